Source: an optimization exercise on an open RTL-to-GDS flow (aim: small area, a short achievable clock period and few clock cycles per item). Production flows keep margins and buffers that such runs may drop. RTL that was checked went through simulation tests only; none was proved equivalent to the original. Order is by start time. A run may have started before the one above it ended, and the first run may already hold edits. The series may have gaps, and a smaller design here may also do less where the tests do not look. Only the layout flow was run in runs 10 and 22; the RTL was not checked for function there.

<file path="flow/run.sh">
#!/bin/bash
# synth_recipe.tcl (not shown) runs the flow's synth.tcl, then flattens the netlist and writes it again
# the make line also repeats each setting of config.mk as NAME=value (left out here)
make -C /OpenROAD-flow-scripts/flow DESIGN_CONFIG=/design/flow/config.mk WORK_HOME=/design/flow/orfs CLKGATE_MAP_FILE= SYNTH_SCRIPT=/design/flow/synth_recipe.tcl finish
</file>
<file path="flow/config.mk">
export PLATFORM = sky130hd
export DESIGN_NAME = bcd_calc
export DESIGN_NICKNAME = bcd_calc
export VERILOG_FILES = /design/flow/design.v
export SDC_FILE = /design/flow/constraint.sdc
export NUM_CORES = 4
export LEC_CHECK = 0
export CAP_MARGIN = 20
export CORE_MARGIN = 2
export CORE_UTILIZATION = 40
export PLACE_DENSITY = 0.6
export SLEW_MARGIN = 20
</file>
<file path="flow/constraint.sdc">
create_clock -name core_clock -period 42.0 [get_ports {clk}]
set_input_delay 8.4000 -clock core_clock [delete_from_list [all_inputs] [get_ports {clk}]]
set_output_delay 8.4000 -clock core_clock [all_outputs]
set_load 0.01 [all_outputs]
</file>
<file path="flow/design.v">
`timescale 1ns / 1ps
module n2bcd(
input signed [15:0] n,
input clk,
output reg [19:0] bcd
);
reg signed [15:0] abs_n;     
wire [15:0] d1,d2,d3;        
wire [15:0] q1,q2,q3;        
wire [15:0] f1,f2,f3;        
	assign d1=16'd1000;
	assign d2=16'd100;
	assign d3=16'd10;
always@(posedge clk)
begin
	bcd[19:16]<=n>=0?4'd0:4'd5;
	bcd[15:12]<=q1[3:0];
	bcd[11:8]<=q2[3:0];
	bcd[7:4] <=q3[3:0];
	bcd[3:0] <=f3[3:0];
end
always@(*)
	abs_n=n>0?n:-n;
assign q1=abs_n/d1;
assign f1=abs_n%d1;
assign q2=f1/d2;
assign f2=f1%d2;
assign q3=f2/d3;
assign f3=f2%d3;
endmodule
module bcd2n(
input signed [19:0] bcd,
input en,
input clk,
output reg signed [15:0] n
);
always@(posedge clk)
if(en)
	n<=(bcd[19:16]==4'd5)?(-bcd[15:12]*1000-bcd[11:8]*100-bcd[7:4]*10-bcd[3:0]):(bcd[15:12]*1000+bcd[11:8]*100+bcd[7:4]*10+bcd[3:0]);
else
	n<=0;
endmodule
`timescale 1ns / 1ps
module bcd_calc(
	input clk,
	input rst,
	input in_valid,
	input [19:0] in_a,
	input [19:0] in_b,
	input [1:0] in_op,        
	output in_ready,
	output out_valid,
	output [19:0] out_result,
	output out_error
);
wire signed [15:0] lo,ro;
wire signed [31:0] mult_re;
wire signed [15:0] div_re;
reg signed [31:0] result;
wire [19:0] re_bcd;
reg [1:0] op1;
reg v1,v2,v3;
reg dz2;
reg error;
assign in_ready = 1'b1;
bcd2n lb(in_a,1'b1,clk,lo);				 
bcd2n rb(in_b,1'b1,clk,ro);
n2bcd reb(result[15:0],clk,re_bcd);		 
assign mult_re = lo*ro;					 
assign div_re = lo/ro;					 
always@(posedge clk)
begin
	op1<=in_op;
	if(op1==2'd0)
		result<=lo+ro;
	else if(op1==2'd1)
		result<=lo-ro;
	else if(op1==2'd2)
		result<=mult_re;
	else
		result<=div_re;
	dz2<=(op1==2'd3)&&(ro==0);
	error<=dz2||(result>9999)||(result<-9999);
end
always@(posedge clk)
if(rst)
begin
	v1<=0;
	v2<=0;
	v3<=0;
end
else
begin
	v1<=in_valid;
	v2<=v1;
	v3<=v2;
end
assign out_valid = v3;
assign out_error = error;
assign out_result = error ? 20'd0 : re_bcd;
endmodule
</file>
==> flow_metrics.tcl, run 1 <==
set metrics [dict create \
    outcome "complete, no violations" \
    cts_root_buffer "clkbuf_16" \
    cp_common_cell "o21a_1" \
    synthAdderAreaFrac_pct 41.71 \
    grt_max_degree 52 \
    synthFlopType "dfxtp_1" \
    syn_to_final_growth_pct 7.705 \
    synthXorXnorAreaFrac_pct 6.489 \
    dpl.cell_count 4784 \
    die_h_um 281.4 \
    drv_cap 0 \
    antenna_found_initial 1 \
    register_area_um2 1765 \
    nets 4622 \
    wl_per_cell_um 16.78 \
    ant_nets 0 \
    yosysTopAreaCellShare_pct 23.55 \
    final-hold-violation-count 0 \
    layout_common_cells "inv_1, ha_1, fa_1" \
    numClockSinks 88 \
    max_freq_mhz 25.55 \
    initial_core_util_pct 40.45 \
    synth.distinct_cells 107 \
    worstHoldPathType "register to register" \
    hpwl_um 66650 \
    timing.final.ws_setup_ns 2.867 \
    yosys.area.top_type "fa_1" \
    startpoint_type "register" \
    multiInputGateArea_um2 26430 \
    synth-simple-area-share_pct 15.90 \
    cp_max_fo 20 \
    grt_pass1_vias 25630 \
    synth-async-reset-ratio_pct 0 \
    cts.clk_slew.worst_paths_ns 0.07 \
    synth_cells 3757 \
    ys_warn_count 3 \
    coreArea_um2 76080 \
    track_usage_pct 21.01 \
    tightest_slew_ns 1.009 \
    cts_hold_buf 0 \
    grt_pass1_wl_um 133800 \
    crit_path_end_kind "register" \
    final_max_slew_viol_count 0 \
    port_buffers 64 \
    final_area_um2 33140 \
    worst-path-buf-inv 8 \
    cts_buffers 9 \
    worstSetupPathType "register to register" \
    required_ns 42.25 \
    final_common_cell "inv_1" \
    avgViaCountPerCell 5.326 \
    drt_pass1_iterations 6 \
    synth_compound_area_share_pct 17.37 \
    htreeDepth 3 \
    instances_no_fill 4805 \
    drtIter0Drc 1787 \
    synthMuxAreaShare_pct 3.810 \
    die_w_um 281.4 \
    io_pins 68 \
    synth.area.top_cells "fa_1, ha_1, inv_1" \
    fin_crit_sh_pct 93.17 \
    clock_path_buffers 2 \
    maxSlewHeadroom_pct 32.63 \
    insertion_delay_ns 0.41 \
    drc_errors 0 \
    grt_overflow 0 \
    fin_skew_ns 0.03666 \
    drive_above_1_share_pct 6.437 \
    min_period_ns 39.13 \
    synth_top_family_by_area "adder cells" \
    finalSetupViolCount 0 \
    synth_area_um2 30770 \
    synth_seq_cells 88 \
    wirelength_um 80640 \
    slowest_stage "or3_1" \
    synth_area_per_cell_um2 8.191 \
    arrival_ns 39.39 \
    cp_top_family "compound AO/OA/AOI/OAI gates" \
    vias 25590 \
    fillCellCount 7725 \
    cpPeakStageDelay_ns 0.46 \
    die_area_um2 79170 \
    dp_slack_ns 0.1927 \
    tritoncts "yes" \
    dpl-instance-area_um2 32690 \
    antenna_cells 0 \
    place.gp.congestion 0.9277 \
    synth_edf_count 0 \
    rows 101 \
    yosysSeqAreaShare_pct 5.725 \
]
-- worst paths after layout --
check | slack [ns] | end | start | depth (start not counted)
hold / removal | 0.44 | v3 | v2 | 1
setup / recovery | 2.87 | result[10] | rb.n[2] | 197
setup reg to reg | 2.87 | result[10] | rb.n[2] | 197
hold reg to reg | 0.44 | v3 | v2 | 1
-- synth_stat cells, types with 45 or more instances --
library cell / instances
dfxtp_1: 88
mux2_2: 72
nand2_1: 297
ha_1: 445
a21o_1: 45
o21ai_0: 149
and2_1: 82
nor3_1: 137
o21a_1: 100
inv_1: 588
xnor2_1: 180
xor2_1: 48
o21bai_1: 56
fa_1: 362
a21oi_1: 206
clkbuf_1: 102
nor2_1: 242
-- timing repair --
item / 4_1_cts / 5_1_grt
buffers inserted: 0 / 5
resized for setup: 0 / 28
setup endpoints to repair: 0 / 32
-- through the flow --
step	hold WS [ns]	utilization, %	setup TNS (ns)
2_1_floorplan	0.3795	-	0
3_3_place_gp	0.4180	42.97	0
3_5_place_dp	0.4303	42.97	0
4_1_cts	0.4478	43.35	0
5_1_grt	0.4612	43.57	-0.07021
6_report	0.4401	43.57	0
-- registers in the layout (all words and copies together), names as in the netlist --
name and count:
dz2 1, error 1, lb.n 16, op1 2, rb.n 16, reb.bcd 17, result 32, v1 1
v2 1, v3 1
-- cell type report --
cell class	count	share of cell area [%]
tap	1030	3.888
clock buffer	10	0.7210
sequential	88	5.327
inverter	595	6.738
timing repair buffer	129	3.416
clock inverter	6	0.1586
multi-input combinational	2947	79.75
-- cell families (layout without fill, tap and decap cells) --
logic type,after synthesis,after routing
xor+xnor,228,228
mux,107,107
fa+ha+maj,809,809
buf+inv,723,740
simple gates,1014,1014
other cells,2,3
compound gates,786,786
flops,88,88
-- layer usage --
layer  vias to the layer above  part of all wire (%)  global-route usage [%]
met2                       603                    47                   35.85
met3                        91                   4.8                   2.428
met1                     12220                    46                   28.59
li1                      12670                     -                       -
met5                         -                 0.012                       0
met4                         2                   1.8                   4.405
Testbench counts, summed over its fixed seeds: cycles 8,024, items 8,000.
Power of run 1 is left out: the tool's default activity adds up to more than one toggle a clock period on the data nets, which glitch-free logic cannot reach.
==> run 2, diff against run 1 <==
==> flow/design.v (replaced) <==
`timescale 1ns / 1ps
module radd #(parameter W = 8, parameter FAST = 0) (
	input  [W-1:0] a,
	input  [W-1:0] b,
	input          ci,
	output [W-1:0] s,
	output         co
);
wire [W:0] c;
assign c[0] = ci;
genvar i;
generate for (i = 0; i < W; i = i + 1) begin : g
	wire p = a[i] ^ b[i];
	assign s[i] = p ^ c[i];
	if (FAST) begin : f
		assign c[i+1] = p ? c[i] : a[i];
	end else begin : r
		assign c[i+1] = (a[i] & b[i]) | (c[i] & p);
	end
end endgenerate
assign co = c[W];
endmodule
module dig10(
	input  [3:0] d,
	input  [3:0] e,
	output [6:0] y
);
wire [5:0] d5;		 
assign d5[1:0] = d[1:0];
radd #(4) a0(.a({2'b00, d[3:2]}), .b(d), .ci(1'b0), .s(d5[5:2]), .co());
assign y[0] = e[0];
radd #(6) a1(.a(d5), .b({3'b000, e[3:1]}), .ci(1'b0), .s(y[6:1]), .co());
endmodule
module bcd2n(
	input  [15:0] bcd,
	output [13:0] n
);
wire [6:0] t, u;
dig10 h(bcd[15:12], bcd[11:8], t);
dig10 l(bcd[7:4], bcd[3:0], u);
wire [8:0] v;		 
assign v[1:0] = u[1:0];
radd #(7) a1(.a(t), .b({2'b00, u[6:2]}), .ci(1'b0), .s(v[8:2]), .co());
wire [8:0] w;		 
assign w[0] = t[0];
radd #(7) a2(.a(t), .b({1'b0, t[6:1]}), .ci(1'b0), .s(w[7:1]), .co(w[8]));
assign n[4:0] = v[4:0];
radd #(9) a3(.a(w), .b({5'd0, v[8:5]}), .ci(1'b0), .s(n[13:5]), .co());
endmodule
module n2bcd(
	input  [13:0] n,
	output [15:0] bcd
);
function [4:0] dbl;	 
	input [3:0] d;
	input b;
	reg c;
	begin
		c = d[3] | (d[2] & (d[1] | d[0]));
		dbl = {c, (d[2] & ~d[1] & ~d[0]) | (d[3] & d[0]),
		          (d[1] & ~d[2]) | (d[1] & d[0]) | (d[3] & ~d[0]),
		          d[0] ^ c, b};
	end
endfunction
reg [3:0] d0, d1, d2, d3;
reg c0, c1, c2;
integer k;
always @(*) begin
	d0 = {1'b0, n[13:11]}; d1 = 4'd0; d2 = 4'd0; d3 = 4'd0;
	for (k = 10; k >= 0; k = k - 1) begin
		{c0, d0} = dbl(d0, n[k]);
		{c1, d1} = dbl(d1, c0);
		{c2, d2} = dbl(d2, c1);
		d3 = {d3[2:0], c2};
	end
end
assign bcd = {d3, d2, d1, d0};
endmodule
`timescale 1ns / 1ps
module bcd_calc(
	input clk,
	input rst,
	input in_valid,
	input [19:0] in_a,
	input [19:0] in_b,
	input [1:0] in_op,        
	output in_ready,
	output out_valid,
	output [19:0] out_result,
	output out_error
);
localparam K1 = 3;
localparam K2 = 8;
localparam K3 = 13;
assign in_ready = 1'b1;
reg [4:0] vp;
always @(posedge clk)
	if (rst) vp <= 5'd0;
	else vp <= {vp[3:0], in_valid};
assign out_valid = vp[4];
reg [15:0] a0, b0;
reg sa0, sb0;
reg [1:0] op0;
always @(posedge clk) begin
	a0 <= in_a[15:0];
	b0 <= in_b[15:0];
	sa0 <= in_a[16];	 
	sb0 <= in_b[16];
	op0 <= in_op;
end
wire [13:0] ma, mb;
bcd2n ca(a0, ma);
bcd2n cb(b0, mb);
wire gt = a0 > b0;
wire is_div0 = op0 == 2'd3;
wire is_mul0 = op0 == 2'd2;
wire is_add0 = ~op0[1];
wire esb = sb0 ^ op0[0];
wire diff = sa0 ^ esb;		 
wire sub_b = is_div0 | (is_add0 & diff & gt);
wire inv_a = is_add0 & diff & ~gt;
wire cin0 = is_div0 | (is_add0 & diff);
wire sign0 = is_add0 ? ((~diff | gt) ? sa0 : esb) : (sa0 ^ sb0);
wire [14:0] bor;	 
assign bor[14] = 1'b0;
genvar i;
generate for (i = 13; i >= 0; i = i - 1) begin : borg
	assign bor[i] = bor[i+1] | mb[i];
end endgenerate
wire m_hi = |(ma[13:1] & {bor[1], bor[2], bor[3], bor[4], bor[5], bor[6], bor[7],
	bor[8], bor[9], bor[10], bor[11], bor[12], bor[13]});
wire err0 = (is_div0 & (b0 == 16'd0)) | (is_mul0 & m_hi);
wire [13:0] xs [0:14];
wire [13:0] zs [0:14];
wire [13:0] ys [0:14];
wire [5:0]  fs [0:14];	 
assign xs[0] = 14'd0;
assign zs[0] = ma;
assign ys[0] = mb ^ {14{sub_b}};
assign fs[0] = {is_div0, is_mul0, inv_a, cin0, err0, sign0};
genvar k;
generate for (k = 1; k <= 14; k = k + 1) begin : row
	wire [13:0] xi, zi, yi;
	wire [5:0] fi;
	if (k - 1 == K1 || k - 1 == K2 || k - 1 == K3) begin : cut
		reg [13:0] xr, zr, yr;
		reg [5:0] fr;
		always @(posedge clk) begin
			xr <= xs[k-1];
			zr <= zs[k-1];
			yr <= ys[k-1];
			fr <= fs[k-1];
		end
		assign xi = xr; assign zi = zr; assign yi = yr; assign fi = fr;
	end else begin : nocut
		assign xi = xs[k-1]; assign zi = zs[k-1]; assign yi = ys[k-1]; assign fi = fs[k-1];
	end
	wire f_div = fi[5], f_mul = fi[4], f_inva = fi[3], f_cin = fi[2];
	wire zb = zi[13];
	wire inj = ~f_mul & (zb ^ f_inva);
	wire [k-1:0] p;
	if (k == 1) begin : p1
		assign p = inj;
	end else begin : pk
		assign p = {xi[k-2:0], inj};
	end
	wire [k-1:0] s;
	wire co;
	radd #(.W(k), .FAST(1)) ad(.a(p), .b(yi[k-1:0]), .ci(f_cin), .s(s), .co(co));
	wire yok;	 
	if (k == 14) begin : yk14
		assign yok = 1'b1;
	end else begin : ykn
		assign yok = &yi[13:k];
	end
	wire q = co & yok;
	wire sel = f_div ? q : f_mul ? zb : ((k == 14) & ~f_div & ~f_mul);
	wire [k-1:0] xo = sel ? s : p;
	if (k == 14) begin : x14
		assign xs[k] = xo;
	end else begin : xk
		assign xs[k] = {{(14-k){1'b0}}, xo};
	end
	assign zs[k] = {zi[12:0], q};
	assign ys[k] = yi;
	wire ovf = (f_mul & zb & co) | ((k == 14) & ~f_div & ~f_mul & ~f_cin & co);
	assign fs[k] = {fi[5:2], fi[1] | ovf, fi[0]};
end endgenerate
wire [5:0] ff = fs[14];
wire [13:0] mag = ff[5] ? zs[14] : xs[14];
wire err3 = ff[1] | (mag > 14'd9999);
wire neg3 = ff[0] & (mag != 14'd0) & ~err3;
wire [15:0] dig;
n2bcd cv(mag, dig);
reg [15:0] res5;
reg neg5, err5;
always @(posedge clk) begin
	res5 <= err3 ? 16'd0 : dig;
	neg5 <= neg3;
	err5 <= err3;
end
assign out_result = {1'b0, neg5, 1'b0, neg5, res5};
assign out_error = err5;
endmodule
--- a/flow/config.mk
+++ b/flow/config.mk
@@ -7,2 +7,3 @@
 export LEC_CHECK = 0
+export ABC_AREA = 1
 export CAP_MARGIN = 20
==> run 2 against run 1 <==
  * Critical path type unchanged
  * Highest routed layer is now met4
  * Hold slack worse by 0.11 ns
  * Setup slack better by 28 ns
  * Via count is 54% lower
  * Register-to-register slack better by 28 ns
==> flow_metrics.tcl, run 2 <==
set metrics [dict create \
    grt_pass1_vias 11050 \
    rrSetupSlack_ns 31.21 \
    cts.clk_slew.worst_paths_ns 0.08 \
    cts_resized 0 \
    grt_pass1_wl_um 52590 \
    synthFlopType "dfxtp_1" \
    cts_root_buffer "clkbuf_16" \
    fin_crit_sh_pct 25.68 \
    maxSlewHeadroom_pct 45.06 \
    grt_overflow 0 \
    cpPeakStageDelay_ns 0.71 \
    cts_buffers 17 \
    clock_path_buffers 2 \
    tightest_slew_ns 0.8230 \
    synth_area_um2 13470 \
    htreeDepth 4 \
    wl_per_cell_um 12.73 \
    synth_edf_count 0 \
    track_usage_pct 18.18 \
    vias 11720 \
    synth_cells 1941 \
    cts_hold_buf 0 \
    antenna_found_initial 0 \
    insertion_delay_ns 0.44 \
    yosysTopAreaCellShare_pct 27.49 \
    max_freq_mhz 92.71 \
    ys_warn_count 2 \
    fin_setup_tns_ns 0 \
    slowest_stage "dfxtp_1" \
    cp_common_cell "nand2_2" \
    final_max_slew_viol_count 0 \
    crit_path_end_kind "register" \
    yosysMostFrequentCell "nand2_1" \
    antenna_cells 0 \
    rows 67 \
    grt_setup_unrepaired "no" \
    final_common_cell "nand2_1" \
    outcome "complete, no violations" \
    drtIter0Drc 563 \
    grt_max_degree 28 \
    synthTopCellsByCount "nand2_1, inv_1, dfxtp_1" \
    reg_top3 "row.cut.yr: 42 flops, row.cut.zr: 42 flops, row.cut.xr: 24 flops" \
    coreArea_um2 33360 \
    avgViaCountPerCell 4.796 \
    synth-async-reset-ratio_pct 0 \
    drc_errors 0 \
    ant_nets 0 \
    nets 2116 \
    fin_skew_ns 0.01388 \
    hpwl_um 25510 \
    numClockSinks 185 \
    syn_to_final_growth_pct 11.35 \
    min_period_ns 10.79 \
    initial_core_util_pct 40.38 \
    drive_above_1_share_pct 11.17 \
    place.gp.congestion 0.8471 \
    layout_common_cells "nand2_1, inv_1, dfxtp_1" \
    synth.distinct_cells 59 \
    startpoint_type "register" \
    die_area_um2 35170 \
    drt_pass1_iterations 5 \
    yosys.area.top_type "dfxtp_1" \
    wirelength_um 31120 \
    worst-path-buf-inv 5 \
    instances_no_fill 2444 \
    die_h_um 187.5 \
    dpl.cell_count 2412 \
    finalSetupViolCount 0 \
    yosysSeqAreaShare_pct 27.49 \
    cp_top_family "simple AND/OR/NAND/NOR gates" \
    postCtsSetupBuffers 0 \
    cp_max_fo 21 \
    die_w_um 187.5 \
    worstHoldPathType "register to register" \
    drv_cap 0 \
    io_pins 68 \
    synth_area_per_cell_um2 6.942 \
    port_buffers 58 \
    worstSetupPathType "register to register" \
    final-hold-violation-count 0 \
    synth_seq_cells 185 \
    arrival_ns 11.10 \
    tritoncts "yes" \
    synth.area.top_cells "dfxtp_1, nand2_1, inv_1" \
    required_ns 42.31 \
]
run 2: path summary, 6_finish.rpt:
check | start | end | cells after the start
worst min register to register | row[4].cut.zr[7] | row[9].cut.zr[12] | 0
worst max register to register | row[9].cut.fr[4] | row[14].cut.xr[8] | 114
worst min-delay path | row[4].cut.zr[7] | row[9].cut.zr[12] | 0
worst max-delay path | row[9].cut.fr[4] | row[14].cut.xr[8] | 114
run 2: routing by layer:
layer	global-route usage [%]	share of wire, %	wire [µm]	vias up
li1	-	-	-	6219
met1	23.57	48	14920	5290
met2	31.21	47	14590	171
met3	2.583	3.0	941	42
met4	5.694	2.2	669	0
met5	0	0	0	-
run 2: kinds of logic after synthesis:
logic type	Yosys count	share of synthesized area (%)
AO/OA/AOI/OAI	240	10.34
XOR/XNOR	105	6.825
AND/OR/NAND/NOR	944	33.40
flip-flops	185	27.49
adder cells (fa/ha/maj)	93	10.71
other	2	0.05574
buffers and inverters	372	11.18
run 2: cell type report:
type,count,area [µm²]
Multi-Input combinational cell,1385,8268
Fill cell,3433,18360
Inverter,335,1257
Sequential cell,185,3704
Clock inverter,15,200.2
Clock buffer,17,425.4
Tap cell,448,560.5
Timing Repair Buffer,59,588.1
run 2: stage by stage:
step / util, % / instance area (µm²) / hold slack (ns) / setup WS (ns)
2_1_floorplan: - / 13480 / 0.3096 / 33.18
3_3_place_gp: 43.09 / 14380 / 0.3115 / 31.53
3_5_place_dp: 43.09 / 14380 / 0.3121 / 31.27
4_1_cts: 44.97 / 15000 / 0.3306 / 31.22
5_1_grt: 44.97 / 15000 / 0.3356 / 29.71
6_report: 44.97 / 15000 / 0.3307 / 31.21
Testbench counts for the RTL of run 2, summed over its fixed seeds: cycles 8,040, items 8,000.
Power of run 2 is left out for the same reason.
==> run 3, diff against run 2 <==
--- a/flow/config.mk
+++ b/flow/config.mk
@@ -10,4 +10,4 @@
 export CORE_MARGIN = 2
-export CORE_UTILIZATION = 40
-export PLACE_DENSITY = 0.6
+export CORE_UTILIZATION = 65
+export PLACE_DENSITY = 0.8
 export SLEW_MARGIN = 20
==> run 3 against run 2 <==
  * Final area down 1.6%
  * Flip-flop and latch count stayed put
  * Hold slack worse by 0.0035 ns
  * Synthesized area stayed put
  * Fmax is 0.27% lower
  * Sequential share of layout area rose by 0.41 points
  * Via count up 2.1%
  * Die area shrank 38%
  * Utilization increased by 28 points
  * Final cell count decreased by 7.2%
  * Largest cell class unchanged
==> flow_metrics.tcl, run 3 <==
set metrics [dict create \
    outcome "complete, no violations" \
    synth_top_family_by_area "simple AND/OR/NAND/NOR gates" \
    final-hold-violation-count 0 \
    hold_ws_ns 0.3272 \
    fillCellCount 1683 \
    synth_area_per_cell_um2 6.942 \
    register_area_um2 3704 \
    vias 11970 \
    drv_cap 0 \
    htreeDepth 4 \
    die_area_um2 21900 \
    grt_pass1_wl_um 51250 \
    track_usage_pct 28.73 \
    crit_path_end_kind "register" \
    cts_hold_buf 0 \
    synthMuxAreaShare_pct 0 \
    critPathCapture "row[14].cut.xr[8]" \
    synth-async-reset-ratio_pct 0 \
    wl_per_cell_um 13.44 \
    wl_met3_um 1419 \
    drtIter0Drc 706 \
    synthAdderAreaFrac_pct 10.71 \
    maxSlewHeadroom_pct 45.41 \
    synth_compound_area_share_pct 10.34 \
    top_layer "met4" \
    final_area_um2 14760 \
    startpoint_type "register" \
    layout_common_cells "nand2_1, inv_1, dfxtp_1" \
    drt_pass1_iterations 6 \
    yosysSeqAreaShare_pct 27.49 \
    ant_nets 0 \
    tightest_slew_ns 0.8178 \
    grt_setup_unrepaired "no" \
    rows 52 \
    final_common_cell "nand2_1" \
    slowest_stage "dfxtp_1" \
    arrival_ns 11.13 \
    synth.area.top_cells "dfxtp_1, nand2_1, inv_1" \
    dpl-instance-area_um2 14160 \
    synth.distinct_cells 59 \
    dp_slack_ns 31.27 \
    synth_edf_count 0 \
    grt_pass1_vias 11330 \
    grt_overflow 0 \
    max_freq_mhz 92.46 \
    rr_worst_depth 115 \
    synth-simple-area-share_pct 33.40 \
    crit-reg2reg-launch "row[9].cut.fr[4]" \
    wirelength_um 30470 \
    cpPeakStageDelay_ns 0.73 \
    hpwl_um 24300 \
    synth_seq_cells 185 \
    cts_root_buffer "clkbuf_16" \
    port_buffers 58 \
    place.gp.congestion 0.8971 \
    die_h_um 148.0 \
    nets 2117 \
    tritoncts "yes" \
    antenna_found_initial 0 \
    cts.clk_slew.worst_paths_ns 0.07 \
    postCtsSetupBuffers 0 \
    timing.final.ws_setup_ns 31.18 \
    io_pins 68 \
    synthFlopType "dfxtp_1" \
    worstHoldPathType "register to register" \
    numClockSinks 185 \
    wl_met2_um 15270 \
    fin_crit_sh_pct 25.75 \
    clock_path_buffers 2 \
    final_max_slew_viol_count 0 \
    yosysTopAreaCellShare_pct 27.49 \
    insertion_delay_ns 0.44 \
    worstSetupPathType "register to register" \
    drc_errors 0 \
    yosys.area.top_type "dfxtp_1" \
    cp_max_fo 21 \
    die_w_um 148.0 \
    synth_cells 1941 \
    coreArea_um2 20300 \
    reg_top3 "row.cut.yr: 42 flops, row.cut.zr: 42 flops, row.cut.xr: 24 flops" \
    cts_buffers 17 \
    min_from "row[9].cut.zr[1]" \
    multiInputGateArea_um2 8268 \
    syn_to_final_growth_pct 9.518 \
    cp_common_cell "nand2_2" \
    rrSetupSlack_ns 31.18 \
    min_period_ns 10.82 \
    synthTopCellsByCount "nand2_1, inv_1, dfxtp_1" \
    yosysMostFrequentCell "nand2_1" \
    avgViaCountPerCell 5.281 \
    grt_max_degree 28 \
    synth_area_um2 13470 \
    startpoint "row[9].cut.fr[4]" \
    initial_core_util_pct 66.38 \
    ys_warn_count 2 \
    fin_skew_ns 0.01294 \
    antenna_cells 0 \
    cts_resized 0 \
    required_ns 42.32 \
    drive_above_1_share_pct 11.17 \
    finalSetupViolCount 0 \
    synthXorXnorAreaFrac_pct 6.825 \
    fin_setup_tns_ns 0 \
    met1_length_um 13230 \
    r2r-end "row[14].cut.xr[8]" \
]
run 3: cell types whose count changed in the layout (fill, tap and decap cells not counted), sizes merged:
cell and change:
clkinv -2, inv +2, buf +1, bufinv -1, clkbuf +1
run 3: how the worst min path moves through the flow:
stage	end	slack [ns]	depth (start not counted)
after CTS	row[14].cut.zr[6]	0.33	0
final	row[14].cut.zr[6]	0.33	0
after global routing	row[9].cut.zr[12]	0.33	0
after floorplan	row[14].cut.fr[0]	0.31	0
after global placement	row[9].cut.fr[0]	0.31	0
after detailed placement	row[14].cut.zr[6]	0.31	0
run 3: stage by stage:
step / util (%) / cells
2_1_floorplan: - / 1942
3_3_place_gp: 69.77 / 2235
3_5_place_dp: 69.77 / 2235
4_1_cts: 72.69 / 2267
5_1_grt: 72.69 / 2267
6_report: 72.69 / 2267
run 3: cell families after synthesis:
group	Yosys count
buffers and inverters	372
DFF	185
adders and majority gates	93
other	2
xor gates and xnor gates	105
AOI/OAI and AO/OA	240
and+or+nand+nor	944
run 3: worst max-delay path, delay by kind of cell, from the launching register on:
kind	cells	cell delay [ns]
buf+inv	4	0.27
simple gates	109	9.53
flops	1	0.73
compound gates	2	0.16
run 3: cell type report:
type | instances | area share (%)
clock buffer | 18 | 2.908
clock inverter | 14 | 1.119
inverter | 335 | 8.521
multi-input combinational | 1385 | 56.03
sequential | 185 | 25.10
tap | 270 | 2.289
timing repair buffer | 60 | 4.036
run 3: per-layer routing:
| metal | vias to the layer above | track usage, % |
|---|---|---|
| li1 | 6215 | - |
| met2 | 265 | 52.71 |
| met5 | - | 0 |
| met4 | 0 | 8.000 |
| met3 | 45 | 4.444 |
| met1 | 5448 | 34.87 |
Power of run 3 is left out for the same reason.
==> run 4, diff against run 3 <==
--- a/flow/config.mk
+++ b/flow/config.mk
@@ -10,4 +10,4 @@
 export CORE_MARGIN = 2
-export CORE_UTILIZATION = 65
-export PLACE_DENSITY = 0.8
+export CORE_UTILIZATION = 80
+export PLACE_DENSITY = 0.92
 export SLEW_MARGIN = 20
==> run 4 against run 3 <==
  * Critical path depth increased by 1
  * Largest cell class unchanged
  * Synthesized cell count unchanged
  * Hold slack gained 0.0011 ns
  * Global-route usage grew 13 points
  * Via count is 12% higher
  * Die area down 18%
  * Non-clock buffer count is the same
  * Register-to-register slack got worse by 0.37 ns
  * Final area is 0.39% lower
  * Final cell count shrank 2.2%
  * First-iteration DRC count up 120%
  * Critical path type unchanged
  * Clock skew shrank 0.0033 ns
==> flow_metrics.tcl, run 4 <==
set metrics [dict create \
    layout_common_cells "nand2_1, inv_1, dfxtp_1" \
    drt_pass1_iterations 9 \
    fin_setup_tns_ns 0 \
    cts.clk_slew.worst_paths_ns 0.07 \
    grt_pass1_wl_um 60680 \
    wl_per_cell_um 16.66 \
    fin_skew_ns 0.009665 \
    fillCellCount 832 \
    antenna_found_initial 0 \
    synth_cells 1941 \
    outcome "complete, no violations" \
    rr_worst_depth 116 \
    hpwl_um 26060 \
    numClockSinks 185 \
    initial_core_util_pct 81.54 \
    final_max_slew_viol_count 0 \
    track_usage_pct 42.02 \
    r2r-end "row[14].cut.xr[2]" \
    worstSetupPathType "register to register" \
    syn_to_final_growth_pct 9.091 \
    maxSlewHeadroom_pct 34.43 \
    finalSetupViolCount 0 \
    crit-reg2reg-launch "row[9].cut.fr[4]" \
    io_pins 68 \
    worstHoldPathCells 0 \
    final_common_cell "nand2_1" \
    ys_warn_count 2 \
    grt_overflow 0 \
    die_area_um2 17900 \
    drive_above_1_share_pct 11.22 \
    synthTopCellsByCount "nand2_1, inv_1, dfxtp_1" \
    coreArea_um2 16520 \
    die_w_um 133.8 \
    port_buffers 58 \
    clock_path_buffers 2 \
    die_h_um 133.8 \
    rows 47 \
    tightest_slew_ns 0.9733 \
    cp_max_fo 21 \
    synth_edf_count 0 \
    worstHoldPathType "register to register" \
    required_ns 42.33 \
    grt_pass1_vias 13230 \
    cp_common_cell "nand2_2" \
    fin_crit_sh_pct 26.63 \
    place.gp.congestion 0.9480 \
    insertion_delay_ns 0.45 \
    drc_errors 0 \
    htreeDepth 4 \
    drv_cap 0 \
    synth.distinct_cells 59 \
    final-hold-violation-count 0 \
    synth_area_um2 13470 \
    synthFlopType "dfxtp_1" \
    synth-async-reset-ratio_pct 0 \
    yosysMostFrequentCell "nand2_1" \
    drtIter0Drc 1519 \
    arrival_ns 11.52 \
    nets 2117 \
    synth.area.top_cells "dfxtp_1, nand2_1, inv_1" \
    synth_seq_cells 185 \
    cpPeakStageDelay_ns 0.51 \
    ant_nets 0 \
    startpoint_type "register" \
    avgViaCountPerCell 6.074 \
    tritoncts "yes" \
    vias 13470 \
    startpoint "row[9].cut.fr[4]" \
    wirelength_um 36930 \
    cts_buffers 17 \
    cts_hold_buf 0 \
    grt_setup_unrepaired "no" \
    reg_top3 "row.cut.yr: 42 flops, row.cut.zr: 42 flops, row.cut.xr: 24 flops" \
    yosys.area.top_type "dfxtp_1" \
    yosysTopAreaCellShare_pct 27.49 \
    slowest_stage "dfxtp_1" \
    rrSetupSlack_ns 30.82 \
    cts_resized 0 \
    cts_root_buffer "clkbuf_16" \
    antenna_cells 0 \
    synth_area_per_cell_um2 6.942 \
    max_freq_mhz 89.42 \
    postCtsSetupBuffers 0 \
    crit_path_end_kind "register" \
    grt_max_degree 27 \
    critPathCapture "row[14].cut.xr[2]" \
    min_period_ns 11.18 \
    yosysSeqAreaShare_pct 27.49 \
]
-- run 4: cell counts after synthesis --
No cell type changed its count.
-- run 4: area by class of cell --
type / instances / area, µm² / share of cell area, %
repair buffers: 60 / 595.6 / 4.052
inverters: 335 / 1257 / 8.555
clock inverters: 14 / 160.2 / 1.090
flip-flops and latches: 185 / 3704 / 25.20
well taps: 220 / 275.3 / 1.873
clock buffers: 18 / 439.2 / 2.988
multi-input cells: 1385 / 8268 / 56.25
-- run 4: worst min path at each step --
stage / start / end / slack (ns)
after floorplan: row[9].cut.fr[0] / row[14].cut.fr[0] / 0.31
after global placement: row[9].cut.zr[8] / row[14].cut.zr[13] / 0.31
after detailed placement: row[9].cut.zr[5] / row[14].cut.zr[10] / 0.31
after CTS: row[9].cut.zr[6] / row[14].cut.zr[11] / 0.33
after global routing: row[9].cut.zr[6] / row[14].cut.zr[11] / 0.33
final: row[9].cut.zr[6] / row[14].cut.zr[11] / 0.33
-- run 4: logic make-up after synthesis --
family / after synthesis / synth area share [%]
buffers and inverters: 372 / 11.18
adder cells (fa/ha/maj): 93 / 10.71
XOR/XNOR: 105 / 6.825
flip-flops: 185 / 27.49
AND/OR/NAND/NOR: 944 / 33.40
other: 2 / 0.05574
AO/OA/AOI/OAI: 240 / 10.34
-- run 4: critical path: cells and delay by family, from the launching register on --
family          cells  cell delay, ns
buf+inv             5            0.39
flops               1            0.51
compound gates      2            0.30
simple gates      109            9.84
-- run 4: stage by stage --
step / area, µm² / utilization [%] / setup slack (ns) / hold slack [ns] / instances
2_1_floorplan: 13480 / - / 33.18 / 0.3096 / 1942
3_3_place_gp: 14100 / 85.33 / 31.69 / 0.3111 / 2185
3_5_place_dp: 14100 / 85.33 / 31.27 / 0.3121 / 2185
4_1_cts: 14700 / 88.95 / 31.09 / 0.3268 / 2217
5_1_grt: 14700 / 88.95 / 29.72 / 0.3347 / 2217
6_report: 14700 / 88.95 / 30.82 / 0.3282 / 2217
-- run 4: metal layers --
layer	global-route usage [%]	share of wire, %	routed length [µm]	vias to the layer above
met3	7.937	9.5	3513	278
met2	74.16	49	17920	914
li1	-	-	-	6221
met4	27.60	6.8	2522	0
met1	46.13	35	12980	6054
met5	0	0	0	-
Power of run 4 is left out for the same reason.
==> run 5, diff against run 4 <==
--- a/flow/design.v
+++ b/flow/design.v
@@ -91,11 +91,11 @@
 );
-localparam K1 = 3;
-localparam K2 = 8;
-localparam K3 = 13;
+localparam K1 = 2;
+localparam K2 = 6;
+localparam K3 = 10;
 assign in_ready = 1'b1;
-reg [4:0] vp;
+reg [5:0] vp;
 always @(posedge clk)
-	if (rst) vp <= 5'd0;
-	else vp <= {vp[3:0], in_valid};
-assign out_valid = vp[4];
+	if (rst) vp <= 6'd0;
+	else vp <= {vp[4:0], in_valid};
+assign out_valid = vp[5];
 reg [15:0] a0, b0;
@@ -190,6 +190,12 @@
 wire [13:0] mag = ff[5] ? zs[14] : xs[14];
-wire err3 = ff[1] | (mag > 14'd9999);
-wire neg3 = ff[0] & (mag != 14'd0) & ~err3;
+reg [13:0] mag4;
+reg err4, sg4;
+always @(posedge clk) begin
+	mag4 <= mag;
+	err4 <= ff[1];
+	sg4 <= ff[0];
+end
+wire err = err4 | (mag4 > 14'd9999);
 wire [15:0] dig;
-n2bcd cv(mag, dig);
+n2bcd cv(mag4, dig);
 reg [15:0] res5;
@@ -197,5 +203,5 @@
 always @(posedge clk) begin
-	res5 <= err3 ? 16'd0 : dig;
-	neg5 <= neg3;
-	err5 <= err3;
+	res5 <= err ? 16'd0 : dig;
+	neg5 <= sg4 & (mag4 != 14'd0) & ~err;
+	err5 <= err;
 end
--- a/flow/config.mk
+++ b/flow/config.mk
@@ -10,4 +10,4 @@
 export CORE_MARGIN = 2
-export CORE_UTILIZATION = 80
-export PLACE_DENSITY = 0.92
+export CORE_UTILIZATION = 40
+export PLACE_DENSITY = 0.6
 export SLEW_MARGIN = 20
==> run 5 against run 4 <==
  * Still clean
  * Sequential share of layout area rose by 0.15 points
  * Via count fell by 14%
  * Utilization fell by 44 points
  * Clock-buffer cell count fell by 1
  * Critical path depth fell by 115
  * Wire length fell by 18%
  * Hold slack improved by 0.00068 ns
  * First-iteration DRC count fell by 70%
  * Die area rose by 100%
  * Critical path type is now register to output pin
==> flow_metrics.tcl, run 5 <==
set metrics [dict create \
    cp_cell_sequence "clkdlybuf4s50_1" \
    layout_common_cells "nand2_1, inv_1, dfxtp_1" \
    wirelength_um 30300 \
    syn_to_final_growth_pct 10.82 \
    worstHoldEndpoint "row[7].cut.zr[13]" \
    worstHoldPathCells 0 \
    final_common_cell "nand2_1" \
    ys_warn_count 2 \
    finalSetupViolCount 0 \
    synth_seq_cells 196 \
    drt_pass1_iterations 5 \
    cp_top_family "buffers and inverters" \
    die_w_um 190.9 \
    max_freq_mhz 103.0 \
    nets 2155 \
    drv_cap 0 \
    cts_root_buffer "clkbuf_16" \
    yosysMostFrequentCell "nand2_1" \
    synthTopCellsByCount "nand2_1, inv_1, dfxtp_1" \
    grtUsageMet1_pct 21.04 \
    synth_edf_count 0 \
    dp_slack_ns 32.76 \
    worst-path-buf-inv 1 \
    numClockSinks 196 \
    grt_setup_unrepaired "no" \
    crit-reg2reg-launch "row[7].cut.fr[3]" \
    reg_top3 "row.cut.yr: 42 flops, row.cut.zr: 42 flops" \
    postCtsSetupBuffers 0 \
    outcome "complete, no violations" \
    required_ns 33.60 \
    min_from "row[3].cut.zr[9]" \
    crit_cells 1 \
    worstHoldPathType "register to register" \
    avgViaCountPerCell 4.673 \
    antenna_cells 0 \
    fin_crit_sh_pct 23.13 \
    maxSlewHeadroom_pct 52.99 \
    wl_per_cell_um 12.17 \
    gr-max-usage-layer "met2" \
    synthFlopType "dfxtp_1" \
    grt_max_degree 25 \
    port_buffers 58 \
    drtIter0Drc 462 \
    synth_area_per_cell_um2 7.068 \
    synth.distinct_cells 63 \
    die_h_um 190.9 \
    r2r-end "row[11].cut.xr[5]" \
    place.gp.congestion 0.8197 \
    use_met3_pct 2.466 \
    cts.clk_slew.worst_paths_ns 0.08 \
    fin_skew_ns 0.01349 \
    synth-async-reset-ratio_pct 0 \
    fillCellCount 3538 \
    slowest_stage "clkdlybuf4s50_1" \
    post-route-util_pct 44.92 \
    arrival_ns 1.31 \
    final_max_slew_viol_count 0 \
    dpl.cell_count 2458 \
    hpwl_um 25050 \
    grt_pass1_vias 10910 \
    worstSetupPathType "register to output pin" \
    drive_above_1_share_pct 13.17 \
    grt_pass1_wl_um 51290 \
    synth_area_um2 13970 \
    clock_path_buffers 2 \
    final-hold-violation-count 0 \
    initial_core_util_pct 40.53 \
    tritoncts "yes" \
    cts_resized 0 \
    startpoint_type "register" \
    io_pins 68 \
    rr_worst_depth 86 \
    min_period_ns 9.713 \
    tightest_slew_ns 0.7051 \
    insertion_delay_ns 0.45 \
    yosysTopAreaCellShare_pct 28.09 \
    track_usage_pct 17.45 \
    htreeDepth 4 \
    rows 68 \
    synth_cells 1976 \
    timing.final.ws_setup_ns 32.29 \
    yosys.area.top_type "dfxtp_1" \
    cp_max_fo 2 \
    cpPeakStageDelay_ns 0.53 \
    die_area_um2 36430 \
    yosysSeqAreaShare_pct 28.09 \
    cts_buffers 17 \
    cts_hold_buf 0 \
    crit_path_end_kind "output pin" \
    antenna_found_initial 0 \
    fin_setup_tns_ns 0 \
    rrSetupSlack_ns 33.42 \
    coreArea_um2 34460 \
    ant_nets 0 \
    instances_no_fill 2490 \
    use_met2_pct 31.95 \
    grt_overflow 0 \
    vias 11640 \
    synth.area.top_cells "dfxtp_1, nand2_1, inv_1" \
    drc_errors 0 \
]
## run 5: cell count changes in the layout (fill, tap and decap cells not counted), moves of 6 or more
cell | previous run | this run
o21ai_2 | 11 | 26
or2_2 | 27 | 21
a21oi_1 | 48 | 54
dfxtp_1 | 185 | 196
inv_1 | 318 | 331
o21ai_0 | 93 | 78
nand2_1 | 463 | 470
nand3_2 | 32 | 23
o21ai_1 | 27 | 12
nand2_2 | 72 | 99
nand2_4 | 9 | 27
## run 5: worst max-delay path by stage
stage                     end  start  slack [ns]
2_1_floorplan  out_result[16]   neg5       33.18
3_3_place_gp   out_result[16]   neg5       32.77
3_5_place_dp   out_result[18]   neg5       32.76
4_1_cts        out_result[18]   neg5       32.26
5_1_grt        out_result[16]   neg5       32.22
6_report       out_result[18]   neg5       32.29
## run 5: metal layers
| layer | part of all wire, % | wire length, µm |
|---|---|---|
| met5 | 0 | 0 |
| met1 | 46 | 13980 |
| met3 | 2.5 | 754 |
| met4 | 2.1 | 634 |
| met2 | 49 | 14930 |
## run 5: kinds of logic (layout without fill, tap and decap cells)
family,count (synthesis),after routing,share of synthesized area (%)
other,2,3,0.05377
buffers and inverters,386,444,11.76
adder cells (fa/ha/maj),89,89,9.997
multiplexers,1,1,0.08062
AND/OR/NAND/NOR,971,971,33.69
flip-flops,196,196,28.09
AO/OA/AOI/OAI,227,227,9.747
XOR/XNOR,104,104,6.575
## run 5: cell type report
| cell class | instances | area [µm²] | share of cell area [%] |
|---|---|---|---|
| Inverter | 352 | 1331 | 8.601 |
| Timing Repair Buffer | 60 | 595.6 | 3.848 |
| Clock buffer | 17 | 425.4 | 2.748 |
| Multi-Input combinational cell | 1395 | 8404 | 54.30 |
| Sequential cell | 196 | 3924 | 25.35 |
| Tap cell | 455 | 569.3 | 3.678 |
| Clock inverter | 15 | 229.0 | 1.479 |
## run 5: metrics by stage
step / area (µm²) / hold slack [ns]
floorplan: 13970 / 0.3096
global placement: 14820 / 0.3097
detailed placement: 14820 / 0.3121
CTS: 15480 / 0.3326
global route: 15480 / 0.3350
finish: 15480 / 0.3289
Testbench counts for the RTL of run 5, summed over its fixed seeds: cycles 8,048, items 8,000.
Power of run 5 is left out for the same reason.
==> run 6, diff against run 5 <==
--- a/flow/design.v
+++ b/flow/design.v
@@ -91,11 +91,11 @@
 );
-localparam K1 = 2;
-localparam K2 = 6;
-localparam K3 = 10;
+localparam K1 = 3;
+localparam K2 = 8;
+localparam K3 = 13;
 assign in_ready = 1'b1;
-reg [5:0] vp;
+reg [4:0] vp;
 always @(posedge clk)
-	if (rst) vp <= 6'd0;
-	else vp <= {vp[4:0], in_valid};
-assign out_valid = vp[5];
+	if (rst) vp <= 5'd0;
+	else vp <= {vp[3:0], in_valid};
+assign out_valid = vp[4];
 reg [15:0] a0, b0;
@@ -190,12 +190,6 @@
 wire [13:0] mag = ff[5] ? zs[14] : xs[14];
-reg [13:0] mag4;
-reg err4, sg4;
-always @(posedge clk) begin
-	mag4 <= mag;
-	err4 <= ff[1];
-	sg4 <= ff[0];
-end
-wire err = err4 | (mag4 > 14'd9999);
+wire err3 = ff[1] | (mag > 14'd9999);
+wire neg3 = ff[0] & (mag != 14'd0) & ~err3;
 wire [15:0] dig;
-n2bcd cv(mag4, dig);
+n2bcd cv(mag, dig);
 reg [15:0] res5;
@@ -203,5 +197,5 @@
 always @(posedge clk) begin
-	res5 <= err ? 16'd0 : dig;
-	neg5 <= sg4 & (mag4 != 14'd0) & ~err;
-	err5 <= err;
+	res5 <= err3 ? 16'd0 : dig;
+	neg5 <= neg3;
+	err5 <= err3;
 end
==> flow/flow/run.sh (new file) <==
#!/bin/bash
# Own layout flow: the standard ORFS flow (standard.sh), with the port
# buffers made from sky130_fd_sc_hd__buf_2 cells, and timing repair asked to
# leave a setup margin. Each ORFS step logs to orfs/logs/; the make output
# goes to flow.log in this folder.
set -euo pipefail
bash standard.sh "BUFFER_PORTS_ARGS=-buffer_cell sky130_fd_sc_hd__buf_2" "SETUP_SLACK_MARGIN=32.6" finish > flow.log 2>&1
==> flow/standard.sh (new file) <==
#!/bin/bash
# synth_recipe.tcl (not shown) runs the flow's synth.tcl, then flattens the netlist and writes it again
# the make line also repeats each setting of config.mk as NAME=value (left out here)
make -C /OpenROAD-flow-scripts/flow DESIGN_CONFIG=/design/flow/config.mk WORK_HOME=/design/flow/orfs CLKGATE_MAP_FILE= SYNTH_SCRIPT=/design/flow/synth_recipe.tcl "${@:-finish}"
removed: flow/run.sh
==> run 6 against run 5 <==
  * Die area decreased by 3.5%
  * Non-clock buffer count up 276
  * Wire length grew 27%
  * Clock-buffer cell count rose by 2
  * Synthesized area decreased by 3.5%
  * Global-route usage increased by 3.2 points
  * Fmax is 0.76% higher
  * Flip-flop and latch count down 11
  * Critical path type is now register to register
  * Highest routed layer unchanged
==> flow_metrics.tcl, run 6 <==
set metrics [dict create \
    yosysSeqAreaShare_pct 27.49 \
    wl_met3_um 1839 \
    synthTopCellsByCount "nand2_1, inv_1, dfxtp_1" \
    cts_root_buffer "clkbuf_16" \
    synth_edf_count 0 \
    cts_buffers 17 \
    synth_seq_cells 185 \
    fin_skew_ns 0.01228 \
    drt_pass1_iterations 6 \
    drc_errors 0 \
    vias 13580 \
    fin_crit_sh_pct 22.95 \
    finalSetupViolCount 0 \
    worstHoldEndpoint "row[14].cut.zr[13]" \
    insertion_delay_ns 0.45 \
    worst-path-buf-inv 5 \
    wirelength_um 38460 \
    avgViaCountPerCell 4.978 \
    reg_top3 "row.cut.yr: 42 flops, row.cut.zr: 42 flops, row.cut.xr: 24 flops" \
    io_pins 68 \
    grt_max_degree 28 \
    maxSlewHeadroom_pct 36.85 \
    min_from "row[9].cut.zr[8]" \
    yosysTopAreaCellShare_pct 27.49 \
    cp_common_cell "nand2_2" \
    die_w_um 187.5 \
    required_ns 42.39 \
    timing.final.ws_setup_ns 32.36 \
    rrSetupSlack_ns 32.36 \
    tightest_slew_ns 0.9460 \
    grt_pass1_vias 12740 \
    clock_path_buffers 2 \
    cts.clk_slew.worst_paths_ns 0.08 \
    dp_slack_ns 31.21 \
    coreArea_um2 33360 \
    rr_worst_depth 110 \
    instances_no_fill 2728 \
    synthFlopType "dfxtp_1" \
    fin_setup_tns_ns 0 \
    htreeDepth 4 \
    grt_pass1_wl_um 59460 \
    nets 2400 \
    cts_hold_buf 0 \
    die_area_um2 35170 \
    arrival_ns 10.03 \
    cp_max_fo 7 \
    drtIter0Drc 833 \
    antenna_found_initial 0 \
    top_layer "met4" \
    worstSetupPathType "register to register" \
    yosysMostFrequentCell "nand2_1" \
    max_freq_mhz 103.7 \
    outcome "complete, no violations" \
    met1_length_um 16020 \
    initial_core_util_pct 40.38 \
    place.gp.congestion 0.8580 \
    r2r-end "row[14].cut.xr[4]" \
    yosys.area.top_type "dfxtp_1" \
    min_period_ns 9.640 \
    synth_area_um2 13470 \
    ys_warn_count 2 \
    cpPeakStageDelay_ns 0.37 \
    antenna_cells 0 \
    startpoint_type "register" \
    hpwl_um 25470 \
    crit_path_end_kind "register" \
    wl_met2_um 19110 \
    worstHoldPathType "register to register" \
    drv_cap 0 \
    synth.area.top_cells "dfxtp_1, nand2_1, inv_1" \
    layout_common_cells "nand2_1, inv_1, buf_4" \
    port_buffers 58 \
    synth_area_per_cell_um2 6.942 \
    worstHoldPathCells 0 \
    syn_to_final_growth_pct 34.09 \
    wl_per_cell_um 14.10 \
    grt_overflow 0 \
    ant_nets 0 \
    drive_above_1_share_pct 34.12 \
    numClockSinks 185 \
    die_h_um 187.5 \
    rows 67 \
    final_common_cell "nand2_1" \
    final-hold-violation-count 0 \
    crit-reg2reg-launch "row[9].cut.zr[13]" \
    slowest_stage "dfxtp_4" \
    dpl.cell_count 2412 \
    synth_cells 1941 \
    final_max_slew_viol_count 0 \
    synth-async-reset-ratio_pct 0 \
    cp_top_family "simple AND/OR/NAND/NOR gates" \
    grt_setup_unrepaired "yes" \
    tritoncts "yes" \
    track_usage_pct 20.69 \
    synth.distinct_cells 59 \
]
run 6: changes by cell type after synthesis, moves of 11 or more:
cell	before	now
o21ai_1	12	27
dfxtp_1	196	185
o21ai_2	26	11
nand2_4	27	9
nand2_2	99	72
inv_1	331	318
o21ai_0	78	93
run 6: metal layers:
metal | track usage (%) | vias up
met5 | 0 | -
met4 | 8.480 | 0
met3 | 3.275 | 108
met2 | 36.32 | 387
met1 | 25.21 | 6282
li1 | - | 6804
run 6: per-stage QoR:
step	hold slack [ns]	util (%)	area, µm²
final	0.3144	54.15	18070
after global routing	0.3245	54.15	18070
after CTS	0.3167	49.86	16640
after detailed placement	0.3121	42.22	14090
after global placement	0.3118	42.22	14090
after floorplan	0.3096	-	13480
run 6: worst max path at each step:
stage / startpoint / cells after the start / endpoint / slack, ns
5_1_grt: row[9].cut.fr[3] / 111 / row[14].cut.xr[10] / 31.61
3_3_place_gp: row[9].cut.fr[4] / 114 / row[14].cut.xr[7] / 31.52
4_1_cts: row[9].cut.zr[13] / 117 / row[14].cut.xr[8] / 32.58
6_report: row[9].cut.zr[13] / 110 / row[14].cut.xr[4] / 32.36
2_1_floorplan: neg5 / 1 / out_result[16] / 33.18
3_5_place_dp: row[9].cut.fr[4] / 114 / row[14].cut.xr[7] / 31.21
run 6: kinds of logic (layout without fill, tap and decap cells):
family,Yosys count,in the layout,share of synthesized area (%)
adders and majority gates,93,93,10.71
other,2,3,0.05574
xor gates and xnor gates,105,105,6.825
and+or+nand+nor,944,948,33.40
DFF,185,185,27.49
AOI/OAI and AO/OA,240,240,10.34
buffers and inverters,372,706,11.18
run 6: repair_timing:
item,4_1_cts,5_1_grt
endpoints found under the setup margin,40,43
buffers inserted,186,91
resized for setup,136,209
gates cloned,5,2
pin swaps,91,189
run 6: area by class of cell:
cell class / count / area [µm²]
Sequential cell: 185 / 3735
Timing Repair Buffer: 336 / 2436
Clock inverter: 13 / 131.4
Tap cell: 448 / 560.5
Timing Repair inverter: 3 / 25.02
Multi-Input combinational cell: 1389 / 9442
Inverter: 335 / 1285
Clock buffer: 19 / 452.9
Fill cell: 3090 / 15300
Testbench counts for the RTL of run 6, summed over its fixed seeds: cycles 8,040, items 8,000.
Power of run 6 is left out for the same reason.
==> run 7, diff against run 6 <==
--- a/flow/design.v
+++ b/flow/design.v
@@ -91,11 +91,11 @@
 );
-localparam K1 = 3;
-localparam K2 = 8;
-localparam K3 = 13;
+localparam K1 = 2;
+localparam K2 = 6;
+localparam K3 = 10;
 assign in_ready = 1'b1;
-reg [4:0] vp;
+reg [5:0] vp;
 always @(posedge clk)
-	if (rst) vp <= 5'd0;
-	else vp <= {vp[3:0], in_valid};
-assign out_valid = vp[4];
+	if (rst) vp <= 6'd0;
+	else vp <= {vp[4:0], in_valid};
+assign out_valid = vp[5];
 reg [15:0] a0, b0;
@@ -190,6 +190,12 @@
 wire [13:0] mag = ff[5] ? zs[14] : xs[14];
-wire err3 = ff[1] | (mag > 14'd9999);
-wire neg3 = ff[0] & (mag != 14'd0) & ~err3;
+reg [13:0] mag4;
+reg err4, sg4;
+always @(posedge clk) begin
+	mag4 <= mag;
+	err4 <= ff[1];
+	sg4 <= ff[0];
+end
+wire err = err4 | (mag4 > 14'd9999);
 wire [15:0] dig;
-n2bcd cv(mag, dig);
+n2bcd cv(mag4, dig);
 reg [15:0] res5;
@@ -197,5 +203,5 @@
 always @(posedge clk) begin
-	res5 <= err3 ? 16'd0 : dig;
-	neg5 <= neg3;
-	err5 <= err3;
+	res5 <= err ? 16'd0 : dig;
+	neg5 <= sg4 & (mag4 != 14'd0) & ~err;
+	err5 <= err;
 end
==> flow/flow/run.sh (replaced) <==
#!/bin/bash
# Own layout flow: the standard ORFS flow (standard.sh), with the port
# buffers made from sky130_fd_sc_hd__buf_2 cells instead of the cell
# buffer_ports picks by default. Each ORFS step logs to orfs/logs/; the make
# output goes to flow.log in this folder.
set -euo pipefail
bash standard.sh "BUFFER_PORTS_ARGS=-buffer_cell sky130_fd_sc_hd__buf_2" finish > flow.log 2>&1
==> run 7 against run 6 <==
  * Wire length is 21% lower
  * Via count is 14% lower
  * Non-clock buffer count is 276 lower
  * Critical path depth is 109 lower
  * Register-to-register slack better by 1.0 ns
  * Die area is 3.6% higher
  * Critical path type is now register to output pin
  * Highest routed layer unchanged
==> flow_metrics.tcl, run 7 <==
set metrics [dict create \
    outcome "complete, no violations" \
    final_max_slew_viol_count 0 \
    yosysSeqAreaShare_pct 28.09 \
    maxSlewHeadroom_pct 52.84 \
    ys_warn_count 2 \
    fin_crit_sh_pct 22.13 \
    port_buffers 58 \
    vias 11650 \
    track_usage_pct 17.71 \
    required_ns 33.60 \
    worstSetupPathType "register to output pin" \
    grt_overflow 0 \
    clock_path_buffers 2 \
    nets 2155 \
    rr_worst_depth 85 \
    drtIter0Drc 519 \
    worst-path-buf-inv 1 \
    place.gp.congestion 0.8361 \
    syn_to_final_growth_pct 8.376 \
    grt_pass1_wl_um 52110 \
    finalSetupViolCount 0 \
    cpPeakStageDelay_ns 0.32 \
    grt_pass1_vias 11270 \
    crit-reg2reg-launch "row[7].cut.fr[3]" \
    yosysTopAreaCellShare_pct 28.09 \
    insertion_delay_ns 0.45 \
    wl_per_cell_um 12.18 \
    wirelength_um 30320 \
    min_period_ns 9.295 \
    rows 68 \
    cp_max_fo 2 \
    yosys.area.top_type "dfxtp_1" \
    synthFlopType "dfxtp_1" \
    final_area_um2 15140 \
    max_freq_mhz 107.6 \
    die_h_um 190.9 \
    dpl-instance-area_um2 14530 \
    final-hold-violation-count 0 \
    fin_skew_ns 0.01416 \
    cp_cell_sequence "buf_2" \
    post-route-util_pct 43.93 \
    die_area_um2 36430 \
    tightest_slew_ns 0.7073 \
    rrSetupSlack_ns 33.37 \
    worstHoldPathType "register to register" \
    antenna_cells 0 \
    synth_area_um2 13970 \
    final_common_cell "nand2_1" \
    min_from "row[7].cut.zr[0]" \
    drt_pass1_iterations 5 \
    cts.clk_slew.worst_paths_ns 0.08 \
    arrival_ns 0.90 \
    numClockSinks 196 \
    synth-async-reset-ratio_pct 0 \
    reg_top3 "row.cut.yr: 42 flops, row.cut.zr: 42 flops" \
    coreArea_um2 34460 \
    die_w_um 190.9 \
    avgViaCountPerCell 4.680 \
    ant_nets 0 \
    synth_cells 1976 \
    layout_common_cells "nand2_1, inv_1, dfxtp_1" \
    synth_edf_count 0 \
    synth.area.top_cells "dfxtp_1, nand2_1, inv_1" \
    cts_root_buffer "clkbuf_16" \
    drive_above_1_share_pct 15.97 \
    grt_setup_unrepaired "no" \
    htreeDepth 4 \
    synth.distinct_cells 63 \
    io_pins 68 \
    worstHoldPathCells 0 \
    synth_area_per_cell_um2 7.068 \
    drv_cap 0 \
    drc_errors 0 \
    cts_resized 0 \
    crit_path_end_kind "output pin" \
    slowest_stage "dfxtp_1" \
    worstHoldEndpoint "row[11].cut.zr[4]" \
    cts_buffers 17 \
    hold_ws_ns 0.3289 \
    antenna_found_initial 0 \
    initial_core_util_pct 40.53 \
    postCtsSetupBuffers 0 \
    grt_max_degree 24 \
    startpoint_type "register" \
    synthTopCellsByCount "nand2_1, inv_1, dfxtp_1" \
    yosysMostFrequentCell "nand2_1" \
    hpwl_um 25220 \
    synth_seq_cells 196 \
    r2r-end "row[11].cut.xr[0]" \
    fin_setup_tns_ns 0 \
    cp_top_family "flip-flops" \
    tritoncts "yes" \
    cts_hold_buf 0 \
]
==> run 7: cell types whose count changed after synthesis, sizes merged, moves of 4 or more <==
cell    previous run  this run
a21oi             50        55
dfxtp            185       196
inv              334       349
maj3               5         1
nand2            544       597
nand3            174       164
nand3b            11         6
nand4             23        16
nor2             131       127
nor3              13        18
o21ai            131       116
o22ai             16        20
or2               40        32
==> run 7: worst max-delay path by stage <==
stage	slack, ns	end	cells past startpoint	startpoint
floorplan	33.18	out_result[16]	1	neg5
global placement	33.18	out_result[16]	1	neg5
detailed placement	33.18	out_result[16]	1	neg5
CTS	32.68	out_result[16]	1	neg5
global route	32.26	row[11].cut.xr[1]	86	row[7].cut.fr[3]
finish	32.70	out_result[16]	1	neg5
==> run 7: cells by family (layout without fill, tap and decap cells) <==
logic type                 count (synthesis)  after routing  share of synthesized area (%)
buffers and inverters                    386            444                          11.76
adders and majority gates                 89             89                          9.997
DFF                                      196            196                          28.09
other                                      2              3                        0.05377
AOI/OAI and AO/OA                        227            227                          9.747
muxes                                      1              1                        0.08062
xor gates and xnor gates                 104            104                          6.575
and+or+nand+nor                          971            971                          33.69
==> run 7: routing by layer <==
| layer | wire length, µm | GRT usage (%) | vias to the layer above |
|---|---|---|---|
| li1 | - | - | 6273 |
| met1 | 14150 | 21.30 | 5209 |
| met2 | 14880 | 32.29 | 128 |
| met3 | 618 | 2.503 | 44 |
| met4 | 671 | 5.635 | 0 |
| met5 | 0 | 0 | - |
==> run 7: area by class of cell <==
cell class,count,area (µm²)
fillers,3532,19320
multi-input cells,1395,8404
flip-flops and latches,196,3924
inverters,352,1331
well taps,455,569.3
clock buffers,18,429.2
repair buffers,60,305.3
clock inverters,14,173.9
==> run 7: metrics by stage <==
stage	std cells	setup WS [ns]
3_5_place_dp	2458	33.18
5_1_grt	2490	32.26
3_3_place_gp	2458	33.18
2_1_floorplan	1977	33.18
4_1_cts	2490	32.68
6_report	2490	32.70
Testbench counts for the RTL of run 7, summed over its fixed seeds: cycles 8,048, items 8,000.
Power of run 7 is left out for the same reason.
==> run 8, diff against run 7 <==
--- a/flow/flow/run.sh
+++ b/flow/flow/run.sh
@@ -6,2 +6,2 @@
 set -euo pipefail
-bash standard.sh "BUFFER_PORTS_ARGS=-buffer_cell sky130_fd_sc_hd__buf_2" finish > flow.log 2>&1
+bash standard.sh "BUFFER_PORTS_ARGS=-buffer_cell sky130_fd_sc_hd__buf_1" finish > flow.log 2>&1
==> run 8 against run 7 <==
  * Still clean on timing, DRC and antenna
  * Wire length increased by 0.42%
  * Setup slack got worse by 0.029 ns
  * Synthesized cell count unchanged
  * Clock-buffer cell count decreased by 1
  * First-iteration DRC count decreased by 4.0%
  * Clock skew decreased by 0.0028 ns
==> flow_metrics.tcl, run 8 <==
set metrics [dict create \
    final_area_um2 15060 \
    antenna_found_initial 0 \
    slowest_stage "dfxtp_1" \
    required_ns 33.60 \
    yosysMostFrequentCell "nand2_1" \
    fin_crit_sh_pct 22.20 \
    die_w_um 190.9 \
    postCtsSetupBuffers 0 \
    startpoint_type "register" \
    coreArea_um2 34460 \
    io_pins 68 \
    finalSetupViolCount 0 \
    post-route-util_pct 43.70 \
    numClockSinks 196 \
    tightest_slew_ns 0.6964 \
    synth_area_per_cell_um2 7.068 \
    synth_seq_cells 196 \
    hpwl_um 25080 \
    cts_hold_buf 0 \
    htreeDepth 4 \
    synth.distinct_cells 63 \
    grt_max_degree 24 \
    crit-reg2reg-launch "row[7].cut.fr[3]" \
    ys_warn_count 2 \
    clock_path_buffers 2 \
    avgViaCountPerCell 4.704 \
    syn_to_final_growth_pct 7.820 \
    grt_pass1_wl_um 51660 \
    synth_area_um2 13970 \
    maxSlewHeadroom_pct 53.57 \
    synth_cells 1976 \
    die_h_um 190.9 \
    cts.clk_slew.worst_paths_ns 0.08 \
    drive_above_1_share_pct 13.17 \
    worstHoldPathCells 0 \
    grt_pass1_vias 11130 \
    wl_per_cell_um 12.23 \
    cp_top_family "flip-flops" \
    antenna_cells 0 \
    cts_resized 0 \
    min_from "row[7].cut.zr[2]" \
    drv_cap 0 \
    max_freq_mhz 107.2 \
    track_usage_pct 17.58 \
    fillCellCount 3517 \
    rrSetupSlack_ns 33.35 \
    arrival_ns 0.92 \
    min_period_ns 9.324 \
    yosysSeqAreaShare_pct 28.09 \
    yosys.area.top_type "dfxtp_1" \
    synth_edf_count 0 \
    rows 68 \
    synth-async-reset-ratio_pct 0 \
    hold_ws_ns 0.3286 \
    drc_errors 0 \
    tritoncts "yes" \
    cts_root_buffer "clkbuf_16" \
    die_area_um2 36430 \
    grt_overflow 0 \
    synthTopCellsByCount "nand2_1, inv_1, dfxtp_1" \
    nets 2155 \
    worstSetupPathType "register to output pin" \
    layout_common_cells "nand2_1, inv_1, dfxtp_1" \
    place.gp.congestion 0.8341 \
    worstHoldPathType "register to register" \
    crit_path_end_kind "output pin" \
    grt_setup_unrepaired "no" \
    cp_max_fo 2 \
    r2r-end "row[11].cut.xr[4]" \
    worstHoldEndpoint "row[11].cut.zr[6]" \
    drtIter0Drc 498 \
    final-hold-violation-count 0 \
    cts_buffers 17 \
    initial_core_util_pct 40.53 \
    cp_cell_sequence "buf_1" \
    fin_skew_ns 0.01131 \
    synthFlopType "dfxtp_1" \
    port_buffers 58 \
    reg_top3 "row.cut.yr: 42 flops, row.cut.zr: 42 flops" \
    ant_nets 0 \
    wirelength_um 30450 \
    fin_setup_tns_ns 0 \
    yosysTopAreaCellShare_pct 28.09 \
    dpl-instance-area_um2 14460 \
    insertion_delay_ns 0.45 \
    outcome "complete, no violations" \
    vias 11710 \
    cpPeakStageDelay_ns 0.33 \
    synth.area.top_cells "dfxtp_1, nand2_1, inv_1" \
    final_max_slew_viol_count 0 \
    drt_pass1_iterations 6 \
    worst-path-buf-inv 1 \
    rr_worst_depth 86 \
    final_common_cell "nand2_1" \
]
[run 8: cell types whose count changed in the layout (fill, tap and decap cells not counted), sizes merged]
cell / before / now
inv: 355 / 358
clkbuf: 18 / 17
clkinvlp: 1 / 0
clkinv: 10 / 9
[run 8: area by class of cell]
cell class              count  area (µm²)  share of cell area (%)
multi-input cells        1395        8404                   55.81
flip-flops and latches    196        3924                   26.06
inverters                 352        1331                   8.840
well taps                 455       569.3                   3.780
clock buffers              17       425.4                   2.825
repair buffers             60       232.7                   1.545
clock inverters            15       172.7                   1.147
[run 8: cell families after synthesis]
group / after synthesis / synth area share (%)
AOI/OAI and AO/OA: 227 / 9.747
xor gates and xnor gates: 104 / 6.575
adders and majority gates: 89 / 9.997
buffers and inverters: 386 / 11.76
DFF: 196 / 28.09
muxes: 1 / 0.08062
other: 2 / 0.05377
and+or+nand+nor: 971 / 33.69
[run 8: through the flow]
stage / setup WS (ns) / cells
2_1_floorplan: 33.18 / 1977
3_3_place_gp: 33.15 / 2458
3_5_place_dp: 33.15 / 2458
4_1_cts: 32.65 / 2490
5_1_grt: 32.31 / 2490
6_report: 32.68 / 2490
[run 8: worst max-delay path by stage]
stage / from / end / slack (ns) / cells past startpoint
after floorplan: neg5 / out_result[16] / 33.18 / 1
after global placement: neg5 / out_result[16] / 33.15 / 1
final: neg5 / out_result[16] / 32.68 / 1
after detailed placement: neg5 / out_result[16] / 33.15 / 1
after CTS: neg5 / out_result[16] / 32.65 / 1
after global routing: row[7].cut.fr[3] / row[11].cut.xr[2] / 32.31 / 86
[run 8: per-layer routing]
layer	share of wire [%]	track usage, %	vias up
met5	0	0	-
met4	2.4	6.023	0
met3	2.5	2.282	44
met2	49	31.87	169
met1	46	21.25	5223
li1	-	-	6278
Power of run 8 is left out for the same reason.
==> run 9, diff against run 8 <==
--- a/flow/flow/run.sh
+++ b/flow/flow/run.sh
@@ -6,2 +6,2 @@
 set -euo pipefail
-bash standard.sh "BUFFER_PORTS_ARGS=-buffer_cell sky130_fd_sc_hd__buf_1" finish > flow.log 2>&1
+bash standard.sh "BUFFER_PORTS_ARGS=-buffer_cell sky130_fd_sc_hd__buf_2" finish > flow.log 2>&1
--- a/flow/config.mk
+++ b/flow/config.mk
@@ -11,2 +11,4 @@
 export CORE_UTILIZATION = 40
+export CTS_BUF_LIST = sky130_fd_sc_hd__clkbuf_8
+export CTS_CLUSTER_SIZE = 10
 export PLACE_DENSITY = 0.6
==> run 9 against run 8 <==
  * Fmax decreased by 0.20%
  * Final area down 0.76%
  * Critical path depth is the same
  * Still clean
  * Die area is the same
  * Via count is 0.51% lower
  * Critical endpoint unchanged
  * Wire length decreased by 0.92%
  * Setup slack worse by 0.018 ns
  * Flip-flop and latch count is the same
  * Largest cell class unchanged
  * Hold slack gained 0.0078 ns
  * Clock skew up 0.0064 ns
  * Sequential share of layout area increased by 0.20 points
  * Synthesized area unchanged
==> flow_metrics.tcl, run 9 <==
set metrics [dict create \
    reg_top3 "row.cut.yr: 42 flops, row.cut.zr: 42 flops" \
    htreeDepth 4 \
    tritoncts "yes" \
    worstHoldEndpoint "row[7].cut.zr[10]" \
    worst-path-buf-inv 1 \
    insertion_delay_ns 0.49 \
    tightest_slew_ns 0.7037 \
    grt_setup_unrepaired "no" \
    worstSetupPathType "register to output pin" \
    synth_seq_cells 196 \
    synth-async-reset-ratio_pct 0 \
    final_common_cell "nand2_1" \
    startpoint_type "register" \
    cp_max_fo 2 \
    hpwl_um 25220 \
    cp_cell_sequence "buf_2" \
    avgViaCountPerCell 4.680 \
    worstHoldPathCells 0 \
    rrSetupSlack_ns 33.34 \
    register_area_um2 3924 \
    initial_core_util_pct 40.53 \
    yosysSeqAreaShare_pct 28.09 \
    grtUsageMet1_pct 21.27 \
    min_period_ns 9.343 \
    synth.distinct_cells 63 \
    synth_cells 1976 \
    drive_above_1_share_pct 15.97 \
    worstHoldPathType "register to register" \
    cpPeakStageDelay_ns 0.34 \
    multiInputGateArea_um2 8404 \
    coreArea_um2 34460 \
    yosysTopAreaCellShare_pct 28.09 \
    drv_cap 0 \
    nets 2155 \
    cts_resized 0 \
    synthFlopType "dfxtp_1" \
    fin_skew_ns 0.01773 \
    cts_root_buffer "clkbuf_8" \
    required_ns 33.60 \
    grt_overflow 0 \
    synth.area.top_cells "dfxtp_1, nand2_1, inv_1" \
    fillCellCount 3565 \
    wirelength_um 30170 \
    layout_common_cells "nand2_1, inv_1, dfxtp_1" \
    cp_top_family "flip-flops" \
    ant_nets 0 \
    gr-max-usage-layer "met2" \
    synth_edf_count 0 \
    io_pins 68 \
    die_w_um 190.9 \
    rr_worst_depth 85 \
    grt_pass1_vias 11200 \
    drc_errors 0 \
    yosys.area.top_type "dfxtp_1" \
    crit-reg2reg-launch "row[7].cut.fr[3]" \
    synth_area_per_cell_um2 7.068 \
    use_met2_pct 32.30 \
    track_usage_pct 17.55 \
    final_max_slew_viol_count 0 \
    clock_path_buffers 2 \
    arrival_ns 0.94 \
    yosysMostFrequentCell "nand2_1" \
    cts_buffers 17 \
    grt_pass1_wl_um 51840 \
    numClockSinks 196 \
    drt_pass1_iterations 8 \
    final-hold-violation-count 0 \
    fin_setup_tns_ns 0 \
    cts.clk_slew.worst_paths_ns 0.11 \
    grt_max_degree 24 \
    syn_to_final_growth_pct 7.005 \
    postCtsSetupBuffers 0 \
    port_buffers 58 \
    min_from "row[3].cut.zr[6]" \
    fin_crit_sh_pct 22.24 \
    ys_warn_count 2 \
    finalSetupViolCount 0 \
    r2r-end "row[11].cut.xr[0]" \
    slowest_stage "dfxtp_1" \
    rows 68 \
    cts_hold_buf 0 \
    crit_cells 1 \
    drtIter0Drc 435 \
    max_freq_mhz 107.0 \
    die_area_um2 36430 \
    wl_per_cell_um 12.12 \
    synth_area_um2 13970 \
    antenna_cells 0 \
    maxSlewHeadroom_pct 53.08 \
    use_met3_pct 2.411 \
    place.gp.congestion 0.8361 \
    vias 11650 \
    antenna_found_initial 0 \
    outcome "complete, no violations" \
    die_h_um 190.9 \
    synthTopCellsByCount "nand2_1, inv_1, dfxtp_1" \
    crit_path_end_kind "output pin" \
]
-- run 9: cell types whose count changed in the layout (fill, tap and decap cells not counted), moves of 2 or more --
cell,change
buf_2,+58
clkinv_8,+2
buf_1,-58
clkbuf_8,+17
clkbuf_16,-17
inv_6,-2
-- run 9: cell families after synthesis --
| logic type | Yosys count | synth area share (%) |
|---|---|---|
| multiplexers | 1 | 0.08062 |
| buffers and inverters | 386 | 11.76 |
| AND/OR/NAND/NOR | 971 | 33.69 |
| other | 2 | 0.05377 |
| flip-flops | 196 | 28.09 |
| XOR/XNOR | 104 | 6.575 |
| adder cells (fa/ha/maj) | 89 | 9.997 |
| AO/OA/AOI/OAI | 227 | 9.747 |
-- run 9: metal layers --
metal	share of wire [%]	up-vias
met5	0	-
met4	1.9	0
met3	2.4	32
met2	49	149
met1	46	5202
li1	-	6271
-- run 9: stage by stage --
| step | hold WS, ns | setup WS [ns] | utilization (%) | instances | cell area (µm²) |
|---|---|---|---|---|---|
| 2_1_floorplan | 0.3096 | 33.18 | - | 1977 | 13970 |
| 3_3_place_gp | 0.3103 | 33.18 | 42.18 | 2458 | 14530 |
| 3_5_place_dp | 0.3121 | 33.18 | 42.18 | 2458 | 14530 |
| 4_1_cts | 0.3379 | 32.62 | 43.37 | 2490 | 14950 |
| 5_1_grt | 0.3329 | 32.26 | 43.37 | 2490 | 14950 |
| 6_report | 0.3364 | 32.66 | 43.37 | 2490 | 14950 |
-- run 9: final cells by class --
class | instances | share of cell area (%)
Multi-Input combinational cell | 1395 | 56.23
Clock buffer | 17 | 1.566
Clock inverter | 15 | 1.189
Tap cell | 455 | 3.809
Sequential cell | 196 | 26.25
Timing Repair Buffer | 60 | 2.043
Inverter | 352 | 8.908
-- run 9: worst max-delay path by stage --
stage | from | end | slack (ns)
finish | neg5 | out_result[16] | 32.66
global route | row[7].cut.fr[3] | row[11].cut.xr[1] | 32.26
CTS | neg5 | out_result[16] | 32.62
detailed placement | neg5 | out_result[16] | 33.18
global placement | neg5 | out_result[16] | 33.18
floorplan | neg5 | out_result[16] | 33.18
Power of run 9 is left out for the same reason.
==> run 10, diff against run 9 <==
--- a/flow/design.v
+++ b/flow/design.v
@@ -113,3 +113,4 @@
 bcd2n cb(b0, mb);
-wire gt = a0 > b0;
+wire gt;	 
+radd #(14) cmp(.a(ma), .b(~mb), .ci(1'b0), .s(), .co(gt));
 wire is_div0 = op0 == 2'd3;
@@ -119,5 +120,5 @@
 wire diff = sa0 ^ esb;		 
-wire sub_b = is_div0 | (is_add0 & diff & gt);
-wire inv_a = is_add0 & diff & ~gt;
-wire cin0 = is_div0 | (is_add0 & diff);
+wire sub_b = is_div0 | (is_add0 & diff);
+wire inv_r = is_add0 & diff & ~gt;	 
+wire cin0 = is_div0 | (is_add0 & diff & gt);
 wire sign0 = is_add0 ? ((~diff | gt) ? sa0 : esb) : (sa0 ^ sb0);
@@ -139,3 +140,3 @@
 assign ys[0] = mb ^ {14{sub_b}};
-assign fs[0] = {is_div0, is_mul0, inv_a, cin0, err0, sign0};
+assign fs[0] = {is_div0, is_mul0, inv_r, cin0, err0, sign0};
 genvar k;
@@ -157,5 +158,5 @@
 	end
-	wire f_div = fi[5], f_mul = fi[4], f_inva = fi[3], f_cin = fi[2];
+	wire f_div = fi[5], f_mul = fi[4], f_cin = fi[2];
 	wire zb = zi[13];
-	wire inj = ~f_mul & (zb ^ f_inva);
+	wire inj = ~f_mul & zb;
 	wire [k-1:0] p;
@@ -168,3 +169,4 @@
 	wire co;
-	radd #(.W(k), .FAST(1)) ad(.a(p), .b(yi[k-1:0]), .ci(f_cin), .s(s), .co(co));
+	wire ci = (k == 14) ? f_cin : f_div;
+	radd #(.W(k), .FAST(1)) ad(.a(p), .b(yi[k-1:0]), .ci(ci), .s(s), .co(co));
 	wire yok;	 
@@ -189,3 +191,3 @@
 wire [5:0] ff = fs[14];
-wire [13:0] mag = ff[5] ? zs[14] : xs[14];
+wire [13:0] mag = ff[5] ? zs[14] : xs[14] ^ {14{ff[3]}};
 reg [13:0] mag4;
==> run 10 against run 9 <==
  * Setup slack got worse by 0.43 ns
  * Final area decreased by 2.0%
  * Sequential share of layout area increased by 0.53 points
  * Die area is 2.1% lower
  * Register-to-register slack got worse by 1.1 ns
  * Non-clock buffer count unchanged
  * Critical path depth up 101
  * Clock skew rose by 0.0056 ns
  * Utilization is 0.21 points higher
  * Clock-buffer cell count did not move
  * Flip-flop and latch count unchanged
  * Critical endpoint is now mag4[8]
==> flow_metrics.tcl, run 10 <==
set metrics [dict create \
    nets 2114 \
    wl_met3_um 826 \
    htreeDepth 4 \
    place.gp.congestion 0.8485 \
    port_buffers 58 \
    hpwl_um 23870 \
    wirelength_um 29300 \
    numClockSinks 196 \
    final_max_slew_viol_count 0 \
    finalSetupViolCount 0 \
    wl_per_cell_um 11.98 \
    die_area_um2 35660 \
    yosysTopAreaCellShare_pct 28.71 \
    synth_compound_area_share_pct 8.845 \
    required_ns 42.36 \
    synth_top_family_by_area "simple AND/OR/NAND/NOR gates" \
    postCtsSetupBuffers 0 \
    synthXorXnorAreaFrac_pct 7.178 \
    layout_common_cells "nand2_1, inv_1, dfxtp_1" \
    synth-simple-area-share_pct 33.38 \
    drv_cap 0 \
    arrival_ns 10.13 \
    grt_max_degree 26 \
    startpoint_type "register" \
    grt_pass1_vias 11070 \
    cts_resized 0 \
    slowest_stage "dfxtp_1" \
    drt_pass1_iterations 5 \
    met1_length_um 13950 \
    synth.area.top_cells "dfxtp_1, nand2_1, inv_1" \
    synth_seq_cells 196 \
    worst-path-buf-inv 3 \
    max_freq_mhz 102.4 \
    syn_to_final_growth_pct 7.215 \
    outcome "complete, no violations" \
    grt_setup_unrepaired "no" \
    drive_above_1_share_pct 14.82 \
    tritoncts "yes" \
    yosys.area.top_type "dfxtp_1" \
    synth_edf_count 0 \
    worstSetupPathType "register to register" \
    initial_core_util_pct 40.65 \
    die_h_um 188.8 \
    die_w_um 188.8 \
    insertion_delay_ns 0.48 \
    ys_warn_count 2 \
    fin_setup_tns_ns 0 \
    dp_slack_ns 32.26 \
    drc_errors 0 \
    cts.clk_slew.worst_paths_ns 0.12 \
    coreArea_um2 33620 \
    worstHoldPathType "register to register" \
    post-route-util_pct 43.59 \
    cts_buffers 17 \
    synth_cells 1935 \
    synth.distinct_cells 57 \
    top_layer "met4" \
    synth_area_per_cell_um2 7.062 \
    rows 67 \
    grt_pass1_wl_um 49820 \
    yosysSeqAreaShare_pct 28.71 \
    cts_hold_buf 0 \
    grt_overflow 0 \
    synth-async-reset-ratio_pct 0 \
    track_usage_pct 16.94 \
    io_pins 68 \
    fin_crit_sh_pct 23.26 \
    timing.final.ws_setup_ns 32.23 \
    wl_met2_um 14060 \
    crit_path_end_kind "register" \
    antenna_cells 0 \
    synthTopCellsByCount "nand2_1, inv_1, dfxtp_1" \
    synthAdderAreaFrac_pct 10.36 \
    antenna_found_initial 0 \
    synth_area_um2 13670 \
    synthMuxAreaShare_pct 0 \
    cts_root_buffer "clkbuf_8" \
    synthFlopType "dfxtp_1" \
    tightest_slew_ns 1.045 \
    vias 11620 \
    cp_max_fo 25 \
    maxSlewHeadroom_pct 29.88 \
    reg_top3 "row.cut.yr: 42 flops, row.cut.zr: 42 flops" \
    yosysMostFrequentCell "nand2_1" \
    drtIter0Drc 544 \
    cp_common_cell "nand2_2" \
    avgViaCountPerCell 4.754 \
    cp_top_family "simple AND/OR/NAND/NOR gates" \
    clock_path_buffers 2 \
    ant_nets 0 \
    min_period_ns 9.769 \
    final_common_cell "nand2_1" \
    fin_skew_ns 0.02334 \
    final-hold-violation-count 0 \
    cpPeakStageDelay_ns 0.33 \
]
==> run 10: cell count changes in the layout (fill, tap and decap cells not counted), moves of 9 or more <==
cell	before	now
nand3_1	137	168
nor2_1	122	94
nand2_4	27	12
nand2_1	470	484
inv_1	332	319
nand2_2	99	112
a21oi_1	54	43
o21ai_2	26	15
xor2_1	78	89
inv_2	16	6
o21ai_0	78	87
==> run 10: path summary, 6_finish.rpt <==
check | endpoint | slack (ns) | startpoint | cells past startpoint
min | row[7].cut.zr[10] | 0.32 | row[3].cut.zr[6] | 0
max reg2reg | mag4[8] | 32.23 | row[11].cut.fr[5] | 102
min reg2reg | row[7].cut.zr[10] | 0.32 | row[3].cut.zr[6] | 0
max | mag4[8] | 32.23 | row[11].cut.fr[5] | 102
==> run 10: final cells by class <==
class | instances | area, µm²
fillers | 3416 | 18960
multi-input cells | 1379 | 8178
flip-flops and latches | 196 | 3924
inverters | 330 | 1257
well taps | 448 | 560.5
repair buffers | 60 | 305.3
clock buffers | 17 | 234.0
clock inverters | 15 | 192.7
==> run 10: layer usage <==
layer / up-vias / global-route usage (%)
li1: 6172 / -
met1: 5267 / 20.80
met2: 159 / 30.80
met3: 25 / 2.347
met4: 0 / 4.748
met5: - / 0
==> run 10: kinds of logic after synthesis <==
| kind of cell | count (synthesis) |
|---|---|
| XOR/XNOR | 112 |
| flip-flops | 196 |
| buffers and inverters | 361 |
| adder cells (fa/ha/maj) | 91 |
| AND/OR/NAND/NOR | 964 |
| other | 2 |
| AO/OA/AOI/OAI | 209 |
==> run 10: through the flow <==
stage                     hold WS, ns  instances  area (µm²)
after global placement         0.3101       2413       14220
after CTS                      0.3313       2445       14650
after floorplan                0.3096       1936       13670
after global routing           0.3401       2445       14650
final                          0.3237       2445       14650
after detailed placement       0.3121       2413       14220
Power of run 10 is left out for the same reason.
==> run 11, diff against run 10 <==
--- a/flow/design.v
+++ b/flow/design.v
@@ -27,7 +27,7 @@
 );
-wire [5:0] d5;		 
-assign d5[1:0] = d[1:0];
-radd #(4) a0(.a({2'b00, d[3:2]}), .b(d), .ci(1'b0), .s(d5[5:2]), .co());
+wire c4 = d[2] & d[0];
+wire c5 = d[1] & c4;
+wire [6:0] d10 = {d[3] | (d[2] & c5), d[2] ^ c5, d[3] | (d[1] ^ c4), d[2] ^ d[0], d[1], d[0], 1'b0};
 assign y[0] = e[0];
-radd #(6) a1(.a(d5), .b({3'b000, e[3:1]}), .ci(1'b0), .s(y[6:1]), .co());
+radd #(6) a1(.a(d10[6:1]), .b({3'b000, e[3:1]}), .ci(1'b0), .s(y[6:1]), .co());
 endmodule
@@ -191,7 +191,8 @@
 wire [5:0] ff = fs[14];
-wire [13:0] mag = ff[5] ? zs[14] : xs[14] ^ {14{ff[3]}};
+wire [13:0] mag = ff[5] ? zs[14] : xs[14];
 reg [13:0] mag4;
-reg err4, sg4;
+reg err4, sg4, inv4;
 always @(posedge clk) begin
 	mag4 <= mag;
+	inv4 <= ff[3];
 	err4 <= ff[1];
@@ -199,5 +200,6 @@
 end
-wire err = err4 | (mag4 > 14'd9999);
+wire [13:0] m = mag4 ^ {14{inv4}};
+wire err = err4 | (m > 14'd9999);
 wire [15:0] dig;
-n2bcd cv(mag4, dig);
+n2bcd cv(m, dig);
 reg [15:0] res5;
@@ -206,3 +208,3 @@
 	res5 <= err ? 16'd0 : dig;
-	neg5 <= sg4 & (mag4 != 14'd0) & ~err;
+	neg5 <= sg4 & (m != 14'd0) & ~err;
 	err5 <= err;
--- a/flow/config.mk
+++ b/flow/config.mk
@@ -11,4 +11,2 @@
 export CORE_UTILIZATION = 40
-export CTS_BUF_LIST = sky130_fd_sc_hd__clkbuf_8
-export CTS_CLUSTER_SIZE = 10
 export PLACE_DENSITY = 0.6
==> run 11 against run 10 <==
  * Utilization up 0.36 points
  * Flip-flop and latch count grew 1
  * Final area is 0.19% lower
  * Critical path depth shrank 101
  * Synthesized cell count down 2.3%
  * First-iteration DRC count rose by 17%
  * Clock skew fell by 0.012 ns
  * Setup slack improved by 0.46 ns
  * Die area is 1.9% lower
  * Synthesized area decreased by 1.9%
  * Highest routed layer unchanged
==> flow_metrics.tcl, run 11 <==
set metrics [dict create \
    wirelength_um 29060 \
    synth_compound_area_share_pct 10.19 \
    synthXorXnorAreaFrac_pct 7.188 \
    grt_overflow 0 \
    place.gp.congestion 0.8369 \
    vias 11470 \
    synth.distinct_cells 62 \
    tightest_slew_ns 0.7775 \
    yosysMostFrequentCell "nand2_1" \
    drive_above_1_share_pct 14.24 \
    maxSlewHeadroom_pct 48.10 \
    numClockSinks 197 \
    port_buffers 58 \
    die_area_um2 34990 \
    cpPeakStageDelay_ns 0.34 \
    drv_cap 0 \
    tritoncts "yes" \
    timing.final.ws_setup_ns 32.70 \
    required_ns 33.60 \
    synth_edf_count 0 \
    postCtsSetupBuffers 0 \
    synth_seq_cells 197 \
    cts.clk_slew.worst_paths_ns 0.08 \
    crit_path_end_kind "output pin" \
    drc_errors 0 \
    worst-path-buf-inv 1 \
    coreArea_um2 33280 \
    cts_resized 0 \
    worstHoldPathType "register to register" \
    synthTopCellsByCount "nand2_1, inv_1, dfxtp_1" \
    io_pins 68 \
    synth_area_um2 13400 \
    syn_to_final_growth_pct 9.111 \
    synthAdderAreaFrac_pct 9.998 \
    max_freq_mhz 107.5 \
    hpwl_um 23300 \
    yosysTopAreaCellShare_pct 29.42 \
    synth_top_family_by_area "simple AND/OR/NAND/NOR gates" \
    grt_setup_unrepaired "no" \
    die_h_um 187.1 \
    final_common_cell "nand2_1" \
    synthFlopType "dfxtp_1" \
    synth.area.top_cells "dfxtp_1, nand2_1, inv_1" \
    clock_path_buffers 2 \
    cts_hold_buf 0 \
    rrSetupSlack_ns 32.99 \
    fin_setup_tns_ns 0 \
    yosysSeqAreaShare_pct 29.42 \
    final-hold-violation-count 0 \
    grt_pass1_vias 10960 \
    yosys.area.top_type "dfxtp_1" \
    htreeDepth 4 \
    grt_max_degree 29 \
    reg_top3 "row.cut.yr: 42 flops, row.cut.zr: 42 flops" \
    synth-async-reset-ratio_pct 0 \
    antenna_cells 0 \
    finalSetupViolCount 0 \
    insertion_delay_ns 0.44 \
    cp_cell_sequence "buf_2" \
    avgViaCountPerCell 4.778 \
    synth_cells 1890 \
    die_w_um 187.1 \
    ant_nets 0 \
    outcome "complete, no violations" \
    fin_crit_sh_pct 22.15 \
    slowest_stage "dfxtp_1" \
    cts_buffers 17 \
    drt_pass1_iterations 5 \
    worstSetupPathType "register to output pin" \
    ys_warn_count 2 \
    arrival_ns 0.90 \
    layout_common_cells "nand2_1, inv_1, dfxtp_1" \
    startpoint_type "register" \
    final_max_slew_viol_count 0 \
    synth-simple-area-share_pct 32.22 \
    rows 67 \
    min_period_ns 9.304 \
    grt_pass1_wl_um 50060 \
    drtIter0Drc 638 \
    cp_top_family "flip-flops" \
    cts_root_buffer "clkbuf_16" \
    initial_core_util_pct 40.27 \
    dp_slack_ns 33.07 \
    antenna_found_initial 0 \
    track_usage_pct 17.12 \
    fillCellCount 3390 \
    fin_skew_ns 0.01152 \
    synthMuxAreaShare_pct 0.1680 \
    cp_max_fo 2 \
    wl_per_cell_um 12.11 \
    nets 2069 \
    synth_area_per_cell_um2 7.091 \
]
-- run 11: cells by family after synthesis --
kind of cell / Yosys count
AND/OR/NAND/NOR: 922
flip-flops: 197
XOR/XNOR: 110
adder cells (fa/ha/maj): 87
buffers and inverters: 336
other: 2
AO/OA/AOI/OAI: 234
multiplexers: 2
-- run 11: path summary, 6_finish.rpt --
path	start	end	cells after the start
hold reg to reg	row[7].cut.zr[6]	row[11].cut.zr[10]	0
setup / recovery	neg5	out_result[18]	1
hold / removal	row[7].cut.zr[6]	row[11].cut.zr[10]	0
setup reg to reg	row[11].cut.fr[5]	mag4[1]	89
-- run 11: cell type report --
type	instances	area, µm²	share of cell area, %
clock inverter	15	217.7	1.489
clock buffer	17	425.4	2.909
inverter	306	1157	7.914
tap	448	560.5	3.833
multi-input combinational	1358	8021	54.85
sequential	197	3944	26.97
timing repair buffer	59	297.8	2.036
-- run 11: per-layer routing --
metal  share of wire [%]  global-route usage [%]  up-vias
li1                    -                       -     6065
met1                  46                   21.18     5190
met2                  49                   31.04      172
met3                 3.0                   2.064       41
met4                 2.1                   5.098        0
met5                   0                       0        -
-- run 11: per-stage QoR --
step / cell area, µm² / hold slack, ns / std cells / util, %
floorplan: 13410 / 0.3096 / 1891 / -
global placement: 13980 / 0.3113 / 2368 / 42.01
detailed placement: 13980 / 0.3121 / 2368 / 42.01
CTS: 14620 / 0.3310 / 2400 / 43.94
global route: 14620 / 0.3338 / 2400 / 43.94
finish: 14620 / 0.3301 / 2400 / 43.94
Testbench counts for the RTL of run 11, summed over its fixed seeds: cycles 8,048, items 8,000.
Power of run 11 is left out for the same reason.
==> run 12, diff against run 11 <==
--- a/flow/config.mk
+++ b/flow/config.mk
@@ -11,2 +11,3 @@
 export CORE_UTILIZATION = 40
+export CTS_BUF_LIST = sky130_fd_sc_hd__clkbuf_8 sky130_fd_sc_hd__clkbuf_16
 export PLACE_DENSITY = 0.6
==> run 12 against run 11 <==
  * Still clean on timing, DRC and antenna
  * Flip-flop and latch count unchanged
  * Utilization unchanged
  * Setup slack unchanged
  * Hold slack unchanged
  * Die area unchanged
==> flow_metrics.tcl, run 12 <==
set metrics [dict create \
    outcome "complete, no violations" \
    cpPeakStageDelay_ns 0.34 \
    avgViaCountPerCell 4.778 \
    yosysMostFrequentCell "nand2_1" \
    synth_area_per_cell_um2 7.091 \
    worstSetupPathType "register to output pin" \
    cts_root_buffer "clkbuf_16" \
    final-hold-violation-count 0 \
    numClockSinks 197 \
    wirelength_um 29060 \
    cts_resized 0 \
    coreArea_um2 33280 \
    tritoncts "yes" \
    cts_hold_buf 0 \
    synth_seq_cells 197 \
    final_max_slew_viol_count 0 \
    cp_top_family "flip-flops" \
    startpoint_type "register" \
    drc_errors 0 \
    worstHoldEndpoint "row[11].cut.zr[10]" \
    grt_pass1_vias 10960 \
    cp_cell_sequence "buf_2" \
    io_pins 68 \
    antenna_found_initial 0 \
    synth-async-reset-ratio_pct 0 \
    top_layer "met4" \
    drt_pass1_iterations 5 \
    met1_length_um 13400 \
    synthFlopType "dfxtp_1" \
    cts_buffers 17 \
    synth_edf_count 0 \
    yosys.area.top_type "dfxtp_1" \
    synth_cells 1890 \
    required_ns 33.60 \
    syn_to_final_growth_pct 9.111 \
    antenna_cells 0 \
    nets 2069 \
    worst-path-buf-inv 1 \
    maxSlewHeadroom_pct 48.10 \
    grt_pass1_wl_um 50060 \
    hpwl_um 23300 \
    rr_worst_depth 89 \
    htreeDepth 4 \
    drv_cap 0 \
    die_w_um 187.1 \
    fin_setup_tns_ns 0 \
    r2r-end "mag4[1]" \
    slowest_stage "dfxtp_1" \
    drive_above_1_share_pct 14.24 \
    grt_max_degree 29 \
    tightest_slew_ns 0.7775 \
    max_freq_mhz 107.5 \
    fin_skew_ns 0.01152 \
    synthTopCellsByCount "nand2_1, inv_1, dfxtp_1" \
    worstHoldPathType "register to register" \
    min_from "row[7].cut.zr[6]" \
    crit-reg2reg-launch "row[11].cut.fr[5]" \
    wl_met3_um 872 \
    die_h_um 187.1 \
    worstHoldPathCells 0 \
    grt_overflow 0 \
    reg_top3 "row.cut.yr: 42 flops, row.cut.zr: 42 flops" \
    cp_max_fo 2 \
    fillCellCount 3390 \
    grt_setup_unrepaired "no" \
    synth.distinct_cells 62 \
    track_usage_pct 17.12 \
    yosysTopAreaCellShare_pct 29.42 \
    crit_path_end_kind "output pin" \
    final_common_cell "nand2_1" \
    wl_met2_um 14180 \
    finalSetupViolCount 0 \
    die_area_um2 34990 \
    cts.clk_slew.worst_paths_ns 0.08 \
    insertion_delay_ns 0.44 \
    rrSetupSlack_ns 32.99 \
    min_period_ns 9.304 \
    synth_area_um2 13400 \
    initial_core_util_pct 40.27 \
    place.gp.congestion 0.8369 \
    synth.area.top_cells "dfxtp_1, nand2_1, inv_1" \
    ant_nets 0 \
    layout_common_cells "nand2_1, inv_1, dfxtp_1" \
    ys_warn_count 2 \
    clock_path_buffers 2 \
    rows 67 \
    drtIter0Drc 638 \
    wl_per_cell_um 12.11 \
    yosysSeqAreaShare_pct 29.42 \
    fin_crit_sh_pct 22.15 \
    postCtsSetupBuffers 0 \
    arrival_ns 0.90 \
    port_buffers 58 \
    vias 11470 \
    hold_ws_ns 0.3301 \
]
[run 12: kinds of logic after synthesis]
kind of cell	after synthesis	share of synthesized area, %
compound gates	234	10.19
xor+xnor	110	7.188
fa+ha+maj	87	9.998
buf+inv	336	10.75
flops	197	29.42
mux	2	0.1680
other cells	2	0.05603
simple gates	922	32.22
[run 12: stage by stage]
step	utilization, %	instance area, µm²	instances	worst slack (ns)
final	43.94	14620	2400	32.70
after global routing	43.94	14620	2400	31.87
after CTS	43.94	14620	2400	32.67
after detailed placement	42.01	13980	2368	33.07
after global placement	42.01	13980	2368	33.16
after floorplan	-	13410	1891	33.18
[run 12: how the worst max path moves through the flow]
stage | depth (start not counted) | from | end
global route | 89 | row[11].cut.fr[5] | mag4[1]
floorplan | 1 | neg5 | out_result[16]
CTS | 1 | neg5 | out_result[18]
global placement | 1 | neg5 | out_result[16]
detailed placement | 89 | row[11].cut.fr[5] | mag4[1]
finish | 1 | neg5 | out_result[18]
[run 12: cell type report]
| class | instances | area, µm² | area share (%) |
|---|---|---|---|
| repair buffers | 59 | 297.8 | 2.036 |
| flip-flops and latches | 197 | 3944 | 26.97 |
| clock buffers | 17 | 425.4 | 2.909 |
| inverters | 306 | 1157 | 7.914 |
| clock inverters | 15 | 217.7 | 1.489 |
| well taps | 448 | 560.5 | 3.833 |
| multi-input cells | 1358 | 8021 | 54.85 |
[run 12: metal layers]
layer  global-route usage, %  up-vias
met5                       0        -
met4                   5.098        0
met3                   2.064       41
met2                   31.04      172
met1                   21.18     5190
li1                        -     6065
Power of run 12 is left out for the same reason.
==> run 13, diff against run 12 <==
--- a/flow/config.mk
+++ b/flow/config.mk
@@ -11,3 +11,3 @@
 export CORE_UTILIZATION = 40
-export CTS_BUF_LIST = sky130_fd_sc_hd__clkbuf_8 sky130_fd_sc_hd__clkbuf_16
+export CTS_CLUSTER_SIZE = 24
 export PLACE_DENSITY = 0.6
==> run 13 against run 12 <==
  * Flip-flop and latch count stayed put
  * Clock skew is the same
  * Wire length is the same
  * Hold slack is the same
  * Synthesized area unchanged
  * Final area unchanged
  * Synthesized cell count is the same
  * Critical endpoint unchanged
  * Largest cell class unchanged
==> flow_metrics.tcl, run 13 <==
set metrics [dict create \
    outcome "complete, no violations" \
    initial_core_util_pct 40.27 \
    required_ns 33.60 \
    synthFlopType "dfxtp_1" \
    max_freq_mhz 107.5 \
    use_met2_pct 31.04 \
    synth-async-reset-ratio_pct 0 \
    fin_setup_tns_ns 0 \
    drive_above_1_share_pct 14.24 \
    grtUsageMet1_pct 21.18 \
    yosysMostFrequentCell "nand2_1" \
    drc_errors 0 \
    cpPeakStageDelay_ns 0.34 \
    cts_buffers 17 \
    cts_root_buffer "clkbuf_16" \
    cts_hold_buf 0 \
    grt_max_degree 29 \
    syn_to_final_growth_pct 9.111 \
    avgViaCountPerCell 4.778 \
    insertion_delay_ns 0.44 \
    synth.distinct_cells 62 \
    worstHoldPathType "register to register" \
    wirelength_um 29060 \
    die_area_um2 34990 \
    synth_edf_count 0 \
    vias 11470 \
    layout_common_cells "nand2_1, inv_1, dfxtp_1" \
    post-route-util_pct 43.94 \
    clock_path_buffers 2 \
    io_pins 68 \
    synth_seq_cells 197 \
    fillCellCount 3390 \
    rows 67 \
    numClockSinks 197 \
    cts.clk_slew.worst_paths_ns 0.08 \
    min_period_ns 9.304 \
    crit_path_end_kind "output pin" \
    startpoint_type "register" \
    reg_top3 "row.cut.yr: 42 flops, row.cut.zr: 42 flops" \
    worstSetupPathType "register to output pin" \
    synth.area.top_cells "dfxtp_1, nand2_1, inv_1" \
    dpl.cell_count 2368 \
    worst-path-buf-inv 1 \
    yosysSeqAreaShare_pct 29.42 \
    die_w_um 187.1 \
    grt_overflow 0 \
    htreeDepth 4 \
    finalSetupViolCount 0 \
    drtIter0Drc 638 \
    final_common_cell "nand2_1" \
    postCtsSetupBuffers 0 \
    drt_pass1_iterations 5 \
    track_usage_pct 17.12 \
    yosys.area.top_type "dfxtp_1" \
    final_max_slew_viol_count 0 \
    ant_nets 0 \
    yosysTopAreaCellShare_pct 29.42 \
    cp_max_fo 2 \
    antenna_found_initial 0 \
    cp_cell_sequence "buf_2" \
    port_buffers 58 \
    antenna_cells 0 \
    cts_resized 0 \
    grt_pass1_vias 10960 \
    ys_warn_count 2 \
    grt_setup_unrepaired "no" \
    grt_pass1_wl_um 50060 \
    synthTopCellsByCount "nand2_1, inv_1, dfxtp_1" \
    coreArea_um2 33280 \
    synth_cells 1890 \
    wl_per_cell_um 12.11 \
    tightest_slew_ns 0.7775 \
    fin_skew_ns 0.01152 \
    tritoncts "yes" \
    instances_no_fill 2400 \
    nets 2069 \
    slowest_stage "dfxtp_1" \
    fin_crit_sh_pct 22.15 \
    die_h_um 187.1 \
    synth_area_per_cell_um2 7.091 \
    use_met3_pct 2.064 \
    place.gp.congestion 0.8369 \
    arrival_ns 0.90 \
    gr-max-usage-layer "met2" \
    drv_cap 0 \
    synth_area_um2 13400 \
    cp_top_family "flip-flops" \
    maxSlewHeadroom_pct 48.10 \
    final-hold-violation-count 0 \
    hpwl_um 23300 \
]
## run 13: cell counts after synthesis
Identical to the previous run, type by type.
## run 13: cells by family after synthesis
| family | after synthesis | share of synthesized area [%] |
|---|---|---|
| and+or+nand+nor | 922 | 32.22 |
| buffers and inverters | 336 | 10.75 |
| AOI/OAI and AO/OA | 234 | 10.19 |
| DFF | 197 | 29.42 |
| xor gates and xnor gates | 110 | 7.188 |
| adders and majority gates | 87 | 9.998 |
| other | 2 | 0.05603 |
| muxes | 2 | 0.1680 |
## run 13: final timing paths
kind | to | from | slack, ns | depth (start not counted)
setup / recovery | out_result[18] | neg5 | 32.70 | 1
hold / removal | row[11].cut.zr[10] | row[7].cut.zr[6] | 0.33 | 0
setup reg to reg | mag4[1] | row[11].cut.fr[5] | 32.99 | 89
hold reg to reg | row[11].cut.zr[10] | row[7].cut.zr[6] | 0.33 | 0
## run 13: metrics by stage
stage / setup slack (ns) / instance area [µm²] / hold slack (ns)
final: 32.70 / 14620 / 0.3301
after global routing: 31.87 / 14620 / 0.3338
after CTS: 32.67 / 14620 / 0.3310
after detailed placement: 33.07 / 13980 / 0.3121
after global placement: 33.16 / 13980 / 0.3113
after floorplan: 33.18 / 13410 / 0.3096
## run 13: routing by layer
layer	vias up	wire [µm]
met1	5190	13400
met5	-	0
met2	172	14180
met3	41	872
li1	6065	-
met4	0	609
## run 13: area by class of cell
| class | instances | area, µm² | share of cell area, % |
|---|---|---|---|
| Timing Repair Buffer | 59 | 297.8 | 2.036 |
| Inverter | 306 | 1157 | 7.914 |
| Multi-Input combinational cell | 1358 | 8021 | 54.85 |
| Clock inverter | 15 | 217.7 | 1.489 |
| Sequential cell | 197 | 3944 | 26.97 |
| Tap cell | 448 | 560.5 | 3.833 |
| Clock buffer | 17 | 425.4 | 2.909 |
Power of run 13 is left out for the same reason.
==> run 14, diff against run 13 <==
--- a/flow/config.mk
+++ b/flow/config.mk
@@ -11,3 +11,3 @@
 export CORE_UTILIZATION = 40
-export CTS_CLUSTER_SIZE = 24
+export CTS_CLUSTER_SIZE = 32
 export PLACE_DENSITY = 0.6
==> run 14 against run 13 <==
  * Still clean on timing, DRC and antenna
  * Clock-buffer cell count unchanged
  * Synthesized area unchanged
  * Wire length unchanged
  * Via count unchanged
  * Flip-flop and latch count unchanged
  * Critical endpoint unchanged
  * Largest cell class unchanged
  * Highest routed layer unchanged
==> flow_metrics.tcl, run 14 <==
set metrics [dict create \
    outcome "complete, no violations" \
    cp_top_family "flip-flops" \
    synth_compound_area_share_pct 10.19 \
    synthTopCellsByCount "nand2_1, inv_1, dfxtp_1" \
    synth_area_per_cell_um2 7.091 \
    postCtsSetupBuffers 0 \
    synth-async-reset-ratio_pct 0 \
    initial_core_util_pct 40.27 \
    die_area_um2 34990 \
    final-hold-violation-count 0 \
    worst-path-buf-inv 1 \
    grt_overflow 0 \
    synth_seq_cells 197 \
    wl_per_cell_um 12.11 \
    clock_path_buffers 2 \
    rr_worst_depth 89 \
    vias 11470 \
    crit_cells 1 \
    place.gp.congestion 0.8369 \
    nets 2069 \
    synth.area.top_cells "dfxtp_1, nand2_1, inv_1" \
    ant_nets 0 \
    htreeDepth 4 \
    antenna_found_initial 0 \
    hpwl_um 23300 \
    port_buffers 58 \
    maxSlewHeadroom_pct 48.10 \
    fin_crit_sh_pct 22.15 \
    syn_to_final_growth_pct 9.111 \
    cp_max_fo 2 \
    drtIter0Drc 638 \
    synthXorXnorAreaFrac_pct 7.188 \
    cts_buffers 17 \
    die_h_um 187.1 \
    fin_setup_tns_ns 0 \
    cts_hold_buf 0 \
    required_ns 33.60 \
    grt_setup_unrepaired "no" \
    rrSetupSlack_ns 32.99 \
    fillCellCount 3390 \
    r2r-end "mag4[1]" \
    cts_root_buffer "clkbuf_16" \
    final_common_cell "nand2_1" \
    min_from "row[7].cut.zr[6]" \
    rows 67 \
    drv_cap 0 \
    fin_skew_ns 0.01152 \
    synth_edf_count 0 \
    io_pins 68 \
    tritoncts "yes" \
    min_period_ns 9.304 \
    layout_common_cells "nand2_1, inv_1, dfxtp_1" \
    insertion_delay_ns 0.44 \
    drt_pass1_iterations 5 \
    yosysSeqAreaShare_pct 29.42 \
    arrival_ns 0.90 \
    finalSetupViolCount 0 \
    yosysTopAreaCellShare_pct 29.42 \
    cpPeakStageDelay_ns 0.34 \
    worstHoldPathType "register to register" \
    synth.distinct_cells 62 \
    yosys.area.top_type "dfxtp_1" \
    synth_cells 1890 \
    grt_pass1_wl_um 50060 \
    worstHoldPathCells 0 \
    antenna_cells 0 \
    synth_area_um2 13400 \
    grt_max_degree 29 \
    worstSetupPathType "register to output pin" \
    hold_ws_ns 0.3301 \
    startpoint_type "register" \
    grt_pass1_vias 10960 \
    wirelength_um 29060 \
    crit_path_end_kind "output pin" \
    drc_errors 0 \
    synthFlopType "dfxtp_1" \
    synthAdderAreaFrac_pct 9.998 \
    cp_cell_sequence "buf_2" \
    synthMuxAreaShare_pct 0.1680 \
    worstHoldEndpoint "row[11].cut.zr[10]" \
    cts.clk_slew.worst_paths_ns 0.08 \
    reg_top3 "row.cut.yr: 42 flops, row.cut.zr: 42 flops" \
    post-route-util_pct 43.94 \
    slowest_stage "dfxtp_1" \
    yosysMostFrequentCell "nand2_1" \
    max_freq_mhz 107.5 \
    track_usage_pct 17.12 \
    coreArea_um2 33280 \
    die_w_um 187.1 \
    final_max_slew_viol_count 0 \
    numClockSinks 197 \
    tightest_slew_ns 0.7775 \
    avgViaCountPerCell 4.778 \
    drive_above_1_share_pct 14.24 \
    synth_top_family_by_area "simple AND/OR/NAND/NOR gates" \
    ys_warn_count 2 \
    cts_resized 0 \
    crit-reg2reg-launch "row[11].cut.fr[5]" \
    synth-simple-area-share_pct 32.22 \
]
## run 14: cell counts after synthesis
Identical to the previous run, type by type.
## run 14: worst max path at each step
stage	start	end	slack, ns
after floorplan	neg5	out_result[16]	33.18
after global placement	neg5	out_result[16]	33.16
after detailed placement	row[11].cut.fr[5]	mag4[1]	33.07
after CTS	neg5	out_result[18]	32.67
after global routing	row[11].cut.fr[5]	mag4[1]	31.87
final	neg5	out_result[18]	32.70
## run 14: routing by layer
layer	share of wire, %	global-route usage, %	vias to the layer above
li1	-	-	6065
met1	46	21.18	5190
met2	49	31.04	172
met3	3.0	2.064	41
met4	2.1	5.098	0
met5	0	0	-
## run 14: kinds of logic after synthesis
kind of cell,Yosys count
AOI/OAI and AO/OA,234
other,2
DFF,197
xor gates and xnor gates,110
and+or+nand+nor,922
muxes,2
adders and majority gates,87
buffers and inverters,336
## run 14: layout make-up
type	instances	area [µm²]	share of cell area, %
well taps	448	560.5	3.833
clock buffers	17	425.4	2.909
clock inverters	15	217.7	1.489
repair buffers	59	297.8	2.036
multi-input cells	1358	8021	54.85
inverters	306	1157	7.914
flip-flops and latches	197	3944	26.97
## run 14: through the flow
stage / instance area [µm²] / setup WS [ns] / std cells
2_1_floorplan: 13410 / 33.18 / 1891
3_3_place_gp: 13980 / 33.16 / 2368
3_5_place_dp: 13980 / 33.07 / 2368
4_1_cts: 14620 / 32.67 / 2400
5_1_grt: 14620 / 31.87 / 2400
6_report: 14620 / 32.70 / 2400
Power of run 14 is left out for the same reason.
==> run 15, diff against run 14 <==
--- a/flow/config.mk
+++ b/flow/config.mk
@@ -8,7 +8,6 @@
 export ABC_AREA = 1
-export CAP_MARGIN = 20
+export CAP_MARGIN = 0
 export CORE_MARGIN = 2
 export CORE_UTILIZATION = 40
-export CTS_CLUSTER_SIZE = 32
 export PLACE_DENSITY = 0.6
-export SLEW_MARGIN = 20
+export SLEW_MARGIN = 0
==> run 15 against run 14 <==
  * Still clean on timing, DRC and antenna
  * Global-route usage unchanged
  * Synthesized area unchanged
  * Final cell count unchanged
  * Critical endpoint unchanged
  * Largest cell class unchanged
==> flow_metrics.tcl, run 15 <==
set metrics [dict create \
    worstHoldPathType "register to register" \
    layout_common_cells "nand2_1, inv_1, dfxtp_1" \
    multiInputGateArea_um2 8021 \
    wirelength_um 29060 \
    synth.distinct_cells 62 \
    cp_top_family "flip-flops" \
    synth_area_um2 13400 \
    grt_setup_unrepaired "no" \
    reg_top3 "row.cut.yr: 42 flops, row.cut.zr: 42 flops" \
    outcome "complete, no violations" \
    min_period_ns 9.304 \
    final_max_slew_viol_count 0 \
    die_w_um 187.1 \
    worstSetupPathType "register to output pin" \
    synthFlopType "dfxtp_1" \
    grt_pass1_vias 10960 \
    synth_edf_count 0 \
    fin_skew_ns 0.01152 \
    syn_to_final_growth_pct 9.111 \
    register_area_um2 3944 \
    drive_above_1_share_pct 14.24 \
    finalSetupViolCount 0 \
    postCtsSetupBuffers 0 \
    antenna_cells 0 \
    cpPeakStageDelay_ns 0.34 \
    htreeDepth 4 \
    die_h_um 187.1 \
    tightest_slew_ns 0.7775 \
    io_pins 68 \
    grt_pass1_wl_um 50060 \
    max_freq_mhz 107.5 \
    instances_no_fill 2400 \
    cts_root_buffer "clkbuf_16" \
    track_usage_pct 17.12 \
    cp_max_fo 2 \
    arrival_ns 0.90 \
    fin_setup_tns_ns 0 \
    initial_core_util_pct 40.27 \
    clock_path_buffers 2 \
    synth-async-reset-ratio_pct 0 \
    cts.clk_slew.worst_paths_ns 0.08 \
    fin_crit_sh_pct 22.15 \
    fillCellCount 3390 \
    drt_pass1_iterations 5 \
    cts_buffers 17 \
    synth_cells 1890 \
    insertion_delay_ns 0.44 \
    slowest_stage "dfxtp_1" \
    startpoint_type "register" \
    synth.area.top_cells "dfxtp_1, nand2_1, inv_1" \
    yosysTopAreaCellShare_pct 29.42 \
    synth_area_per_cell_um2 7.091 \
    ant_nets 0 \
    wl_per_cell_um 12.11 \
    drc_errors 0 \
    synth_seq_cells 197 \
    cp_cell_sequence "buf_2" \
    yosysSeqAreaShare_pct 29.42 \
    drtIter0Drc 638 \
    yosys.area.top_type "dfxtp_1" \
    final-hold-violation-count 0 \
    grt_max_degree 29 \
    vias 11470 \
    cts_resized 0 \
    worst-path-buf-inv 1 \
    post-route-util_pct 43.94 \
    rows 67 \
    avgViaCountPerCell 4.778 \
    place.gp.congestion 0.8369 \
    port_buffers 58 \
    drv_cap 0 \
    dpl.cell_count 2368 \
    final_common_cell "nand2_1" \
    coreArea_um2 33280 \
    ys_warn_count 2 \
    cts_hold_buf 0 \
    grt_overflow 0 \
    maxSlewHeadroom_pct 48.10 \
    yosysMostFrequentCell "nand2_1" \
    tritoncts "yes" \
    synthTopCellsByCount "nand2_1, inv_1, dfxtp_1" \
    required_ns 33.60 \
    crit_path_end_kind "output pin" \
    nets 2069 \
    hpwl_um 23300 \
    die_area_um2 34990 \
    antenna_found_initial 0 \
    numClockSinks 197 \
]
## run 15: final timing paths
path                     startpoint            endpoint  cells after the start  slack [ns]
setup / recovery               neg5      out_result[18]                      1       32.70
hold / removal     row[7].cut.zr[6]  row[11].cut.zr[10]                      0        0.33
setup reg to reg  row[11].cut.fr[5]             mag4[1]                     89       32.99
hold reg to reg    row[7].cut.zr[6]  row[11].cut.zr[10]                      0        0.33
## run 15: cells by family (layout without fill, tap and decap cells)
family	count (synthesis)	in the layout	share of synthesized area, %
flops	197	197	29.42
xor+xnor	110	110	7.188
compound gates	234	234	10.19
mux	2	2	0.1680
other cells	2	3	0.05603
buf+inv	336	397	10.75
fa+ha+maj	87	87	9.998
simple gates	922	922	32.22
## run 15: per-stage QoR
step | area (µm²) | hold WS (ns) | setup slack, ns
2_1_floorplan | 13410 | 0.3096 | 33.18
3_3_place_gp | 13980 | 0.3113 | 33.16
3_5_place_dp | 13980 | 0.3121 | 33.07
4_1_cts | 14620 | 0.3310 | 32.67
5_1_grt | 14620 | 0.3338 | 31.87
6_report | 14620 | 0.3301 | 32.70
## run 15: per-layer routing
| metal | global-route usage (%) | vias up | part of all wire (%) | wire, µm |
|---|---|---|---|---|
| met2 | 31.04 | 172 | 49 | 14180 |
| met5 | 0 | - | 0 | 0 |
| met1 | 21.18 | 5190 | 46 | 13400 |
| li1 | - | 6065 | - | - |
| met3 | 2.064 | 41 | 3.0 | 872 |
| met4 | 5.098 | 0 | 2.1 | 609 |
## run 15: final cells by class
| class | count | share of cell area, % |
|---|---|---|
| Tap cell | 448 | 3.833 |
| Timing Repair Buffer | 59 | 2.036 |
| Clock buffer | 17 | 2.909 |
| Inverter | 306 | 7.914 |
| Clock inverter | 15 | 1.489 |
| Sequential cell | 197 | 26.97 |
| Multi-Input combinational cell | 1358 | 54.85 |
Power of run 15 is left out for the same reason.
==> run 16, diff against run 15 <==
--- a/flow/config.mk
+++ b/flow/config.mk
@@ -8,3 +8,3 @@
 export ABC_AREA = 1
-export CAP_MARGIN = 0
+export CAP_MARGIN = 10
 export CORE_MARGIN = 2
@@ -12,2 +12,2 @@
 export PLACE_DENSITY = 0.6
-export SLEW_MARGIN = 0
+export SLEW_MARGIN = 10
==> run 16 against run 15 <==
  * Final area unchanged
  * Die area did not move
  * Sequential share of layout area is the same
  * Synthesized cell count unchanged
  * Clock skew stayed put
  * Non-clock buffer count unchanged
  * Clock-buffer cell count is the same
  * First-iteration DRC count unchanged
  * Final cell count unchanged
  * Still clean
==> flow_metrics.tcl, run 16 <==
set metrics [dict create \
    worstHoldPathType "register to register" \
    drtIter0Drc 638 \
    grt_pass1_vias 10960 \
    final_common_cell "nand2_1" \
    rr_worst_depth 89 \
    yosysSeqAreaShare_pct 29.42 \
    fin_crit_sh_pct 22.15 \
    finalSetupViolCount 0 \
    grt_setup_unrepaired "no" \
    cts_root_buffer "clkbuf_16" \
    arrival_ns 0.90 \
    port_buffers 58 \
    tightest_slew_ns 0.7775 \
    rrSetupSlack_ns 32.99 \
    yosys.area.top_type "dfxtp_1" \
    r2r-end "mag4[1]" \
    fin_skew_ns 0.01152 \
    layout_common_cells "nand2_1, inv_1, dfxtp_1" \
    drc_errors 0 \
    postCtsSetupBuffers 0 \
    startpoint_type "register" \
    crit_path_end_kind "output pin" \
    cts_resized 0 \
    antenna_found_initial 0 \
    slowest_stage "dfxtp_1" \
    initial_core_util_pct 40.27 \
    synth.distinct_cells 62 \
    max_freq_mhz 107.5 \
    synth-async-reset-ratio_pct 0 \
    io_pins 68 \
    final-hold-violation-count 0 \
    worstSetupPathType "register to output pin" \
    worstHoldPathCells 0 \
    grt_overflow 0 \
    ant_nets 0 \
    synth_area_per_cell_um2 7.091 \
    avgViaCountPerCell 4.778 \
    yosysMostFrequentCell "nand2_1" \
    hold_ws_ns 0.3301 \
    die_w_um 187.1 \
    dp_slack_ns 33.07 \
    synthFlopType "dfxtp_1" \
    dpl.cell_count 2368 \
    cp_max_fo 2 \
    drt_pass1_iterations 5 \
    synth.area.top_cells "dfxtp_1, nand2_1, inv_1" \
    coreArea_um2 33280 \
    cp_top_family "flip-flops" \
    synth_seq_cells 197 \
    synth_edf_count 0 \
    worst-path-buf-inv 1 \
    cts_buffers 17 \
    htreeDepth 4 \
    tritoncts "yes" \
    timing.final.ws_setup_ns 32.70 \
    crit-reg2reg-launch "row[11].cut.fr[5]" \
    cts_hold_buf 0 \
    insertion_delay_ns 0.44 \
    top_layer "met4" \
    clock_path_buffers 2 \
    numClockSinks 197 \
    die_h_um 187.1 \
    die_area_um2 34990 \
    wirelength_um 29060 \
    ys_warn_count 2 \
    drive_above_1_share_pct 14.24 \
    cts.clk_slew.worst_paths_ns 0.08 \
    wl_met3_um 872 \
    cpPeakStageDelay_ns 0.34 \
    synthTopCellsByCount "nand2_1, inv_1, dfxtp_1" \
    drv_cap 0 \
    hpwl_um 23300 \
    synth_area_um2 13400 \
    grt_max_degree 29 \
    required_ns 33.60 \
    worstHoldEndpoint "row[11].cut.zr[10]" \
    maxSlewHeadroom_pct 48.10 \
    instances_no_fill 2400 \
    grt_pass1_wl_um 50060 \
    antenna_cells 0 \
    rows 67 \
    yosysTopAreaCellShare_pct 29.42 \
    cp_cell_sequence "buf_2" \
    place.gp.congestion 0.8369 \
    vias 11470 \
    reg_top3 "row.cut.yr: 42 flops, row.cut.zr: 42 flops" \
    wl_per_cell_um 12.11 \
    syn_to_final_growth_pct 9.111 \
    wl_met2_um 14180 \
    min_from "row[7].cut.zr[6]" \
    met1_length_um 13400 \
    final_max_slew_viol_count 0 \
    synth_cells 1890 \
    nets 2069 \
    min_period_ns 9.304 \
    outcome "complete, no violations" \
    track_usage_pct 17.12 \
    fin_setup_tns_ns 0 \
]
-- run 16: logic make-up (layout without fill, tap and decap cells) --
kind of cell,after synthesis,after routing,synth area share [%]
AND/OR/NAND/NOR,922,922,32.22
other,2,3,0.05603
AO/OA/AOI/OAI,234,234,10.19
buffers and inverters,336,397,10.75
flip-flops,197,197,29.42
XOR/XNOR,110,110,7.188
adder cells (fa/ha/maj),87,87,9.998
multiplexers,2,2,0.1680
-- run 16: how the worst max path moves through the flow --
stage,from,depth (start not counted),to
finish,neg5,1,out_result[18]
global route,row[11].cut.fr[5],89,mag4[1]
CTS,neg5,1,out_result[18]
detailed placement,row[11].cut.fr[5],89,mag4[1]
global placement,neg5,1,out_result[16]
floorplan,neg5,1,out_result[16]
-- run 16: metal layers --
| layer | up-vias | track usage, % |
|---|---|---|
| met1 | 5190 | 21.18 |
| met4 | 0 | 5.098 |
| li1 | 6065 | - |
| met5 | - | 0 |
| met3 | 41 | 2.064 |
| met2 | 172 | 31.04 |
-- run 16: final cells by class --
| cell class | count | area (µm²) |
|---|---|---|
| sequential | 197 | 3944 |
| inverter | 306 | 1157 |
| multi-input combinational | 1358 | 8021 |
| tap | 448 | 560.5 |
| clock buffer | 17 | 425.4 |
| timing repair buffer | 59 | 297.8 |
| clock inverter | 15 | 217.7 |
| fill | 3390 | 18660 |
-- run 16: metrics by stage --
stage                     util [%]  instance area [µm²]
after CTS                    43.94                14620
after detailed placement     42.01                13980
after global routing         43.94                14620
after global placement       42.01                13980
final                        43.94                14620
after floorplan                  -                13410
Power of run 16 is left out for the same reason.
==> run 17, diff against run 16 <==
==> flow/flow/run.sh (replaced) <==
#!/bin/bash
# Own layout flow: the standard ORFS flow (standard.sh), with the port
# buffers made from sky130_fd_sc_hd__buf_2 cells and the clock tree built
# with its own options. Each ORFS step logs to orfs/logs/; the make output
# goes to flow.log in this folder.
set -euo pipefail
bash standard.sh "BUFFER_PORTS_ARGS=-buffer_cell sky130_fd_sc_hd__buf_2" "CTS_ARGS=-sink_clustering_enable -repair_clock_nets -sink_clustering_size 24 -sink_clustering_max_diameter 100 -dont_use_dummy_load" finish > flow.log 2>&1
--- a/flow/config.mk
+++ b/flow/config.mk
@@ -8,3 +8,3 @@
 export ABC_AREA = 1
-export CAP_MARGIN = 10
+export CAP_MARGIN = 20
 export CORE_MARGIN = 2
@@ -12,2 +12,2 @@
 export PLACE_DENSITY = 0.6
-export SLEW_MARGIN = 10
+export SLEW_MARGIN = 20
==> run 17 against run 16 <==
  * Via count is 0.68% lower
  * Non-clock buffer count did not move
  * Critical path type unchanged
  * Critical path depth stayed put
  * Fmax rose by 0.31%
  * First-iteration DRC count is 0.63% higher
  * Synthesized area is the same
  * Synthesized cell count unchanged
  * Critical endpoint unchanged
  * Still clean on timing, DRC and antenna
  * Hold slack lost 0.0099 ns
  * Sequential share of layout area rose by 0.41 points
==> flow_metrics.tcl, run 17 <==
set metrics [dict create \
    worstHoldEndpoint "row[7].cut.zr[13]" \
    cpPeakStageDelay_ns 0.33 \
    dpl.cell_count 2368 \
    die_w_um 187.1 \
    place.gp.congestion 0.8369 \
    fin_setup_tns_ns 0 \
    cts_hold_buf 0 \
    clock_path_buffers 2 \
    crit-reg2reg-launch "row[11].cut.fr[5]" \
    cp_cell_sequence "buf_2" \
    synth_edf_count 0 \
    drt_pass1_iterations 7 \
    antenna_found_initial 0 \
    syn_to_final_growth_pct 7.487 \
    drtIter0Drc 642 \
    track_usage_pct 16.99 \
    rr_worst_depth 89 \
    r2r-end "mag4[1]" \
    rrSetupSlack_ns 33.03 \
    grt_max_degree 29 \
    layout_common_cells "nand2_1, inv_1, dfxtp_1" \
    synth_cells 1890 \
    wl_per_cell_um 12.06 \
    worstHoldPathCells 0 \
    hpwl_um 23300 \
    htreeDepth 4 \
    instances_no_fill 2385 \
    ys_warn_count 2 \
    cp_max_fo 2 \
    drc_errors 0 \
    tightest_slew_ns 0.7760 \
    worst-path-buf-inv 1 \
    final-hold-violation-count 0 \
    synthTopCellsByCount "nand2_1, inv_1, dfxtp_1" \
    drive_above_1_share_pct 13.58 \
    min_from "row[3].cut.zr[9]" \
    drv_cap 0 \
    finalSetupViolCount 0 \
    worstHoldPathType "register to register" \
    grt_pass1_vias 10910 \
    cp_top_family "flip-flops" \
    grt_overflow 0 \
    insertion_delay_ns 0.44 \
    min_period_ns 9.276 \
    io_pins 68 \
    startpoint_type "register" \
    cts_resized 0 \
    synth_seq_cells 197 \
    die_area_um2 34990 \
    yosysMostFrequentCell "nand2_1" \
    max_freq_mhz 107.8 \
    synth_area_um2 13400 \
    vias 11390 \
    synthFlopType "dfxtp_1" \
    synth_area_per_cell_um2 7.091 \
    reg_top3 "row.cut.yr: 42 flops, row.cut.zr: 42 flops" \
    antenna_cells 0 \
    ant_nets 0 \
    grt_setup_unrepaired "no" \
    synth.distinct_cells 62 \
    yosys.area.top_type "dfxtp_1" \
    fin_crit_sh_pct 22.09 \
    crit_path_end_kind "output pin" \
    cts_buffers 17 \
    die_h_um 187.1 \
    rows 67 \
    numClockSinks 197 \
    slowest_stage "dfxtp_1" \
    required_ns 33.60 \
    cts_root_buffer "clkbuf_16" \
    initial_core_util_pct 40.27 \
    maxSlewHeadroom_pct 48.19 \
    final_max_slew_viol_count 0 \
    grt_pass1_wl_um 49690 \
    postCtsSetupBuffers 0 \
    synth-async-reset-ratio_pct 0 \
    fin_skew_ns 0.03013 \
    worstSetupPathType "register to output pin" \
    synth.area.top_cells "dfxtp_1, nand2_1, inv_1" \
    tritoncts "yes" \
    coreArea_um2 33280 \
    nets 2069 \
    yosysSeqAreaShare_pct 29.42 \
    outcome "complete, no violations" \
    port_buffers 58 \
    yosysTopAreaCellShare_pct 29.42 \
    avgViaCountPerCell 4.776 \
    final_common_cell "nand2_1" \
    arrival_ns 0.88 \
    cts.clk_slew.worst_paths_ns 0.06 \
    wirelength_um 28760 \
]
## run 17: changes by cell type in the layout (fill, tap and decap cells not counted)
cell | before | now
inv_8 | 5 | 0
clkinv_8 | 3 | 0
inv_12 | 3 | 0
bufinv_16 | 1 | 0
clkinv_2 | 2 | 1
inv_16 | 1 | 0
inv_6 | 2 | 1
## run 17: logic make-up after synthesis
logic type	share of synthesized area (%)
AOI/OAI and AO/OA	10.19
xor gates and xnor gates	7.188
adders and majority gates	9.998
buffers and inverters	10.75
DFF	29.42
muxes	0.1680
other	0.05603
and+or+nand+nor	32.22
## run 17: per-stage QoR
step	hold WS [ns]	util, %	cell area, µm²	worst slack [ns]
4_1_cts	0.3236	43.29	14410	32.69
3_5_place_dp	0.3121	42.01	13980	33.07
2_1_floorplan	0.3096	-	13410	33.18
3_3_place_gp	0.3113	42.01	13980	33.16
5_1_grt	0.3213	43.29	14410	31.90
6_report	0.3202	43.29	14410	32.72
## run 17: area by class of cell
type                            count  area [µm²]
Fill cell                        3417       18870
Multi-Input combinational cell   1358        8021
Sequential cell                   197        3944
Inverter                          306        1157
Tap cell                          448       560.5
Clock buffer                       17       425.4
Timing Repair Buffer               59       297.8
## run 17: per-layer routing
layer	share of wire [%]	track usage, %	vias up	wire [µm]
li1	-	-	6035	-
met1	47	21.20	5159	13430
met2	49	30.75	160	14050
met3	2.5	2.026	36	713
met4	2.0	4.792	0	566
met5	0	0	-	0
## run 17: worst max-delay path by stage
stage | slack (ns) | depth (start not counted) | end | from
4_1_cts | 32.69 | 1 | out_result[18] | neg5
3_5_place_dp | 33.07 | 89 | mag4[1] | row[11].cut.fr[5]
6_report | 32.72 | 1 | out_result[18] | neg5
3_3_place_gp | 33.16 | 1 | out_result[16] | neg5
2_1_floorplan | 33.18 | 1 | out_result[16] | neg5
5_1_grt | 31.90 | 89 | mag4[1] | row[11].cut.fr[5]
Power of run 17 is left out for the same reason.
==> run 18, diff against run 17 <==
==> flow/flow/run.sh (replaced) <==
#!/bin/bash
# Own layout flow: the standard ORFS flow (standard.sh), with the port
# buffers made from sky130_fd_sc_hd__buf_2 cells and the clock tree built
# with its own options. Each ORFS step logs to orfs/logs/; the make output
# goes to flow.log in this folder.
set -euo pipefail
bash standard.sh "BUFFER_PORTS_ARGS=-buffer_cell sky130_fd_sc_hd__buf_2" "CTS_ARGS=-sink_clustering_enable -repair_clock_nets -root_buf sky130_fd_sc_hd__clkbuf_16 -buf_list sky130_fd_sc_hd__clkbuf_8 -sink_clustering_size 8 -sink_clustering_max_diameter 30 -dont_use_dummy_load" finish > flow.log 2>&1
==> run 18 against run 17 <==
  * First-iteration DRC count is 6.5% higher
  * Setup slack improved by 0.039 ns
  * Register-to-register slack about the same
  * Synthesized cell count unchanged
  * Final area down 1.3%
  * Critical path type unchanged
  * Clock skew grew 0.018 ns
  * Fmax is 0.42% higher
  * Utilization decreased by 0.54 points
  * Wire length is 0.74% lower
  * Still clean
  * Clock-buffer cell count unchanged
==> flow_metrics.tcl, run 18 <==
set metrics [dict create \
    outcome "complete, no violations" \
    synth.distinct_cells 62 \
    drt_pass1_iterations 8 \
    dpl-instance-area_um2 13980 \
    htreeDepth 4 \
    synth_area_um2 13400 \
    antenna_cells 0 \
    worstHoldPathType "register to register" \
    dpl.cell_count 2368 \
    synth.area.top_cells "dfxtp_1, nand2_1, inv_1" \
    cts_buffers 17 \
    min_period_ns 9.237 \
    yosysTopAreaCellShare_pct 29.42 \
    final-hold-violation-count 0 \
    startpoint_type "register" \
    yosys.area.top_type "dfxtp_1" \
    antenna_found_initial 0 \
    fin_crit_sh_pct 21.99 \
    use_met3_pct 2.233 \
    ant_nets 0 \
    wirelength_um 28550 \
    rr_worst_depth 89 \
    yosysMostFrequentCell "nand2_1" \
    multiInputGateArea_um2 8021 \
    use_met2_pct 30.65 \
    startpoint "res5[11]" \
    reg_top3 "row.cut.yr: 42 flops, row.cut.zr: 42 flops" \
    cp_cell_sequence "buf_2" \
    drtIter0Drc 684 \
    grt_setup_unrepaired "no" \
    die_area_um2 34990 \
    avgViaCountPerCell 4.756 \
    synth_edf_count 0 \
    register_area_um2 3944 \
    worstSetupPathType "register to output pin" \
    required_ns 33.60 \
    grtUsageMet1_pct 21.08 \
    cts_resized 0 \
    slowest_stage "dfxtp_1" \
    min_from "row[3].cut.zr[9]" \
    arrival_ns 0.84 \
    cts.clk_slew.worst_paths_ns 0.10 \
    drive_above_1_share_pct 13.58 \
    fillCellCount 3420 \
    insertion_delay_ns 0.40 \
    grt_max_degree 29 \
    synth_area_per_cell_um2 7.091 \
    die_h_um 187.1 \
    crit_path_end_kind "output pin" \
    nets 2069 \
    coreArea_um2 33280 \
    synth_seq_cells 197 \
    rows 67 \
    finalSetupViolCount 0 \
    grt_overflow 0 \
    final_max_slew_viol_count 0 \
    hpwl_um 23300 \
    track_usage_pct 16.84 \
    port_buffers 58 \
    vias 11340 \
    grt_pass1_vias 10810 \
    max_freq_mhz 108.3 \
    wl_per_cell_um 11.97 \
    synth_cells 1890 \
    cp_max_fo 1 \
    synth-async-reset-ratio_pct 0 \
    synthFlopType "dfxtp_1" \
    cpPeakStageDelay_ns 0.33 \
    die_w_um 187.1 \
    drc_errors 0 \
    crit_cells 1 \
    final_area_um2 14230 \
    cts_root_buffer "clkbuf_16" \
    clock_path_buffers 2 \
    io_pins 68 \
    fin_skew_ns 0.04798 \
    post-route-util_pct 42.75 \
    drv_cap 0 \
    syn_to_final_growth_pct 6.142 \
    synthTopCellsByCount "nand2_1, inv_1, dfxtp_1" \
    tritoncts "yes" \
    worst-path-buf-inv 1 \
    crit-reg2reg-launch "row[11].cut.fr[5]" \
    gr-max-usage-layer "met2" \
    grt_pass1_wl_um 49310 \
    maxSlewHeadroom_pct 48.17 \
    cp_top_family "flip-flops" \
    instances_no_fill 2385 \
    yosysSeqAreaShare_pct 29.42 \
    tightest_slew_ns 0.7764 \
    numClockSinks 197 \
    cts_hold_buf 0 \
    fin_setup_tns_ns 0 \
    initial_core_util_pct 40.27 \
    place.gp.congestion 0.8369 \
    worstHoldPathCells 0 \
    final_common_cell "nand2_1" \
    postCtsSetupBuffers 0 \
    ys_warn_count 2 \
    layout_common_cells "nand2_1, inv_1, dfxtp_1" \
]
[run 18: cell counts after synthesis]
No cell type changed its count.
[run 18: final timing paths]
| kind | to | slack [ns] |
|---|---|---|
| min reg2reg | row[7].cut.zr[13] | 0.32 |
| max reg2reg | mag4[1] | 33.03 |
| min | row[7].cut.zr[13] | 0.32 |
| max | out_result[11] | 32.76 |
[run 18: kinds of logic (layout without fill, tap and decap cells)]
kind of cell               after synthesis  in the layout  share of synthesized area (%)
adders and majority gates               87             87                          9.998
xor gates and xnor gates               110            110                          7.188
muxes                                    2              2                         0.1680
other                                    2              3                        0.05603
DFF                                    197            197                          29.42
and+or+nand+nor                        922            922                          32.22
AOI/OAI and AO/OA                      234            234                          10.19
buffers and inverters                  336            382                          10.75
[run 18: area by class of cell]
type	instances	area share (%)
Clock buffer	17	1.724
Multi-Input combinational cell	1358	56.39
Timing Repair Buffer	59	2.093
Inverter	306	8.135
Sequential cell	197	27.72
Tap cell	448	3.940
[run 18: per-layer routing]
| metal | share of wire [%] | vias up |
|---|---|---|
| met5 | 0 | - |
| met2 | 49 | 146 |
| met4 | 1.6 | 0 |
| met3 | 2.4 | 27 |
| li1 | - | 6038 |
| met1 | 47 | 5131 |
[run 18: stage by stage]
step	setup slack [ns]	hold slack [ns]
6_report	32.76	0.3196
5_1_grt	31.90	0.3178
4_1_cts	32.73	0.3230
3_5_place_dp	33.07	0.3121
3_3_place_gp	33.16	0.3113
2_1_floorplan	33.18	0.3096
Power of run 18 is left out for the same reason.
==> run 19, diff against run 18 <==
--- a/flow/config.mk
+++ b/flow/config.mk
@@ -10,4 +10,4 @@
 export CORE_MARGIN = 2
-export CORE_UTILIZATION = 40
-export PLACE_DENSITY = 0.6
+export CORE_UTILIZATION = 60
+export PLACE_DENSITY = 0.75
 export SLEW_MARGIN = 20
==> run 19 against run 18 <==
  * Hold slack got worse by 0.0094 ns
  * Synthesized cell count is the same
  * Die area down 33%
  * Critical endpoint is now out_result[18]
==> flow_metrics.tcl, run 19 <==
set metrics [dict create \
    drive_above_1_share_pct 13.58 \
    yosysMostFrequentCell "nand2_1" \
    slowest_stage "dfxtp_1" \
    insertion_delay_ns 0.37 \
    synth_edf_count 0 \
    fin_crit_sh_pct 22.02 \
    cp_cell_sequence "buf_2" \
    synth.area.top_cells "dfxtp_1, nand2_1, inv_1" \
    synthTopCellsByCount "nand2_1, inv_1, dfxtp_1" \
    register_area_um2 3944 \
    r2r-end "mag4[1]" \
    finalSetupViolCount 0 \
    vias 11520 \
    drtIter0Drc 511 \
    grt_setup_unrepaired "no" \
    yosysTopAreaCellShare_pct 29.42 \
    synth.distinct_cells 62 \
    final_common_cell "nand2_1" \
    tightest_slew_ns 0.7554 \
    crit-reg2reg-launch "row[11].cut.fr[4]" \
    initial_core_util_pct 61.23 \
    syn_to_final_growth_pct 4.574 \
    die_area_um2 23550 \
    final-hold-violation-count 0 \
    antenna_found_initial 0 \
    wirelength_um 27270 \
    nets 2069 \
    grt_pass1_vias 10630 \
    dpl-instance-area_um2 13770 \
    yosysSeqAreaShare_pct 29.42 \
    place.gp.congestion 0.9023 \
    required_ns 33.60 \
    hpwl_um 22250 \
    cp_max_fo 2 \
    cts_buffers 17 \
    synth_area_per_cell_um2 7.091 \
    max_freq_mhz 108.1 \
    die_h_um 153.5 \
    ys_warn_count 2 \
    synthFlopType "dfxtp_1" \
    fin_skew_ns 0.03470 \
    antenna_cells 0 \
    synth_area_um2 13400 \
    cts.clk_slew.worst_paths_ns 0.10 \
    port_buffers 58 \
    grt_max_degree 28 \
    numClockSinks 197 \
    coreArea_um2 21890 \
    fillCellCount 1998 \
    die_w_um 153.5 \
    grt_overflow 0 \
    final_max_slew_viol_count 0 \
    io_pins 68 \
    min_period_ns 9.250 \
    worstHoldEndpoint "row[11].cut.zr[4]" \
    cts_resized 0 \
    outcome "complete, no violations" \
    worstHoldPathCells 0 \
    avgViaCountPerCell 5.196 \
    worst-path-buf-inv 1 \
    track_usage_pct 23.69 \
    startpoint_type "register" \
    synth_cells 1890 \
    drt_pass1_iterations 5 \
    cp_top_family "flip-flops" \
    crit_path_end_kind "output pin" \
    maxSlewHeadroom_pct 49.57 \
    worstHoldPathType "register to register" \
    reg_top3 "row.cut.yr: 42 flops, row.cut.zr: 42 flops" \
    rrSetupSlack_ns 33.19 \
    fin_setup_tns_ns 0 \
    postCtsSetupBuffers 0 \
    layout_common_cells "nand2_1, inv_1, dfxtp_1" \
    final_area_um2 14020 \
    rr_worst_depth 90 \
    tritoncts "yes" \
    arrival_ns 0.85 \
    drc_errors 0 \
    min_from "row[7].cut.zr[0]" \
    ant_nets 0 \
    synth-async-reset-ratio_pct 0 \
    synth_seq_cells 197 \
    clock_path_buffers 2 \
    drv_cap 0 \
    cpPeakStageDelay_ns 0.34 \
    htreeDepth 4 \
    multiInputGateArea_um2 8021 \
    cts_hold_buf 0 \
    cts_root_buffer "clkbuf_16" \
    wl_per_cell_um 12.30 \
    worstSetupPathType "register to output pin" \
    rows 54 \
    yosys.area.top_type "dfxtp_1" \
    grt_pass1_wl_um 46870 \
]
==> run 19: final cells by class <==
cell class | count | share of cell area (%)
multi-input cells | 1358 | 57.23
flip-flops and latches | 197 | 28.14
inverters | 306 | 8.257
well taps | 280 | 2.500
repair buffers | 59 | 2.125
clock buffers | 17 | 1.750
==> run 19: how the worst max path moves through the flow <==
stage,startpoint,end,cells after the start
6_report,neg5,out_result[18],1
3_3_place_gp,neg5,out_result[16],1
5_1_grt,row[11].cut.fr[4],mag4[1],90
3_5_place_dp,neg5,out_result[18],1
2_1_floorplan,neg5,out_result[16],1
4_1_cts,neg5,out_result[18],1
==> run 19: through the flow <==
step	worst slack, ns	utilization, %	cells	hold slack (ns)
final	32.75	64.03	2217	0.3102
after global routing	32.04	64.03	2217	0.3133
after CTS	32.72	64.03	2217	0.3142
after detailed placement	33.15	62.91	2200	0.3121
after global placement	33.15	62.91	2200	0.3096
after floorplan	33.18	-	1891	0.3096
==> run 19: cell families after synthesis <==
kind of cell	after synthesis	synth area share [%]
AO/OA/AOI/OAI	234	10.19
XOR/XNOR	110	7.188
adder cells (fa/ha/maj)	87	9.998
buffers and inverters	336	10.75
flip-flops	197	29.42
multiplexers	2	0.1680
other	2	0.05603
AND/OR/NAND/NOR	922	32.22
==> run 19: metal layers <==
layer	wire length, µm	track usage (%)	vias to the layer above
li1	-	-	6044
met1	12380	30.15	5247
met2	13580	43.03	199
met3	925	2.835	29
met4	391	5.330	0
met5	0	0	-
Power of run 19 is left out for the same reason.
==> run 20, diff against run 19 <==
--- a/flow/config.mk
+++ b/flow/config.mk
@@ -10,4 +10,4 @@
 export CORE_MARGIN = 2
-export CORE_UTILIZATION = 60
-export PLACE_DENSITY = 0.75
+export CORE_UTILIZATION = 75
+export PLACE_DENSITY = 0.9
 export SLEW_MARGIN = 20
==> run 20 against run 19 <==
  * Final area decreased by 0.49%
  * Still clean
  * Wire length grew 9.3%
  * Flip-flop and latch count unchanged
  * First-iteration DRC count up 92%
  * Critical path depth unchanged
  * Register-to-register slack worse by 0.03 ns
  * Global-route usage is 8.7 points higher
  * Hold slack got worse by 0.0068 ns
  * Synthesized cell count is the same
==> flow_metrics.tcl, run 20 <==
set metrics [dict create \
    ys_warn_count 2 \
    yosysSeqAreaShare_pct 29.42 \
    grt_max_degree 29 \
    grt_pass1_wl_um 49340 \
    cts_hold_buf 0 \
    synth.distinct_cells 62 \
    rows 48 \
    synth.area.top_cells "dfxtp_1, nand2_1, inv_1" \
    wl_per_cell_um 13.79 \
    tritoncts "yes" \
    cpPeakStageDelay_ns 0.35 \
    layout_common_cells "nand2_1, inv_1, dfxtp_1" \
    drtIter0Drc 979 \
    tightest_slew_ns 0.7628 \
    worstHoldEndpoint "row[7].cut.zr[12]" \
    drive_above_1_share_pct 13.58 \
    synthTopCellsByCount "nand2_1, inv_1, dfxtp_1" \
    maxSlewHeadroom_pct 49.02 \
    synth_area_per_cell_um2 7.091 \
    wirelength_um 29810 \
    cp_max_fo 1 \
    port_buffers 58 \
    crit_path_end_kind "output pin" \
    synth_seq_cells 197 \
    clock_path_buffers 2 \
    place.gp.congestion 0.9231 \
    synthFlopType "dfxtp_1" \
    final-hold-violation-count 0 \
    vias 11950 \
    final_common_cell "nand2_1" \
    grt_setup_unrepaired "no" \
    slowest_stage "dfxtp_1" \
    fin_crit_sh_pct 22.12 \
    cp_cell_sequence "buf_2" \
    yosys.area.top_type "dfxtp_1" \
    drc_errors 0 \
    final_max_slew_viol_count 0 \
    numClockSinks 197 \
    die_h_um 137.7 \
    coreArea_um2 17360 \
    fin_skew_ns 0.05390 \
    synth-async-reset-ratio_pct 0 \
    initial_core_util_pct 77.22 \
    ant_nets 0 \
    fin_setup_tns_ns 0 \
    worstHoldPathCells 0 \
    antenna_cells 0 \
    drt_pass1_iterations 8 \
    track_usage_pct 32.38 \
    startpoint_type "register" \
    worstHoldPathType "register to register" \
    grt_pass1_vias 11380 \
    yosysTopAreaCellShare_pct 29.42 \
    grt_overflow 0 \
    rrSetupSlack_ns 33.16 \
    reg_top3 "row.cut.yr: 42 flops, row.cut.zr: 42 flops" \
    postCtsSetupBuffers 0 \
    avgViaCountPerCell 5.527 \
    finalSetupViolCount 0 \
    cts.clk_slew.worst_paths_ns 0.11 \
    cp_top_family "flip-flops" \
    synth_cells 1890 \
    htreeDepth 4 \
    die_w_um 137.7 \
    r2r-end "mag4[5]" \
    worst-path-buf-inv 1 \
    insertion_delay_ns 0.40 \
    syn_to_final_growth_pct 4.061 \
    synth_edf_count 0 \
    synth_area_um2 13400 \
    die_area_um2 18960 \
    required_ns 33.60 \
    min_period_ns 9.290 \
    worstSetupPathType "register to output pin" \
    antenna_found_initial 0 \
    arrival_ns 0.89 \
    nets 2069 \
    cts_buffers 17 \
    cts_resized 0 \
    drv_cap 0 \
    yosysMostFrequentCell "nand2_1" \
    hpwl_um 23850 \
    outcome "complete, no violations" \
    io_pins 68 \
    crit-reg2reg-launch "row[11].cut.fr[4]" \
    min_from "row[3].cut.zr[8]" \
    max_freq_mhz 107.6 \
    cts_root_buffer "clkbuf_16" \
    rr_worst_depth 89 \
]
run 20: layer usage:
| layer | global-route usage (%) | wire [µm] |
|---|---|---|
| met2 | 59.18 | 15170 |
| met1 | 37.50 | 12250 |
| met4 | 13.52 | 951 |
| met3 | 5.004 | 1428 |
| met5 | 0 | 0 |
run 20: cells by family (layout without fill, tap and decap cells):
family	count (synthesis)	in the layout	share of synthesized area, %
and+or+nand+nor	922	922	32.22
buffers and inverters	336	382	10.75
AOI/OAI and AO/OA	234	234	10.19
DFF	197	197	29.42
xor gates and xnor gates	110	110	7.188
adders and majority gates	87	87	9.998
other	2	3	0.05603
muxes	2	2	0.1680
run 20: final cells by class:
type / instances / area, µm²
tap: 225 / 281.5
timing repair buffer: 59 / 297.8
inverter: 306 / 1157
multi-input combinational: 1358 / 8021
clock buffer: 17 / 245.2
sequential: 197 / 3944
fill: 1252 / 3410
run 20: per-stage QoR:
step	util (%)	hold WS (ns)	setup WS, ns	cells	area (µm²)
after detailed placement	78.94	0.3121	33.15	2145	13700
after floorplan	-	0.3096	33.18	1891	13410
after global placement	78.94	0.3109	33.15	2145	13700
after CTS	80.36	0.3057	32.70	2162	13950
after global routing	80.36	0.2987	32.15	2162	13950
final	80.36	0.3034	32.71	2162	13950
run 20: worst max path at each step:
stage / slack [ns] / from / depth (start not counted) / end
final: 32.71 / res5[6] / 1 / out_result[6]
after global routing: 32.15 / row[11].cut.fr[4] / 89 / mag4[11]
after CTS: 32.70 / res5[6] / 1 / out_result[6]
after detailed placement: 33.15 / neg5 / 1 / out_result[18]
after global placement: 33.15 / neg5 / 1 / out_result[18]
after floorplan: 33.18 / neg5 / 1 / out_result[16]
Power of run 20 is left out for the same reason.
==> run 21, diff against run 20 <==
--- a/flow/config.mk
+++ b/flow/config.mk
@@ -7,7 +7,6 @@
 export LEC_CHECK = 0
-export ABC_AREA = 1
 export CAP_MARGIN = 20
 export CORE_MARGIN = 2
-export CORE_UTILIZATION = 75
-export PLACE_DENSITY = 0.9
+export CORE_UTILIZATION = 40
+export PLACE_DENSITY = 0.6
 export SLEW_MARGIN = 20
==> run 21 against run 20 <==
  * Still clean on timing, DRC and antenna
  * Setup slack got worse by 0.95 ns
  * Die area rose by 120%
  * Wire length rose by 44%
  * Utilization decreased by 38 points
  * Clock-buffer cell count unchanged
  * Global-route usage fell by 12 points
  * Final cell count rose by 18%
  * Highest routed layer unchanged
==> flow_metrics.tcl, run 21 <==
set metrics [dict create \
    die_w_um 204.0 \
    synth.area.top_cells "dfxtp_1, xnor2_1, fa_1" \
    clock_path_buffers 2 \
    syn_to_final_growth_pct 5.387 \
    nets 2159 \
    numClockSinks 197 \
    min_period_ns 10.24 \
    reg_top3 "row.cut.yr: 42 flops, row.cut.zr: 42 flops" \
    final_max_slew_viol_count 0 \
    synth_seq_cells 197 \
    cts_root_buffer "clkbuf_16" \
    synth_area_um2 16000 \
    synthFlopType "dfxtp_1" \
    slowest_stage "a2111oi_0" \
    yosysTopAreaCellShare_pct 24.64 \
    postCtsSetupBuffers 0 \
    crit_path_end_kind "register" \
    final_common_cell "dfxtp_1" \
    drt_pass1_iterations 8 \
    outcome "complete, no violations" \
    port_buffers 58 \
    track_usage_pct 20.50 \
    synth_cells 2045 \
    tritoncts "yes" \
    synthTopCellsByCount "dfxtp_1, nand2_1, nor2_1" \
    drive_above_1_share_pct 7.499 \
    ys_warn_count 2 \
    rr_worst_depth 27 \
    required_ns 42.30 \
    synth.distinct_cells 102 \
    crit_cells 27 \
    arrival_ns 10.54 \
    max_freq_mhz 97.65 \
    ant_nets 0 \
    die_area_um2 41630 \
    grt_pass1_wl_um 70320 \
    hpwl_um 33130 \
    yosysMostFrequentCell "dfxtp_1" \
    cp_top_family "compound AO/OA/AOI/OAI gates" \
    die_h_um 204.0 \
    antenna_cells 0 \
    synth-async-reset-ratio_pct 0 \
    final-hold-violation-count 0 \
    initial_core_util_pct 40.37 \
    drtIter0Drc 1140 \
    grt_max_degree 44 \
    fin_skew_ns 0.03117 \
    cts_buffers 17 \
    grt_overflow 0 \
    fin_setup_tns_ns 0 \
    cts_resized 0 \
    fin_crit_sh_pct 24.38 \
    io_pins 68 \
    drc_errors 0 \
    finalSetupViolCount 0 \
    synth_area_per_cell_um2 7.826 \
    worst-path-buf-inv 1 \
    wl_per_cell_um 16.81 \
    coreArea_um2 39640 \
    grt_setup_unrepaired "no" \
    rows 73 \
    grt_pass1_vias 13730 \
    layout_common_cells "dfxtp_1, nand2_1, nor2_1" \
    synth_edf_count 0 \
    cp_max_fo 15 \
    tightest_slew_ns 1.020 \
    wirelength_um 42910 \
    yosysSeqAreaShare_pct 24.64 \
    maxSlewHeadroom_pct 31.51 \
    hold_ws_ns 0.3082 \
    drv_cap 0 \
    htreeDepth 4 \
    place.gp.congestion 0.9563 \
    avgViaCountPerCell 5.841 \
    insertion_delay_ns 0.39 \
    cpPeakStageDelay_ns 0.84 \
    worstSetupPathType "register to register" \
    yosys.area.top_type "dfxtp_1" \
    cts.clk_slew.worst_paths_ns 0.10 \
    worstHoldPathCells 0 \
    vias 14910 \
    cts_hold_buf 0 \
    antenna_found_initial 0 \
    startpoint_type "register" \
    worstHoldPathType "register to register" \
]
run 21: changes by cell type after synthesis, moves of 73 or more:
cell      change
a21oi_1      +84
clkbuf_1     +80
inv_1       -181
nand2_1     -304
nand2_2      -91
nand3_1      -73
nor2_1       +80
xnor2_1     +104
run 21: per-stage QoR:
stage	instances	setup WS [ns]	cell area, µm²	util, %
finish	2552	31.76	16870	42.55
detailed placement	2535	31.97	16620	41.93
CTS	2552	31.93	16870	42.55
global route	2552	30.98	16870	42.55
global placement	2535	32.12	16620	41.93
floorplan	2046	33.18	16010	-
run 21: worst paths after layout:
| check | startpoint | end | slack (ns) |
|---|---|---|---|
| max reg2reg | row[11].cut.yr[0] | mag4[13] | 31.76 |
| max | row[11].cut.yr[0] | mag4[13] | 31.76 |
| min | row[7].cut.zr[5] | row[11].cut.zr[9] | 0.31 |
| min reg2reg | row[7].cut.zr[5] | row[11].cut.zr[9] | 0.31 |
run 21: cell families (layout without fill, tap and decap cells):
| logic type | count (synthesis) | count (layout) | synth area share (%) |
|---|---|---|---|
| XOR/XNOR | 190 | 190 | 10.44 |
| AND/OR/NAND/NOR | 709 | 709 | 21.77 |
| AO/OA/AOI/OAI | 567 | 567 | 24.81 |
| adder cells (fa/ha/maj) | 127 | 127 | 10.91 |
| multiplexers | 31 | 31 | 2.009 |
| other | 2 | 3 | 0.04693 |
| buffers and inverters | 222 | 203 | 5.371 |
| flip-flops | 197 | 197 | 24.64 |
run 21: metal layers:
layer | global-route usage, % | vias up | wire length (µm)
li1 | - | 7321 | -
met3 | 2.280 | 61 | 1965
met5 | 0 | - | 0
met1 | 28.05 | 7116 | 19990
met4 | 5.797 | 0 | 956
met2 | 34.07 | 409 | 20000
run 21: area by class of cell:
cell class | instances | area [µm²]
sequential | 197 | 3944
inverter | 120 | 450.4
tap | 525 | 656.9
multi-input combinational | 1627 | 11220
clock buffer | 17 | 245.2
timing repair buffer | 66 | 350.3
fill | 4025 | 22770
Power of run 21 is left out for the same reason.
==> run 22, diff against run 21 <==
--- a/flow/design.v
+++ b/flow/design.v
@@ -113,4 +113,2 @@
 bcd2n cb(b0, mb);
-wire gt;	 
-radd #(14) cmp(.a(ma), .b(~mb), .ci(1'b0), .s(), .co(gt));
 wire is_div0 = op0 == 2'd3;
@@ -121,5 +119,3 @@
 wire sub_b = is_div0 | (is_add0 & diff);
-wire inv_r = is_add0 & diff & ~gt;	 
-wire cin0 = is_div0 | (is_add0 & diff & gt);
-wire sign0 = is_add0 ? ((~diff | gt) ? sa0 : esb) : (sa0 ^ sb0);
+wire sign0 = is_add0 ? sa0 : (sa0 ^ sb0);
 wire [14:0] bor;	 
@@ -140,3 +136,3 @@
 assign ys[0] = mb ^ {14{sub_b}};
-assign fs[0] = {is_div0, is_mul0, inv_r, cin0, err0, sign0};
+assign fs[0] = {is_div0, is_mul0, is_add0 & diff, 1'b0, err0, sign0};
 genvar k;
@@ -158,3 +154,13 @@
 	end
-	wire f_div = fi[5], f_mul = fi[4], f_cin = fi[2];
+	wire [5:0] fj;
+	if (k == K2 + 1) begin : gtk
+		wire [13:0] av = {xi[K2-1:0], zi[13:K2]};
+		wire gt;
+		radd #(14) cmp(.a(av), .b(yi), .ci(1'b0), .s(), .co(gt));
+		wire inv = fi[3] & ~gt;		 
+		assign fj = {fi[5], fi[4], inv, fi[5] | (fi[3] & gt), fi[1], fi[0] ^ inv};
+	end else begin : ngt
+		assign fj = fi;
+	end
+	wire f_div = fj[5], f_mul = fj[4], f_cin = fj[2];
 	wire zb = zi[13];
@@ -188,3 +194,3 @@
 	wire ovf = (f_mul & zb & co) | ((k == 14) & ~f_div & ~f_mul & ~f_cin & co);
-	assign fs[k] = {fi[5:2], fi[1] | ovf, fi[0]};
+	assign fs[k] = {fj[5:2], fj[1] | ovf, fj[0]};
 end endgenerate
--- a/flow/config.mk
+++ b/flow/config.mk
@@ -7,2 +7,3 @@
 export LEC_CHECK = 0
+export ABC_AREA = 1
 export CAP_MARGIN = 20
==> run 22 against run 21 <==
  * Fmax increased by 11%
  * Global-route usage decreased by 3.3 points
  * Hold slack gained 0.0015 ns
  * Setup slack improved by 1.0 ns
  * Non-clock buffer count fell by 5
  * Synthesized cell count shrank 6.5%
  * Sequential share of layout area increased by 3.4 points
  * Wire length shrank 32%
  * Critical path type is now register to output pin
  * Largest cell class unchanged
==> flow_metrics.tcl, run 22 <==
set metrics [dict create \
    rows 67 \
    crit_path_end_kind "output pin" \
    startpoint_type "register" \
    vias 11310 \
    fin_crit_sh_pct 22.01 \
    port_buffers 58 \
    ys_warn_count 2 \
    cpPeakStageDelay_ns 0.33 \
    yosysMostFrequentCell "nand2_1" \
    numClockSinks 195 \
    drt_pass1_iterations 7 \
    die_h_um 189.4 \
    maxSlewHeadroom_pct 49.26 \
    final-hold-violation-count 0 \
    antenna_found_initial 0 \
    cp_cell_sequence "buf_2" \
    crit-reg2reg-launch "row[11].cut.fr[5]" \
    rr_worst_depth 87 \
    cts_hold_buf 0 \
    synth.distinct_cells 68 \
    yosys.area.top_type "dfxtp_1" \
    timing.final.ws_setup_ns 32.76 \
    synth.area.top_cells "dfxtp_1, nand2_1, inv_1" \
    antenna_cells 0 \
    hpwl_um 23910 \
    min_period_ns 9.243 \
    die_area_um2 35860 \
    synth_area_per_cell_um2 7.189 \
    tightest_slew_ns 0.7601 \
    synth-async-reset-ratio_pct 0 \
    grt_overflow 0 \
    cts.clk_slew.worst_paths_ns 0.11 \
    worst-path-buf-inv 1 \
    wirelength_um 29040 \
    synthTopCellsByCount "nand2_1, inv_1, dfxtp_1" \
    instances_no_fill 2408 \
    synth_area_um2 13750 \
    dpl-instance-area_um2 14300 \
    cp_top_family "flip-flops" \
    cp_max_fo 2 \
    r2r-end "mag4[8]" \
    syn_to_final_growth_pct 5.844 \
    outcome "complete, no violations" \
    max_freq_mhz 108.2 \
    grt_setup_unrepaired "no" \
    fillCellCount 3540 \
    dpl.cell_count 2391 \
    synth_cells 1912 \
    synth_seq_cells 195 \
    grt_pass1_vias 10930 \
    drive_above_1_share_pct 16.07 \
    worstSetupPathType "register to output pin" \
    final_common_cell "nand2_1" \
    wl_per_cell_um 12.06 \
    insertion_delay_ns 0.41 \
    initial_core_util_pct 40.79 \
    grt_pass1_wl_um 50470 \
    reg_top3 "row.cut.yr: 42 flops, row.cut.zr: 42 flops, row.cut.xr: 18 flops" \
    drv_cap 0 \
    postCtsSetupBuffers 0 \
    drtIter0Drc 510 \
    crit_cells 1 \
    die_w_um 189.4 \
    nets 2092 \
    drc_errors 0 \
    avgViaCountPerCell 4.699 \
    place.gp.congestion 0.8472 \
    critPathCapture "out_result[18]" \
    fin_skew_ns 0.03973 \
    track_usage_pct 17.23 \
    worstHoldPathType "register to register" \
    cts_buffers 17 \
    required_ns 33.60 \
    slowest_stage "dfxtp_1" \
    cts_resized 0 \
    synth_edf_count 0 \
    arrival_ns 0.84 \
    coreArea_um2 33700 \
    fin_setup_tns_ns 0 \
    synthFlopType "dfxtp_1" \
    final_max_slew_viol_count 0 \
    layout_common_cells "nand2_1, inv_1, dfxtp_1" \
    startpoint "neg5" \
    final_area_um2 14550 \
    io_pins 68 \
    dp_slack_ns 33.16 \
    tritoncts "yes" \
    ant_nets 0 \
    htreeDepth 4 \
    yosysTopAreaCellShare_pct 28.40 \
    rrSetupSlack_ns 33.35 \
    finalSetupViolCount 0 \
    clock_path_buffers 2 \
    yosysSeqAreaShare_pct 28.40 \
    cts_root_buffer "clkbuf_16" \
    grt_max_degree 29 \
]
-- run 22: kinds of logic after synthesis --
family	share of synthesized area [%]
xor+xnor	7.510
flops	28.40
compound gates	9.594
buf+inv	10.80
other cells	0.05464
fa+ha+maj	9.667
simple gates	33.97
-- run 22: per-layer routing --
layer / GRT usage (%) / share of wire (%)
met5: 0 / 0
met4: 4.293 / 1.1
met2: 32.19 / 51
met3: 2.187 / 2.2
met1: 20.77 / 46
-- run 22: how the worst min path moves through the flow --
stage | from | endpoint | slack (ns) | cells after the start
after CTS | row[7].cut.zr[0] | row[11].cut.zr[4] | 0.31 | 0
after floorplan | row[11].cut.fr[3] | inv4 | 0.31 | 0
after global placement | row[11].cut.fr[0] | sg4 | 0.31 | 0
final | row[7].cut.zr[0] | row[11].cut.zr[4] | 0.31 | 0
after global routing | row[7].cut.zr[0] | row[11].cut.zr[4] | 0.31 | 0
after detailed placement | row[3].cut.zr[6] | row[7].cut.zr[10] | 0.31 | 0
-- run 22: worst reg2reg max path: cells and delay by family, from the launching register on --
family,cells,cell delay [ns]
AND/OR/NAND/NOR,82,7.41
AO/OA/AOI/OAI,1,0.15
flip-flops,1,0.32
buffers and inverters,4,0.65
-- run 22: area by class of cell --
class / instances / area (µm²) / area share (%)
timing repair buffer: 61 / 312.8 / 2.150
multi-input combinational: 1380 / 8361 / 57.46
clock buffer: 17 / 245.2 / 1.686
sequential: 195 / 3904 / 26.83
inverter: 307 / 1166 / 8.015
tap: 448 / 560.5 / 3.853
-- run 22: through the flow --
stage / hold WS [ns] / util [%]
global route: 0.3140 / 43.17
detailed placement: 0.3121 / 42.44
CTS: 0.3101 / 43.17
floorplan: 0.3096 / -
finish: 0.3096 / 43.17
global placement: 0.3119 / 42.44
Power of run 22 is left out for the same reason.

afterwards: timing with drivers on the ports:
How much do the figures lean on ideal ports? The routed layouts below were timed once more, with nothing changed but the port constraints.
Step 1, drivers: a clkbuf_16 drives clk and a buf_2 each remaining input, both assumed.
Step 2 adds t to the input delays and takes it off the output delays; t is the mean of the earliest and latest rising clock arrival at the registers after step 1. Input paths then give back, and output paths get back, about the clock's delay inside the block.
a / b / c = ideal / step 1 / step 2; a / b = the first two.
| run | t, ns | setup slack, ns | hold WS [ns] | cell pins on the clock port's net |
|---|---|---|---|---|
| run 1 | 0.449 | 2.867 / 2.867 / 2.867 | 0.440 / 0.440 / 0.440 | 1 |
| run 2 | 0.486 | 31.214 / 31.214 / 31.214 | 0.331 / 0.331 / 0.331 | 1 |
| run 3 | 0.487 | 31.185 / 31.185 / 31.185 | 0.327 / 0.327 / 0.327 | 1 |
| run 4 | 0.488 | 30.817 / 30.817 / 30.817 | 0.328 / 0.328 / 0.328 | 1 |
| run 5 | 0.492 | 32.287 / 32.240 / 32.732 | 0.329 / 0.329 / 0.329 | 1 |
| run 6 | 0.494 | 32.360 / 32.360 / 32.360 | 0.314 / 0.314 / 0.314 | 1 |
| run 7 | 0.496 | 32.705 / 32.655 / 33.152 | 0.329 / 0.329 / 0.329 | 1 |
| run 8 | 0.491 | 32.676 / 32.629 / 33.120 | 0.329 / 0.329 / 0.329 | 1 |
| run 9 | 0.525 | 32.657 / 32.613 / 33.138 | 0.336 / 0.336 / 0.336 | 1 |
| run 10 | 0.520 | 32.231 / 32.231 / 32.231 | 0.324 / 0.324 / 0.324 | 1 |
| run 11 | 0.485 | 32.696 / 32.645 / 32.993 | 0.330 / 0.330 / 0.330 | 1 |
| run 12 | 0.485 | 32.696 / 32.645 / 32.993 | 0.330 / 0.330 / 0.330 | 1 |
| run 13 | 0.485 | 32.696 / 32.645 / 32.993 | 0.330 / 0.330 / 0.330 | 1 |
| run 14 | 0.485 | 32.696 / 32.645 / 32.993 | 0.330 / 0.330 / 0.330 | 1 |
| run 15 | 0.485 | 32.696 / 32.645 / 32.993 | 0.330 / 0.330 / 0.330 | 1 |
| run 16 | 0.485 | 32.696 / 32.645 / 32.993 | 0.330 / 0.330 / 0.330 | 1 |
| run 17 | 0.472 | 32.724 / 32.676 / 33.029 | 0.320 / 0.320 / 0.320 | 1 |
| run 18 | 0.427 | 32.763 / 32.715 / 33.032 | 0.320 / 0.320 / 0.320 | 1 |
| run 19 | 0.404 | 32.750 / 32.703 / 33.107 | 0.310 / 0.310 / 0.310 | 1 |
| run 20 | 0.417 | 32.710 / 32.665 / 33.082 | 0.303 / 0.303 / 0.303 | 1 |
| run 21 | 0.424 | 31.759 / 31.759 / 31.759 | 0.308 / 0.308 / 0.308 | 1 |
| run 22 | 0.439 | 32.756 / 32.707 / 33.146 | 0.310 / 0.310 / 0.310 | 1 |
After both steps every run listed still meets setup and hold.
